This is an optimization exercise on Yosys and OpenROAD, whose aim is small area and a short achievable clock period, not a production implementation. Function was checked by simulation only, so behaviour that the tests miss may differ from the original. The runs stand in the order in which they began. Some may have run side by side, so a run need not build on the results above it, and the first need not be the original design. Not every run is shown, and edits may drop behaviour that the tests do not exercise. Power and IR drop assume default switching activity.

## design/flow/run.sh

```bash
#!/bin/bash
# synth_recipe.tcl (not shown) runs the flow's synth.tcl, then flattens the netlist and writes it again
# the make line also repeats each setting of config.mk as NAME=value (left out here)
make -C /OpenROAD-flow-scripts/flow DESIGN_CONFIG=/design/flow/config.mk WORK_HOME=/design/flow/orfs CLKGATE_MAP_FILE= SYNTH_SCRIPT=/design/flow/synth_recipe.tcl finish
```

## design/flow/config.mk

```make
export PLATFORM = sky130hd
export DESIGN_NAME = alu
export DESIGN_NICKNAME = alu
export VERILOG_FILES = /design/flow/design.v
export SDC_FILE = /design/flow/constraint.sdc
export NUM_CORES = 8
export LEC_CHECK = 0
export CAP_MARGIN = 20
export CORE_MARGIN = 2
export CORE_UTILIZATION = 40
export SETUP_SLACK_MARGIN = 0.2
export SLEW_MARGIN = 20
```

## design/flow/constraint.sdc

```tcl
create_clock -name core_clock -period 7.5 [get_ports {clk}]
set_input_delay 1.5000 -clock core_clock [delete_from_list [all_inputs] [get_ports {clk}]]
set_output_delay 1.5000 -clock core_clock [all_outputs]
set_load 0.01 [all_outputs]
```

## design/flow/design.v

```verilog
`default_nettype none
module alu (
  input logic clk, rst,          
  input logic [31:0] in1, in2,   
  input logic fue,               
  input logic [4:0] op,          
  output logic [31:0] out,       
  output logic [3:0] fout        
);
localparam logic [4:0] ALU_CMP = 5'd0;
localparam logic [4:0] ALU_NEG = 5'd1;
localparam logic [4:0] ALU_ADD = 5'd2;
localparam logic [4:0] ALU_ADC = 5'd3;
localparam logic [4:0] ALU_SUB = 5'd4;
localparam logic [4:0] ALU_SBC = 5'd5;
localparam logic [4:0] ALU_NOT = 5'd10;
localparam logic [4:0] ALU_OR  = 5'd11;
localparam logic [4:0] ALU_AND = 5'd12;
localparam logic [4:0] ALU_BIC = 5'd13;
localparam logic [4:0] ALU_XOR = 5'd14;
localparam logic [4:0] ALU_CPY = 5'd15;
logic Ncur, Zcur, Ccur, Vcur;
assign Ncur = fout[3];
assign Zcur = fout[2];
assign Ccur = fout[1];
assign Vcur = fout[0];
logic N, Z, C, V;
logic [3:0]nfout;
always_comb begin
  case (op) 
    ALU_CMP: begin out = in1 - in2; end
    ALU_NEG: begin out = 0 - in2; end
    ALU_ADD: begin out = in1 + in2; end
    ALU_ADC: begin out = in1 + in2 + {31'b0, Ccur}; end
    ALU_SUB: begin out = in1 - in2; end
    ALU_SBC: begin out = in1 - in2 + {31'b0, Ccur}; end
    ALU_NOT: begin out = ~in2; end
    ALU_OR : begin out = in1 | in2; end
    ALU_AND: begin out = in1 & in2; end
    ALU_BIC: begin out = in1 & ~in2; end
    ALU_XOR: begin out = in1 ^ in2; end
    ALU_CPY: begin out = in2; end
    default: begin out = 0; end
  endcase
end
always_comb begin
  N = out[31] == 1'b1 ? 1'b1 : 1'b0;
  Z = out == 0 ? 1'b1: 1'b0;  
  if(op == ALU_ADD || op == ALU_ADC) begin
    if ((in1[31] == 1 && in2[31] == 1) || (in1[31] == 1 && out[31] == 0) || (in2[31] == 1 && out[31] == 0))  
      C = 1'b1;
    else
      C = 1'b0;
  end
  else if(op == ALU_SUB || op == ALU_SBC) begin
    if ((in1[31] == 1 && in2[31] == 0) || (in1[31] == 1 && out[31] == 0) || (in2[31] == 0 && out[31] == 0))  
      C = 1'b1;
    else
      C = 1'b0;
  end
  else
    C = 1'b0;
  if(op == ALU_ADD || op == ALU_ADC) begin
    if((in1[31] == 1 && in2[31] == 1 && out[31] == 0) || (in1[31] == 0 && in2[31] == 0 && out[31] == 1) )  
      V = 1'b1;
    else
      V = 1'b0;
  end
  else if (op == ALU_SUB || op == ALU_SBC) begin
    if ((in1[31] == 1 && in2[31] == 1 && out[31] == 0) || (in1[31] == 0 && in2[31] == 1 && out[31] == 1))  
      V = 1'b1;
    else
      V = 1'b0;
  end
  else
    V = 1'b0;
end
always_comb begin
  case (op) 
    ALU_CMP: nfout = {N, Z, C, V};
    ALU_NEG: nfout = {N, Z, C, V};
    ALU_ADD: nfout = {N, Z, C, V};
    ALU_ADC: nfout = {N, Z, C, V};
    ALU_SUB: nfout = {N, Z, C, V};
    ALU_SBC: nfout = {N, Z, C, V};
    ALU_NOT: nfout = {N, Z, Ccur, Vcur};
    ALU_OR : nfout = {N, Z, Ccur, Vcur};
    ALU_AND: nfout = {N, Z, Ccur, Vcur};
    ALU_BIC: nfout = {N, Z, Ccur, Vcur};
    ALU_XOR: nfout = {N, Z, Ccur, Vcur};
    ALU_CPY: nfout = {N, Z, Ccur, Vcur};
    default: nfout = {Ncur, Zcur, Ccur, Vcur};
  endcase
end
always_ff @ (posedge rst, posedge clk)
if (rst)
  fout <= 0;
else if (fue == 1)
  fout <= nfout;
endmodule
```

==> impl_metrics.yaml, run 1 <==
status:
  status: "timing/DRC/antenna clean"
routing:
  drtPass1Iterations: 6
  post_drt_wl_per_cell_um: 21.2
  postRouteAntennaNets: 0
  wl_mm: 45.9
  drtIter0Drc: 1374
  num_vias: 13500
  drc_errors: 0
  vias_per_cell: 6.21
placed_design:
  dp.final_hpwl_mm: 36.4
  place.gp.congestion: 1.01
  dp.cells: 2148
  io_buffers: 107
  post-place-ws_ns: -0.612
clock_network:
  insertion_delay_ns: 0.23
  cts_tree: "yes"
  clock-sinks: 4
  clockBufferDepth: 2
  cts_buffers: 3
  clk_pin_slew_ns: 0.03
  cts_root_buffer: "clkbuf_16"
  cts_hold_buf: 0
  cts_max_level: 1
logic_synthesis:
  synth_nets: 1644
  ys_seq_elements: 4
  synth_ff_type: "dfrtp_1"
  ys_seq_area_share_pct: 1.07
  async_flop_share_pct: 100
  yosysUniqueCellTypes: 78
  syn_area_per_cell_um2: 6.38
  syn-cell-area_um2: 9330
  postSynthCellCount: 1463
  ys_warn_count: 1
  synth_edf_count: 0
power_and_ir_drop:
  power.leakage_uw: 0.00618
  powerDensity_nw_per_um2: 90.9
  ir_worst_vdd_mv: 0.0679
sta:
  rsz0062_at_grt: "true"
  setup_viol: 0
  finalHoldViolCount: 0
  setup_tns_ns: 0
  finalClockSkew_ns: 0.000101
  final_max_slew_viol_count: 0
  fin_ws_ns: 0.270
  slew_headroom_pct: 35.3
  fin_crit_ns: 7.23
  worst_slew_pin_slew_ns: 0.966
  fmax_mhz: 138
  period_share_pct: 96.4
floorplan:
  die-area_um2: 24600
  initial_utilization_pct: 41.0
  die_h_um: 157
  dieWidth_um: 157
  coreArea_um2: 22800
  io-pin-count: 108
  row_count: 55
worst_hold_path:
  hold_path_depth: 2
  hold_path.class: "flop to flop"
setup_path:
  r2r_cells: 12
  crit_path_start_kind: "primary input"
  worstPathArrival_ns: 5.73
  endpoint_kind: "output port"
  path_max_fanout: 7
  crit_type: "primary input to output port"
  worstPathRequired_ns: 6.00
global_routing:
  grt_pass1_vias: 12800
  grt_max_degree: 41
  gr-usage-all-layers_pct: 36.1
  antenna_found_initial: 1
  grt_pass1_wl_mm: 70.0
  grt_overflow_total: 0
final_layout:
  num-fill-cells: 2181
  layout_common_cells: "buf_4, nor2_1, o21ai_0"
  drive_above_1_share_pct: 27.6
  final_common_cell: "buf_4"
  top_regs: "fout (4)"
  fin_nets: 2038
  stdcell_count: 2169
  finalCoreUtilization_pct: 61.3
  syn_to_final_growth_pct: 49.7
  top_register: "fout"
  largest_reg_flops: 4
flow_run:
  maxCapViolCount: 0
[final timing paths]
kind / start / end / slack, ns
min in group asynchronous: rst / fout[3]$_DFFE_PP0P_ / 1.47
max in group asynchronous: rst / fout[0]$_DFFE_PP0P_ / 5.87
max: in1[4] / out[13] / 0.27
min: fout[3]$_DFFE_PP0P_ / fout[3]$_DFFE_PP0P_ / 0.54
max reg2reg: fout[1]$_DFFE_PP0P_ / fout[2]$_DFFE_PP0P_ / 2.41
min reg2reg: fout[3]$_DFFE_PP0P_ / fout[3]$_DFFE_PP0P_ / 0.54
[what timing repair did]
item | in CTS | in global routing
endpoints found under the setup margin | 19 | 18
resized for setup | 86 | 92
endpoints found under the hold margin | 0 | 0
buffers inserted | 11 | 6
pin swaps | 32 | 30
[critical path: stages]
cell             delay [ns]
clkdlybuf4s50_1        0.50
inv_2                  0.06
ha_4                   0.25
a21o_1                 0.20
a221o_1                0.39
a221oi_2               0.30
o22ai_1                0.13
xnor2_1                0.17
or4b_4                 0.59
buf_4                  0.18
nor3_1                 0.22
xnor2_1                0.08
o21ai_0                0.50
clkdlybuf4s50_1        0.66
[metal layers]
layer  track usage [%]  vias to the layer above  part of all wire (%)  wire length, um
li1                  -                     6326                     -                -
met1              46.2                     6317                    41            18900
met2              61.2                      686                    45            20800
met3              4.85                      141                   9.0             4110
met4              13.8                        0                   4.6             2130
met5                 0                        -                     0                0
[Yosys cell counts, types with 13 or more instances]
| cell | instances | share of area, % |
|---|---|---|
| a211o_1 | 13 | 1.2 |
| a211oi_1 | 27 | 2.2 |
| a21oi_1 | 105 | 5.6 |
| a221o_1 | 19 | 2.0 |
| a221oi_1 | 26 | 2.4 |
| a31oi_1 | 25 | 1.7 |
| clkbuf_1 | 83 | 3.3 |
| ha_1 | 107 | 14 |
| inv_1 | 112 | 4.5 |
| mux2i_1 | 14 | 1.5 |
| nand2_1 | 108 | 4.3 |
| nand2b_1 | 16 | 1.1 |
| nand3_1 | 74 | 4.0 |
| nand4_1 | 20 | 1.3 |
| nor2_1 | 119 | 4.8 |
| nor2b_1 | 15 | 1.0 |
| nor3_1 | 47 | 2.5 |
| nor4_1 | 24 | 1.6 |
| o211ai_1 | 37 | 3.0 |
| o21ai_0 | 126 | 6.8 |
| o221ai_1 | 22 | 2.1 |
| o31ai_1 | 15 | 1.2 |
| or3_1 | 16 | 1.1 |
| or4_1 | 16 | 1.3 |
| xnor2_1 | 48 | 4.5 |
| xor2_1 | 16 | 1.5 |
[metrics by stage]
stage,area (um2),total power (uW),hold slack (ns)
after floorplan,9350,556,0.482
after global placement,13200,1090,0.521
after detailed placement,13200,1090,0.527
after CTS,13600,1210,0.540
after global routing,14000,1350,0.577
final,14000,1270,0.542
[power by group]
group | internal, uW | switching [uW] | leakage, uW
Sequential | 25.0 | 2.90 | 0.0000500
Clock | 68.4 | 17.4 | 0.0000370
Combinational | 532 | 624 | 0.00609
Total | 626 | 645 | 0.00618
[layout make-up]
class / count / area [um2] / area share [%]
flip-flops and latches: 4 / 100 / 0.716
well taps: 313 / 392 / 2.80
repair buffers: 494 / 4000 / 28.7
multi-input cells: 1241 / 8970 / 64.2
inverters: 113 / 424 / 3.04
clock buffers: 3 / 75.1 / 0.537
diodes: 1 / 2.50 / 0.0179
[logic make-up (layout without fill, tap and decap cells)]
group | count (synthesis) | in the layout | share of synthesized area, %
AOI/OAI and AO/OA | 540 | 540 | 39.6
xor gates and xnor gates | 64 | 64 | 6.01
adders and majority gates | 109 | 109 | 14.8
buffers and inverters | 218 | 610 | 9.13
DFF | 4 | 4 | 1.07
muxes | 15 | 15 | 1.62
other | 0 | 1 | 0
and+or+nand+nor | 513 | 513 | 27.8
==> run 2: changes to the inputs <==
==> design/flow/design.v (replaced) <==
`default_nettype none
module g_inv (input wire a, output wire y);
  assign y = ~a;
endmodule
module g_buf (input wire a, output wire y);
  assign y = a;
endmodule
module g_nand2 (input wire a, b, output wire y);
  assign y = ~(a & b);
endmodule
module g_nor2 (input wire a, b, output wire y);
  assign y = ~(a | b);
endmodule
module g_and2 (input wire a, b, output wire y);
  assign y = a & b;
endmodule
module g_or2 (input wire a, b, output wire y);
  assign y = a | b;
endmodule
module g_nand3 (input wire a, b, c, output wire y);
  assign y = ~(a & b & c);
endmodule
module g_nor3 (input wire a, b, c, output wire y);
  assign y = ~(a | b | c);
endmodule
module g_nand4 (input wire a, b, c, d, output wire y);
  assign y = ~(a & b & c & d);
endmodule
module g_nor4 (input wire a, b, c, d, output wire y);
  assign y = ~(a | b | c | d);
endmodule
module g_xor2 (input wire a, b, output wire y);
  assign y = a ^ b;
endmodule
module g_xnor2 (input wire a, b, output wire y);
  assign y = ~(a ^ b);
endmodule
module g_a21oi (input wire a1, a2, b1, output wire y);
  assign y = ~((a1 & a2) | b1);
endmodule
module g_o21ai (input wire a1, a2, b1, output wire y);
  assign y = ~((a1 | a2) & b1);
endmodule
module g_a22oi (input wire a1, a2, b1, b2, output wire y);
  assign y = ~((a1 & a2) | (b1 & b2));
endmodule
module g_o22ai (input wire a1, a2, b1, b2, output wire y);
  assign y = ~((a1 | a2) & (b1 | b2));
endmodule
module g_a2bb2oi (input wire a1n, a2n, b1, b2, output wire y);
  assign y = ~((~a1n & ~a2n) | (b1 & b2));
endmodule
module alu (
  input  logic clk, rst,
  input  logic [31:0] in1, in2,
  input  logic fue,
  input  logic [4:0] op,
  output logic [31:0] out,
  output logic [3:0] fout
);
  logic Ccur;
  assign Ccur = fout[1];
  logic valid, ar, arn, lg, inv, negb, nnegb, qn0, cin, cinn, cm0;
  logic sp, sg, sx, spn, sgn;
  assign lg    = ~op[4] &  op[3] &  (op[2] | op[1]);          
  assign valid = ~op[4] & ~(op[3] ? ~(op[2] | op[1]) : (op[2] & op[1]));
  assign ar    = ~op[4] & ~op[3] & ~(op[2] & op[1]) & (op[2] | op[1] | ~op[0]);  
  assign arn   = ~ar;
  logic o1, o1n, u, un;
  assign o1    = op[1];
  assign o1n   = ~op[1];
  assign u     = op[3] & ~op[2] & ~op[0];
  assign un    = ~u;
  assign inv   = ~op[1] | u;                                  
  assign negb  = op[0] & ~op[3] & (~op[2] | Ccur);             
  assign nnegb = ~negb;
  assign qn0   = ~(inv & nnegb);
  assign cin   = ~op[3] & (~op[1] | (op[0] & Ccur));          
  assign cinn  = ~cin;
  assign cm0   = cin & ar;
  assign sp    = valid & ~(op[3] & op[2] & ~op[1]);           
  assign sg    = lg & ((op[1] & op[0] & ~op[2]) | (op[2] & ~op[1]));    
  assign sx    = valid & ((~op[3] & ~op[2] & ~op[1] & op[0]) | (op[3] & ~op[2] & op[1] & ~op[0])
                          | (op[3] & op[2] & ~op[1] & ~op[0]) | (op[3] & op[2] & op[1] & op[0]));  
  assign spn   = ~sp;
  assign sgn   = ~sg;
  wire n1, n101, n103, n105, n107, n109, n11, n111, n113, n115, n117, n119;
  wire n121, n123, n125, n127, n129, n13, n131, n133, n135, n137, n139, n141;
  wire n143, n145, n147, n149, n15, n151, n153, n155, n157, n159, n161, n163;
  wire n165, n167, n169, n17, n171, n173, n175, n177, n179, n181, n183, n185;
  wire n187, n189, n19, n191, n193, n195, n197, n199, n201, n203, n205, n207;
  wire n209, n21, n211, n213, n215, n217, n219, n221, n223, n225, n227, n229;
  wire n23, n231, n233, n235, n237, n239, n241, n243, n245, n247, n249, n25;
  wire n251, n253, n255, n257, n259, n261, n263, n265, n267, n269, n27, n271;
  wire n273, n275, n277, n279, n281, n283, n285, n287, n289, n29, n291, n293;
  wire n295, n297, n299, n3, n301, n303, n305, n307, n309, n31, n311, n313;
  wire n315, n317, n319, n321, n323, n325, n327, n329, n33, n331, n333, n335;
  wire n337, n339, n341, n343, n345, n347, n349, n35, n351, n353, n355, n357;
  wire n359, n361, n363, n365, n367, n369, n37, n371, n373, n375, n377, n379;
  wire n381, n383, n385, n387, n389, n39, n391, n393, n395, n397, n399, n401;
  wire n403, n405, n407, n409, n41, n411, n413, n415, n417, n419, n421, n423;
  wire n425, n427, n429, n43, n431, n433, n435, n437, n439, n441, n443, n445;
  wire n447, n449, n45, n451, n453, n455, n457, n459, n461, n463, n465, n467;
  wire n469, n47, n471, n473, n475, n477, n479, n481, n483, n485, n487, n489;
  wire n49, n491, n493, n495, n497, n499, n5, n501, n503, n505, n507, n509;
  wire n51, n511, n513, n515, n517, n519, n521, n523, n525, n527, n529, n53;
  wire n531, n533, n535, n537, n539, n541, n543, n545, n547, n549, n55, n551;
  wire n553, n555, n557, n559, n561, n563, n565, n567, n569, n57, n571, n573;
  wire n575, n577, n579, n581, n583, n585, n587, n589, n59, n591, n593, n595;
  wire n597, n599, n601, n603, n605, n607, n609, n61, n611, n613, n615, n617;
  wire n619, n621, n623, n625, n627, n629, n63, n631, n633, n635, n637, n639;
  wire n641, n643, n645, n647, n649, n65, n651, n653, n655, n657, n659, n661;
  wire n663, n665, n667, n669, n67, n671, n673, n675, n677, n679, n681, n683;
  wire n685, n687, n689, n69, n691, n693, n695, n697, n699, n7, n701, n703;
  wire n705, n707, n709, n71, n711, n713, n715, n717, n719, n721, n723, n725;
  wire n727, n729, n73, n731, n733, n735, n737, n739, n741, n743, n745, n747;
  wire n749, n75, n751, n753, n755, n757, n759, n761, n763, n765, n767, n769;
  wire n77, n771, n773, n775, n777, n779, n781, n783, n785, n787, n789, n79;
  wire n792, n794, n797, n799, n802, n804, n807, n809, n81, n812, n814, n817;
  wire n819, n822, n824, n827, n829, n83, n832, n834, n837, n839, n842, n844;
  wire n847, n849, n85, n852, n854, n857, n859, n862, n864, n867, n869, n87;
  wire n872, n874, n877, n879, n882, n884, n887, n889, n89, n892, n894, n897;
  wire n899, n9, n902, n904, n907, n909, n91, n912, n914, n917, n919, n922;
  wire n924, n927, n929, n93, n932, n934, n937, n939, n942, n944, n95, n97;
  wire n99;
  g_nor2 u2 (.a(in2[1]), .b(in2[0]), .y(n1));
  g_nor2 u4 (.a(in2[3]), .b(in2[2]), .y(n3));
  g_nor2 u6 (.a(in2[5]), .b(in2[4]), .y(n5));
  g_nor2 u8 (.a(in2[7]), .b(in2[6]), .y(n7));
  g_nor2 u10 (.a(in2[9]), .b(in2[8]), .y(n9));
  g_nor2 u12 (.a(in2[11]), .b(in2[10]), .y(n11));
  g_nor2 u14 (.a(in2[13]), .b(in2[12]), .y(n13));
  g_nor2 u16 (.a(in2[15]), .b(in2[14]), .y(n15));
  g_nor2 u18 (.a(in2[17]), .b(in2[16]), .y(n17));
  g_nor2 u20 (.a(in2[19]), .b(in2[18]), .y(n19));
  g_nor2 u22 (.a(in2[21]), .b(in2[20]), .y(n21));
  g_nor2 u24 (.a(in2[23]), .b(in2[22]), .y(n23));
  g_nor2 u26 (.a(in2[25]), .b(in2[24]), .y(n25));
  g_nor2 u28 (.a(in2[27]), .b(in2[26]), .y(n27));
  g_nor2 u30 (.a(in2[29]), .b(in2[28]), .y(n29));
  g_nand2 u32 (.a(n3), .b(n1), .y(n31));
  g_nand2 u34 (.a(n5), .b(n3), .y(n33));
  g_nand2 u36 (.a(n7), .b(n5), .y(n35));
  g_nand2 u38 (.a(n9), .b(n7), .y(n37));
  g_nand2 u40 (.a(n11), .b(n9), .y(n39));
  g_nand2 u42 (.a(n13), .b(n11), .y(n41));
  g_nand2 u44 (.a(n15), .b(n13), .y(n43));
  g_nand2 u46 (.a(n17), .b(n15), .y(n45));
  g_nand2 u48 (.a(n19), .b(n17), .y(n47));
  g_nand2 u50 (.a(n21), .b(n19), .y(n49));
  g_nand2 u52 (.a(n23), .b(n21), .y(n51));
  g_nand2 u54 (.a(n25), .b(n23), .y(n53));
  g_nand2 u56 (.a(n27), .b(n25), .y(n55));
  g_nand2 u58 (.a(n29), .b(n27), .y(n57));
  g_inv u60 (.a(n1), .y(n59));
  g_nor2 u62 (.a(n33), .b(n59), .y(n61));
  g_nor2 u64 (.a(n35), .b(n31), .y(n63));
  g_nor2 u66 (.a(n37), .b(n33), .y(n65));
  g_nor2 u68 (.a(n39), .b(n35), .y(n67));
  g_nor2 u70 (.a(n41), .b(n37), .y(n69));
  g_nor2 u72 (.a(n43), .b(n39), .y(n71));
  g_nor2 u74 (.a(n45), .b(n41), .y(n73));
  g_nor2 u76 (.a(n47), .b(n43), .y(n75));
  g_nor2 u78 (.a(n49), .b(n45), .y(n77));
  g_nor2 u80 (.a(n51), .b(n47), .y(n79));
  g_nor2 u82 (.a(n53), .b(n49), .y(n81));
  g_nor2 u84 (.a(n55), .b(n51), .y(n83));
  g_nor2 u86 (.a(n57), .b(n53), .y(n85));
  g_nand2 u88 (.a(n65), .b(n1), .y(n87));
  g_inv u90 (.a(n31), .y(n89));
  g_nand2 u92 (.a(n67), .b(n89), .y(n91));
  g_nand2 u94 (.a(n69), .b(n61), .y(n93));
  g_nand2 u96 (.a(n71), .b(n63), .y(n95));
  g_nand2 u98 (.a(n73), .b(n65), .y(n97));
  g_nand2 u100 (.a(n75), .b(n67), .y(n99));
  g_nand2 u102 (.a(n77), .b(n69), .y(n101));
  g_nand2 u104 (.a(n79), .b(n71), .y(n103));
  g_nand2 u106 (.a(n81), .b(n73), .y(n105));
  g_nand2 u108 (.a(n83), .b(n75), .y(n107));
  g_nand2 u110 (.a(n85), .b(n77), .y(n109));
  g_nor2 u112 (.a(n97), .b(n59), .y(n111));
  g_nor2 u114 (.a(n99), .b(n31), .y(n113));
  g_inv u116 (.a(n61), .y(n115));
  g_nor2 u118 (.a(n101), .b(n115), .y(n117));
  g_inv u120 (.a(n63), .y(n119));
  g_nor2 u122 (.a(n103), .b(n119), .y(n121));
  g_nor2 u124 (.a(n105), .b(n87), .y(n123));
  g_nor2 u126 (.a(n107), .b(n91), .y(n125));
  g_nor2 u128 (.a(n109), .b(n93), .y(n127));
  g_nor2 u130 (.a(in2[2]), .b(n59), .y(n129));
  g_nor2 u132 (.a(in2[4]), .b(n31), .y(n131));
  g_nor2 u134 (.a(in2[6]), .b(n115), .y(n133));
  g_nor2 u136 (.a(in2[8]), .b(n119), .y(n135));
  g_nor2 u138 (.a(in2[10]), .b(n87), .y(n137));
  g_nor2 u140 (.a(in2[12]), .b(n91), .y(n139));
  g_nor2 u142 (.a(in2[14]), .b(n93), .y(n141));
  g_nor2 u144 (.a(in2[16]), .b(n95), .y(n143));
  g_inv u146 (.a(n111), .y(n145));
  g_nor2 u148 (.a(in2[18]), .b(n145), .y(n147));
  g_inv u150 (.a(n113), .y(n149));
  g_nor2 u152 (.a(in2[20]), .b(n149), .y(n151));
  g_inv u154 (.a(n117), .y(n153));
  g_nor2 u156 (.a(in2[22]), .b(n153), .y(n155));
  g_inv u158 (.a(n121), .y(n157));
  g_nor2 u160 (.a(in2[24]), .b(n157), .y(n159));
  g_inv u162 (.a(n123), .y(n161));
  g_nor2 u164 (.a(in2[26]), .b(n161), .y(n163));
  g_inv u166 (.a(n125), .y(n165));
  g_nor2 u168 (.a(in2[28]), .b(n165), .y(n167));
  g_inv u170 (.a(n127), .y(n169));
  g_nor2 u172 (.a(in2[30]), .b(n169), .y(n171));
  g_xnor2 b_0 (.a(in2[0]), .b(qn0), .y(n173));
  g_xnor2 p_0 (.a(in1[0]), .b(n173), .y(n175));
  g_nand2 g_0 (.a(in1[0]), .b(n173), .y(n177));
  g_nor2 t_0 (.a(in1[0]), .b(n173), .y(n179));
  g_o22ai q_1 (.a1(o1n), .a2(u), .b1(in2[0]), .b2(nnegb), .y(n181));
  g_xnor2 b_1 (.a(in2[1]), .b(n181), .y(n183));
  g_xnor2 p_1 (.a(in1[1]), .b(n183), .y(n185));
  g_nand2 g_1 (.a(in1[1]), .b(n183), .y(n187));
  g_nor2 t_1 (.a(in1[1]), .b(n183), .y(n189));
  g_a22oi q_2 (.a1(o1), .a2(un), .b1(n1), .b2(negb), .y(n191));
  g_xor2 b_2 (.a(in2[2]), .b(n191), .y(n193));
  g_xnor2 p_2 (.a(in1[2]), .b(n193), .y(n195));
  g_nand2 g_2 (.a(in1[2]), .b(n193), .y(n197));
  g_nor2 t_2 (.a(in1[2]), .b(n193), .y(n199));
  g_a22oi q_3 (.a1(o1), .a2(un), .b1(n129), .b2(negb), .y(n201));
  g_xor2 b_3 (.a(in2[3]), .b(n201), .y(n203));
  g_xnor2 p_3 (.a(in1[3]), .b(n203), .y(n205));
  g_nand2 g_3 (.a(in1[3]), .b(n203), .y(n207));
  g_nor2 t_3 (.a(in1[3]), .b(n203), .y(n209));
  g_o22ai q_4 (.a1(o1n), .a2(u), .b1(n31), .b2(nnegb), .y(n211));
  g_xnor2 b_4 (.a(in2[4]), .b(n211), .y(n213));
  g_xnor2 p_4 (.a(in1[4]), .b(n213), .y(n215));
  g_nand2 g_4 (.a(in1[4]), .b(n213), .y(n217));
  g_nor2 t_4 (.a(in1[4]), .b(n213), .y(n219));
  g_a22oi q_5 (.a1(o1), .a2(un), .b1(n131), .b2(negb), .y(n221));
  g_xor2 b_5 (.a(in2[5]), .b(n221), .y(n223));
  g_xnor2 p_5 (.a(in1[5]), .b(n223), .y(n225));
  g_nand2 g_5 (.a(in1[5]), .b(n223), .y(n227));
  g_nor2 t_5 (.a(in1[5]), .b(n223), .y(n229));
  g_a22oi q_6 (.a1(o1), .a2(un), .b1(n61), .b2(negb), .y(n231));
  g_xor2 b_6 (.a(in2[6]), .b(n231), .y(n233));
  g_xnor2 p_6 (.a(in1[6]), .b(n233), .y(n235));
  g_nand2 g_6 (.a(in1[6]), .b(n233), .y(n237));
  g_nor2 t_6 (.a(in1[6]), .b(n233), .y(n239));
  g_a22oi q_7 (.a1(o1), .a2(un), .b1(n133), .b2(negb), .y(n241));
  g_xor2 b_7 (.a(in2[7]), .b(n241), .y(n243));
  g_xnor2 p_7 (.a(in1[7]), .b(n243), .y(n245));
  g_nand2 g_7 (.a(in1[7]), .b(n243), .y(n247));
  g_nor2 t_7 (.a(in1[7]), .b(n243), .y(n249));
  g_a22oi q_8 (.a1(o1), .a2(un), .b1(n63), .b2(negb), .y(n251));
  g_xor2 b_8 (.a(in2[8]), .b(n251), .y(n253));
  g_xnor2 p_8 (.a(in1[8]), .b(n253), .y(n255));
  g_nand2 g_8 (.a(in1[8]), .b(n253), .y(n257));
  g_nor2 t_8 (.a(in1[8]), .b(n253), .y(n259));
  g_a22oi q_9 (.a1(o1), .a2(un), .b1(n135), .b2(negb), .y(n261));
  g_xor2 b_9 (.a(in2[9]), .b(n261), .y(n263));
  g_xnor2 p_9 (.a(in1[9]), .b(n263), .y(n265));
  g_nand2 g_9 (.a(in1[9]), .b(n263), .y(n267));
  g_nor2 t_9 (.a(in1[9]), .b(n263), .y(n269));
  g_o22ai q_10 (.a1(o1n), .a2(u), .b1(n87), .b2(nnegb), .y(n271));
  g_xnor2 b_10 (.a(in2[10]), .b(n271), .y(n273));
  g_xnor2 p_10 (.a(in1[10]), .b(n273), .y(n275));
  g_nand2 g_10 (.a(in1[10]), .b(n273), .y(n277));
  g_nor2 t_10 (.a(in1[10]), .b(n273), .y(n279));
  g_a22oi q_11 (.a1(o1), .a2(un), .b1(n137), .b2(negb), .y(n281));
  g_xor2 b_11 (.a(in2[11]), .b(n281), .y(n283));
  g_xnor2 p_11 (.a(in1[11]), .b(n283), .y(n285));
  g_nand2 g_11 (.a(in1[11]), .b(n283), .y(n287));
  g_nor2 t_11 (.a(in1[11]), .b(n283), .y(n289));
  g_o22ai q_12 (.a1(o1n), .a2(u), .b1(n91), .b2(nnegb), .y(n291));
  g_xnor2 b_12 (.a(in2[12]), .b(n291), .y(n293));
  g_xnor2 p_12 (.a(in1[12]), .b(n293), .y(n295));
  g_nand2 g_12 (.a(in1[12]), .b(n293), .y(n297));
  g_nor2 t_12 (.a(in1[12]), .b(n293), .y(n299));
  g_a22oi q_13 (.a1(o1), .a2(un), .b1(n139), .b2(negb), .y(n301));
  g_xor2 b_13 (.a(in2[13]), .b(n301), .y(n303));
  g_xnor2 p_13 (.a(in1[13]), .b(n303), .y(n305));
  g_nand2 g_13 (.a(in1[13]), .b(n303), .y(n307));
  g_nor2 t_13 (.a(in1[13]), .b(n303), .y(n309));
  g_o22ai q_14 (.a1(o1n), .a2(u), .b1(n93), .b2(nnegb), .y(n311));
  g_xnor2 b_14 (.a(in2[14]), .b(n311), .y(n313));
  g_xnor2 p_14 (.a(in1[14]), .b(n313), .y(n315));
  g_nand2 g_14 (.a(in1[14]), .b(n313), .y(n317));
  g_nor2 t_14 (.a(in1[14]), .b(n313), .y(n319));
  g_a22oi q_15 (.a1(o1), .a2(un), .b1(n141), .b2(negb), .y(n321));
  g_xor2 b_15 (.a(in2[15]), .b(n321), .y(n323));
  g_xnor2 p_15 (.a(in1[15]), .b(n323), .y(n325));
  g_nand2 g_15 (.a(in1[15]), .b(n323), .y(n327));
  g_nor2 t_15 (.a(in1[15]), .b(n323), .y(n329));
  g_o22ai q_16 (.a1(o1n), .a2(u), .b1(n95), .b2(nnegb), .y(n331));
  g_xnor2 b_16 (.a(in2[16]), .b(n331), .y(n333));
  g_xnor2 p_16 (.a(in1[16]), .b(n333), .y(n335));
  g_nand2 g_16 (.a(in1[16]), .b(n333), .y(n337));
  g_nor2 t_16 (.a(in1[16]), .b(n333), .y(n339));
  g_a22oi q_17 (.a1(o1), .a2(un), .b1(n143), .b2(negb), .y(n341));
  g_xor2 b_17 (.a(in2[17]), .b(n341), .y(n343));
  g_xnor2 p_17 (.a(in1[17]), .b(n343), .y(n345));
  g_nand2 g_17 (.a(in1[17]), .b(n343), .y(n347));
  g_nor2 t_17 (.a(in1[17]), .b(n343), .y(n349));
  g_a22oi q_18 (.a1(o1), .a2(un), .b1(n111), .b2(negb), .y(n351));
  g_xor2 b_18 (.a(in2[18]), .b(n351), .y(n353));
  g_xnor2 p_18 (.a(in1[18]), .b(n353), .y(n355));
  g_nand2 g_18 (.a(in1[18]), .b(n353), .y(n357));
  g_nor2 t_18 (.a(in1[18]), .b(n353), .y(n359));
  g_a22oi q_19 (.a1(o1), .a2(un), .b1(n147), .b2(negb), .y(n361));
  g_xor2 b_19 (.a(in2[19]), .b(n361), .y(n363));
  g_xnor2 p_19 (.a(in1[19]), .b(n363), .y(n365));
  g_nand2 g_19 (.a(in1[19]), .b(n363), .y(n367));
  g_nor2 t_19 (.a(in1[19]), .b(n363), .y(n369));
  g_a22oi q_20 (.a1(o1), .a2(un), .b1(n113), .b2(negb), .y(n371));
  g_xor2 b_20 (.a(in2[20]), .b(n371), .y(n373));
  g_xnor2 p_20 (.a(in1[20]), .b(n373), .y(n375));
  g_nand2 g_20 (.a(in1[20]), .b(n373), .y(n377));
  g_nor2 t_20 (.a(in1[20]), .b(n373), .y(n379));
  g_a22oi q_21 (.a1(o1), .a2(un), .b1(n151), .b2(negb), .y(n381));
  g_xor2 b_21 (.a(in2[21]), .b(n381), .y(n383));
  g_xnor2 p_21 (.a(in1[21]), .b(n383), .y(n385));
  g_nand2 g_21 (.a(in1[21]), .b(n383), .y(n387));
  g_nor2 t_21 (.a(in1[21]), .b(n383), .y(n389));
  g_a22oi q_22 (.a1(o1), .a2(un), .b1(n117), .b2(negb), .y(n391));
  g_xor2 b_22 (.a(in2[22]), .b(n391), .y(n393));
  g_xnor2 p_22 (.a(in1[22]), .b(n393), .y(n395));
  g_nand2 g_22 (.a(in1[22]), .b(n393), .y(n397));
  g_nor2 t_22 (.a(in1[22]), .b(n393), .y(n399));
  g_a22oi q_23 (.a1(o1), .a2(un), .b1(n155), .b2(negb), .y(n401));
  g_xor2 b_23 (.a(in2[23]), .b(n401), .y(n403));
  g_xnor2 p_23 (.a(in1[23]), .b(n403), .y(n405));
  g_nand2 g_23 (.a(in1[23]), .b(n403), .y(n407));
  g_nor2 t_23 (.a(in1[23]), .b(n403), .y(n409));
  g_a22oi q_24 (.a1(o1), .a2(un), .b1(n121), .b2(negb), .y(n411));
  g_xor2 b_24 (.a(in2[24]), .b(n411), .y(n413));
  g_xnor2 p_24 (.a(in1[24]), .b(n413), .y(n415));
  g_nand2 g_24 (.a(in1[24]), .b(n413), .y(n417));
  g_nor2 t_24 (.a(in1[24]), .b(n413), .y(n419));
  g_a22oi q_25 (.a1(o1), .a2(un), .b1(n159), .b2(negb), .y(n421));
  g_xor2 b_25 (.a(in2[25]), .b(n421), .y(n423));
  g_xnor2 p_25 (.a(in1[25]), .b(n423), .y(n425));
  g_nand2 g_25 (.a(in1[25]), .b(n423), .y(n427));
  g_nor2 t_25 (.a(in1[25]), .b(n423), .y(n429));
  g_a22oi q_26 (.a1(o1), .a2(un), .b1(n123), .b2(negb), .y(n431));
  g_xor2 b_26 (.a(in2[26]), .b(n431), .y(n433));
  g_xnor2 p_26 (.a(in1[26]), .b(n433), .y(n435));
  g_nand2 g_26 (.a(in1[26]), .b(n433), .y(n437));
  g_nor2 t_26 (.a(in1[26]), .b(n433), .y(n439));
  g_a22oi q_27 (.a1(o1), .a2(un), .b1(n163), .b2(negb), .y(n441));
  g_xor2 b_27 (.a(in2[27]), .b(n441), .y(n443));
  g_xnor2 p_27 (.a(in1[27]), .b(n443), .y(n445));
  g_nand2 g_27 (.a(in1[27]), .b(n443), .y(n447));
  g_nor2 t_27 (.a(in1[27]), .b(n443), .y(n449));
  g_a22oi q_28 (.a1(o1), .a2(un), .b1(n125), .b2(negb), .y(n451));
  g_xor2 b_28 (.a(in2[28]), .b(n451), .y(n453));
  g_xnor2 p_28 (.a(in1[28]), .b(n453), .y(n455));
  g_nand2 g_28 (.a(in1[28]), .b(n453), .y(n457));
  g_nor2 t_28 (.a(in1[28]), .b(n453), .y(n459));
  g_a22oi q_29 (.a1(o1), .a2(un), .b1(n167), .b2(negb), .y(n461));
  g_xor2 b_29 (.a(in2[29]), .b(n461), .y(n463));
  g_xnor2 p_29 (.a(in1[29]), .b(n463), .y(n465));
  g_nand2 g_29 (.a(in1[29]), .b(n463), .y(n467));
  g_nor2 t_29 (.a(in1[29]), .b(n463), .y(n469));
  g_a22oi q_30 (.a1(o1), .a2(un), .b1(n127), .b2(negb), .y(n471));
  g_xor2 b_30 (.a(in2[30]), .b(n471), .y(n473));
  g_xnor2 p_30 (.a(in1[30]), .b(n473), .y(n475));
  g_nand2 g_30 (.a(in1[30]), .b(n473), .y(n477));
  g_nor2 t_30 (.a(in1[30]), .b(n473), .y(n479));
  g_a22oi q_31 (.a1(o1), .a2(un), .b1(n171), .b2(negb), .y(n481));
  g_xor2 b_31 (.a(in2[31]), .b(n481), .y(n483));
  g_xnor2 p_31 (.a(in1[31]), .b(n483), .y(n485));
  g_nand2 g_31 (.a(in1[31]), .b(n483), .y(n487));
  g_nor2 t_31 (.a(in1[31]), .b(n483), .y(n489));
  g_o21ai u492 (.a1(n179), .a2(cinn), .b1(n177), .y(n491));
  g_inv u494 (.a(n491), .y(n493));
  g_o21ai u496 (.a1(n189), .a2(n493), .b1(n187), .y(n495));
  g_o21ai u498 (.a1(n209), .a2(n197), .b1(n207), .y(n497));
  g_nor2 u500 (.a(n209), .b(n199), .y(n499));
  g_o21ai u502 (.a1(n229), .a2(n217), .b1(n227), .y(n501));
  g_nor2 u504 (.a(n229), .b(n219), .y(n503));
  g_o21ai u506 (.a1(n249), .a2(n237), .b1(n247), .y(n505));
  g_nor2 u508 (.a(n249), .b(n239), .y(n507));
  g_o21ai u510 (.a1(n269), .a2(n257), .b1(n267), .y(n509));
  g_nor2 u512 (.a(n269), .b(n259), .y(n511));
  g_o21ai u514 (.a1(n289), .a2(n277), .b1(n287), .y(n513));
  g_nor2 u516 (.a(n289), .b(n279), .y(n515));
  g_o21ai u518 (.a1(n309), .a2(n297), .b1(n307), .y(n517));
  g_nor2 u520 (.a(n309), .b(n299), .y(n519));
  g_o21ai u522 (.a1(n329), .a2(n317), .b1(n327), .y(n521));
  g_nor2 u524 (.a(n329), .b(n319), .y(n523));
  g_o21ai u526 (.a1(n349), .a2(n337), .b1(n347), .y(n525));
  g_nor2 u528 (.a(n349), .b(n339), .y(n527));
  g_o21ai u530 (.a1(n369), .a2(n357), .b1(n367), .y(n529));
  g_nor2 u532 (.a(n369), .b(n359), .y(n531));
  g_o21ai u534 (.a1(n389), .a2(n377), .b1(n387), .y(n533));
  g_nor2 u536 (.a(n389), .b(n379), .y(n535));
  g_o21ai u538 (.a1(n409), .a2(n397), .b1(n407), .y(n537));
  g_nor2 u540 (.a(n409), .b(n399), .y(n539));
  g_o21ai u542 (.a1(n429), .a2(n417), .b1(n427), .y(n541));
  g_nor2 u544 (.a(n429), .b(n419), .y(n543));
  g_o21ai u546 (.a1(n449), .a2(n437), .b1(n447), .y(n545));
  g_nor2 u548 (.a(n449), .b(n439), .y(n547));
  g_o21ai u550 (.a1(n469), .a2(n457), .b1(n467), .y(n549));
  g_nor2 u552 (.a(n469), .b(n459), .y(n551));
  g_inv u554 (.a(n495), .y(n553));
  g_o21ai u556 (.a1(n199), .a2(n553), .b1(n197), .y(n555));
  g_a21oi u558 (.a1(n499), .a2(n495), .b1(n497), .y(n557));
  g_inv u560 (.a(n501), .y(n559));
  g_o21ai u562 (.a1(n239), .a2(n559), .b1(n237), .y(n561));
  g_inv u564 (.a(n503), .y(n563));
  g_nor2 u566 (.a(n239), .b(n563), .y(n565));
  g_a21oi u568 (.a1(n507), .a2(n501), .b1(n505), .y(n567));
  g_nand2 u570 (.a(n507), .b(n503), .y(n569));
  g_inv u572 (.a(n509), .y(n571));
  g_o21ai u574 (.a1(n279), .a2(n571), .b1(n277), .y(n573));
  g_inv u576 (.a(n511), .y(n575));
  g_nor2 u578 (.a(n279), .b(n575), .y(n577));
  g_a21oi u580 (.a1(n515), .a2(n509), .b1(n513), .y(n579));
  g_nand2 u582 (.a(n515), .b(n511), .y(n581));
  g_inv u584 (.a(n517), .y(n583));
  g_o21ai u586 (.a1(n319), .a2(n583), .b1(n317), .y(n585));
  g_inv u588 (.a(n519), .y(n587));
  g_nor2 u590 (.a(n319), .b(n587), .y(n589));
  g_a21oi u592 (.a1(n523), .a2(n517), .b1(n521), .y(n591));
  g_nand2 u594 (.a(n523), .b(n519), .y(n593));
  g_inv u596 (.a(n525), .y(n595));
  g_o21ai u598 (.a1(n359), .a2(n595), .b1(n357), .y(n597));
  g_inv u600 (.a(n527), .y(n599));
  g_nor2 u602 (.a(n359), .b(n599), .y(n601));
  g_a21oi u604 (.a1(n531), .a2(n525), .b1(n529), .y(n603));
  g_nand2 u606 (.a(n531), .b(n527), .y(n605));
  g_inv u608 (.a(n533), .y(n607));
  g_o21ai u610 (.a1(n399), .a2(n607), .b1(n397), .y(n609));
  g_inv u612 (.a(n535), .y(n611));
  g_nor2 u614 (.a(n399), .b(n611), .y(n613));
  g_a21oi u616 (.a1(n539), .a2(n533), .b1(n537), .y(n615));
  g_nand2 u618 (.a(n539), .b(n535), .y(n617));
  g_inv u620 (.a(n541), .y(n619));
  g_o21ai u622 (.a1(n439), .a2(n619), .b1(n437), .y(n621));
  g_inv u624 (.a(n543), .y(n623));
  g_nor2 u626 (.a(n439), .b(n623), .y(n625));
  g_a21oi u628 (.a1(n547), .a2(n541), .b1(n545), .y(n627));
  g_nand2 u630 (.a(n547), .b(n543), .y(n629));
  g_inv u632 (.a(n549), .y(n631));
  g_o21ai u634 (.a1(n479), .a2(n631), .b1(n477), .y(n633));
  g_inv u636 (.a(n551), .y(n635));
  g_nor2 u638 (.a(n479), .b(n635), .y(n637));
  g_o21ai u640 (.a1(n219), .a2(n557), .b1(n217), .y(n639));
  g_inv u642 (.a(n557), .y(n641));
  g_a21oi u644 (.a1(n503), .a2(n641), .b1(n501), .y(n643));
  g_a21oi u646 (.a1(n565), .a2(n641), .b1(n561), .y(n645));
  g_o21ai u648 (.a1(n569), .a2(n557), .b1(n567), .y(n647));
  g_o21ai u650 (.a1(n299), .a2(n579), .b1(n297), .y(n649));
  g_nor2 u652 (.a(n299), .b(n581), .y(n651));
  g_inv u654 (.a(n579), .y(n653));
  g_a21oi u656 (.a1(n519), .a2(n653), .b1(n517), .y(n655));
  g_inv u658 (.a(n581), .y(n657));
  g_nand2 u660 (.a(n519), .b(n657), .y(n659));
  g_a21oi u662 (.a1(n589), .a2(n653), .b1(n585), .y(n661));
  g_nand2 u664 (.a(n589), .b(n657), .y(n663));
  g_o21ai u666 (.a1(n593), .a2(n579), .b1(n591), .y(n665));
  g_nor2 u668 (.a(n593), .b(n581), .y(n667));
  g_o21ai u670 (.a1(n379), .a2(n603), .b1(n377), .y(n669));
  g_nor2 u672 (.a(n379), .b(n605), .y(n671));
  g_inv u674 (.a(n603), .y(n673));
  g_a21oi u676 (.a1(n535), .a2(n673), .b1(n533), .y(n675));
  g_inv u678 (.a(n605), .y(n677));
  g_nand2 u680 (.a(n535), .b(n677), .y(n679));
  g_a21oi u682 (.a1(n613), .a2(n673), .b1(n609), .y(n681));
  g_nand2 u684 (.a(n613), .b(n677), .y(n683));
  g_o21ai u686 (.a1(n617), .a2(n603), .b1(n615), .y(n685));
  g_nor2 u688 (.a(n617), .b(n605), .y(n687));
  g_o21ai u690 (.a1(n459), .a2(n627), .b1(n457), .y(n689));
  g_nor2 u692 (.a(n459), .b(n629), .y(n691));
  g_inv u694 (.a(n627), .y(n693));
  g_a21oi u696 (.a1(n551), .a2(n693), .b1(n549), .y(n695));
  g_inv u698 (.a(n629), .y(n697));
  g_nand2 u700 (.a(n551), .b(n697), .y(n699));
  g_a21oi u702 (.a1(n637), .a2(n693), .b1(n633), .y(n701));
  g_nand2 u704 (.a(n637), .b(n697), .y(n703));
  g_inv u706 (.a(n647), .y(n705));
  g_o21ai u708 (.a1(n259), .a2(n705), .b1(n257), .y(n707));
  g_a21oi u710 (.a1(n511), .a2(n647), .b1(n509), .y(n709));
  g_a21oi u712 (.a1(n577), .a2(n647), .b1(n573), .y(n711));
  g_o21ai u714 (.a1(n581), .a2(n705), .b1(n579), .y(n713));
  g_a21oi u716 (.a1(n651), .a2(n647), .b1(n649), .y(n715));
  g_o21ai u718 (.a1(n659), .a2(n705), .b1(n655), .y(n717));
  g_o21ai u720 (.a1(n663), .a2(n705), .b1(n661), .y(n719));
  g_a21oi u722 (.a1(n667), .a2(n647), .b1(n665), .y(n721));
  g_inv u724 (.a(n685), .y(n723));
  g_o21ai u726 (.a1(n419), .a2(n723), .b1(n417), .y(n725));
  g_inv u728 (.a(n687), .y(n727));
  g_nor2 u730 (.a(n419), .b(n727), .y(n729));
  g_a21oi u732 (.a1(n543), .a2(n685), .b1(n541), .y(n731));
  g_nand2 u734 (.a(n543), .b(n687), .y(n733));
  g_a21oi u736 (.a1(n625), .a2(n685), .b1(n621), .y(n735));
  g_nand2 u738 (.a(n625), .b(n687), .y(n737));
  g_o21ai u740 (.a1(n629), .a2(n723), .b1(n627), .y(n739));
  g_nor2 u742 (.a(n629), .b(n727), .y(n741));
  g_a21oi u744 (.a1(n691), .a2(n685), .b1(n689), .y(n743));
  g_nand2 u746 (.a(n691), .b(n687), .y(n745));
  g_o21ai u748 (.a1(n699), .a2(n723), .b1(n695), .y(n747));
  g_nor2 u750 (.a(n699), .b(n727), .y(n749));
  g_o21ai u752 (.a1(n703), .a2(n723), .b1(n701), .y(n751));
  g_nor2 u754 (.a(n703), .b(n727), .y(n753));
  g_o21ai u756 (.a1(n339), .a2(n721), .b1(n337), .y(n755));
  g_inv u758 (.a(n721), .y(n757));
  g_a21oi u760 (.a1(n527), .a2(n757), .b1(n525), .y(n759));
  g_a21oi u762 (.a1(n601), .a2(n757), .b1(n597), .y(n761));
  g_o21ai u764 (.a1(n605), .a2(n721), .b1(n603), .y(n763));
  g_a21oi u766 (.a1(n671), .a2(n757), .b1(n669), .y(n765));
  g_o21ai u768 (.a1(n679), .a2(n721), .b1(n675), .y(n767));
  g_o21ai u770 (.a1(n683), .a2(n721), .b1(n681), .y(n769));
  g_a21oi u772 (.a1(n687), .a2(n757), .b1(n685), .y(n771));
  g_a21oi u774 (.a1(n729), .a2(n757), .b1(n725), .y(n773));
  g_o21ai u776 (.a1(n733), .a2(n721), .b1(n731), .y(n775));
  g_o21ai u778 (.a1(n737), .a2(n721), .b1(n735), .y(n777));
  g_a21oi u780 (.a1(n741), .a2(n757), .b1(n739), .y(n779));
  g_o21ai u782 (.a1(n745), .a2(n721), .b1(n743), .y(n781));
  g_a21oi u784 (.a1(n749), .a2(n757), .b1(n747), .y(n783));
  g_a21oi u786 (.a1(n753), .a2(n757), .b1(n751), .y(n785));
  g_o22ai l_0 (.a1(n175), .a2(spn), .b1(n177), .b2(sgn), .y(n787));
  g_a21oi m_0 (.a1(in1[0]), .a2(sx), .b1(cm0), .y(n789));
  g_xnor2 o_0 (.a(n787), .b(n789), .y(out[0]));
  g_o22ai l_1 (.a1(n185), .a2(spn), .b1(n187), .b2(sgn), .y(n792));
  g_a22oi m_1 (.a1(n491), .a2(ar), .b1(in1[1]), .b2(sx), .y(n794));
  g_xnor2 o_1 (.a(n792), .b(n794), .y(out[1]));
  g_o22ai l_2 (.a1(n195), .a2(spn), .b1(n197), .b2(sgn), .y(n797));
  g_a22oi m_2 (.a1(n495), .a2(ar), .b1(in1[2]), .b2(sx), .y(n799));
  g_xnor2 o_2 (.a(n797), .b(n799), .y(out[2]));
  g_o22ai l_3 (.a1(n205), .a2(spn), .b1(n207), .b2(sgn), .y(n802));
  g_a22oi m_3 (.a1(n555), .a2(ar), .b1(in1[3]), .b2(sx), .y(n804));
  g_xnor2 o_3 (.a(n802), .b(n804), .y(out[3]));
  g_o22ai l_4 (.a1(n215), .a2(spn), .b1(n217), .b2(sgn), .y(n807));
  g_a2bb2oi m_4 (.a1n(n557), .a2n(arn), .b1(in1[4]), .b2(sx), .y(n809));
  g_xnor2 o_4 (.a(n807), .b(n809), .y(out[4]));
  g_o22ai l_5 (.a1(n225), .a2(spn), .b1(n227), .b2(sgn), .y(n812));
  g_a22oi m_5 (.a1(n639), .a2(ar), .b1(in1[5]), .b2(sx), .y(n814));
  g_xnor2 o_5 (.a(n812), .b(n814), .y(out[5]));
  g_o22ai l_6 (.a1(n235), .a2(spn), .b1(n237), .b2(sgn), .y(n817));
  g_a2bb2oi m_6 (.a1n(n643), .a2n(arn), .b1(in1[6]), .b2(sx), .y(n819));
  g_xnor2 o_6 (.a(n817), .b(n819), .y(out[6]));
  g_o22ai l_7 (.a1(n245), .a2(spn), .b1(n247), .b2(sgn), .y(n822));
  g_a2bb2oi m_7 (.a1n(n645), .a2n(arn), .b1(in1[7]), .b2(sx), .y(n824));
  g_xnor2 o_7 (.a(n822), .b(n824), .y(out[7]));
  g_o22ai l_8 (.a1(n255), .a2(spn), .b1(n257), .b2(sgn), .y(n827));
  g_a22oi m_8 (.a1(n647), .a2(ar), .b1(in1[8]), .b2(sx), .y(n829));
  g_xnor2 o_8 (.a(n827), .b(n829), .y(out[8]));
  g_o22ai l_9 (.a1(n265), .a2(spn), .b1(n267), .b2(sgn), .y(n832));
  g_a22oi m_9 (.a1(n707), .a2(ar), .b1(in1[9]), .b2(sx), .y(n834));
  g_xnor2 o_9 (.a(n832), .b(n834), .y(out[9]));
  g_o22ai l_10 (.a1(n275), .a2(spn), .b1(n277), .b2(sgn), .y(n837));
  g_a2bb2oi m_10 (.a1n(n709), .a2n(arn), .b1(in1[10]), .b2(sx), .y(n839));
  g_xnor2 o_10 (.a(n837), .b(n839), .y(out[10]));
  g_o22ai l_11 (.a1(n285), .a2(spn), .b1(n287), .b2(sgn), .y(n842));
  g_a2bb2oi m_11 (.a1n(n711), .a2n(arn), .b1(in1[11]), .b2(sx), .y(n844));
  g_xnor2 o_11 (.a(n842), .b(n844), .y(out[11]));
  g_o22ai l_12 (.a1(n295), .a2(spn), .b1(n297), .b2(sgn), .y(n847));
  g_a22oi m_12 (.a1(n713), .a2(ar), .b1(in1[12]), .b2(sx), .y(n849));
  g_xnor2 o_12 (.a(n847), .b(n849), .y(out[12]));
  g_o22ai l_13 (.a1(n305), .a2(spn), .b1(n307), .b2(sgn), .y(n852));
  g_a2bb2oi m_13 (.a1n(n715), .a2n(arn), .b1(in1[13]), .b2(sx), .y(n854));
  g_xnor2 o_13 (.a(n852), .b(n854), .y(out[13]));
  g_o22ai l_14 (.a1(n315), .a2(spn), .b1(n317), .b2(sgn), .y(n857));
  g_a22oi m_14 (.a1(n717), .a2(ar), .b1(in1[14]), .b2(sx), .y(n859));
  g_xnor2 o_14 (.a(n857), .b(n859), .y(out[14]));
  g_o22ai l_15 (.a1(n325), .a2(spn), .b1(n327), .b2(sgn), .y(n862));
  g_a22oi m_15 (.a1(n719), .a2(ar), .b1(in1[15]), .b2(sx), .y(n864));
  g_xnor2 o_15 (.a(n862), .b(n864), .y(out[15]));
  g_o22ai l_16 (.a1(n335), .a2(spn), .b1(n337), .b2(sgn), .y(n867));
  g_a2bb2oi m_16 (.a1n(n721), .a2n(arn), .b1(in1[16]), .b2(sx), .y(n869));
  g_xnor2 o_16 (.a(n867), .b(n869), .y(out[16]));
  g_o22ai l_17 (.a1(n345), .a2(spn), .b1(n347), .b2(sgn), .y(n872));
  g_a22oi m_17 (.a1(n755), .a2(ar), .b1(in1[17]), .b2(sx), .y(n874));
  g_xnor2 o_17 (.a(n872), .b(n874), .y(out[17]));
  g_o22ai l_18 (.a1(n355), .a2(spn), .b1(n357), .b2(sgn), .y(n877));
  g_a2bb2oi m_18 (.a1n(n759), .a2n(arn), .b1(in1[18]), .b2(sx), .y(n879));
  g_xnor2 o_18 (.a(n877), .b(n879), .y(out[18]));
  g_o22ai l_19 (.a1(n365), .a2(spn), .b1(n367), .b2(sgn), .y(n882));
  g_a2bb2oi m_19 (.a1n(n761), .a2n(arn), .b1(in1[19]), .b2(sx), .y(n884));
  g_xnor2 o_19 (.a(n882), .b(n884), .y(out[19]));
  g_o22ai l_20 (.a1(n375), .a2(spn), .b1(n377), .b2(sgn), .y(n887));
  g_a22oi m_20 (.a1(n763), .a2(ar), .b1(in1[20]), .b2(sx), .y(n889));
  g_xnor2 o_20 (.a(n887), .b(n889), .y(out[20]));
  g_o22ai l_21 (.a1(n385), .a2(spn), .b1(n387), .b2(sgn), .y(n892));
  g_a2bb2oi m_21 (.a1n(n765), .a2n(arn), .b1(in1[21]), .b2(sx), .y(n894));
  g_xnor2 o_21 (.a(n892), .b(n894), .y(out[21]));
  g_o22ai l_22 (.a1(n395), .a2(spn), .b1(n397), .b2(sgn), .y(n897));
  g_a22oi m_22 (.a1(n767), .a2(ar), .b1(in1[22]), .b2(sx), .y(n899));
  g_xnor2 o_22 (.a(n897), .b(n899), .y(out[22]));
  g_o22ai l_23 (.a1(n405), .a2(spn), .b1(n407), .b2(sgn), .y(n902));
  g_a22oi m_23 (.a1(n769), .a2(ar), .b1(in1[23]), .b2(sx), .y(n904));
  g_xnor2 o_23 (.a(n902), .b(n904), .y(out[23]));
  g_o22ai l_24 (.a1(n415), .a2(spn), .b1(n417), .b2(sgn), .y(n907));
  g_a2bb2oi m_24 (.a1n(n771), .a2n(arn), .b1(in1[24]), .b2(sx), .y(n909));
  g_xnor2 o_24 (.a(n907), .b(n909), .y(out[24]));
  g_o22ai l_25 (.a1(n425), .a2(spn), .b1(n427), .b2(sgn), .y(n912));
  g_a2bb2oi m_25 (.a1n(n773), .a2n(arn), .b1(in1[25]), .b2(sx), .y(n914));
  g_xnor2 o_25 (.a(n912), .b(n914), .y(out[25]));
  g_o22ai l_26 (.a1(n435), .a2(spn), .b1(n437), .b2(sgn), .y(n917));
  g_a22oi m_26 (.a1(n775), .a2(ar), .b1(in1[26]), .b2(sx), .y(n919));
  g_xnor2 o_26 (.a(n917), .b(n919), .y(out[26]));
  g_o22ai l_27 (.a1(n445), .a2(spn), .b1(n447), .b2(sgn), .y(n922));
  g_a22oi m_27 (.a1(n777), .a2(ar), .b1(in1[27]), .b2(sx), .y(n924));
  g_xnor2 o_27 (.a(n922), .b(n924), .y(out[27]));
  g_o22ai l_28 (.a1(n455), .a2(spn), .b1(n457), .b2(sgn), .y(n927));
  g_a2bb2oi m_28 (.a1n(n779), .a2n(arn), .b1(in1[28]), .b2(sx), .y(n929));
  g_xnor2 o_28 (.a(n927), .b(n929), .y(out[28]));
  g_o22ai l_29 (.a1(n465), .a2(spn), .b1(n467), .b2(sgn), .y(n932));
  g_a22oi m_29 (.a1(n781), .a2(ar), .b1(in1[29]), .b2(sx), .y(n934));
  g_xnor2 o_29 (.a(n932), .b(n934), .y(out[29]));
  g_o22ai l_30 (.a1(n475), .a2(spn), .b1(n477), .b2(sgn), .y(n937));
  g_a2bb2oi m_30 (.a1n(n783), .a2n(arn), .b1(in1[30]), .b2(sx), .y(n939));
  g_xnor2 o_30 (.a(n937), .b(n939), .y(out[30]));
  g_o22ai l_31 (.a1(n485), .a2(spn), .b1(n487), .b2(sgn), .y(n942));
  g_a2bb2oi m_31 (.a1n(n785), .a2n(arn), .b1(in1[31]), .b2(sx), .y(n944));
  g_xnor2 o_31 (.a(n942), .b(n944), .y(out[31]));
  logic a, b, o, N, Z, C, V, bx, cv_on, subf;
  assign a = in1[31];
  assign b = in2[31];
  assign o = out[31];
  assign N = o;
  assign Z = ~|out;
  assign subf  = (op == 5'd4) | (op == 5'd5);
  assign cv_on = (op == 5'd2) | (op == 5'd3) | subf;
  assign bx = b ^ subf;
  assign C = cv_on & ((a & bx) | (a & ~o) | (bx & ~o));
  assign V = cv_on & (subf ? (b & (a ^ o)) : (~(a ^ b) & (a ^ o)));
  always_ff @(posedge rst, posedge clk)
    if (rst)
      fout <= 4'b0;
    else if (fue) begin
      if (valid)          fout[3:2] <= {N, Z};
      if (~op[4] & ~op[3] & ~(op[2] & op[1])) fout[1:0] <= {C, V};
    end
endmodule
==> design/flow/flow/run.sh (new file) <==
#!/bin/bash
# Layout flow: the standard ORFS flow (standard.sh) with two changes:
#  - the port buffers are sky130_fd_sc_hd__buf_1 (the default choice is a
#    large delay cell);
#  - before floorplanning, every logic cell is set to drive strength 1
#    (flow/downsize.tcl), so that timing repair upsizes only what it needs.
set -euo pipefail
export BUFFER_PORTS_ARGS="-buffer_cell sky130_fd_sc_hd__buf_1"
export PRE_FLOORPLAN_TCL="$PWD/flow/downsize.tcl"
bash standard.sh synth > synth.log 2>&1
bash standard.sh finish > layout.log 2>&1
==> design/flow/flow/downsize.tcl (new file) <==
# Set every logic cell that synthesis mapped to a larger drive strength back
# to drive strength 1; timing repair later upsizes only where it is needed.
set db [ord::get_db]
set lib [lindex [$db getLibs] 0]
set n 0
foreach inst [[ord::get_db_block] getInsts] {
  set m [[$inst getMaster] getName]
  if {[regexp {^(sky130_fd_sc_hd__[a-z0-9]+)_([0-9]+)$} $m -> base size]} {
    if {$size > 1 && ![string match *df* $base] && ![string match *buf* $base]} {
      set target [$db findMaster ${base}_1]
      if {$target != "NULL" && $target != ""} {
        $inst swapMaster $target
        incr n
      }
    }
  }
}
puts "downsize: $n cells set to drive strength 1"
==> design/flow/standard.sh (new file) <==
#!/bin/bash
# synth_recipe.tcl (not shown) runs the flow's synth.tcl, then flattens the netlist and writes it again
# the make line also repeats each setting of config.mk as NAME=value (left out here)
make -C /OpenROAD-flow-scripts/flow DESIGN_CONFIG=/design/flow/config.mk WORK_HOME=/design/flow/orfs CLKGATE_MAP_FILE= SYNTH_SCRIPT=/design/flow/synth_recipe.tcl "${@:-finish}"
--- a/design/flow/config.mk
+++ b/design/flow/config.mk
@@ -8,5 +8,6 @@
 export CAP_MARGIN = 20
 export CORE_MARGIN = 2
 export CORE_UTILIZATION = 40
-export SETUP_SLACK_MARGIN = 0.2
+export SETUP_SLACK_MARGIN = 1.5
 export SLEW_MARGIN = 20
+export SYNTH_HIERARCHICAL = 1
removed: design/flow/run.sh
==> impl_metrics.yaml, run 2 <==
setup_path:
  worstPathRequired_ns: 6.00
  crit_type: "primary input to output port"
  worstPathArrival_ns: 4.50
  path_max_fanout: 8
  endpoint_kind: "output port"
  crit_path_start_kind: "primary input"
power_and_ir_drop:
  powerDensity_nw_per_um2: 126
  seqPwrFrac_pct: 4.8
  ir_worst_vdd_mv: 0.0629
  internal-power_uw: 283
  switchingPower_uw: 312
  swShare_pct: 52.4
  power.leakage_uw: 0.00178
  clkPwrFrac_pct: 7.6
  combPwrFrac_pct: 87.6
final_layout:
  multi_input_area_um2: 3410
  final_common_cell: "nor2_1"
  drive_above_1_share_pct: 23.1
  top_register: "fout"
  fin_nets: 789
  stdcell_count: 816
  fin_area_um2: 4710
  num-fill-cells: 792
  diodes: 0
  layout_common_cells: "nor2_1, buf_1, nand2_1"
  top_regs: "fout (4)"
  largest_reg_flops: 4
  register_area_um2: 100
  finalCoreUtilization_pct: 60.6
sta:
  finalClockSkew_ns: 0.00224
  period_share_pct: 80.0
  slew_headroom_pct: 39.4
  fin_crit_ns: 6.00
  worst_slew_pin_slew_ns: 0.909
  rsz0062_at_grt: "true"
  setup_viol: 0
  holdWs_ns: 0.484
  fmax_mhz: 167
  finalHoldViolCount: 0
  final_max_slew_viol_count: 0
  setup_tns_ns: 0
floorplan:
  coreArea_um2: 7770
  initial_utilization_pct: 41.6
  die-area_um2: 8810
  dieWidth_um: 93.9
  row_count: 32
  io-pin-count: 108
  die_h_um: 93.9
routing:
  drtIter0Drc: 297
  wl_mm: 13.1
  drtPass1Iterations: 4
  drc_errors: 0
  post_drt_wl_per_cell_um: 16.0
  postRouteAntennaNets: 0
  vias_per_cell: 5.68
  num_vias: 4634
clock_network:
  cts_root_buffer: "clkbuf_8"
  cts_hold_buf: 0
  clock-sinks: 4
  insertion_delay_ns: 0.22
  clockBufferDepth: 2
  clk_pin_slew_ns: 0.03
  cts_max_level: 1
  cts_buffers: 3
  cts_tree: "yes"
logic_synthesis:
  postSynthCellCount: 556
  synth_nets: 629
  ys_warn_count: 7
placed_design:
  dp.final_hpwl_mm: 9.27
  io_buffers: 107
  place.gp.congestion: 0.944
  dp.cells: 767
  placed_area_um2: 3840
global_routing:
  grt_max_degree: 24
  antenna_found_initial: 0
  gr-usage-all-layers_pct: 26.7
  grt_overflow_total: 0
  grt_pass1_vias: 4145
  grt_pass1_wl_mm: 19.2
worst_hold_path:
  hold_path.class: "flop to flop"
status:
  status: "timing/DRC/antenna clean"
flow_run:
  maxCapViolCount: 0
run 2: metrics by stage:
stage	total power (uW)	setup slack [ns]
finish	595	1.50
global route	640	1.35
CTS	498	1.49
detailed placement	430	0.692
global placement	427	0.793
floorplan	318	1.56
run 2: what timing repair did:
action | in CTS | in global routing
resized for setup | 20 | 110
setup buffers | 10 | 32
gates cloned | 2 | 2
endpoints found under the hold margin | 0 | 0
pin swaps | 13 | 51
endpoints found under the setup margin | 27 | 21
run 2: final cells by class:
type | count | area share (%)
clock buffer | 3 | 0.876
tap | 102 | 2.71
sequential | 4 | 2.12
multi-input combinational | 505 | 72.5
timing repair buffer | 158 | 18.2
inverter | 44 | 3.64
run 2: final timing paths:
check | startpoint | to | slack (ns) | cells after the start
min in group asynchronous | rst | fout[0]$_DFFE_PP0P_ | 1.13 | 2
max reg2reg | fout[1]$_DFFE_PP0P_ | fout[2]$_DFFE_PP0P_ | 3.28 | 21
min reg2reg | fout[3]$_DFFE_PP0P_ | fout[3]$_DFFE_PP0P_ | 0.48 | 1
max in group asynchronous | rst | fout[2]$_DFFE_PP0P_ | 6.22 | 2
max | op[2] | out[25] | 1.50 | 16
min | fout[3]$_DFFE_PP0P_ | fout[3]$_DFFE_PP0P_ | 0.48 | 1
run 2: worst max-delay path, cell delays in order:
cell	delay, ns
buf_12	0.10
nor2b_4	0.12
nor3b_4	0.34
buf_2	0.27
a22oi_1	0.10
xor2_1	0.22
nor2_1	0.17
o21ai_1	0.13
a21oi_2	0.20
o21ai_4	0.11
a21oi_4	0.30
inv_4	0.12
a21oi_1	0.24
a2bb2oi_2	0.23
xnor2_2	0.16
buf_2	0.17
run 2: power groups by stage:
stage          combinational [uW]  clock (uW)  sequential (uW)
2_1_floorplan                 289           0             29.7
3_3_place_gp                  398           0             29.0
3_5_place_dp                  401           0             29.3
4_1_cts                       423        46.3             29.0
5_1_grt                       562        49.3             29.3
6_report                      521        45.2             28.8
run 2: routing by layer:
| layer | share of wire (%) | global-route usage (%) | up-vias |
|---|---|---|---|
| li1 | - | - | 2280 |
| met1 | 45 | 36.3 | 2150 |
| met2 | 47 | 46.0 | 183 |
| met3 | 6.6 | 2.49 | 21 |
| met4 | 1.7 | 5.31 | 0 |
| met5 | 0 | 0 | - |
==> run 3: changes to the inputs <==
--- a/design/flow/design.v
+++ b/design/flow/design.v
@@ -110,19 +110,13 @@
   wire n597, n599, n601, n603, n605, n607, n609, n61, n611, n613, n615, n617;
   wire n619, n621, n623, n625, n627, n629, n63, n631, n633, n635, n637, n639;
   wire n641, n643, n645, n647, n649, n65, n651, n653, n655, n657, n659, n661;
-  wire n663, n665, n667, n669, n67, n671, n673, n675, n677, n679, n681, n683;
-  wire n685, n687, n689, n69, n691, n693, n695, n697, n699, n7, n701, n703;
-  wire n705, n707, n709, n71, n711, n713, n715, n717, n719, n721, n723, n725;
-  wire n727, n729, n73, n731, n733, n735, n737, n739, n741, n743, n745, n747;
-  wire n749, n75, n751, n753, n755, n757, n759, n761, n763, n765, n767, n769;
-  wire n77, n771, n773, n775, n777, n779, n781, n783, n785, n787, n789, n79;
-  wire n792, n794, n797, n799, n802, n804, n807, n809, n81, n812, n814, n817;
-  wire n819, n822, n824, n827, n829, n83, n832, n834, n837, n839, n842, n844;
-  wire n847, n849, n85, n852, n854, n857, n859, n862, n864, n867, n869, n87;
-  wire n872, n874, n877, n879, n882, n884, n887, n889, n89, n892, n894, n897;
-  wire n899, n9, n902, n904, n907, n909, n91, n912, n914, n917, n919, n922;
-  wire n924, n927, n929, n93, n932, n934, n937, n939, n942, n944, n95, n97;
-  wire n99;
+  wire n664, n666, n669, n67, n671, n674, n676, n679, n681, n684, n686, n689;
+  wire n69, n691, n694, n696, n699, n7, n701, n704, n706, n709, n71, n711;
+  wire n714, n716, n719, n721, n724, n726, n729, n73, n731, n734, n736, n739;
+  wire n741, n744, n746, n749, n75, n751, n754, n756, n759, n761, n764, n766;
+  wire n769, n77, n771, n774, n776, n779, n781, n784, n786, n789, n79, n791;
+  wire n794, n796, n799, n801, n804, n806, n809, n81, n811, n814, n816, n83;
+  wire n85, n87, n89, n9, n91, n93, n95, n97, n99;
   g_nor2 u2 (.a(in2[1]), .b(in2[0]), .y(n1));
   g_nor2 u4 (.a(in2[3]), .b(in2[2]), .y(n3));
   g_nor2 u6 (.a(in2[5]), .b(in2[4]), .y(n5));
@@ -399,219 +393,155 @@
   g_nor2 u548 (.a(n449), .b(n439), .y(n547));
   g_o21ai u550 (.a1(n469), .a2(n457), .b1(n467), .y(n549));
   g_nor2 u552 (.a(n469), .b(n459), .y(n551));
-  g_inv u554 (.a(n495), .y(n553));
-  g_o21ai u556 (.a1(n199), .a2(n553), .b1(n197), .y(n555));
-  g_a21oi u558 (.a1(n499), .a2(n495), .b1(n497), .y(n557));
-  g_inv u560 (.a(n501), .y(n559));
-  g_o21ai u562 (.a1(n239), .a2(n559), .b1(n237), .y(n561));
-  g_inv u564 (.a(n503), .y(n563));
-  g_nor2 u566 (.a(n239), .b(n563), .y(n565));
-  g_a21oi u568 (.a1(n507), .a2(n501), .b1(n505), .y(n567));
-  g_nand2 u570 (.a(n507), .b(n503), .y(n569));
-  g_inv u572 (.a(n509), .y(n571));
-  g_o21ai u574 (.a1(n279), .a2(n571), .b1(n277), .y(n573));
-  g_inv u576 (.a(n511), .y(n575));
-  g_nor2 u578 (.a(n279), .b(n575), .y(n577));
-  g_a21oi u580 (.a1(n515), .a2(n509), .b1(n513), .y(n579));
-  g_nand2 u582 (.a(n515), .b(n511), .y(n581));
-  g_inv u584 (.a(n517), .y(n583));
-  g_o21ai u586 (.a1(n319), .a2(n583), .b1(n317), .y(n585));
-  g_inv u588 (.a(n519), .y(n587));
-  g_nor2 u590 (.a(n319), .b(n587), .y(n589));
-  g_a21oi u592 (.a1(n523), .a2(n517), .b1(n521), .y(n591));
-  g_nand2 u594 (.a(n523), .b(n519), .y(n593));
-  g_inv u596 (.a(n525), .y(n595));
-  g_o21ai u598 (.a1(n359), .a2(n595), .b1(n357), .y(n597));
-  g_inv u600 (.a(n527), .y(n599));
-  g_nor2 u602 (.a(n359), .b(n599), .y(n601));
-  g_a21oi u604 (.a1(n531), .a2(n525), .b1(n529), .y(n603));
-  g_nand2 u606 (.a(n531), .b(n527), .y(n605));
-  g_inv u608 (.a(n533), .y(n607));
-  g_o21ai u610 (.a1(n399), .a2(n607), .b1(n397), .y(n609));
-  g_inv u612 (.a(n535), .y(n611));
-  g_nor2 u614 (.a(n399), .b(n611), .y(n613));
-  g_a21oi u616 (.a1(n539), .a2(n533), .b1(n537), .y(n615));
-  g_nand2 u618 (.a(n539), .b(n535), .y(n617));
-  g_inv u620 (.a(n541), .y(n619));
-  g_o21ai u622 (.a1(n439), .a2(n619), .b1(n437), .y(n621));
-  g_inv u624 (.a(n543), .y(n623));
-  g_nor2 u626 (.a(n439), .b(n623), .y(n625));
-  g_a21oi u628 (.a1(n547), .a2(n541), .b1(n545), .y(n627));
-  g_nand2 u630 (.a(n547), .b(n543), .y(n629));
-  g_inv u632 (.a(n549), .y(n631));
-  g_o21ai u634 (.a1(n479), .a2(n631), .b1(n477), .y(n633));
-  g_inv u636 (.a(n551), .y(n635));
-  g_nor2 u638 (.a(n479), .b(n635), .y(n637));
-  g_o21ai u640 (.a1(n219), .a2(n557), .b1(n217), .y(n639));
-  g_inv u642 (.a(n557), .y(n641));
-  g_a21oi u644 (.a1(n503), .a2(n641), .b1(n501), .y(n643));
-  g_a21oi u646 (.a1(n565), .a2(n641), .b1(n561), .y(n645));
-  g_o21ai u648 (.a1(n569), .a2(n557), .b1(n567), .y(n647));
-  g_o21ai u650 (.a1(n299), .a2(n579), .b1(n297), .y(n649));
-  g_nor2 u652 (.a(n299), .b(n581), .y(n651));
-  g_inv u654 (.a(n579), .y(n653));
-  g_a21oi u656 (.a1(n519), .a2(n653), .b1(n517), .y(n655));
-  g_inv u658 (.a(n581), .y(n657));
-  g_nand2 u660 (.a(n519), .b(n657), .y(n659));
-  g_a21oi u662 (.a1(n589), .a2(n653), .b1(n585), .y(n661));
-  g_nand2 u664 (.a(n589), .b(n657), .y(n663));
-  g_o21ai u666 (.a1(n593), .a2(n579), .b1(n591), .y(n665));
-  g_nor2 u668 (.a(n593), .b(n581), .y(n667));
-  g_o21ai u670 (.a1(n379), .a2(n603), .b1(n377), .y(n669));
-  g_nor2 u672 (.a(n379), .b(n605), .y(n671));
-  g_inv u674 (.a(n603), .y(n673));
-  g_a21oi u676 (.a1(n535), .a2(n673), .b1(n533), .y(n675));
-  g_inv u678 (.a(n605), .y(n677));
-  g_nand2 u680 (.a(n535), .b(n677), .y(n679));
-  g_a21oi u682 (.a1(n613), .a2(n673), .b1(n609), .y(n681));
-  g_nand2 u684 (.a(n613), .b(n677), .y(n683));
-  g_o21ai u686 (.a1(n617), .a2(n603), .b1(n615), .y(n685));
-  g_nor2 u688 (.a(n617), .b(n605), .y(n687));
-  g_o21ai u690 (.a1(n459), .a2(n627), .b1(n457), .y(n689));
-  g_nor2 u692 (.a(n459), .b(n629), .y(n691));
-  g_inv u694 (.a(n627), .y(n693));
-  g_a21oi u696 (.a1(n551), .a2(n693), .b1(n549), .y(n695));
-  g_inv u698 (.a(n629), .y(n697));
-  g_nand2 u700 (.a(n551), .b(n697), .y(n699));
-  g_a21oi u702 (.a1(n637), .a2(n693), .b1(n633), .y(n701));
-  g_nand2 u704 (.a(n637), .b(n697), .y(n703));
-  g_inv u706 (.a(n647), .y(n705));
-  g_o21ai u708 (.a1(n259), .a2(n705), .b1(n257), .y(n707));
-  g_a21oi u710 (.a1(n511), .a2(n647), .b1(n509), .y(n709));
-  g_a21oi u712 (.a1(n577), .a2(n647), .b1(n573), .y(n711));
-  g_o21ai u714 (.a1(n581), .a2(n705), .b1(n579), .y(n713));
-  g_a21oi u716 (.a1(n651), .a2(n647), .b1(n649), .y(n715));
-  g_o21ai u718 (.a1(n659), .a2(n705), .b1(n655), .y(n717));
-  g_o21ai u720 (.a1(n663), .a2(n705), .b1(n661), .y(n719));
-  g_a21oi u722 (.a1(n667), .a2(n647), .b1(n665), .y(n721));
-  g_inv u724 (.a(n685), .y(n723));
-  g_o21ai u726 (.a1(n419), .a2(n723), .b1(n417), .y(n725));
-  g_inv u728 (.a(n687), .y(n727));
-  g_nor2 u730 (.a(n419), .b(n727), .y(n729));
-  g_a21oi u732 (.a1(n543), .a2(n685), .b1(n541), .y(n731));
-  g_nand2 u734 (.a(n543), .b(n687), .y(n733));
-  g_a21oi u736 (.a1(n625), .a2(n685), .b1(n621), .y(n735));
-  g_nand2 u738 (.a(n625), .b(n687), .y(n737));
-  g_o21ai u740 (.a1(n629), .a2(n723), .b1(n627), .y(n739));
-  g_nor2 u742 (.a(n629), .b(n727), .y(n741));
-  g_a21oi u744 (.a1(n691), .a2(n685), .b1(n689), .y(n743));
-  g_nand2 u746 (.a(n691), .b(n687), .y(n745));
-  g_o21ai u748 (.a1(n699), .a2(n723), .b1(n695), .y(n747));
-  g_nor2 u750 (.a(n699), .b(n727), .y(n749));
-  g_o21ai u752 (.a1(n703), .a2(n723), .b1(n701), .y(n751));
-  g_nor2 u754 (.a(n703), .b(n727), .y(n753));
-  g_o21ai u756 (.a1(n339), .a2(n721), .b1(n337), .y(n755));
-  g_inv u758 (.a(n721), .y(n757));
-  g_a21oi u760 (.a1(n527), .a2(n757), .b1(n525), .y(n759));
-  g_a21oi u762 (.a1(n601), .a2(n757), .b1(n597), .y(n761));
-  g_o21ai u764 (.a1(n605), .a2(n721), .b1(n603), .y(n763));
-  g_a21oi u766 (.a1(n671), .a2(n757), .b1(n669), .y(n765));
-  g_o21ai u768 (.a1(n679), .a2(n721), .b1(n675), .y(n767));
-  g_o21ai u770 (.a1(n683), .a2(n721), .b1(n681), .y(n769));
-  g_a21oi u772 (.a1(n687), .a2(n757), .b1(n685), .y(n771));
-  g_a21oi u774 (.a1(n729), .a2(n757), .b1(n725), .y(n773));
-  g_o21ai u776 (.a1(n733), .a2(n721), .b1(n731), .y(n775));
-  g_o21ai u778 (.a1(n737), .a2(n721), .b1(n735), .y(n777));
-  g_a21oi u780 (.a1(n741), .a2(n757), .b1(n739), .y(n779));
-  g_o21ai u782 (.a1(n745), .a2(n721), .b1(n743), .y(n781));
-  g_a21oi u784 (.a1(n749), .a2(n757), .b1(n747), .y(n783));
-  g_a21oi u786 (.a1(n753), .a2(n757), .b1(n751), .y(n785));
-  g_o22ai l_0 (.a1(n175), .a2(spn), .b1(n177), .b2(sgn), .y(n787));
-  g_a21oi m_0 (.a1(in1[0]), .a2(sx), .b1(cm0), .y(n789));
-  g_xnor2 o_0 (.a(n787), .b(n789), .y(out[0]));
-  g_o22ai l_1 (.a1(n185), .a2(spn), .b1(n187), .b2(sgn), .y(n792));
-  g_a22oi m_1 (.a1(n491), .a2(ar), .b1(in1[1]), .b2(sx), .y(n794));
-  g_xnor2 o_1 (.a(n792), .b(n794), .y(out[1]));
-  g_o22ai l_2 (.a1(n195), .a2(spn), .b1(n197), .b2(sgn), .y(n797));
-  g_a22oi m_2 (.a1(n495), .a2(ar), .b1(in1[2]), .b2(sx), .y(n799));
-  g_xnor2 o_2 (.a(n797), .b(n799), .y(out[2]));
-  g_o22ai l_3 (.a1(n205), .a2(spn), .b1(n207), .b2(sgn), .y(n802));
-  g_a22oi m_3 (.a1(n555), .a2(ar), .b1(in1[3]), .b2(sx), .y(n804));
-  g_xnor2 o_3 (.a(n802), .b(n804), .y(out[3]));
-  g_o22ai l_4 (.a1(n215), .a2(spn), .b1(n217), .b2(sgn), .y(n807));
-  g_a2bb2oi m_4 (.a1n(n557), .a2n(arn), .b1(in1[4]), .b2(sx), .y(n809));
-  g_xnor2 o_4 (.a(n807), .b(n809), .y(out[4]));
-  g_o22ai l_5 (.a1(n225), .a2(spn), .b1(n227), .b2(sgn), .y(n812));
-  g_a22oi m_5 (.a1(n639), .a2(ar), .b1(in1[5]), .b2(sx), .y(n814));
-  g_xnor2 o_5 (.a(n812), .b(n814), .y(out[5]));
-  g_o22ai l_6 (.a1(n235), .a2(spn), .b1(n237), .b2(sgn), .y(n817));
-  g_a2bb2oi m_6 (.a1n(n643), .a2n(arn), .b1(in1[6]), .b2(sx), .y(n819));
-  g_xnor2 o_6 (.a(n817), .b(n819), .y(out[6]));
-  g_o22ai l_7 (.a1(n245), .a2(spn), .b1(n247), .b2(sgn), .y(n822));
-  g_a2bb2oi m_7 (.a1n(n645), .a2n(arn), .b1(in1[7]), .b2(sx), .y(n824));
-  g_xnor2 o_7 (.a(n822), .b(n824), .y(out[7]));
-  g_o22ai l_8 (.a1(n255), .a2(spn), .b1(n257), .b2(sgn), .y(n827));
-  g_a22oi m_8 (.a1(n647), .a2(ar), .b1(in1[8]), .b2(sx), .y(n829));
-  g_xnor2 o_8 (.a(n827), .b(n829), .y(out[8]));
-  g_o22ai l_9 (.a1(n265), .a2(spn), .b1(n267), .b2(sgn), .y(n832));
-  g_a22oi m_9 (.a1(n707), .a2(ar), .b1(in1[9]), .b2(sx), .y(n834));
-  g_xnor2 o_9 (.a(n832), .b(n834), .y(out[9]));
-  g_o22ai l_10 (.a1(n275), .a2(spn), .b1(n277), .b2(sgn), .y(n837));
-  g_a2bb2oi m_10 (.a1n(n709), .a2n(arn), .b1(in1[10]), .b2(sx), .y(n839));
-  g_xnor2 o_10 (.a(n837), .b(n839), .y(out[10]));
-  g_o22ai l_11 (.a1(n285), .a2(spn), .b1(n287), .b2(sgn), .y(n842));
-  g_a2bb2oi m_11 (.a1n(n711), .a2n(arn), .b1(in1[11]), .b2(sx), .y(n844));
-  g_xnor2 o_11 (.a(n842), .b(n844), .y(out[11]));
-  g_o22ai l_12 (.a1(n295), .a2(spn), .b1(n297), .b2(sgn), .y(n847));
-  g_a22oi m_12 (.a1(n713), .a2(ar), .b1(in1[12]), .b2(sx), .y(n849));
-  g_xnor2 o_12 (.a(n847), .b(n849), .y(out[12]));
-  g_o22ai l_13 (.a1(n305), .a2(spn), .b1(n307), .b2(sgn), .y(n852));
-  g_a2bb2oi m_13 (.a1n(n715), .a2n(arn), .b1(in1[13]), .b2(sx), .y(n854));
-  g_xnor2 o_13 (.a(n852), .b(n854), .y(out[13]));
-  g_o22ai l_14 (.a1(n315), .a2(spn), .b1(n317), .b2(sgn), .y(n857));
-  g_a22oi m_14 (.a1(n717), .a2(ar), .b1(in1[14]), .b2(sx), .y(n859));
-  g_xnor2 o_14 (.a(n857), .b(n859), .y(out[14]));
-  g_o22ai l_15 (.a1(n325), .a2(spn), .b1(n327), .b2(sgn), .y(n862));
-  g_a22oi m_15 (.a1(n719), .a2(ar), .b1(in1[15]), .b2(sx), .y(n864));
-  g_xnor2 o_15 (.a(n862), .b(n864), .y(out[15]));
-  g_o22ai l_16 (.a1(n335), .a2(spn), .b1(n337), .b2(sgn), .y(n867));
-  g_a2bb2oi m_16 (.a1n(n721), .a2n(arn), .b1(in1[16]), .b2(sx), .y(n869));
-  g_xnor2 o_16 (.a(n867), .b(n869), .y(out[16]));
-  g_o22ai l_17 (.a1(n345), .a2(spn), .b1(n347), .b2(sgn), .y(n872));
-  g_a22oi m_17 (.a1(n755), .a2(ar), .b1(in1[17]), .b2(sx), .y(n874));
-  g_xnor2 o_17 (.a(n872), .b(n874), .y(out[17]));
-  g_o22ai l_18 (.a1(n355), .a2(spn), .b1(n357), .b2(sgn), .y(n877));
-  g_a2bb2oi m_18 (.a1n(n759), .a2n(arn), .b1(in1[18]), .b2(sx), .y(n879));
-  g_xnor2 o_18 (.a(n877), .b(n879), .y(out[18]));
-  g_o22ai l_19 (.a1(n365), .a2(spn), .b1(n367), .b2(sgn), .y(n882));
-  g_a2bb2oi m_19 (.a1n(n761), .a2n(arn), .b1(in1[19]), .b2(sx), .y(n884));
-  g_xnor2 o_19 (.a(n882), .b(n884), .y(out[19]));
-  g_o22ai l_20 (.a1(n375), .a2(spn), .b1(n377), .b2(sgn), .y(n887));
-  g_a22oi m_20 (.a1(n763), .a2(ar), .b1(in1[20]), .b2(sx), .y(n889));
-  g_xnor2 o_20 (.a(n887), .b(n889), .y(out[20]));
-  g_o22ai l_21 (.a1(n385), .a2(spn), .b1(n387), .b2(sgn), .y(n892));
-  g_a2bb2oi m_21 (.a1n(n765), .a2n(arn), .b1(in1[21]), .b2(sx), .y(n894));
-  g_xnor2 o_21 (.a(n892), .b(n894), .y(out[21]));
-  g_o22ai l_22 (.a1(n395), .a2(spn), .b1(n397), .b2(sgn), .y(n897));
-  g_a22oi m_22 (.a1(n767), .a2(ar), .b1(in1[22]), .b2(sx), .y(n899));
-  g_xnor2 o_22 (.a(n897), .b(n899), .y(out[22]));
-  g_o22ai l_23 (.a1(n405), .a2(spn), .b1(n407), .b2(sgn), .y(n902));
-  g_a22oi m_23 (.a1(n769), .a2(ar), .b1(in1[23]), .b2(sx), .y(n904));
-  g_xnor2 o_23 (.a(n902), .b(n904), .y(out[23]));
-  g_o22ai l_24 (.a1(n415), .a2(spn), .b1(n417), .b2(sgn), .y(n907));
-  g_a2bb2oi m_24 (.a1n(n771), .a2n(arn), .b1(in1[24]), .b2(sx), .y(n909));
-  g_xnor2 o_24 (.a(n907), .b(n909), .y(out[24]));
-  g_o22ai l_25 (.a1(n425), .a2(spn), .b1(n427), .b2(sgn), .y(n912));
-  g_a2bb2oi m_25 (.a1n(n773), .a2n(arn), .b1(in1[25]), .b2(sx), .y(n914));
-  g_xnor2 o_25 (.a(n912), .b(n914), .y(out[25]));
-  g_o22ai l_26 (.a1(n435), .a2(spn), .b1(n437), .b2(sgn), .y(n917));
-  g_a22oi m_26 (.a1(n775), .a2(ar), .b1(in1[26]), .b2(sx), .y(n919));
-  g_xnor2 o_26 (.a(n917), .b(n919), .y(out[26]));
-  g_o22ai l_27 (.a1(n445), .a2(spn), .b1(n447), .b2(sgn), .y(n922));
-  g_a22oi m_27 (.a1(n777), .a2(ar), .b1(in1[27]), .b2(sx), .y(n924));
-  g_xnor2 o_27 (.a(n922), .b(n924), .y(out[27]));
-  g_o22ai l_28 (.a1(n455), .a2(spn), .b1(n457), .b2(sgn), .y(n927));
-  g_a2bb2oi m_28 (.a1n(n779), .a2n(arn), .b1(in1[28]), .b2(sx), .y(n929));
-  g_xnor2 o_28 (.a(n927), .b(n929), .y(out[28]));
-  g_o22ai l_29 (.a1(n465), .a2(spn), .b1(n467), .b2(sgn), .y(n932));
-  g_a22oi m_29 (.a1(n781), .a2(ar), .b1(in1[29]), .b2(sx), .y(n934));
-  g_xnor2 o_29 (.a(n932), .b(n934), .y(out[29]));
-  g_o22ai l_30 (.a1(n475), .a2(spn), .b1(n477), .b2(sgn), .y(n937));
-  g_a2bb2oi m_30 (.a1n(n783), .a2n(arn), .b1(in1[30]), .b2(sx), .y(n939));
-  g_xnor2 o_30 (.a(n937), .b(n939), .y(out[30]));
-  g_o22ai l_31 (.a1(n485), .a2(spn), .b1(n487), .b2(sgn), .y(n942));
-  g_a2bb2oi m_31 (.a1n(n785), .a2n(arn), .b1(in1[31]), .b2(sx), .y(n944));
-  g_xnor2 o_31 (.a(n942), .b(n944), .y(out[31]));
+  g_a21oi u554 (.a1(n499), .a2(n495), .b1(n497), .y(n553));
+  g_a21oi u556 (.a1(n507), .a2(n501), .b1(n505), .y(n555));
+  g_nand2 u558 (.a(n507), .b(n503), .y(n557));
+  g_a21oi u560 (.a1(n515), .a2(n509), .b1(n513), .y(n559));
+  g_nand2 u562 (.a(n515), .b(n511), .y(n561));
+  g_a21oi u564 (.a1(n523), .a2(n517), .b1(n521), .y(n563));
+  g_nand2 u566 (.a(n523), .b(n519), .y(n565));
+  g_a21oi u568 (.a1(n531), .a2(n525), .b1(n529), .y(n567));
+  g_nand2 u570 (.a(n531), .b(n527), .y(n569));
+  g_a21oi u572 (.a1(n539), .a2(n533), .b1(n537), .y(n571));
+  g_nand2 u574 (.a(n539), .b(n535), .y(n573));
+  g_a21oi u576 (.a1(n547), .a2(n541), .b1(n545), .y(n575));
+  g_nand2 u578 (.a(n547), .b(n543), .y(n577));
+  g_o21ai u580 (.a1(n557), .a2(n553), .b1(n555), .y(n579));
+  g_o21ai u582 (.a1(n565), .a2(n559), .b1(n563), .y(n581));
+  g_nor2 u584 (.a(n565), .b(n561), .y(n583));
+  g_o21ai u586 (.a1(n573), .a2(n567), .b1(n571), .y(n585));
+  g_nor2 u588 (.a(n573), .b(n569), .y(n587));
+  g_a21oi u590 (.a1(n583), .a2(n579), .b1(n581), .y(n589));
+  g_inv u592 (.a(n589), .y(n591));
+  g_a21oi u594 (.a1(n587), .a2(n591), .b1(n585), .y(n593));
+  g_inv u596 (.a(n579), .y(n595));
+  g_o21ai u598 (.a1(n561), .a2(n595), .b1(n559), .y(n597));
+  g_o21ai u600 (.a1(n569), .a2(n589), .b1(n567), .y(n599));
+  g_o21ai u602 (.a1(n577), .a2(n593), .b1(n575), .y(n601));
+  g_inv u604 (.a(n553), .y(n603));
+  g_a21oi u606 (.a1(n503), .a2(n603), .b1(n501), .y(n605));
+  g_a21oi u608 (.a1(n511), .a2(n579), .b1(n509), .y(n607));
+  g_a21oi u610 (.a1(n519), .a2(n597), .b1(n517), .y(n609));
+  g_a21oi u612 (.a1(n527), .a2(n591), .b1(n525), .y(n611));
+  g_a21oi u614 (.a1(n535), .a2(n599), .b1(n533), .y(n613));
+  g_inv u616 (.a(n593), .y(n615));
+  g_a21oi u618 (.a1(n543), .a2(n615), .b1(n541), .y(n617));
+  g_a21oi u620 (.a1(n551), .a2(n601), .b1(n549), .y(n619));
+  g_inv u622 (.a(n495), .y(n621));
+  g_o21ai u624 (.a1(n199), .a2(n621), .b1(n197), .y(n623));
+  g_o21ai u626 (.a1(n219), .a2(n553), .b1(n217), .y(n625));
+  g_o21ai u628 (.a1(n239), .a2(n605), .b1(n237), .y(n627));
+  g_o21ai u630 (.a1(n259), .a2(n595), .b1(n257), .y(n629));
+  g_o21ai u632 (.a1(n279), .a2(n607), .b1(n277), .y(n631));
+  g_inv u634 (.a(n597), .y(n633));
+  g_o21ai u636 (.a1(n299), .a2(n633), .b1(n297), .y(n635));
+  g_o21ai u638 (.a1(n319), .a2(n609), .b1(n317), .y(n637));
+  g_o21ai u640 (.a1(n339), .a2(n589), .b1(n337), .y(n639));
+  g_o21ai u642 (.a1(n359), .a2(n611), .b1(n357), .y(n641));
+  g_inv u644 (.a(n599), .y(n643));
+  g_o21ai u646 (.a1(n379), .a2(n643), .b1(n377), .y(n645));
+  g_o21ai u648 (.a1(n399), .a2(n613), .b1(n397), .y(n647));
+  g_o21ai u650 (.a1(n419), .a2(n593), .b1(n417), .y(n649));
+  g_o21ai u652 (.a1(n439), .a2(n617), .b1(n437), .y(n651));
+  g_inv u654 (.a(n601), .y(n653));
+  g_o21ai u656 (.a1(n459), .a2(n653), .b1(n457), .y(n655));
+  g_o21ai u658 (.a1(n479), .a2(n619), .b1(n477), .y(n657));
+  g_o22ai l_0 (.a1(n175), .a2(spn), .b1(n177), .b2(sgn), .y(n659));
+  g_a21oi m_0 (.a1(in1[0]), .a2(sx), .b1(cm0), .y(n661));
+  g_xnor2 o_0 (.a(n659), .b(n661), .y(out[0]));
+  g_o22ai l_1 (.a1(n185), .a2(spn), .b1(n187), .b2(sgn), .y(n664));
+  g_a22oi m_1 (.a1(n491), .a2(ar), .b1(in1[1]), .b2(sx), .y(n666));
+  g_xnor2 o_1 (.a(n664), .b(n666), .y(out[1]));
+  g_o22ai l_2 (.a1(n195), .a2(spn), .b1(n197), .b2(sgn), .y(n669));
+  g_a22oi m_2 (.a1(n495), .a2(ar), .b1(in1[2]), .b2(sx), .y(n671));
+  g_xnor2 o_2 (.a(n669), .b(n671), .y(out[2]));
+  g_o22ai l_3 (.a1(n205), .a2(spn), .b1(n207), .b2(sgn), .y(n674));
+  g_a22oi m_3 (.a1(n623), .a2(ar), .b1(in1[3]), .b2(sx), .y(n676));
+  g_xnor2 o_3 (.a(n674), .b(n676), .y(out[3]));
+  g_o22ai l_4 (.a1(n215), .a2(spn), .b1(n217), .b2(sgn), .y(n679));
+  g_a2bb2oi m_4 (.a1n(n553), .a2n(arn), .b1(in1[4]), .b2(sx), .y(n681));
+  g_xnor2 o_4 (.a(n679), .b(n681), .y(out[4]));
+  g_o22ai l_5 (.a1(n225), .a2(spn), .b1(n227), .b2(sgn), .y(n684));
+  g_a22oi m_5 (.a1(n625), .a2(ar), .b1(in1[5]), .b2(sx), .y(n686));
+  g_xnor2 o_5 (.a(n684), .b(n686), .y(out[5]));
+  g_o22ai l_6 (.a1(n235), .a2(spn), .b1(n237), .b2(sgn), .y(n689));
+  g_a2bb2oi m_6 (.a1n(n605), .a2n(arn), .b1(in1[6]), .b2(sx), .y(n691));
+  g_xnor2 o_6 (.a(n689), .b(n691), .y(out[6]));
+  g_o22ai l_7 (.a1(n245), .a2(spn), .b1(n247), .b2(sgn), .y(n694));
+  g_a22oi m_7 (.a1(n627), .a2(ar), .b1(in1[7]), .b2(sx), .y(n696));
+  g_xnor2 o_7 (.a(n694), .b(n696), .y(out[7]));
+  g_o22ai l_8 (.a1(n255), .a2(spn), .b1(n257), .b2(sgn), .y(n699));
+  g_a22oi m_8 (.a1(n579), .a2(ar), .b1(in1[8]), .b2(sx), .y(n701));
+  g_xnor2 o_8 (.a(n699), .b(n701), .y(out[8]));
+  g_o22ai l_9 (.a1(n265), .a2(spn), .b1(n267), .b2(sgn), .y(n704));
+  g_a22oi m_9 (.a1(n629), .a2(ar), .b1(in1[9]), .b2(sx), .y(n706));
+  g_xnor2 o_9 (.a(n704), .b(n706), .y(out[9]));
+  g_o22ai l_10 (.a1(n275), .a2(spn), .b1(n277), .b2(sgn), .y(n709));
+  g_a2bb2oi m_10 (.a1n(n607), .a2n(arn), .b1(in1[10]), .b2(sx), .y(n711));
+  g_xnor2 o_10 (.a(n709), .b(n711), .y(out[10]));
+  g_o22ai l_11 (.a1(n285), .a2(spn), .b1(n287), .b2(sgn), .y(n714));
+  g_a22oi m_11 (.a1(n631), .a2(ar), .b1(in1[11]), .b2(sx), .y(n716));
+  g_xnor2 o_11 (.a(n714), .b(n716), .y(out[11]));
+  g_o22ai l_12 (.a1(n295), .a2(spn), .b1(n297), .b2(sgn), .y(n719));
+  g_a22oi m_12 (.a1(n597), .a2(ar), .b1(in1[12]), .b2(sx), .y(n721));
+  g_xnor2 o_12 (.a(n719), .b(n721), .y(out[12]));
+  g_o22ai l_13 (.a1(n305), .a2(spn), .b1(n307), .b2(sgn), .y(n724));
+  g_a22oi m_13 (.a1(n635), .a2(ar), .b1(in1[13]), .b2(sx), .y(n726));
+  g_xnor2 o_13 (.a(n724), .b(n726), .y(out[13]));
+  g_o22ai l_14 (.a1(n315), .a2(spn), .b1(n317), .b2(sgn), .y(n729));
+  g_a2bb2oi m_14 (.a1n(n609), .a2n(arn), .b1(in1[14]), .b2(sx), .y(n731));
+  g_xnor2 o_14 (.a(n729), .b(n731), .y(out[14]));
+  g_o22ai l_15 (.a1(n325), .a2(spn), .b1(n327), .b2(sgn), .y(n734));
+  g_a22oi m_15 (.a1(n637), .a2(ar), .b1(in1[15]), .b2(sx), .y(n736));
+  g_xnor2 o_15 (.a(n734), .b(n736), .y(out[15]));
+  g_o22ai l_16 (.a1(n335), .a2(spn), .b1(n337), .b2(sgn), .y(n739));
+  g_a2bb2oi m_16 (.a1n(n589), .a2n(arn), .b1(in1[16]), .b2(sx), .y(n741));
+  g_xnor2 o_16 (.a(n739), .b(n741), .y(out[16]));
+  g_o22ai l_17 (.a1(n345), .a2(spn), .b1(n347), .b2(sgn), .y(n744));
+  g_a22oi m_17 (.a1(n639), .a2(ar), .b1(in1[17]), .b2(sx), .y(n746));
+  g_xnor2 o_17 (.a(n744), .b(n746), .y(out[17]));
+  g_o22ai l_18 (.a1(n355), .a2(spn), .b1(n357), .b2(sgn), .y(n749));
+  g_a2bb2oi m_18 (.a1n(n611), .a2n(arn), .b1(in1[18]), .b2(sx), .y(n751));
+  g_xnor2 o_18 (.a(n749), .b(n751), .y(out[18]));
+  g_o22ai l_19 (.a1(n365), .a2(spn), .b1(n367), .b2(sgn), .y(n754));
+  g_a22oi m_19 (.a1(n641), .a2(ar), .b1(in1[19]), .b2(sx), .y(n756));
+  g_xnor2 o_19 (.a(n754), .b(n756), .y(out[19]));
+  g_o22ai l_20 (.a1(n375), .a2(spn), .b1(n377), .b2(sgn), .y(n759));
+  g_a22oi m_20 (.a1(n599), .a2(ar), .b1(in1[20]), .b2(sx), .y(n761));
+  g_xnor2 o_20 (.a(n759), .b(n761), .y(out[20]));
+  g_o22ai l_21 (.a1(n385), .a2(spn), .b1(n387), .b2(sgn), .y(n764));
+  g_a22oi m_21 (.a1(n645), .a2(ar), .b1(in1[21]), .b2(sx), .y(n766));
+  g_xnor2 o_21 (.a(n764), .b(n766), .y(out[21]));
+  g_o22ai l_22 (.a1(n395), .a2(spn), .b1(n397), .b2(sgn), .y(n769));
+  g_a2bb2oi m_22 (.a1n(n613), .a2n(arn), .b1(in1[22]), .b2(sx), .y(n771));
+  g_xnor2 o_22 (.a(n769), .b(n771), .y(out[22]));
+  g_o22ai l_23 (.a1(n405), .a2(spn), .b1(n407), .b2(sgn), .y(n774));
+  g_a22oi m_23 (.a1(n647), .a2(ar), .b1(in1[23]), .b2(sx), .y(n776));
+  g_xnor2 o_23 (.a(n774), .b(n776), .y(out[23]));
+  g_o22ai l_24 (.a1(n415), .a2(spn), .b1(n417), .b2(sgn), .y(n779));
+  g_a2bb2oi m_24 (.a1n(n593), .a2n(arn), .b1(in1[24]), .b2(sx), .y(n781));
+  g_xnor2 o_24 (.a(n779), .b(n781), .y(out[24]));
+  g_o22ai l_25 (.a1(n425), .a2(spn), .b1(n427), .b2(sgn), .y(n784));
+  g_a22oi m_25 (.a1(n649), .a2(ar), .b1(in1[25]), .b2(sx), .y(n786));
+  g_xnor2 o_25 (.a(n784), .b(n786), .y(out[25]));
+  g_o22ai l_26 (.a1(n435), .a2(spn), .b1(n437), .b2(sgn), .y(n789));
+  g_a2bb2oi m_26 (.a1n(n617), .a2n(arn), .b1(in1[26]), .b2(sx), .y(n791));
+  g_xnor2 o_26 (.a(n789), .b(n791), .y(out[26]));
+  g_o22ai l_27 (.a1(n445), .a2(spn), .b1(n447), .b2(sgn), .y(n794));
+  g_a22oi m_27 (.a1(n651), .a2(ar), .b1(in1[27]), .b2(sx), .y(n796));
+  g_xnor2 o_27 (.a(n794), .b(n796), .y(out[27]));
+  g_o22ai l_28 (.a1(n455), .a2(spn), .b1(n457), .b2(sgn), .y(n799));
+  g_a22oi m_28 (.a1(n601), .a2(ar), .b1(in1[28]), .b2(sx), .y(n801));
+  g_xnor2 o_28 (.a(n799), .b(n801), .y(out[28]));
+  g_o22ai l_29 (.a1(n465), .a2(spn), .b1(n467), .b2(sgn), .y(n804));
+  g_a22oi m_29 (.a1(n655), .a2(ar), .b1(in1[29]), .b2(sx), .y(n806));
+  g_xnor2 o_29 (.a(n804), .b(n806), .y(out[29]));
+  g_o22ai l_30 (.a1(n475), .a2(spn), .b1(n477), .b2(sgn), .y(n809));
+  g_a2bb2oi m_30 (.a1n(n619), .a2n(arn), .b1(in1[30]), .b2(sx), .y(n811));
+  g_xnor2 o_30 (.a(n809), .b(n811), .y(out[30]));
+  g_o22ai l_31 (.a1(n485), .a2(spn), .b1(n487), .b2(sgn), .y(n814));
+  g_a22oi m_31 (.a1(n657), .a2(ar), .b1(in1[31]), .b2(sx), .y(n816));
+  g_xnor2 o_31 (.a(n814), .b(n816), .y(out[31]));
   logic a, b, o, N, Z, C, V, bx, cv_on, subf;
   assign a = in1[31];
   assign b = in2[31];
==> impl_metrics.yaml, run 3 <==
worst_hold_path:
  hold_path.class: "flop to flop"
  hold_path_depth: 1
  holdPathEnd: "fout[3]$_DFFE_PP0P_"
  min_from: "fout[3]$_DFFE_PP0P_"
final_layout:
  final_common_cell: "buf_1"
  register_area_um2: 100
  multi_input_area_um2: 3190
  fin_area_um2: 4440
  diodes: 0
  stdcell_count: 748
  fin_nets: 724
  layout_common_cells: "buf_1, nor2_1, nand2_1, xnor2_1, buf_4"
  drive_above_1_share_pct: 26.3
  top_register: "fout"
  largest_reg_flops: 4
  top_regs: "fout (4)"
  num-fill-cells: 731
routing:
  vias_per_cell: 5.63
  drtPass1Iterations: 7
  drc_errors: 0
  drtIter0Drc: 260
  postRouteAntennaNets: 0
  num_vias: 4214
  post_drt_wl_per_cell_um: 15.3
  wl_mm: 11.4
power_and_ir_drop:
  ir_worst_vdd_mv: 0.0519
  powerDensity_nw_per_um2: 118
  power.leakage_uw: 0.00158
setup_path:
  r2r_start: "fout[1]$_DFFE_PP0P_"
  worstPathArrival_ns: 4.57
  crit_path_start_kind: "primary input"
  endpoint_kind: "output port"
  path_max_fanout: 9
  rr_endpoint: "fout[2]$_DFFE_PP0P_"
  crit_type: "primary input to output port"
  worstPathRequired_ns: 6.00
  rrSetupSlack_ns: 3.01
  crit_start: "op[2]"
  r2r_cells: 23
placed_design:
  dp.final_hpwl_mm: 7.86
  io_buffers: 107
  dp.cells: 701
  place.gp.congestion: 0.889
  placed_area_um2: 3560
logic_synthesis:
  synth_nets: 565
  postSynthCellCount: 492
  ys_warn_count: 7
floorplan:
  coreArea_um2: 7210
  die_h_um: 90.0
  io-pin-count: 108
  initial_utilization_pct: 41.0
  dieWidth_um: 90.0
  die-area_um2: 8090
  row_count: 31
global_routing:
  antenna_found_initial: 0
  grt_overflow_total: 0
  grt_max_degree: 33
  grt_pass1_wl_mm: 17.1
  gr-usage-all-layers_pct: 24.8
  grt_pass1_vias: 3790
sta:
  finalClockSkew_ns: 0.00157
  finalHoldViolCount: 0
  final_max_slew_viol_count: 0
  fmax_mhz: 165
  setup_viol: 0
  holdWs_ns: 0.473
  slew_headroom_pct: 41.5
  setup_tns_ns: 0
  worst_slew_pin_slew_ns: 0.876
  period_share_pct: 80.9
  rsz0062_at_grt: "true"
  fin_crit_ns: 6.07
status:
  status: "timing/DRC/antenna clean"
clock_network:
  insertion_delay_ns: 0.22
  clk_pin_slew_ns: 0.03
  clockBufferDepth: 2
  cts_max_level: 1
  cts_buffers: 3
  clock-sinks: 4
  cts_root_buffer: "clkbuf_8"
  cts_tree: "yes"
flow_run:
  maxCapViolCount: 0
[run 3: changes by cell type in the layout (fill, tap and decap cells not counted), sizes merged]
cell	change
a22oi	+5
a21oi	-14
nand2	-9
clkbuf	-5
buf	+6
nor2	-14
o21ai	-9
or3b	-2
inv	-18
a2bb2oi	-5
[run 3: where the power goes]
| part | total, uW | switching, uW | leakage, uW | internal [uW] |
|---|---|---|---|---|
| combinational | 450 | 253 | 0.00150 | 197 |
| clock | 45.1 | 10.9 | 0.0000216 | 34.2 |
| sequential | 28.8 | 3.35 | 0.0000529 | 25.4 |
| total | 524 | 267 | 0.00158 | 257 |
[run 3: worst max-delay path by stage]
stage,to,slack (ns),cells after the start
finish,out[31],1.43,20
global route,out[31],1.30,20
CTS,out[31],1.51,20
detailed placement,out[31],0.76,18
global placement,out[31],0.88,18
floorplan,out[31],1.28,21
[run 3: layout make-up]
class | count | area share (%)
multi-input combinational | 457 | 71.9
tap | 99 | 2.79
timing repair buffer | 159 | 19.8
sequential | 4 | 2.26
clock buffer | 3 | 0.931
inverter | 26 | 2.28
[run 3: per-stage QoR]
stage | total power, uW | util (%) | worst slack, ns
after global routing | 563 | 61.5 | 1.30
final | 524 | 61.5 | 1.43
after global placement | 381 | 49.3 | 0.883
after detailed placement | 382 | 49.3 | 0.760
after floorplan | 285 | - | 1.28
after CTS | 465 | 54.3 | 1.51
[run 3: per-layer routing]
| metal | vias to the layer above | wire length (um) | share of wire [%] | global-route usage [%] |
|---|---|---|---|---|
| met5 | - | 0 | 0 | 0 |
| met4 | 0 | 223 | 2.0 | 5.26 |
| met3 | 27 | 557 | 4.9 | 1.76 |
| met2 | 153 | 5520 | 48 | 45.4 |
| met1 | 1968 | 5130 | 45 | 32.1 |
| li1 | 2066 | - | - | - |
[run 3: what timing repair did]
item                                    in CTS  in global routing
gates cloned                                 0                  1
buffers inserted                            25                 18
resized for setup                           32                 96
endpoints found under the setup margin      22                 17
pin swaps                                   38                 67
hold buffers                                 0                  0
endpoints found under the hold margin        0                  0
[run 3: critical path, cell delays in order]
cell and delay, ns:
buf_6 0.11, nor2b_4 0.13, nor3b_4 0.26, inv_2 0.12
buf_4 0.18, o22ai_2 0.16, xnor2_2 0.12, nand2_1 0.14
o21ai_2 0.09, a21oi_1 0.20, o21ai_2 0.12, a21oi_2 0.21
inv_2 0.08, a21oi_4 0.22, o21ai_4 0.08, a21oi_2 0.18
o21ai_2 0.07, a22oi_2 0.23, xnor2_2 0.16, buf_2 0.17
==> run 4: changes to the inputs <==
==> design/flow/design.v (replaced) <==
`default_nettype none
module g_inv (input wire a, output wire y);
  assign y = ~a;
endmodule
module g_buf (input wire a, output wire y);
  assign y = a;
endmodule
module g_nand2 (input wire a, b, output wire y);
  assign y = ~(a & b);
endmodule
module g_nor2 (input wire a, b, output wire y);
  assign y = ~(a | b);
endmodule
module g_and2 (input wire a, b, output wire y);
  assign y = a & b;
endmodule
module g_or2 (input wire a, b, output wire y);
  assign y = a | b;
endmodule
module g_nand3 (input wire a, b, c, output wire y);
  assign y = ~(a & b & c);
endmodule
module g_nor3 (input wire a, b, c, output wire y);
  assign y = ~(a | b | c);
endmodule
module g_nand4 (input wire a, b, c, d, output wire y);
  assign y = ~(a & b & c & d);
endmodule
module g_nor4 (input wire a, b, c, d, output wire y);
  assign y = ~(a | b | c | d);
endmodule
module g_xor2 (input wire a, b, output wire y);
  assign y = a ^ b;
endmodule
module g_xnor2 (input wire a, b, output wire y);
  assign y = ~(a ^ b);
endmodule
module g_a21oi (input wire a1, a2, b1, output wire y);
  assign y = ~((a1 & a2) | b1);
endmodule
module g_o21ai (input wire a1, a2, b1, output wire y);
  assign y = ~((a1 | a2) & b1);
endmodule
module g_a22oi (input wire a1, a2, b1, b2, output wire y);
  assign y = ~((a1 & a2) | (b1 & b2));
endmodule
module g_o22ai (input wire a1, a2, b1, b2, output wire y);
  assign y = ~((a1 | a2) & (b1 | b2));
endmodule
module g_a2bb2oi (input wire a1n, a2n, b1, b2, output wire y);
  assign y = ~((~a1n & ~a2n) | (b1 & b2));
endmodule
module g_o31ai (input wire a1, a2, a3, b1, output wire y);
  assign y = ~((a1 | a2 | a3) & b1);
endmodule
module g_o41ai (input wire a1, a2, a3, a4, b1, output wire y);
  assign y = ~((a1 | a2 | a3 | a4) & b1);
endmodule
module alu (
  input  logic clk, rst,
  input  logic [31:0] in1, in2,
  input  logic fue,
  input  logic [4:0] op,
  output logic [31:0] out,
  output logic [3:0] fout
);
  logic Ccur;
  assign Ccur = fout[1];
  logic valid, ar, arn, lg, inv, negb, nnegb, qn0, cin, cinn, cm0;
  logic sp, sg, sx, spn, sgn;
  assign lg    = ~op[4] &  op[3] &  (op[2] | op[1]);          
  assign valid = ~op[4] & ~(op[3] ? ~(op[2] | op[1]) : (op[2] & op[1]));
  assign ar    = ~op[4] & ~op[3] & ~(op[2] & op[1]) & (op[2] | op[1] | ~op[0]);  
  assign arn   = ~ar;
  logic o1, o1n, u, un;
  assign o1    = op[1];
  assign o1n   = ~op[1];
  assign u     = op[3] & ~op[2] & ~op[0];
  assign un    = ~u;
  assign inv   = ~op[1] | u;                                  
  logic invn;
  assign invn  = ~inv;
  assign negb  = op[0] & ~op[3] & (~op[2] | Ccur);             
  assign nnegb = ~negb;
  assign qn0   = ~(inv & nnegb);
  assign cin   = ~op[3] & (~op[1] | (op[0] & Ccur));          
  assign cinn  = ~cin;
  assign cm0   = cin & ar;
  assign sp    = valid & ~(op[3] & op[2] & ~op[1]);           
  assign sg    = lg & ((op[1] & op[0] & ~op[2]) | (op[2] & ~op[1]));    
  assign sx    = valid & ((~op[3] & ~op[2] & ~op[1] & op[0]) | (op[3] & ~op[2] & op[1] & ~op[0])
                          | (op[3] & op[2] & ~op[1] & ~op[0]) | (op[3] & op[2] & op[1] & op[0]));  
  assign spn   = ~sp;
  assign sgn   = ~sg;
  wire n1, n101, n103, n105, n107, n109, n11, n111, n113, n115, n117, n119;
  wire n121, n123, n125, n127, n129, n13, n131, n133, n135, n137, n139, n141;
  wire n143, n145, n147, n149, n15, n151, n153, n155, n157, n159, n161, n163;
  wire n165, n167, n169, n17, n171, n173, n175, n177, n179, n181, n183, n185;
  wire n187, n189, n19, n191, n193, n195, n197, n199, n201, n203, n205, n207;
  wire n209, n21, n211, n213, n215, n217, n219, n221, n223, n225, n227, n229;
  wire n23, n231, n233, n235, n237, n239, n241, n243, n245, n247, n249, n25;
  wire n251, n253, n255, n257, n259, n261, n263, n265, n267, n269, n27, n271;
  wire n273, n275, n277, n279, n281, n283, n285, n287, n289, n29, n291, n293;
  wire n295, n297, n299, n3, n301, n303, n305, n307, n309, n31, n311, n313;
  wire n315, n317, n319, n321, n323, n325, n327, n329, n33, n331, n333, n335;
  wire n337, n339, n341, n343, n345, n347, n349, n35, n351, n353, n355, n357;
  wire n359, n361, n363, n365, n367, n369, n37, n371, n373, n375, n377, n379;
  wire n381, n383, n385, n387, n389, n39, n391, n393, n395, n397, n399, n401;
  wire n403, n405, n407, n409, n41, n411, n413, n415, n417, n419, n421, n423;
  wire n425, n427, n429, n43, n431, n433, n435, n437, n439, n441, n443, n445;
  wire n447, n449, n45, n451, n453, n455, n457, n460, n462, n465, n467, n47;
  wire n470, n472, n475, n477, n480, n482, n485, n487, n49, n490, n492, n495;
  wire n497, n5, n500, n502, n505, n507, n51, n510, n512, n515, n517, n520;
  wire n522, n525, n527, n53, n530, n532, n535, n537, n540, n542, n545, n547;
  wire n55, n550, n552, n555, n557, n560, n562, n565, n567, n57, n570, n572;
  wire n575, n577, n580, n582, n585, n587, n59, n590, n592, n595, n597, n600;
  wire n602, n605, n607, n61, n610, n612, n63, n65, n67, n69, n7, n71;
  wire n73, n75, n77, n79, n81, n83, n85, n87, n89, n9, n91, n93;
  wire n95, n97, n99;
  g_nor4 u2 (.a(in2[0]), .b(in2[1]), .c(in2[2]), .d(in2[3]), .y(n1));
  g_nor4 u4 (.a(in2[4]), .b(in2[5]), .c(in2[6]), .d(in2[7]), .y(n3));
  g_nor4 u6 (.a(in2[8]), .b(in2[9]), .c(in2[10]), .d(in2[11]), .y(n5));
  g_nor4 u8 (.a(in2[12]), .b(in2[13]), .c(in2[14]), .d(in2[15]), .y(n7));
  g_nor4 u10 (.a(in2[16]), .b(in2[17]), .c(in2[18]), .d(in2[19]), .y(n9));
  g_nor4 u12 (.a(in2[20]), .b(in2[21]), .c(in2[22]), .d(in2[23]), .y(n11));
  g_nor4 u14 (.a(in2[24]), .b(in2[25]), .c(in2[26]), .d(in2[27]), .y(n13));
  g_nand4 u16 (.a(n1), .b(n3), .c(n5), .d(n7), .y(n15));
  g_nor2 u18 (.a(nnegb), .b(n15), .y(n17));
  g_nand2 u20 (.a(negb), .b(n1), .y(n19));
  g_nand3 u22 (.a(negb), .b(n1), .c(n3), .y(n21));
  g_nand4 u24 (.a(negb), .b(n1), .c(n3), .d(n5), .y(n23));
  g_inv u26 (.a(n17), .y(n25));
  g_nand2 u28 (.a(n17), .b(n9), .y(n27));
  g_nand3 u30 (.a(n17), .b(n9), .c(n11), .y(n29));
  g_nand4 u32 (.a(n17), .b(n9), .c(n11), .d(n13), .y(n31));
  g_xnor2 b_0 (.a(in2[0]), .b(qn0), .y(n33));
  g_xnor2 p_0 (.a(in1[0]), .b(n33), .y(n35));
  g_nand2 g_0 (.a(in1[0]), .b(n33), .y(n37));
  g_o21ai q_1 (.a1(nnegb), .a2(in2[0]), .b1(inv), .y(n39));
  g_xnor2 b_1 (.a(in2[1]), .b(n39), .y(n41));
  g_xnor2 p_1 (.a(in1[1]), .b(n41), .y(n43));
  g_nand2 g_1 (.a(in1[1]), .b(n41), .y(n45));
  g_o31ai q_2 (.a1(nnegb), .a2(in2[0]), .a3(in2[1]), .b1(inv), .y(n47));
  g_xnor2 b_2 (.a(in2[2]), .b(n47), .y(n49));
  g_xnor2 p_2 (.a(in1[2]), .b(n49), .y(n51));
  g_nand2 g_2 (.a(in1[2]), .b(n49), .y(n53));
  g_o41ai q_3 (.a1(nnegb), .a2(in2[0]), .a3(in2[1]), .a4(in2[2]), .b1(inv), .y(n55));
  g_xnor2 b_3 (.a(in2[3]), .b(n55), .y(n57));
  g_xnor2 p_3 (.a(in1[3]), .b(n57), .y(n59));
  g_nand2 g_3 (.a(in1[3]), .b(n57), .y(n61));
  g_nand2 q_4 (.a(n19), .b(inv), .y(n63));
  g_xnor2 b_4 (.a(in2[4]), .b(n63), .y(n65));
  g_xnor2 p_4 (.a(in1[4]), .b(n65), .y(n67));
  g_nand2 g_4 (.a(in1[4]), .b(n65), .y(n69));
  g_o21ai q_5 (.a1(n19), .a2(in2[4]), .b1(inv), .y(n71));
  g_xnor2 b_5 (.a(in2[5]), .b(n71), .y(n73));
  g_xnor2 p_5 (.a(in1[5]), .b(n73), .y(n75));
  g_nand2 g_5 (.a(in1[5]), .b(n73), .y(n77));
  g_o31ai q_6 (.a1(n19), .a2(in2[4]), .a3(in2[5]), .b1(inv), .y(n79));
  g_xnor2 b_6 (.a(in2[6]), .b(n79), .y(n81));
  g_xnor2 p_6 (.a(in1[6]), .b(n81), .y(n83));
  g_nand2 g_6 (.a(in1[6]), .b(n81), .y(n85));
  g_o41ai q_7 (.a1(n19), .a2(in2[4]), .a3(in2[5]), .a4(in2[6]), .b1(inv), .y(n87));
  g_xnor2 b_7 (.a(in2[7]), .b(n87), .y(n89));
  g_xnor2 p_7 (.a(in1[7]), .b(n89), .y(n91));
  g_nand2 g_7 (.a(in1[7]), .b(n89), .y(n93));
  g_nand2 q_8 (.a(n21), .b(inv), .y(n95));
  g_xnor2 b_8 (.a(in2[8]), .b(n95), .y(n97));
  g_xnor2 p_8 (.a(in1[8]), .b(n97), .y(n99));
  g_nand2 g_8 (.a(in1[8]), .b(n97), .y(n101));
  g_o21ai q_9 (.a1(n21), .a2(in2[8]), .b1(inv), .y(n103));
  g_xnor2 b_9 (.a(in2[9]), .b(n103), .y(n105));
  g_xnor2 p_9 (.a(in1[9]), .b(n105), .y(n107));
  g_nand2 g_9 (.a(in1[9]), .b(n105), .y(n109));
  g_o31ai q_10 (.a1(n21), .a2(in2[8]), .a3(in2[9]), .b1(inv), .y(n111));
  g_xnor2 b_10 (.a(in2[10]), .b(n111), .y(n113));
  g_xnor2 p_10 (.a(in1[10]), .b(n113), .y(n115));
  g_nand2 g_10 (.a(in1[10]), .b(n113), .y(n117));
  g_o41ai q_11 (.a1(n21), .a2(in2[8]), .a3(in2[9]), .a4(in2[10]), .b1(inv), .y(n119));
  g_xnor2 b_11 (.a(in2[11]), .b(n119), .y(n121));
  g_xnor2 p_11 (.a(in1[11]), .b(n121), .y(n123));
  g_nand2 g_11 (.a(in1[11]), .b(n121), .y(n125));
  g_nand2 q_12 (.a(n23), .b(inv), .y(n127));
  g_xnor2 b_12 (.a(in2[12]), .b(n127), .y(n129));
  g_xnor2 p_12 (.a(in1[12]), .b(n129), .y(n131));
  g_nand2 g_12 (.a(in1[12]), .b(n129), .y(n133));
  g_o21ai q_13 (.a1(n23), .a2(in2[12]), .b1(inv), .y(n135));
  g_xnor2 b_13 (.a(in2[13]), .b(n135), .y(n137));
  g_xnor2 p_13 (.a(in1[13]), .b(n137), .y(n139));
  g_nand2 g_13 (.a(in1[13]), .b(n137), .y(n141));
  g_o31ai q_14 (.a1(n23), .a2(in2[12]), .a3(in2[13]), .b1(inv), .y(n143));
  g_xnor2 b_14 (.a(in2[14]), .b(n143), .y(n145));
  g_xnor2 p_14 (.a(in1[14]), .b(n145), .y(n147));
  g_nand2 g_14 (.a(in1[14]), .b(n145), .y(n149));
  g_o41ai q_15 (.a1(n23), .a2(in2[12]), .a3(in2[13]), .a4(in2[14]), .b1(inv), .y(n151));
  g_xnor2 b_15 (.a(in2[15]), .b(n151), .y(n153));
  g_xnor2 p_15 (.a(in1[15]), .b(n153), .y(n155));
  g_nand2 g_15 (.a(in1[15]), .b(n153), .y(n157));
  g_nand2 q_16 (.a(n25), .b(inv), .y(n159));
  g_xnor2 b_16 (.a(in2[16]), .b(n159), .y(n161));
  g_xnor2 p_16 (.a(in1[16]), .b(n161), .y(n163));
  g_nand2 g_16 (.a(in1[16]), .b(n161), .y(n165));
  g_o21ai q_17 (.a1(n25), .a2(in2[16]), .b1(inv), .y(n167));
  g_xnor2 b_17 (.a(in2[17]), .b(n167), .y(n169));
  g_xnor2 p_17 (.a(in1[17]), .b(n169), .y(n171));
  g_nand2 g_17 (.a(in1[17]), .b(n169), .y(n173));
  g_o31ai q_18 (.a1(n25), .a2(in2[16]), .a3(in2[17]), .b1(inv), .y(n175));
  g_xnor2 b_18 (.a(in2[18]), .b(n175), .y(n177));
  g_xnor2 p_18 (.a(in1[18]), .b(n177), .y(n179));
  g_nand2 g_18 (.a(in1[18]), .b(n177), .y(n181));
  g_o41ai q_19 (.a1(n25), .a2(in2[16]), .a3(in2[17]), .a4(in2[18]), .b1(inv), .y(n183));
  g_xnor2 b_19 (.a(in2[19]), .b(n183), .y(n185));
  g_xnor2 p_19 (.a(in1[19]), .b(n185), .y(n187));
  g_nand2 g_19 (.a(in1[19]), .b(n185), .y(n189));
  g_nand2 q_20 (.a(n27), .b(inv), .y(n191));
  g_xnor2 b_20 (.a(in2[20]), .b(n191), .y(n193));
  g_xnor2 p_20 (.a(in1[20]), .b(n193), .y(n195));
  g_nand2 g_20 (.a(in1[20]), .b(n193), .y(n197));
  g_o21ai q_21 (.a1(n27), .a2(in2[20]), .b1(inv), .y(n199));
  g_xnor2 b_21 (.a(in2[21]), .b(n199), .y(n201));
  g_xnor2 p_21 (.a(in1[21]), .b(n201), .y(n203));
  g_nand2 g_21 (.a(in1[21]), .b(n201), .y(n205));
  g_o31ai q_22 (.a1(n27), .a2(in2[20]), .a3(in2[21]), .b1(inv), .y(n207));
  g_xnor2 b_22 (.a(in2[22]), .b(n207), .y(n209));
  g_xnor2 p_22 (.a(in1[22]), .b(n209), .y(n211));
  g_nand2 g_22 (.a(in1[22]), .b(n209), .y(n213));
  g_o41ai q_23 (.a1(n27), .a2(in2[20]), .a3(in2[21]), .a4(in2[22]), .b1(inv), .y(n215));
  g_xnor2 b_23 (.a(in2[23]), .b(n215), .y(n217));
  g_xnor2 p_23 (.a(in1[23]), .b(n217), .y(n219));
  g_nand2 g_23 (.a(in1[23]), .b(n217), .y(n221));
  g_nand2 q_24 (.a(n29), .b(inv), .y(n223));
  g_xnor2 b_24 (.a(in2[24]), .b(n223), .y(n225));
  g_xnor2 p_24 (.a(in1[24]), .b(n225), .y(n227));
  g_nand2 g_24 (.a(in1[24]), .b(n225), .y(n229));
  g_o21ai q_25 (.a1(n29), .a2(in2[24]), .b1(inv), .y(n231));
  g_xnor2 b_25 (.a(in2[25]), .b(n231), .y(n233));
  g_xnor2 p_25 (.a(in1[25]), .b(n233), .y(n235));
  g_nand2 g_25 (.a(in1[25]), .b(n233), .y(n237));
  g_o31ai q_26 (.a1(n29), .a2(in2[24]), .a3(in2[25]), .b1(inv), .y(n239));
  g_xnor2 b_26 (.a(in2[26]), .b(n239), .y(n241));
  g_xnor2 p_26 (.a(in1[26]), .b(n241), .y(n243));
  g_nand2 g_26 (.a(in1[26]), .b(n241), .y(n245));
  g_o41ai q_27 (.a1(n29), .a2(in2[24]), .a3(in2[25]), .a4(in2[26]), .b1(inv), .y(n247));
  g_xnor2 b_27 (.a(in2[27]), .b(n247), .y(n249));
  g_xnor2 p_27 (.a(in1[27]), .b(n249), .y(n251));
  g_nand2 g_27 (.a(in1[27]), .b(n249), .y(n253));
  g_nand2 q_28 (.a(n31), .b(inv), .y(n255));
  g_xnor2 b_28 (.a(in2[28]), .b(n255), .y(n257));
  g_xnor2 p_28 (.a(in1[28]), .b(n257), .y(n259));
  g_nand2 g_28 (.a(in1[28]), .b(n257), .y(n261));
  g_o21ai q_29 (.a1(n31), .a2(in2[28]), .b1(inv), .y(n263));
  g_xnor2 b_29 (.a(in2[29]), .b(n263), .y(n265));
  g_xnor2 p_29 (.a(in1[29]), .b(n265), .y(n267));
  g_nand2 g_29 (.a(in1[29]), .b(n265), .y(n269));
  g_o31ai q_30 (.a1(n31), .a2(in2[28]), .a3(in2[29]), .b1(inv), .y(n271));
  g_xnor2 b_30 (.a(in2[30]), .b(n271), .y(n273));
  g_xnor2 p_30 (.a(in1[30]), .b(n273), .y(n275));
  g_nand2 g_30 (.a(in1[30]), .b(n273), .y(n277));
  g_o41ai q_31 (.a1(n31), .a2(in2[28]), .a3(in2[29]), .a4(in2[30]), .b1(inv), .y(n279));
  g_xnor2 b_31 (.a(in2[31]), .b(n279), .y(n281));
  g_xnor2 p_31 (.a(in1[31]), .b(n281), .y(n283));
  g_nand2 g_31 (.a(in1[31]), .b(n281), .y(n285));
  g_o21ai u288 (.a1(n35), .a2(cinn), .b1(n37), .y(n287));
  g_inv u290 (.a(n287), .y(n289));
  g_o21ai u292 (.a1(n43), .a2(n289), .b1(n45), .y(n291));
  g_o21ai u294 (.a1(n59), .a2(n53), .b1(n61), .y(n293));
  g_nor2 u296 (.a(n59), .b(n51), .y(n295));
  g_o21ai u298 (.a1(n75), .a2(n69), .b1(n77), .y(n297));
  g_nor2 u300 (.a(n75), .b(n67), .y(n299));
  g_o21ai u302 (.a1(n91), .a2(n85), .b1(n93), .y(n301));
  g_nor2 u304 (.a(n91), .b(n83), .y(n303));
  g_o21ai u306 (.a1(n107), .a2(n101), .b1(n109), .y(n305));
  g_nor2 u308 (.a(n107), .b(n99), .y(n307));
  g_o21ai u310 (.a1(n123), .a2(n117), .b1(n125), .y(n309));
  g_nor2 u312 (.a(n123), .b(n115), .y(n311));
  g_o21ai u314 (.a1(n139), .a2(n133), .b1(n141), .y(n313));
  g_nor2 u316 (.a(n139), .b(n131), .y(n315));
  g_o21ai u318 (.a1(n155), .a2(n149), .b1(n157), .y(n317));
  g_nor2 u320 (.a(n155), .b(n147), .y(n319));
  g_o21ai u322 (.a1(n171), .a2(n165), .b1(n173), .y(n321));
  g_nor2 u324 (.a(n171), .b(n163), .y(n323));
  g_o21ai u326 (.a1(n187), .a2(n181), .b1(n189), .y(n325));
  g_nor2 u328 (.a(n187), .b(n179), .y(n327));
  g_o21ai u330 (.a1(n203), .a2(n197), .b1(n205), .y(n329));
  g_nor2 u332 (.a(n203), .b(n195), .y(n331));
  g_o21ai u334 (.a1(n219), .a2(n213), .b1(n221), .y(n333));
  g_nor2 u336 (.a(n219), .b(n211), .y(n335));
  g_o21ai u338 (.a1(n235), .a2(n229), .b1(n237), .y(n337));
  g_nor2 u340 (.a(n235), .b(n227), .y(n339));
  g_o21ai u342 (.a1(n251), .a2(n245), .b1(n253), .y(n341));
  g_nor2 u344 (.a(n251), .b(n243), .y(n343));
  g_o21ai u346 (.a1(n267), .a2(n261), .b1(n269), .y(n345));
  g_nor2 u348 (.a(n267), .b(n259), .y(n347));
  g_a21oi u350 (.a1(n295), .a2(n291), .b1(n293), .y(n349));
  g_a21oi u352 (.a1(n303), .a2(n297), .b1(n301), .y(n351));
  g_nand2 u354 (.a(n303), .b(n299), .y(n353));
  g_a21oi u356 (.a1(n311), .a2(n305), .b1(n309), .y(n355));
  g_nand2 u358 (.a(n311), .b(n307), .y(n357));
  g_a21oi u360 (.a1(n319), .a2(n313), .b1(n317), .y(n359));
  g_nand2 u362 (.a(n319), .b(n315), .y(n361));
  g_a21oi u364 (.a1(n327), .a2(n321), .b1(n325), .y(n363));
  g_nand2 u366 (.a(n327), .b(n323), .y(n365));
  g_a21oi u368 (.a1(n335), .a2(n329), .b1(n333), .y(n367));
  g_nand2 u370 (.a(n335), .b(n331), .y(n369));
  g_a21oi u372 (.a1(n343), .a2(n337), .b1(n341), .y(n371));
  g_nand2 u374 (.a(n343), .b(n339), .y(n373));
  g_o21ai u376 (.a1(n353), .a2(n349), .b1(n351), .y(n375));
  g_o21ai u378 (.a1(n361), .a2(n355), .b1(n359), .y(n377));
  g_nor2 u380 (.a(n361), .b(n357), .y(n379));
  g_o21ai u382 (.a1(n369), .a2(n363), .b1(n367), .y(n381));
  g_nor2 u384 (.a(n369), .b(n365), .y(n383));
  g_a21oi u386 (.a1(n379), .a2(n375), .b1(n377), .y(n385));
  g_inv u388 (.a(n385), .y(n387));
  g_a21oi u390 (.a1(n383), .a2(n387), .b1(n381), .y(n389));
  g_inv u392 (.a(n375), .y(n391));
  g_o21ai u394 (.a1(n357), .a2(n391), .b1(n355), .y(n393));
  g_o21ai u396 (.a1(n365), .a2(n385), .b1(n363), .y(n395));
  g_o21ai u398 (.a1(n373), .a2(n389), .b1(n371), .y(n397));
  g_inv u400 (.a(n349), .y(n399));
  g_a21oi u402 (.a1(n299), .a2(n399), .b1(n297), .y(n401));
  g_a21oi u404 (.a1(n307), .a2(n375), .b1(n305), .y(n403));
  g_a21oi u406 (.a1(n315), .a2(n393), .b1(n313), .y(n405));
  g_a21oi u408 (.a1(n323), .a2(n387), .b1(n321), .y(n407));
  g_a21oi u410 (.a1(n331), .a2(n395), .b1(n329), .y(n409));
  g_inv u412 (.a(n389), .y(n411));
  g_a21oi u414 (.a1(n339), .a2(n411), .b1(n337), .y(n413));
  g_a21oi u416 (.a1(n347), .a2(n397), .b1(n345), .y(n415));
  g_inv u418 (.a(n291), .y(n417));
  g_o21ai u420 (.a1(n51), .a2(n417), .b1(n53), .y(n419));
  g_o21ai u422 (.a1(n67), .a2(n349), .b1(n69), .y(n421));
  g_o21ai u424 (.a1(n83), .a2(n401), .b1(n85), .y(n423));
  g_o21ai u426 (.a1(n99), .a2(n391), .b1(n101), .y(n425));
  g_o21ai u428 (.a1(n115), .a2(n403), .b1(n117), .y(n427));
  g_inv u430 (.a(n393), .y(n429));
  g_o21ai u432 (.a1(n131), .a2(n429), .b1(n133), .y(n431));
  g_o21ai u434 (.a1(n147), .a2(n405), .b1(n149), .y(n433));
  g_o21ai u436 (.a1(n163), .a2(n385), .b1(n165), .y(n435));
  g_o21ai u438 (.a1(n179), .a2(n407), .b1(n181), .y(n437));
  g_inv u440 (.a(n395), .y(n439));
  g_o21ai u442 (.a1(n195), .a2(n439), .b1(n197), .y(n441));
  g_o21ai u444 (.a1(n211), .a2(n409), .b1(n213), .y(n443));
  g_o21ai u446 (.a1(n227), .a2(n389), .b1(n229), .y(n445));
  g_o21ai u448 (.a1(n243), .a2(n413), .b1(n245), .y(n447));
  g_inv u450 (.a(n397), .y(n449));
  g_o21ai u452 (.a1(n259), .a2(n449), .b1(n261), .y(n451));
  g_o21ai u454 (.a1(n275), .a2(n415), .b1(n277), .y(n453));
  g_o22ai l_0 (.a1(n35), .a2(spn), .b1(n37), .b2(sgn), .y(n455));
  g_a21oi m_0 (.a1(in1[0]), .a2(sx), .b1(cm0), .y(n457));
  g_xnor2 o_0 (.a(n455), .b(n457), .y(out[0]));
  g_o22ai l_1 (.a1(n43), .a2(spn), .b1(n45), .b2(sgn), .y(n460));
  g_a22oi m_1 (.a1(n287), .a2(ar), .b1(in1[1]), .b2(sx), .y(n462));
  g_xnor2 o_1 (.a(n460), .b(n462), .y(out[1]));
  g_o22ai l_2 (.a1(n51), .a2(spn), .b1(n53), .b2(sgn), .y(n465));
  g_a22oi m_2 (.a1(n291), .a2(ar), .b1(in1[2]), .b2(sx), .y(n467));
  g_xnor2 o_2 (.a(n465), .b(n467), .y(out[2]));
  g_o22ai l_3 (.a1(n59), .a2(spn), .b1(n61), .b2(sgn), .y(n470));
  g_a22oi m_3 (.a1(n419), .a2(ar), .b1(in1[3]), .b2(sx), .y(n472));
  g_xnor2 o_3 (.a(n470), .b(n472), .y(out[3]));
  g_o22ai l_4 (.a1(n67), .a2(spn), .b1(n69), .b2(sgn), .y(n475));
  g_a2bb2oi m_4 (.a1n(n349), .a2n(arn), .b1(in1[4]), .b2(sx), .y(n477));
  g_xnor2 o_4 (.a(n475), .b(n477), .y(out[4]));
  g_o22ai l_5 (.a1(n75), .a2(spn), .b1(n77), .b2(sgn), .y(n480));
  g_a22oi m_5 (.a1(n421), .a2(ar), .b1(in1[5]), .b2(sx), .y(n482));
  g_xnor2 o_5 (.a(n480), .b(n482), .y(out[5]));
  g_o22ai l_6 (.a1(n83), .a2(spn), .b1(n85), .b2(sgn), .y(n485));
  g_a2bb2oi m_6 (.a1n(n401), .a2n(arn), .b1(in1[6]), .b2(sx), .y(n487));
  g_xnor2 o_6 (.a(n485), .b(n487), .y(out[6]));
  g_o22ai l_7 (.a1(n91), .a2(spn), .b1(n93), .b2(sgn), .y(n490));
  g_a22oi m_7 (.a1(n423), .a2(ar), .b1(in1[7]), .b2(sx), .y(n492));
  g_xnor2 o_7 (.a(n490), .b(n492), .y(out[7]));
  g_o22ai l_8 (.a1(n99), .a2(spn), .b1(n101), .b2(sgn), .y(n495));
  g_a22oi m_8 (.a1(n375), .a2(ar), .b1(in1[8]), .b2(sx), .y(n497));
  g_xnor2 o_8 (.a(n495), .b(n497), .y(out[8]));
  g_o22ai l_9 (.a1(n107), .a2(spn), .b1(n109), .b2(sgn), .y(n500));
  g_a22oi m_9 (.a1(n425), .a2(ar), .b1(in1[9]), .b2(sx), .y(n502));
  g_xnor2 o_9 (.a(n500), .b(n502), .y(out[9]));
  g_o22ai l_10 (.a1(n115), .a2(spn), .b1(n117), .b2(sgn), .y(n505));
  g_a2bb2oi m_10 (.a1n(n403), .a2n(arn), .b1(in1[10]), .b2(sx), .y(n507));
  g_xnor2 o_10 (.a(n505), .b(n507), .y(out[10]));
  g_o22ai l_11 (.a1(n123), .a2(spn), .b1(n125), .b2(sgn), .y(n510));
  g_a22oi m_11 (.a1(n427), .a2(ar), .b1(in1[11]), .b2(sx), .y(n512));
  g_xnor2 o_11 (.a(n510), .b(n512), .y(out[11]));
  g_o22ai l_12 (.a1(n131), .a2(spn), .b1(n133), .b2(sgn), .y(n515));
  g_a22oi m_12 (.a1(n393), .a2(ar), .b1(in1[12]), .b2(sx), .y(n517));
  g_xnor2 o_12 (.a(n515), .b(n517), .y(out[12]));
  g_o22ai l_13 (.a1(n139), .a2(spn), .b1(n141), .b2(sgn), .y(n520));
  g_a22oi m_13 (.a1(n431), .a2(ar), .b1(in1[13]), .b2(sx), .y(n522));
  g_xnor2 o_13 (.a(n520), .b(n522), .y(out[13]));
  g_o22ai l_14 (.a1(n147), .a2(spn), .b1(n149), .b2(sgn), .y(n525));
  g_a2bb2oi m_14 (.a1n(n405), .a2n(arn), .b1(in1[14]), .b2(sx), .y(n527));
  g_xnor2 o_14 (.a(n525), .b(n527), .y(out[14]));
  g_o22ai l_15 (.a1(n155), .a2(spn), .b1(n157), .b2(sgn), .y(n530));
  g_a22oi m_15 (.a1(n433), .a2(ar), .b1(in1[15]), .b2(sx), .y(n532));
  g_xnor2 o_15 (.a(n530), .b(n532), .y(out[15]));
  g_o22ai l_16 (.a1(n163), .a2(spn), .b1(n165), .b2(sgn), .y(n535));
  g_a2bb2oi m_16 (.a1n(n385), .a2n(arn), .b1(in1[16]), .b2(sx), .y(n537));
  g_xnor2 o_16 (.a(n535), .b(n537), .y(out[16]));
  g_o22ai l_17 (.a1(n171), .a2(spn), .b1(n173), .b2(sgn), .y(n540));
  g_a22oi m_17 (.a1(n435), .a2(ar), .b1(in1[17]), .b2(sx), .y(n542));
  g_xnor2 o_17 (.a(n540), .b(n542), .y(out[17]));
  g_o22ai l_18 (.a1(n179), .a2(spn), .b1(n181), .b2(sgn), .y(n545));
  g_a2bb2oi m_18 (.a1n(n407), .a2n(arn), .b1(in1[18]), .b2(sx), .y(n547));
  g_xnor2 o_18 (.a(n545), .b(n547), .y(out[18]));
  g_o22ai l_19 (.a1(n187), .a2(spn), .b1(n189), .b2(sgn), .y(n550));
  g_a22oi m_19 (.a1(n437), .a2(ar), .b1(in1[19]), .b2(sx), .y(n552));
  g_xnor2 o_19 (.a(n550), .b(n552), .y(out[19]));
  g_o22ai l_20 (.a1(n195), .a2(spn), .b1(n197), .b2(sgn), .y(n555));
  g_a22oi m_20 (.a1(n395), .a2(ar), .b1(in1[20]), .b2(sx), .y(n557));
  g_xnor2 o_20 (.a(n555), .b(n557), .y(out[20]));
  g_o22ai l_21 (.a1(n203), .a2(spn), .b1(n205), .b2(sgn), .y(n560));
  g_a22oi m_21 (.a1(n441), .a2(ar), .b1(in1[21]), .b2(sx), .y(n562));
  g_xnor2 o_21 (.a(n560), .b(n562), .y(out[21]));
  g_o22ai l_22 (.a1(n211), .a2(spn), .b1(n213), .b2(sgn), .y(n565));
  g_a2bb2oi m_22 (.a1n(n409), .a2n(arn), .b1(in1[22]), .b2(sx), .y(n567));
  g_xnor2 o_22 (.a(n565), .b(n567), .y(out[22]));
  g_o22ai l_23 (.a1(n219), .a2(spn), .b1(n221), .b2(sgn), .y(n570));
  g_a22oi m_23 (.a1(n443), .a2(ar), .b1(in1[23]), .b2(sx), .y(n572));
  g_xnor2 o_23 (.a(n570), .b(n572), .y(out[23]));
  g_o22ai l_24 (.a1(n227), .a2(spn), .b1(n229), .b2(sgn), .y(n575));
  g_a2bb2oi m_24 (.a1n(n389), .a2n(arn), .b1(in1[24]), .b2(sx), .y(n577));
  g_xnor2 o_24 (.a(n575), .b(n577), .y(out[24]));
  g_o22ai l_25 (.a1(n235), .a2(spn), .b1(n237), .b2(sgn), .y(n580));
  g_a22oi m_25 (.a1(n445), .a2(ar), .b1(in1[25]), .b2(sx), .y(n582));
  g_xnor2 o_25 (.a(n580), .b(n582), .y(out[25]));
  g_o22ai l_26 (.a1(n243), .a2(spn), .b1(n245), .b2(sgn), .y(n585));
  g_a2bb2oi m_26 (.a1n(n413), .a2n(arn), .b1(in1[26]), .b2(sx), .y(n587));
  g_xnor2 o_26 (.a(n585), .b(n587), .y(out[26]));
  g_o22ai l_27 (.a1(n251), .a2(spn), .b1(n253), .b2(sgn), .y(n590));
  g_a22oi m_27 (.a1(n447), .a2(ar), .b1(in1[27]), .b2(sx), .y(n592));
  g_xnor2 o_27 (.a(n590), .b(n592), .y(out[27]));
  g_o22ai l_28 (.a1(n259), .a2(spn), .b1(n261), .b2(sgn), .y(n595));
  g_a22oi m_28 (.a1(n397), .a2(ar), .b1(in1[28]), .b2(sx), .y(n597));
  g_xnor2 o_28 (.a(n595), .b(n597), .y(out[28]));
  g_o22ai l_29 (.a1(n267), .a2(spn), .b1(n269), .b2(sgn), .y(n600));
  g_a22oi m_29 (.a1(n451), .a2(ar), .b1(in1[29]), .b2(sx), .y(n602));
  g_xnor2 o_29 (.a(n600), .b(n602), .y(out[29]));
  g_o22ai l_30 (.a1(n275), .a2(spn), .b1(n277), .b2(sgn), .y(n605));
  g_a2bb2oi m_30 (.a1n(n415), .a2n(arn), .b1(in1[30]), .b2(sx), .y(n607));
  g_xnor2 o_30 (.a(n605), .b(n607), .y(out[30]));
  g_o22ai l_31 (.a1(n283), .a2(spn), .b1(n285), .b2(sgn), .y(n610));
  g_a22oi m_31 (.a1(n453), .a2(ar), .b1(in1[31]), .b2(sx), .y(n612));
  g_xnor2 o_31 (.a(n610), .b(n612), .y(out[31]));
  logic a, b, o, N, Z, C, V, bx, cv_on, subf;
  assign a = in1[31];
  assign b = in2[31];
  assign o = out[31];
  assign N = o;
  assign Z = ~|out;
  assign subf  = (op == 5'd4) | (op == 5'd5);
  assign cv_on = (op == 5'd2) | (op == 5'd3) | subf;
  assign bx = b ^ subf;
  assign C = cv_on & ((a & bx) | (a & ~o) | (bx & ~o));
  assign V = cv_on & (subf ? (b & (a ^ o)) : (~(a ^ b) & (a ^ o)));
  always_ff @(posedge rst, posedge clk)
    if (rst)
      fout <= 4'b0;
    else if (fue) begin
      if (valid)          fout[3:2] <= {N, Z};
      if (~op[4] & ~op[3] & ~(op[2] & op[1])) fout[1:0] <= {C, V};
    end
endmodule
==> design/flow/flow/run.sh (replaced) <==
#!/bin/bash
# Layout flow: the standard ORFS flow (standard.sh), with these changes:
#  - the port buffers are sky130_fd_sc_hd__buf_1 (the default choice is a
#    large delay cell);
#  - before floorplanning, every logic cell is set to drive strength 1
#    (flow/downsize.tcl), so that timing repair upsizes only what it needs;
set -euo pipefail
export BUFFER_PORTS_ARGS="-buffer_cell sky130_fd_sc_hd__buf_1"
export PRE_FLOORPLAN_TCL="$PWD/flow/downsize.tcl"
bash standard.sh synth > synth.log 2>&1
bash standard.sh cts SETUP_SLACK_MARGIN=1.2 > layout_cts.log 2>&1
bash standard.sh finish SETUP_SLACK_MARGIN=0.3 > layout_finish.log 2>&1
--- a/design/flow/config.mk
+++ b/design/flow/config.mk
@@ -7,7 +7,7 @@
 export LEC_CHECK = 0
 export CAP_MARGIN = 20
 export CORE_MARGIN = 2
-export CORE_UTILIZATION = 40
-export SETUP_SLACK_MARGIN = 1.5
+export CORE_UTILIZATION = 55
+export SETUP_SLACK_MARGIN = 1.2
 export SLEW_MARGIN = 20
 export SYNTH_HIERARCHICAL = 1
==> impl_metrics.yaml, run 4 <==
status:
  status: "timing/DRC/antenna clean"
routing:
  drtPass1Iterations: 5
  wl_mm: 8.56
  postRouteAntennaNets: 0
  post_drt_wl_per_cell_um: 15.1
  num_vias: 3552
  drtIter0Drc: 208
  drc_errors: 0
  vias_per_cell: 6.25
sta:
  setup_tns_ns: 0
  holdWs_ns: 0.500
  period_share_pct: 85.8
  rsz0062_at_grt: "false"
  slew_headroom_pct: 43.5
  finalHoldViolCount: 0
  setup_viol: 0
  finalClockSkew_ns: 0.00466
  worst_slew_pin_slew_ns: 0.847
  fin_crit_ns: 6.44
  fmax_mhz: 155
  final_max_slew_viol_count: 0
  fin_ws_ns: 1.06
floorplan:
  die-area_um2: 5180
  coreArea_um2: 4410
  initial_utilization_pct: 57.5
  dieWidth_um: 71.9
  io-pin-count: 108
  die_h_um: 71.9
  row_count: 24
placed_design:
  dp.final_hpwl_mm: 6.26
  place.gp.congestion: 0.890
  io_buffers: 107
  post-place-ws_ns: 0.516
global_routing:
  use_met3_pct: 1.81
  grt_overflow_total: 0
  grt_pass1_wl_mm: 13.6
  grt-busiest-layer: "met2"
  grt_use_met2_pct: 57.9
  grt_max_degree: 33
  gr-usage-all-layers_pct: 31.7
  use_met1_pct: 40.8
  grt_pass1_vias: 3163
  antenna_found_initial: 0
setup_path:
  r2r_cells: 23
  worstPathArrival_ns: 4.94
  crit_path_end: "out[31]"
  endpoint_kind: "output port"
  crit_top_cell: "o21ai_1"
  worstPathRequired_ns: 6.00
  cp_cell_sequence: "buf_1 > nor4_4 > nand4_1 > nor2_2 > nand2_1 > o31ai_2 > xnor2_1 > xnor2_1 > nor2_1 > a21oi_1 > o21ai_1 > a21oi_4 > o21ai_1 > a21oi_1 > o21ai_1 > a22oi_2 > xnor2_2 > buf_2"
  crit_path_start_kind: "primary input"
  path_max_fanout: 4
  slowest_delay_ns: 0.40
  crit_type: "primary input to output port"
  slowest_stage: "nor4_4"
  crit_start: "in2[1]"
  rrSetupSlack_ns: 3.16
  rr_endpoint: "fout[2]$_DFFE_PP0P_"
  r2r_start: "fout[1]$_DFFE_PP0P_"
clock_network:
  cts_hold_buf: 0
  clk_pin_slew_ns: 0.04
  cts_buffers: 3
  cts_max_level: 1
  cts_tree: "yes"
  cts_root_buffer: "clkbuf_8"
  insertion_delay_ns: 0.22
  clockBufferDepth: 2
  clock-sinks: 4
final_layout:
  layout_common_cells: "buf_1, xnor2_1, nand2_1"
  register_area_um2: 100
  finalCoreUtilization_pct: 76.5
  top_register: "fout"
  num-fill-cells: 364
  multi_input_area_um2: 2540
  final_common_cell: "buf_1"
  top_regs: "fout (4)"
  largest_reg_flops: 4
  drive_above_1_share_pct: 11.2
  diodes: 0
  fin_nets: 591
flow_run:
  maxCapViolCount: 0
logic_synthesis:
  postSynthCellCount: 389
  synth_nets: 462
  ys_warn_count: 7
power_and_ir_drop:
  power_uw: 440
  ir_worst_vdd_mv: 0.120
  power.leakage_uw: 0.00109
  powerDensity_nw_per_um2: 130
worst_hold_path:
  hold_path.class: "flop to flop"
==> run 4: report_power, final <==
part	internal [uW]	switching, uW
Sequential	25.4	2.89
Combinational	149	217
Clock	34.3	12.0
==> run 4: how the worst min path moves through the flow <==
stage / end / cells past startpoint / startpoint / slack (ns)
final: fout[3]$_DFFE_PP0P_ / 1 / fout[3]$_DFFE_PP0P_ / 0.50
after global placement: fout[0]$_DFFE_PP0P_ / 2 / fout[0]$_DFFE_PP0P_ / 0.47
after global routing: fout[0]$_DFFE_PP0P_ / 2 / fout[0]$_DFFE_PP0P_ / 0.51
after detailed placement: fout[3]$_DFFE_PP0P_ / 1 / fout[3]$_DFFE_PP0P_ / 0.48
after CTS: fout[3]$_DFFE_PP0P_ / 1 / fout[3]$_DFFE_PP0P_ / 0.49
after floorplan: fout[1]$_DFFE_PP0P_ / 2 / fout[1]$_DFFE_PP0P_ / 0.50
==> run 4: routing by layer <==
| metal | part of all wire [%] | up-vias |
|---|---|---|
| li1 | - | 1729 |
| met1 | 42 | 1636 |
| met2 | 50 | 167 |
| met3 | 7.3 | 20 |
| met4 | 1.5 | 0 |
| met5 | 0 | - |
==> run 4: critical path: cells and delay by family <==
| kind | cells | cell delay, ns |
|---|---|---|
| simple gates | 5 | 1.04 |
| xor+xnor | 3 | 0.56 |
| compound gates | 8 | 1.53 |
| buf+inv | 2 | 0.31 |
==> run 4: through the flow <==
| step | cell area [um2] | instances |
|---|---|---|
| finish | 3380 | 568 |
| global route | 3380 | 568 |
| CTS | 3380 | 568 |
| detailed placement | 3060 | 549 |
| global placement | 3060 | 549 |
| floorplan | 2580 | 389 |
==> run 4: timing repair <==
action | 4_1_cts | 5_1_grt
setup buffers | 16 | 0
resized for setup | 29 | 0
setup endpoints to repair | 17 | 0
==> run 4: area by class of cell <==
| class | count | area share, % |
|---|---|---|
| multi-input combinational | 365 | 75.3 |
| sequential | 4 | 2.96 |
| tap | 52 | 1.93 |
| clock buffer | 3 | 1.22 |
| inverter | 16 | 1.78 |
| timing repair buffer | 128 | 16.8 |
==> run 5: changes to the inputs <==
==> design/flow/design.v (replaced) <==
`default_nettype none
module g_inv (input wire a, output wire y);
  assign y = ~a;
endmodule
module g_buf (input wire a, output wire y);
  assign y = a;
endmodule
module g_nand2 (input wire a, b, output wire y);
  assign y = ~(a & b);
endmodule
module g_nor2 (input wire a, b, output wire y);
  assign y = ~(a | b);
endmodule
module g_and2 (input wire a, b, output wire y);
  assign y = a & b;
endmodule
module g_or2 (input wire a, b, output wire y);
  assign y = a | b;
endmodule
module g_nand3 (input wire a, b, c, output wire y);
  assign y = ~(a & b & c);
endmodule
module g_nor3 (input wire a, b, c, output wire y);
  assign y = ~(a | b | c);
endmodule
module g_nand4 (input wire a, b, c, d, output wire y);
  assign y = ~(a & b & c & d);
endmodule
module g_nor4 (input wire a, b, c, d, output wire y);
  assign y = ~(a | b | c | d);
endmodule
module g_xor2 (input wire a, b, output wire y);
  assign y = a ^ b;
endmodule
module g_xnor2 (input wire a, b, output wire y);
  assign y = ~(a ^ b);
endmodule
module g_a21oi (input wire a1, a2, b1, output wire y);
  assign y = ~((a1 & a2) | b1);
endmodule
module g_o21ai (input wire a1, a2, b1, output wire y);
  assign y = ~((a1 | a2) & b1);
endmodule
module g_a22oi (input wire a1, a2, b1, b2, output wire y);
  assign y = ~((a1 & a2) | (b1 & b2));
endmodule
module g_o22ai (input wire a1, a2, b1, b2, output wire y);
  assign y = ~((a1 | a2) & (b1 | b2));
endmodule
module g_a2bb2oi (input wire a1n, a2n, b1, b2, output wire y);
  assign y = ~((~a1n & ~a2n) | (b1 & b2));
endmodule
module g_o31ai (input wire a1, a2, a3, b1, output wire y);
  assign y = ~((a1 | a2 | a3) & b1);
endmodule
module g_nor2b (input wire a, bn, output wire y);
  assign y = ~(a | ~bn);
endmodule
module g_o41ai (input wire a1, a2, a3, a4, b1, output wire y);
  assign y = ~((a1 | a2 | a3 | a4) & b1);
endmodule
module alu (
  input  logic clk, rst,
  input  logic [31:0] in1, in2,
  input  logic fue,
  input  logic [4:0] op,
  output logic [31:0] out,
  output logic [3:0] fout
);
  logic Ccur;
  assign Ccur = fout[1];
  logic valid, ar, arn, lg, inv, negb, nnegb, qn0, cin, cinn, cm0;
  logic sp, sg, sx, spn, sgn;
  assign lg    = ~op[4] &  op[3] &  (op[2] | op[1]);          
  assign valid = ~op[4] & ~(op[3] ? ~(op[2] | op[1]) : (op[2] & op[1]));
  assign ar    = ~op[4] & ~op[3] & ~(op[2] & op[1]) & (op[2] | op[1] | ~op[0]);  
  assign arn   = ~ar;
  logic o1, o1n, u, un;
  assign o1    = op[1];
  assign o1n   = ~op[1];
  assign u     = op[3] & ~op[2] & ~op[0];
  assign un    = ~u;
  assign inv   = ~op[1] | u;                                  
  logic invn;
  assign invn  = ~inv;
  assign negb  = op[0] & ~op[3] & (~op[2] | Ccur);             
  assign nnegb = ~negb;
  assign qn0   = ~(inv & nnegb);
  assign cin   = ~op[3] & (~op[1] | (op[0] & Ccur));          
  assign cinn  = ~cin;
  assign cm0   = cin & ar;
  assign sp    = valid & ~(op[3] & op[2] & ~op[1]);           
  assign sg    = lg & ((op[1] & op[0] & ~op[2]) | (op[2] & ~op[1]));    
  assign sx    = valid & ((~op[3] & ~op[2] & ~op[1] & op[0]) | (op[3] & ~op[2] & op[1] & ~op[0])
                          | (op[3] & op[2] & ~op[1] & ~op[0]) | (op[3] & op[2] & op[1] & op[0]));  
  assign spn   = ~sp;
  assign sgn   = ~sg;
  wire n1, n101, n103, n105, n107, n109, n11, n111, n113, n115, n117, n119;
  wire n121, n123, n125, n127, n129, n13, n131, n133, n135, n137, n139, n141;
  wire n143, n145, n147, n149, n15, n151, n153, n155, n157, n159, n161, n163;
  wire n165, n167, n169, n17, n171, n173, n175, n177, n179, n181, n183, n185;
  wire n187, n189, n19, n191, n193, n195, n197, n199, n201, n203, n205, n207;
  wire n209, n21, n211, n213, n215, n217, n219, n221, n223, n225, n227, n229;
  wire n23, n231, n233, n235, n237, n239, n241, n243, n245, n247, n249, n25;
  wire n251, n253, n255, n257, n259, n261, n263, n265, n267, n269, n27, n271;
  wire n273, n275, n277, n279, n281, n283, n285, n287, n289, n29, n291, n293;
  wire n295, n297, n299, n3, n301, n303, n305, n307, n309, n31, n311, n313;
  wire n315, n317, n319, n321, n323, n325, n327, n329, n33, n331, n333, n335;
  wire n337, n339, n341, n343, n345, n347, n349, n35, n351, n353, n355, n357;
  wire n359, n361, n363, n365, n367, n369, n37, n371, n373, n375, n377, n379;
  wire n381, n383, n385, n387, n389, n39, n391, n393, n395, n397, n399, n401;
  wire n403, n405, n407, n409, n41, n411, n413, n415, n417, n419, n421, n423;
  wire n425, n427, n429, n43, n431, n433, n435, n437, n439, n441, n443, n445;
  wire n447, n449, n45, n451, n453, n455, n457, n459, n461, n463, n465, n467;
  wire n469, n47, n471, n473, n475, n477, n479, n481, n483, n485, n487, n489;
  wire n49, n491, n493, n495, n497, n499, n5, n501, n503, n505, n507, n509;
  wire n51, n511, n513, n515, n517, n519, n521, n523, n525, n527, n529, n53;
  wire n531, n533, n535, n537, n539, n541, n544, n546, n549, n55, n551, n554;
  wire n556, n559, n561, n564, n566, n569, n57, n571, n574, n576, n579, n581;
  wire n584, n586, n589, n59, n591, n594, n596, n599, n601, n604, n606, n609;
  wire n61, n611, n614, n616, n619, n621, n624, n626, n629, n63, n631, n634;
  wire n636, n639, n641, n644, n646, n649, n65, n651, n654, n656, n659, n661;
  wire n664, n666, n669, n67, n671, n674, n676, n679, n681, n684, n686, n689;
  wire n69, n691, n694, n696, n7, n71, n73, n75, n77, n79, n81, n83;
  wire n85, n87, n89, n9, n91, n93, n95, n97, n99;
  g_nor2 u2 (.a(in2[0]), .b(in2[1]), .y(n1));
  g_nor2 u4 (.a(in2[2]), .b(in2[3]), .y(n3));
  g_nor2 u6 (.a(in2[4]), .b(in2[5]), .y(n5));
  g_nor2 u8 (.a(in2[6]), .b(in2[7]), .y(n7));
  g_nor2 u10 (.a(in2[8]), .b(in2[9]), .y(n9));
  g_nor2 u12 (.a(in2[10]), .b(in2[11]), .y(n11));
  g_nor2 u14 (.a(in2[12]), .b(in2[13]), .y(n13));
  g_nor2 u16 (.a(in2[14]), .b(in2[15]), .y(n15));
  g_nor2 u18 (.a(in2[16]), .b(in2[17]), .y(n17));
  g_nor2 u20 (.a(in2[18]), .b(in2[19]), .y(n19));
  g_nor2 u22 (.a(in2[20]), .b(in2[21]), .y(n21));
  g_nor2 u24 (.a(in2[22]), .b(in2[23]), .y(n23));
  g_nor2 u26 (.a(in2[24]), .b(in2[25]), .y(n25));
  g_nor2 u28 (.a(in2[26]), .b(in2[27]), .y(n27));
  g_nor2 u30 (.a(in2[28]), .b(in2[29]), .y(n29));
  g_nand2 u32 (.a(n1), .b(n3), .y(n31));
  g_nand2 u34 (.a(n5), .b(n7), .y(n33));
  g_nand2 u36 (.a(n9), .b(n11), .y(n35));
  g_nand2 u38 (.a(n13), .b(n15), .y(n37));
  g_nand2 u40 (.a(n17), .b(n19), .y(n39));
  g_nand2 u42 (.a(n21), .b(n23), .y(n41));
  g_nand2 u44 (.a(n25), .b(n27), .y(n43));
  g_nor2 u46 (.a(n33), .b(n31), .y(n45));
  g_nor2 u48 (.a(n37), .b(n35), .y(n47));
  g_nor2 u50 (.a(n41), .b(n39), .y(n49));
  g_inv u52 (.a(n45), .y(n51));
  g_nor2 u54 (.a(n35), .b(n51), .y(n53));
  g_nand2 u56 (.a(n47), .b(n45), .y(n55));
  g_inv u58 (.a(n49), .y(n57));
  g_nor2 u60 (.a(n43), .b(n57), .y(n59));
  g_nor2 u62 (.a(n39), .b(n55), .y(n61));
  g_inv u64 (.a(n55), .y(n63));
  g_nand2 u66 (.a(n49), .b(n63), .y(n65));
  g_nand2 u68 (.a(n59), .b(n63), .y(n67));
  g_nor2 u70 (.a(nnegb), .b(n31), .y(n69));
  g_nor2b u72 (.a(nnegb), .bn(n45), .y(n71));
  g_nor2b u74 (.a(nnegb), .bn(n53), .y(n73));
  g_nor2 u76 (.a(nnegb), .b(n55), .y(n75));
  g_nor2b u78 (.a(nnegb), .bn(n61), .y(n77));
  g_nor2 u80 (.a(nnegb), .b(n65), .y(n79));
  g_nor2 u82 (.a(nnegb), .b(n67), .y(n81));
  g_nor2 q_0 (.a(invn), .b(negb), .y(n83));
  g_xor2 d_0 (.a(in1[0]), .b(in2[0]), .y(n85));
  g_xnor2 p_0 (.a(n85), .b(n83), .y(n87));
  g_nand2 g_0 (.a(in1[0]), .b(n87), .y(n89));
  g_inv u92 (.a(in2[0]), .y(n91));
  g_a21oi q_1 (.a1(negb), .a2(n91), .b1(invn), .y(n93));
  g_xor2 d_1 (.a(in1[1]), .b(in2[1]), .y(n95));
  g_xnor2 p_1 (.a(n95), .b(n93), .y(n97));
  g_nand2 g_1 (.a(in1[1]), .b(n97), .y(n99));
  g_a21oi q_2 (.a1(negb), .a2(n1), .b1(invn), .y(n101));
  g_xor2 d_2 (.a(in1[2]), .b(in2[2]), .y(n103));
  g_xnor2 p_2 (.a(n103), .b(n101), .y(n105));
  g_nand2 g_2 (.a(in1[2]), .b(n105), .y(n107));
  g_nor3 u110 (.a(in2[0]), .b(in2[1]), .c(in2[2]), .y(n109));
  g_a21oi q_3 (.a1(negb), .a2(n109), .b1(invn), .y(n111));
  g_xor2 d_3 (.a(in1[3]), .b(in2[3]), .y(n113));
  g_xnor2 p_3 (.a(n113), .b(n111), .y(n115));
  g_nand2 g_3 (.a(in1[3]), .b(n115), .y(n117));
  g_nor2 q_4 (.a(invn), .b(n69), .y(n119));
  g_xor2 d_4 (.a(in1[4]), .b(in2[4]), .y(n121));
  g_xnor2 p_4 (.a(n121), .b(n119), .y(n123));
  g_nand2 g_4 (.a(in1[4]), .b(n123), .y(n125));
  g_inv u128 (.a(in2[4]), .y(n127));
  g_a21oi q_5 (.a1(n69), .a2(n127), .b1(invn), .y(n129));
  g_xor2 d_5 (.a(in1[5]), .b(in2[5]), .y(n131));
  g_xnor2 p_5 (.a(n131), .b(n129), .y(n133));
  g_nand2 g_5 (.a(in1[5]), .b(n133), .y(n135));
  g_a21oi q_6 (.a1(n69), .a2(n5), .b1(invn), .y(n137));
  g_xor2 d_6 (.a(in1[6]), .b(in2[6]), .y(n139));
  g_xnor2 p_6 (.a(n139), .b(n137), .y(n141));
  g_nand2 g_6 (.a(in1[6]), .b(n141), .y(n143));
  g_nor3 u146 (.a(in2[4]), .b(in2[5]), .c(in2[6]), .y(n145));
  g_a21oi q_7 (.a1(n69), .a2(n145), .b1(invn), .y(n147));
  g_xor2 d_7 (.a(in1[7]), .b(in2[7]), .y(n149));
  g_xnor2 p_7 (.a(n149), .b(n147), .y(n151));
  g_nand2 g_7 (.a(in1[7]), .b(n151), .y(n153));
  g_nor2 q_8 (.a(invn), .b(n71), .y(n155));
  g_xor2 d_8 (.a(in1[8]), .b(in2[8]), .y(n157));
  g_xnor2 p_8 (.a(n157), .b(n155), .y(n159));
  g_nand2 g_8 (.a(in1[8]), .b(n159), .y(n161));
  g_inv u164 (.a(in2[8]), .y(n163));
  g_a21oi q_9 (.a1(n71), .a2(n163), .b1(invn), .y(n165));
  g_xor2 d_9 (.a(in1[9]), .b(in2[9]), .y(n167));
  g_xnor2 p_9 (.a(n167), .b(n165), .y(n169));
  g_nand2 g_9 (.a(in1[9]), .b(n169), .y(n171));
  g_a21oi q_10 (.a1(n71), .a2(n9), .b1(invn), .y(n173));
  g_xor2 d_10 (.a(in1[10]), .b(in2[10]), .y(n175));
  g_xnor2 p_10 (.a(n175), .b(n173), .y(n177));
  g_nand2 g_10 (.a(in1[10]), .b(n177), .y(n179));
  g_nor3 u182 (.a(in2[8]), .b(in2[9]), .c(in2[10]), .y(n181));
  g_a21oi q_11 (.a1(n71), .a2(n181), .b1(invn), .y(n183));
  g_xor2 d_11 (.a(in1[11]), .b(in2[11]), .y(n185));
  g_xnor2 p_11 (.a(n185), .b(n183), .y(n187));
  g_nand2 g_11 (.a(in1[11]), .b(n187), .y(n189));
  g_nor2 q_12 (.a(invn), .b(n73), .y(n191));
  g_xor2 d_12 (.a(in1[12]), .b(in2[12]), .y(n193));
  g_xnor2 p_12 (.a(n193), .b(n191), .y(n195));
  g_nand2 g_12 (.a(in1[12]), .b(n195), .y(n197));
  g_inv u200 (.a(in2[12]), .y(n199));
  g_a21oi q_13 (.a1(n73), .a2(n199), .b1(invn), .y(n201));
  g_xor2 d_13 (.a(in1[13]), .b(in2[13]), .y(n203));
  g_xnor2 p_13 (.a(n203), .b(n201), .y(n205));
  g_nand2 g_13 (.a(in1[13]), .b(n205), .y(n207));
  g_a21oi q_14 (.a1(n73), .a2(n13), .b1(invn), .y(n209));
  g_xor2 d_14 (.a(in1[14]), .b(in2[14]), .y(n211));
  g_xnor2 p_14 (.a(n211), .b(n209), .y(n213));
  g_nand2 g_14 (.a(in1[14]), .b(n213), .y(n215));
  g_nor3 u218 (.a(in2[12]), .b(in2[13]), .c(in2[14]), .y(n217));
  g_a21oi q_15 (.a1(n73), .a2(n217), .b1(invn), .y(n219));
  g_xor2 d_15 (.a(in1[15]), .b(in2[15]), .y(n221));
  g_xnor2 p_15 (.a(n221), .b(n219), .y(n223));
  g_nand2 g_15 (.a(in1[15]), .b(n223), .y(n225));
  g_nor2 q_16 (.a(invn), .b(n75), .y(n227));
  g_xor2 d_16 (.a(in1[16]), .b(in2[16]), .y(n229));
  g_xnor2 p_16 (.a(n229), .b(n227), .y(n231));
  g_nand2 g_16 (.a(in1[16]), .b(n231), .y(n233));
  g_inv u236 (.a(in2[16]), .y(n235));
  g_a21oi q_17 (.a1(n75), .a2(n235), .b1(invn), .y(n237));
  g_xor2 d_17 (.a(in1[17]), .b(in2[17]), .y(n239));
  g_xnor2 p_17 (.a(n239), .b(n237), .y(n241));
  g_nand2 g_17 (.a(in1[17]), .b(n241), .y(n243));
  g_a21oi q_18 (.a1(n75), .a2(n17), .b1(invn), .y(n245));
  g_xor2 d_18 (.a(in1[18]), .b(in2[18]), .y(n247));
  g_xnor2 p_18 (.a(n247), .b(n245), .y(n249));
  g_nand2 g_18 (.a(in1[18]), .b(n249), .y(n251));
  g_nor3 u254 (.a(in2[16]), .b(in2[17]), .c(in2[18]), .y(n253));
  g_a21oi q_19 (.a1(n75), .a2(n253), .b1(invn), .y(n255));
  g_xor2 d_19 (.a(in1[19]), .b(in2[19]), .y(n257));
  g_xnor2 p_19 (.a(n257), .b(n255), .y(n259));
  g_nand2 g_19 (.a(in1[19]), .b(n259), .y(n261));
  g_nor2 q_20 (.a(invn), .b(n77), .y(n263));
  g_xor2 d_20 (.a(in1[20]), .b(in2[20]), .y(n265));
  g_xnor2 p_20 (.a(n265), .b(n263), .y(n267));
  g_nand2 g_20 (.a(in1[20]), .b(n267), .y(n269));
  g_inv u272 (.a(in2[20]), .y(n271));
  g_a21oi q_21 (.a1(n77), .a2(n271), .b1(invn), .y(n273));
  g_xor2 d_21 (.a(in1[21]), .b(in2[21]), .y(n275));
  g_xnor2 p_21 (.a(n275), .b(n273), .y(n277));
  g_nand2 g_21 (.a(in1[21]), .b(n277), .y(n279));
  g_a21oi q_22 (.a1(n77), .a2(n21), .b1(invn), .y(n281));
  g_xor2 d_22 (.a(in1[22]), .b(in2[22]), .y(n283));
  g_xnor2 p_22 (.a(n283), .b(n281), .y(n285));
  g_nand2 g_22 (.a(in1[22]), .b(n285), .y(n287));
  g_nor3 u290 (.a(in2[20]), .b(in2[21]), .c(in2[22]), .y(n289));
  g_a21oi q_23 (.a1(n77), .a2(n289), .b1(invn), .y(n291));
  g_xor2 d_23 (.a(in1[23]), .b(in2[23]), .y(n293));
  g_xnor2 p_23 (.a(n293), .b(n291), .y(n295));
  g_nand2 g_23 (.a(in1[23]), .b(n295), .y(n297));
  g_nor2 q_24 (.a(invn), .b(n79), .y(n299));
  g_xor2 d_24 (.a(in1[24]), .b(in2[24]), .y(n301));
  g_xnor2 p_24 (.a(n301), .b(n299), .y(n303));
  g_nand2 g_24 (.a(in1[24]), .b(n303), .y(n305));
  g_inv u308 (.a(in2[24]), .y(n307));
  g_a21oi q_25 (.a1(n79), .a2(n307), .b1(invn), .y(n309));
  g_xor2 d_25 (.a(in1[25]), .b(in2[25]), .y(n311));
  g_xnor2 p_25 (.a(n311), .b(n309), .y(n313));
  g_nand2 g_25 (.a(in1[25]), .b(n313), .y(n315));
  g_a21oi q_26 (.a1(n79), .a2(n25), .b1(invn), .y(n317));
  g_xor2 d_26 (.a(in1[26]), .b(in2[26]), .y(n319));
  g_xnor2 p_26 (.a(n319), .b(n317), .y(n321));
  g_nand2 g_26 (.a(in1[26]), .b(n321), .y(n323));
  g_nor3 u326 (.a(in2[24]), .b(in2[25]), .c(in2[26]), .y(n325));
  g_a21oi q_27 (.a1(n79), .a2(n325), .b1(invn), .y(n327));
  g_xor2 d_27 (.a(in1[27]), .b(in2[27]), .y(n329));
  g_xnor2 p_27 (.a(n329), .b(n327), .y(n331));
  g_nand2 g_27 (.a(in1[27]), .b(n331), .y(n333));
  g_nor2 q_28 (.a(invn), .b(n81), .y(n335));
  g_xor2 d_28 (.a(in1[28]), .b(in2[28]), .y(n337));
  g_xnor2 p_28 (.a(n337), .b(n335), .y(n339));
  g_nand2 g_28 (.a(in1[28]), .b(n339), .y(n341));
  g_inv u344 (.a(in2[28]), .y(n343));
  g_a21oi q_29 (.a1(n81), .a2(n343), .b1(invn), .y(n345));
  g_xor2 d_29 (.a(in1[29]), .b(in2[29]), .y(n347));
  g_xnor2 p_29 (.a(n347), .b(n345), .y(n349));
  g_nand2 g_29 (.a(in1[29]), .b(n349), .y(n351));
  g_a21oi q_30 (.a1(n81), .a2(n29), .b1(invn), .y(n353));
  g_xor2 d_30 (.a(in1[30]), .b(in2[30]), .y(n355));
  g_xnor2 p_30 (.a(n355), .b(n353), .y(n357));
  g_nand2 g_30 (.a(in1[30]), .b(n357), .y(n359));
  g_nor3 u362 (.a(in2[28]), .b(in2[29]), .c(in2[30]), .y(n361));
  g_a21oi q_31 (.a1(n81), .a2(n361), .b1(invn), .y(n363));
  g_xor2 d_31 (.a(in1[31]), .b(in2[31]), .y(n365));
  g_xnor2 p_31 (.a(n365), .b(n363), .y(n367));
  g_nand2 g_31 (.a(in1[31]), .b(n367), .y(n369));
  g_o21ai u372 (.a1(n87), .a2(cinn), .b1(n89), .y(n371));
  g_inv u374 (.a(n371), .y(n373));
  g_o21ai u376 (.a1(n97), .a2(n373), .b1(n99), .y(n375));
  g_o21ai u378 (.a1(n115), .a2(n107), .b1(n117), .y(n377));
  g_nor2 u380 (.a(n115), .b(n105), .y(n379));
  g_o21ai u382 (.a1(n133), .a2(n125), .b1(n135), .y(n381));
  g_nor2 u384 (.a(n133), .b(n123), .y(n383));
  g_o21ai u386 (.a1(n151), .a2(n143), .b1(n153), .y(n385));
  g_nor2 u388 (.a(n151), .b(n141), .y(n387));
  g_o21ai u390 (.a1(n169), .a2(n161), .b1(n171), .y(n389));
  g_nor2 u392 (.a(n169), .b(n159), .y(n391));
  g_o21ai u394 (.a1(n187), .a2(n179), .b1(n189), .y(n393));
  g_nor2 u396 (.a(n187), .b(n177), .y(n395));
  g_o21ai u398 (.a1(n205), .a2(n197), .b1(n207), .y(n397));
  g_nor2 u400 (.a(n205), .b(n195), .y(n399));
  g_o21ai u402 (.a1(n223), .a2(n215), .b1(n225), .y(n401));
  g_nor2 u404 (.a(n223), .b(n213), .y(n403));
  g_o21ai u406 (.a1(n241), .a2(n233), .b1(n243), .y(n405));
  g_nor2 u408 (.a(n241), .b(n231), .y(n407));
  g_o21ai u410 (.a1(n259), .a2(n251), .b1(n261), .y(n409));
  g_nor2 u412 (.a(n259), .b(n249), .y(n411));
  g_o21ai u414 (.a1(n277), .a2(n269), .b1(n279), .y(n413));
  g_nor2 u416 (.a(n277), .b(n267), .y(n415));
  g_o21ai u418 (.a1(n295), .a2(n287), .b1(n297), .y(n417));
  g_nor2 u420 (.a(n295), .b(n285), .y(n419));
  g_o21ai u422 (.a1(n313), .a2(n305), .b1(n315), .y(n421));
  g_nor2 u424 (.a(n313), .b(n303), .y(n423));
  g_o21ai u426 (.a1(n331), .a2(n323), .b1(n333), .y(n425));
  g_nor2 u428 (.a(n331), .b(n321), .y(n427));
  g_o21ai u430 (.a1(n349), .a2(n341), .b1(n351), .y(n429));
  g_nor2 u432 (.a(n349), .b(n339), .y(n431));
  g_a21oi u434 (.a1(n379), .a2(n375), .b1(n377), .y(n433));
  g_a21oi u436 (.a1(n387), .a2(n381), .b1(n385), .y(n435));
  g_nand2 u438 (.a(n387), .b(n383), .y(n437));
  g_a21oi u440 (.a1(n395), .a2(n389), .b1(n393), .y(n439));
  g_nand2 u442 (.a(n395), .b(n391), .y(n441));
  g_a21oi u444 (.a1(n403), .a2(n397), .b1(n401), .y(n443));
  g_nand2 u446 (.a(n403), .b(n399), .y(n445));
  g_a21oi u448 (.a1(n411), .a2(n405), .b1(n409), .y(n447));
  g_nand2 u450 (.a(n411), .b(n407), .y(n449));
  g_a21oi u452 (.a1(n419), .a2(n413), .b1(n417), .y(n451));
  g_nand2 u454 (.a(n419), .b(n415), .y(n453));
  g_a21oi u456 (.a1(n427), .a2(n421), .b1(n425), .y(n455));
  g_nand2 u458 (.a(n427), .b(n423), .y(n457));
  g_o21ai u460 (.a1(n437), .a2(n433), .b1(n435), .y(n459));
  g_o21ai u462 (.a1(n445), .a2(n439), .b1(n443), .y(n461));
  g_nor2 u464 (.a(n445), .b(n441), .y(n463));
  g_o21ai u466 (.a1(n453), .a2(n447), .b1(n451), .y(n465));
  g_nor2 u468 (.a(n453), .b(n449), .y(n467));
  g_a21oi u470 (.a1(n463), .a2(n459), .b1(n461), .y(n469));
  g_inv u472 (.a(n469), .y(n471));
  g_a21oi u474 (.a1(n467), .a2(n471), .b1(n465), .y(n473));
  g_inv u476 (.a(n459), .y(n475));
  g_o21ai u478 (.a1(n441), .a2(n475), .b1(n439), .y(n477));
  g_o21ai u480 (.a1(n449), .a2(n469), .b1(n447), .y(n479));
  g_o21ai u482 (.a1(n457), .a2(n473), .b1(n455), .y(n481));
  g_inv u484 (.a(n433), .y(n483));
  g_a21oi u486 (.a1(n383), .a2(n483), .b1(n381), .y(n485));
  g_a21oi u488 (.a1(n391), .a2(n459), .b1(n389), .y(n487));
  g_a21oi u490 (.a1(n399), .a2(n477), .b1(n397), .y(n489));
  g_a21oi u492 (.a1(n407), .a2(n471), .b1(n405), .y(n491));
  g_a21oi u494 (.a1(n415), .a2(n479), .b1(n413), .y(n493));
  g_inv u496 (.a(n473), .y(n495));
  g_a21oi u498 (.a1(n423), .a2(n495), .b1(n421), .y(n497));
  g_a21oi u500 (.a1(n431), .a2(n481), .b1(n429), .y(n499));
  g_inv u502 (.a(n375), .y(n501));
  g_o21ai u504 (.a1(n105), .a2(n501), .b1(n107), .y(n503));
  g_o21ai u506 (.a1(n123), .a2(n433), .b1(n125), .y(n505));
  g_o21ai u508 (.a1(n141), .a2(n485), .b1(n143), .y(n507));
  g_o21ai u510 (.a1(n159), .a2(n475), .b1(n161), .y(n509));
  g_o21ai u512 (.a1(n177), .a2(n487), .b1(n179), .y(n511));
  g_inv u514 (.a(n477), .y(n513));
  g_o21ai u516 (.a1(n195), .a2(n513), .b1(n197), .y(n515));
  g_o21ai u518 (.a1(n213), .a2(n489), .b1(n215), .y(n517));
  g_o21ai u520 (.a1(n231), .a2(n469), .b1(n233), .y(n519));
  g_o21ai u522 (.a1(n249), .a2(n491), .b1(n251), .y(n521));
  g_inv u524 (.a(n479), .y(n523));
  g_o21ai u526 (.a1(n267), .a2(n523), .b1(n269), .y(n525));
  g_o21ai u528 (.a1(n285), .a2(n493), .b1(n287), .y(n527));
  g_o21ai u530 (.a1(n303), .a2(n473), .b1(n305), .y(n529));
  g_o21ai u532 (.a1(n321), .a2(n497), .b1(n323), .y(n531));
  g_inv u534 (.a(n481), .y(n533));
  g_o21ai u536 (.a1(n339), .a2(n533), .b1(n341), .y(n535));
  g_o21ai u538 (.a1(n357), .a2(n499), .b1(n359), .y(n537));
  g_o22ai l_0 (.a1(n87), .a2(spn), .b1(n89), .b2(sgn), .y(n539));
  g_a21oi m_0 (.a1(in1[0]), .a2(sx), .b1(cm0), .y(n541));
  g_xnor2 o_0 (.a(n539), .b(n541), .y(out[0]));
  g_o22ai l_1 (.a1(n97), .a2(spn), .b1(n99), .b2(sgn), .y(n544));
  g_a22oi m_1 (.a1(n371), .a2(ar), .b1(in1[1]), .b2(sx), .y(n546));
  g_xnor2 o_1 (.a(n544), .b(n546), .y(out[1]));
  g_o22ai l_2 (.a1(n105), .a2(spn), .b1(n107), .b2(sgn), .y(n549));
  g_a22oi m_2 (.a1(n375), .a2(ar), .b1(in1[2]), .b2(sx), .y(n551));
  g_xnor2 o_2 (.a(n549), .b(n551), .y(out[2]));
  g_o22ai l_3 (.a1(n115), .a2(spn), .b1(n117), .b2(sgn), .y(n554));
  g_a22oi m_3 (.a1(n503), .a2(ar), .b1(in1[3]), .b2(sx), .y(n556));
  g_xnor2 o_3 (.a(n554), .b(n556), .y(out[3]));
  g_o22ai l_4 (.a1(n123), .a2(spn), .b1(n125), .b2(sgn), .y(n559));
  g_a2bb2oi m_4 (.a1n(n433), .a2n(arn), .b1(in1[4]), .b2(sx), .y(n561));
  g_xnor2 o_4 (.a(n559), .b(n561), .y(out[4]));
  g_o22ai l_5 (.a1(n133), .a2(spn), .b1(n135), .b2(sgn), .y(n564));
  g_a22oi m_5 (.a1(n505), .a2(ar), .b1(in1[5]), .b2(sx), .y(n566));
  g_xnor2 o_5 (.a(n564), .b(n566), .y(out[5]));
  g_o22ai l_6 (.a1(n141), .a2(spn), .b1(n143), .b2(sgn), .y(n569));
  g_a2bb2oi m_6 (.a1n(n485), .a2n(arn), .b1(in1[6]), .b2(sx), .y(n571));
  g_xnor2 o_6 (.a(n569), .b(n571), .y(out[6]));
  g_o22ai l_7 (.a1(n151), .a2(spn), .b1(n153), .b2(sgn), .y(n574));
  g_a22oi m_7 (.a1(n507), .a2(ar), .b1(in1[7]), .b2(sx), .y(n576));
  g_xnor2 o_7 (.a(n574), .b(n576), .y(out[7]));
  g_o22ai l_8 (.a1(n159), .a2(spn), .b1(n161), .b2(sgn), .y(n579));
  g_a22oi m_8 (.a1(n459), .a2(ar), .b1(in1[8]), .b2(sx), .y(n581));
  g_xnor2 o_8 (.a(n579), .b(n581), .y(out[8]));
  g_o22ai l_9 (.a1(n169), .a2(spn), .b1(n171), .b2(sgn), .y(n584));
  g_a22oi m_9 (.a1(n509), .a2(ar), .b1(in1[9]), .b2(sx), .y(n586));
  g_xnor2 o_9 (.a(n584), .b(n586), .y(out[9]));
  g_o22ai l_10 (.a1(n177), .a2(spn), .b1(n179), .b2(sgn), .y(n589));
  g_a2bb2oi m_10 (.a1n(n487), .a2n(arn), .b1(in1[10]), .b2(sx), .y(n591));
  g_xnor2 o_10 (.a(n589), .b(n591), .y(out[10]));
  g_o22ai l_11 (.a1(n187), .a2(spn), .b1(n189), .b2(sgn), .y(n594));
  g_a22oi m_11 (.a1(n511), .a2(ar), .b1(in1[11]), .b2(sx), .y(n596));
  g_xnor2 o_11 (.a(n594), .b(n596), .y(out[11]));
  g_o22ai l_12 (.a1(n195), .a2(spn), .b1(n197), .b2(sgn), .y(n599));
  g_a22oi m_12 (.a1(n477), .a2(ar), .b1(in1[12]), .b2(sx), .y(n601));
  g_xnor2 o_12 (.a(n599), .b(n601), .y(out[12]));
  g_o22ai l_13 (.a1(n205), .a2(spn), .b1(n207), .b2(sgn), .y(n604));
  g_a22oi m_13 (.a1(n515), .a2(ar), .b1(in1[13]), .b2(sx), .y(n606));
  g_xnor2 o_13 (.a(n604), .b(n606), .y(out[13]));
  g_o22ai l_14 (.a1(n213), .a2(spn), .b1(n215), .b2(sgn), .y(n609));
  g_a2bb2oi m_14 (.a1n(n489), .a2n(arn), .b1(in1[14]), .b2(sx), .y(n611));
  g_xnor2 o_14 (.a(n609), .b(n611), .y(out[14]));
  g_o22ai l_15 (.a1(n223), .a2(spn), .b1(n225), .b2(sgn), .y(n614));
  g_a22oi m_15 (.a1(n517), .a2(ar), .b1(in1[15]), .b2(sx), .y(n616));
  g_xnor2 o_15 (.a(n614), .b(n616), .y(out[15]));
  g_o22ai l_16 (.a1(n231), .a2(spn), .b1(n233), .b2(sgn), .y(n619));
  g_a2bb2oi m_16 (.a1n(n469), .a2n(arn), .b1(in1[16]), .b2(sx), .y(n621));
  g_xnor2 o_16 (.a(n619), .b(n621), .y(out[16]));
  g_o22ai l_17 (.a1(n241), .a2(spn), .b1(n243), .b2(sgn), .y(n624));
  g_a22oi m_17 (.a1(n519), .a2(ar), .b1(in1[17]), .b2(sx), .y(n626));
  g_xnor2 o_17 (.a(n624), .b(n626), .y(out[17]));
  g_o22ai l_18 (.a1(n249), .a2(spn), .b1(n251), .b2(sgn), .y(n629));
  g_a2bb2oi m_18 (.a1n(n491), .a2n(arn), .b1(in1[18]), .b2(sx), .y(n631));
  g_xnor2 o_18 (.a(n629), .b(n631), .y(out[18]));
  g_o22ai l_19 (.a1(n259), .a2(spn), .b1(n261), .b2(sgn), .y(n634));
  g_a22oi m_19 (.a1(n521), .a2(ar), .b1(in1[19]), .b2(sx), .y(n636));
  g_xnor2 o_19 (.a(n634), .b(n636), .y(out[19]));
  g_o22ai l_20 (.a1(n267), .a2(spn), .b1(n269), .b2(sgn), .y(n639));
  g_a22oi m_20 (.a1(n479), .a2(ar), .b1(in1[20]), .b2(sx), .y(n641));
  g_xnor2 o_20 (.a(n639), .b(n641), .y(out[20]));
  g_o22ai l_21 (.a1(n277), .a2(spn), .b1(n279), .b2(sgn), .y(n644));
  g_a22oi m_21 (.a1(n525), .a2(ar), .b1(in1[21]), .b2(sx), .y(n646));
  g_xnor2 o_21 (.a(n644), .b(n646), .y(out[21]));
  g_o22ai l_22 (.a1(n285), .a2(spn), .b1(n287), .b2(sgn), .y(n649));
  g_a2bb2oi m_22 (.a1n(n493), .a2n(arn), .b1(in1[22]), .b2(sx), .y(n651));
  g_xnor2 o_22 (.a(n649), .b(n651), .y(out[22]));
  g_o22ai l_23 (.a1(n295), .a2(spn), .b1(n297), .b2(sgn), .y(n654));
  g_a22oi m_23 (.a1(n527), .a2(ar), .b1(in1[23]), .b2(sx), .y(n656));
  g_xnor2 o_23 (.a(n654), .b(n656), .y(out[23]));
  g_o22ai l_24 (.a1(n303), .a2(spn), .b1(n305), .b2(sgn), .y(n659));
  g_a2bb2oi m_24 (.a1n(n473), .a2n(arn), .b1(in1[24]), .b2(sx), .y(n661));
  g_xnor2 o_24 (.a(n659), .b(n661), .y(out[24]));
  g_o22ai l_25 (.a1(n313), .a2(spn), .b1(n315), .b2(sgn), .y(n664));
  g_a22oi m_25 (.a1(n529), .a2(ar), .b1(in1[25]), .b2(sx), .y(n666));
  g_xnor2 o_25 (.a(n664), .b(n666), .y(out[25]));
  g_o22ai l_26 (.a1(n321), .a2(spn), .b1(n323), .b2(sgn), .y(n669));
  g_a2bb2oi m_26 (.a1n(n497), .a2n(arn), .b1(in1[26]), .b2(sx), .y(n671));
  g_xnor2 o_26 (.a(n669), .b(n671), .y(out[26]));
  g_o22ai l_27 (.a1(n331), .a2(spn), .b1(n333), .b2(sgn), .y(n674));
  g_a22oi m_27 (.a1(n531), .a2(ar), .b1(in1[27]), .b2(sx), .y(n676));
  g_xnor2 o_27 (.a(n674), .b(n676), .y(out[27]));
  g_o22ai l_28 (.a1(n339), .a2(spn), .b1(n341), .b2(sgn), .y(n679));
  g_a22oi m_28 (.a1(n481), .a2(ar), .b1(in1[28]), .b2(sx), .y(n681));
  g_xnor2 o_28 (.a(n679), .b(n681), .y(out[28]));
  g_o22ai l_29 (.a1(n349), .a2(spn), .b1(n351), .b2(sgn), .y(n684));
  g_a22oi m_29 (.a1(n535), .a2(ar), .b1(in1[29]), .b2(sx), .y(n686));
  g_xnor2 o_29 (.a(n684), .b(n686), .y(out[29]));
  g_o22ai l_30 (.a1(n357), .a2(spn), .b1(n359), .b2(sgn), .y(n689));
  g_a2bb2oi m_30 (.a1n(n499), .a2n(arn), .b1(in1[30]), .b2(sx), .y(n691));
  g_xnor2 o_30 (.a(n689), .b(n691), .y(out[30]));
  g_o22ai l_31 (.a1(n367), .a2(spn), .b1(n369), .b2(sgn), .y(n694));
  g_a22oi m_31 (.a1(n537), .a2(ar), .b1(in1[31]), .b2(sx), .y(n696));
  g_xnor2 o_31 (.a(n694), .b(n696), .y(out[31]));
  logic a, b, o, N, Z, C, V, bx, cv_on, subf;
  assign a = in1[31];
  assign b = in2[31];
  assign o = out[31];
  assign N = o;
  assign Z = ~|out;
  assign subf  = (op == 5'd4) | (op == 5'd5);
  assign cv_on = (op == 5'd2) | (op == 5'd3) | subf;
  assign bx = b ^ subf;
  assign C = cv_on & ((a & bx) | (a & ~o) | (bx & ~o));
  assign V = cv_on & (subf ? (b & (a ^ o)) : (~(a ^ b) & (a ^ o)));
  always_ff @(posedge rst, posedge clk)
    if (rst)
      fout <= 4'b0;
    else if (fue) begin
      if (valid)          fout[3:2] <= {N, Z};
      if (~op[4] & ~op[3] & ~(op[2] & op[1])) fout[1:0] <= {C, V};
    end
endmodule
--- a/design/flow/flow/run.sh
+++ b/design/flow/flow/run.sh
@@ -8,5 +8,5 @@
 export BUFFER_PORTS_ARGS="-buffer_cell sky130_fd_sc_hd__buf_1"
 export PRE_FLOORPLAN_TCL="$PWD/flow/downsize.tcl"
 bash standard.sh synth > synth.log 2>&1
-bash standard.sh cts SETUP_SLACK_MARGIN=1.2 > layout_cts.log 2>&1
+bash standard.sh cts SETUP_SLACK_MARGIN=1.5 > layout_cts.log 2>&1
 bash standard.sh finish SETUP_SLACK_MARGIN=0.3 > layout_finish.log 2>&1
--- a/design/flow/config.mk
+++ b/design/flow/config.mk
@@ -8,6 +8,7 @@
 export CAP_MARGIN = 20
 export CORE_MARGIN = 2
 export CORE_UTILIZATION = 55
-export SETUP_SLACK_MARGIN = 1.2
+export CTS_BUF_LIST = sky130_fd_sc_hd__clkbuf_2
+export SETUP_SLACK_MARGIN = 1.5
 export SLEW_MARGIN = 20
 export SYNTH_HIERARCHICAL = 1
==> impl_metrics.yaml, run 5 <==
status:
  status: "timing/DRC/antenna clean"
setup_path:
  crit_path_start_kind: "primary input"
  crit_type: "primary input to output port"
  cp_cell_sequence: "buf_1 > nor2_1 > nand2_1 > nor2_4 > nand2_1 > nor2_1 > a21oi_1 > xnor2_1 > nand2_1 > o21ai_1 > a21oi_1 > o21ai_1 > a21oi_4 > o21ai_2 > a21oi_2 > o21ai_1 > a22oi_2 > xnor2_2 > buf_2"
  worstPathRequired_ns: 6.00
  path_max_fanout: 4
  slowest_delay_ns: 0.35
  endpoint_kind: "output port"
  worstPathArrival_ns: 4.56
  critical_path.top_delay_family: "compound AO/OA/AOI/OAI gates"
  rrSetupSlack_ns: 3.19
  slowest_stage: "xnor2_1"
  path_buf_inv: 2
floorplan:
  row_count: 25
  die_h_um: 73.2
  initial_utilization_pct: 56.5
  io-pin-count: 108
  die-area_um2: 5360
  coreArea_um2: 4660
  dieWidth_um: 73.2
clock_network:
  cts_hold_buf: 0
  cts_max_level: 1
  clock-sinks: 4
  clk_pin_slew_ns: 0.05
  clockBufferDepth: 2
  cts_root_buffer: "clkbuf_2"
  cts_buffers: 3
  cts_tree: "yes"
  insertion_delay_ns: 0.22
sta:
  period_share_pct: 80.8
  final_max_slew_viol_count: 0
  setup_tns_ns: 0
  finalClockSkew_ns: 0.00568
  worst_slew_pin_slew_ns: 0.762
  fmax_mhz: 165
  finalHoldViolCount: 0
  slew_headroom_pct: 49.2
  setup_viol: 0
  fin_crit_ns: 6.06
  rsz0062_at_grt: "false"
global_routing:
  antenna_found_initial: 0
  grt_pass1_vias: 3075
  grt_pass1_wl_mm: 13.5
  grt_overflow_total: 0
  gr-usage-all-layers_pct: 30.9
  grt_max_degree: 33
final_layout:
  top_regs: "fout (4)"
  layout_common_cells: "buf_1, xnor2_1, nand2_1, nor2_1, a21oi_1"
  largest_reg_flops: 4
  drive_above_1_share_pct: 7.51
  num-fill-cells: 447
  stdcell_count: 600
  fin_nets: 621
  diodes: 0
  final_common_cell: "buf_1"
  top_register: "fout"
routing:
  num_vias: 3514
  postRouteAntennaNets: 0
  vias_per_cell: 5.86
  post_drt_wl_per_cell_um: 14.1
  drc_errors: 0
  drtIter0Drc: 170
  drtPass1Iterations: 5
  wl_mm: 8.44
power_and_ir_drop:
  ir_worst_vdd_mv: 0.0993
  powerDensity_nw_per_um2: 127
  power.leakage_uw: 0.00117
worst_hold_path:
  hold_path.class: "flop to flop"
placed_design:
  io_buffers: 107
  dp.cells: 589
  place.gp.congestion: 0.883
  dp.final_hpwl_mm: 6.17
flow_run:
  maxCapViolCount: 0
logic_synthesis:
  synth_nets: 503
  ys_warn_count: 7
  postSynthCellCount: 430
-- run 5: path summary, 6_finish.rpt --
kind,to,startpoint,cells past startpoint
max reg2reg,fout[2]$_DFFE_PP0P_,fout[1]$_DFFE_PP0P_,24
max in group asynchronous,fout[1]$_DFFE_PP0P_,rst,2
min in group asynchronous,fout[0]$_DFFE_PP0P_,rst,2
min,fout[0]$_DFFE_PP0P_,fout[0]$_DFFE_PP0P_,2
max,out[31],in2[0],19
min reg2reg,fout[0]$_DFFE_PP0P_,fout[0]$_DFFE_PP0P_,2
-- run 5: area by class of cell --
class                           count  area [um2]  share of cell area (%)
Multi-Input combinational cell    398        2540                    77.0
Inverter                           25        96.3                    2.92
Tap cell                           54        67.6                    2.05
Clock buffer                        3        15.0                   0.455
Timing Repair Buffer              116         479                    14.5
Sequential cell                     4         100                    3.03
-- run 5: tightest hold or removal path, cell delays in order, from the launching register on --
cell and delay (ns):
dfrtp_1 0.35, nand2_1 0.06, o31ai_1 0.06
-- run 5: power by group --
group | total (uW) | internal [uW] | switching, uW
clock | 21.6 | 10.8 | 10.9
combinational | 370 | 146 | 224
sequential | 28.8 | 25.4 | 3.36
total | 421 | 182 | 239
-- run 5: repair_timing --
action                                  4_1_cts  5_1_grt
buffers inserted                              7        0
endpoints found under the setup margin       21        0
gates resized for setup                      30        0
-- run 5: layer usage --
layer	part of all wire, %	routed length [um]	global-route usage (%)	vias up
li1	-	-	-	1787
met2	47	3980	52.7	152
met1	44	3740	41.2	1565
met4	1.6	131	8.02	0
met5	0	0	0	-
met3	6.9	586	3.18	10
-- run 5: stage by stage --
stage	total power [uW]	util, %	cell area, um2	setup slack (ns)	hold slack [ns]
2_1_floorplan	276	-	2640	1.51	0.489
3_3_place_gp	363	66.6	3100	0.863	0.476
3_5_place_dp	368	66.6	3100	0.678	0.480
4_1_cts	415	70.8	3300	1.50	0.505
5_1_grt	459	70.8	3300	1.10	0.528
6_report	421	70.8	3300	1.44	0.503
==> run 6: changes to the inputs <==
--- a/design/flow/design.v
+++ b/design/flow/design.v
@@ -2,33 +2,15 @@
 module g_inv (input wire a, output wire y);
   assign y = ~a;
 endmodule
-module g_buf (input wire a, output wire y);
-  assign y = a;
-endmodule
 module g_nand2 (input wire a, b, output wire y);
   assign y = ~(a & b);
 endmodule
 module g_nor2 (input wire a, b, output wire y);
   assign y = ~(a | b);
 endmodule
-module g_and2 (input wire a, b, output wire y);
-  assign y = a & b;
-endmodule
-module g_or2 (input wire a, b, output wire y);
-  assign y = a | b;
-endmodule
-module g_nand3 (input wire a, b, c, output wire y);
-  assign y = ~(a & b & c);
-endmodule
 module g_nor3 (input wire a, b, c, output wire y);
   assign y = ~(a | b | c);
 endmodule
-module g_nand4 (input wire a, b, c, d, output wire y);
-  assign y = ~(a & b & c & d);
-endmodule
-module g_nor4 (input wire a, b, c, d, output wire y);
-  assign y = ~(a | b | c | d);
-endmodule
 module g_xor2 (input wire a, b, output wire y);
   assign y = a ^ b;
 endmodule
@@ -50,15 +32,9 @@
 module g_a2bb2oi (input wire a1n, a2n, b1, b2, output wire y);
   assign y = ~((~a1n & ~a2n) | (b1 & b2));
 endmodule
-module g_o31ai (input wire a1, a2, a3, b1, output wire y);
-  assign y = ~((a1 | a2 | a3) & b1);
-endmodule
 module g_nor2b (input wire a, bn, output wire y);
   assign y = ~(a | ~bn);
 endmodule
-module g_o41ai (input wire a1, a2, a3, a4, b1, output wire y);
-  assign y = ~((a1 | a2 | a3 | a4) & b1);
-endmodule
 module alu (
   input  logic clk, rst,
   input  logic [31:0] in1, in2,
--- a/design/flow/flow/run.sh
+++ b/design/flow/flow/run.sh
@@ -8,5 +8,5 @@
 export BUFFER_PORTS_ARGS="-buffer_cell sky130_fd_sc_hd__buf_1"
 export PRE_FLOORPLAN_TCL="$PWD/flow/downsize.tcl"
 bash standard.sh synth > synth.log 2>&1
-bash standard.sh cts SETUP_SLACK_MARGIN=1.5 > layout_cts.log 2>&1
+bash standard.sh cts > layout_to_cts.log 2>&1
 bash standard.sh finish SETUP_SLACK_MARGIN=0.3 > layout_finish.log 2>&1
--- a/design/flow/flow/downsize.tcl
+++ b/design/flow/flow/downsize.tcl
@@ -6,7 +6,7 @@
 foreach inst [[ord::get_db_block] getInsts] {
   set m [[$inst getMaster] getName]
   if {[regexp {^(sky130_fd_sc_hd__[a-z0-9]+)_([0-9]+)$} $m -> base size]} {
-    if {$size > 1 && ![string match *df* $base] && ![string match *buf* $base]} {
+    if {$size > 1 && ![string match *df* $base] && ![string match *clk* $base]} {
       set target [$db findMaster ${base}_1]
       if {$target != "NULL" && $target != ""} {
         $inst swapMaster $target
==> impl_metrics.yaml, run 6 <==
logic_synthesis:
  synth_nets: 503
  ys_warn_count: 7
  postSynthCellCount: 430
sta:
  fmax_mhz: 164
  setup_tns_ns: 0
  finalHoldViolCount: 0
  fin_crit_ns: 6.08
  finalClockSkew_ns: 0.0116
  rsz0062_at_grt: "false"
  slew_headroom_pct: 45.4
  setup_viol: 0
  period_share_pct: 81.1
  final_max_slew_viol_count: 0
  worst_slew_pin_slew_ns: 0.818
global_routing:
  grt_max_degree: 33
  grt_overflow_total: 0
  grt_pass1_vias: 2966
  grt_pass1_wl_mm: 13.4
  antenna_found_initial: 0
  gr-usage-all-layers_pct: 30.8
setup_path:
  slowest_stage: "xnor2_1"
  crit_cells: 21
  rrSetupSlack_ns: 3.28
  worstPathRequired_ns: 6.00
  path_buf_inv: 5
  cp_cell_sequence: "buf_2 > nand2b_1 > nand3_4 > inv_1 > nor2_1 > xnor2_1 > nand2_1 > o21ai_1 > inv_1 > o21ai_2 > a21oi_2 > o21ai_2 > a21oi_2 > inv_1 > a21oi_4 > o21ai_2 > a21oi_2 > o21ai_1 > a22oi_2 > xnor2_2 > buf_2"
  worstPathArrival_ns: 4.58
  endpoint_kind: "output port"
  crit_path_start_kind: "primary input"
  crit_type: "primary input to output port"
  slowest_delay_ns: 0.25
  path_max_fanout: 10
  r2r_cells: 24
  critical_path.top_delay_family: "compound AO/OA/AOI/OAI gates"
final_layout:
  num-fill-cells: 447
  final_common_cell: "buf_1"
  layout_common_cells: "buf_1, xnor2_1, nand2_1"
  diodes: 0
  drive_above_1_share_pct: 6.63
  fin_nets: 618
  top_regs: "fout (4)"
  finalCoreUtilization_pct: 69.8
  top_register: "fout"
  largest_reg_flops: 4
routing:
  drc_errors: 0
  drtPass1Iterations: 5
  wl_mm: 8.32
  post_drt_wl_per_cell_um: 13.9
  num_vias: 3482
  vias_per_cell: 5.83
  drtIter0Drc: 202
  postRouteAntennaNets: 0
clock_network:
  cts_hold_buf: 0
  cts_tree: "yes"
  insertion_delay_ns: 0.23
  cts_buffers: 3
  clock-sinks: 4
  cts_max_level: 1
  clockBufferDepth: 2
  cts_root_buffer: "clkbuf_2"
  clk_pin_slew_ns: 0.06
floorplan:
  initial_utilization_pct: 56.2
  die_h_um: 73.0
  coreArea_um2: 4660
  row_count: 25
  io-pin-count: 108
  dieWidth_um: 73.0
  die-area_um2: 5330
power_and_ir_drop:
  powerDensity_nw_per_um2: 127
  power.leakage_uw: 0.00114
  ir_worst_vdd_mv: 0.0900
worst_hold_path:
  hold_path_depth: 2
  hold_path.class: "flop to flop"
placed_design:
  dp.final_hpwl_mm: 5.99
  io_buffers: 107
  place.gp.congestion: 0.855
flow_run:
  maxCapViolCount: 0
status:
  status: "timing/DRC/antenna clean"
run 6: cell types whose count changed in the layout (fill, tap and decap cells not counted):
cell	change
buf_4	-4
xnor2_1	+3
xnor2_2	-3
nor2_1	-2
nor2_2	+2
buf_1	+1
nor2b_2	+1
nor2b_4	-1
run 6: tightest hold or removal path, cell delays in order, from the launching register on:
cell	delay [ns]
dfrtp_1	0.35
nand2_1	0.05
o31ai_1	0.06
run 6: area by class of cell:
| cell class | count | area, um2 | share of cell area, % |
|---|---|---|---|
| well taps | 54 | 67.6 | 2.08 |
| inverters | 25 | 96.3 | 2.96 |
| flip-flops and latches | 4 | 100 | 3.08 |
| repair buffers | 113 | 453 | 13.9 |
| multi-input cells | 398 | 2520 | 77.5 |
| clock buffers | 3 | 15.0 | 0.462 |
run 6: per-stage QoR:
stage          instance area (um2)  instances  hold slack [ns]  worst slack, ns  power [uW]
6_report                      3250        597            0.497             1.42         413
4_1_cts                       3250        597            0.496             1.51         407
3_3_place_gp                  3100        589            0.471            0.844         364
2_1_floorplan                 2630        430            0.486             1.51         274
3_5_place_dp                  3100        589            0.477            0.701         366
5_1_grt                       3250        597            0.536            0.966         450
run 6: power by group:
part	switching, uW	internal, uW
Combinational	222	140
Clock	11.3	10.8
Sequential	2.79	25.4
run 6: what timing repair did:
action | 4_1_cts | 5_1_grt
setup endpoints to repair | 19 | 0
buffers inserted | 4 | 0
gates resized for setup | 26 | 0
run 6: routing by layer:
metal	global-route usage [%]	vias up	part of all wire [%]
met5	0	-	0
met4	8.02	0	1.6
met3	2.62	13	6.5
met2	51.0	154	46
met1	43.0	1537	46
li1	-	1778	-
run 6: worst paths after layout:
kind | from | to
setup / recovery | op[2] | out[31]
hold / removal | fout[0]$_DFFE_PP0P_ | fout[0]$_DFFE_PP0P_
setup reg to reg | fout[1]$_DFFE_PP0P_ | fout[2]$_DFFE_PP0P_
hold reg to reg | fout[0]$_DFFE_PP0P_ | fout[0]$_DFFE_PP0P_
max in group asynchronous | rst | fout[3]$_DFFE_PP0P_
min in group asynchronous | rst | fout[0]$_DFFE_PP0P_

==> static timing again, ports no longer ideal <==
Ports are ideal in the flow. The routed layouts listed here were re-timed in OpenROAD. Step 1 sets driving cells, clkbuf_16 on the clock port and buf_2 on the other inputs (assumed; they add their load-dependent delay and slew). Step 2 adds t to the input delays and takes it off the output delays; t is the mean of the earliest and latest rising clock arrival at the registers after step 1. Input paths then give back, and output paths get back, about the clock's delay inside the block. Slacks: no drivers / after step 1 / after step 2; pairs: no drivers / after step 1.
| run | t, ns | setup slack, ns | worst data-port slew with drivers (ns) |
|---|---|---|---|
| run 1 | 0.250 | 0.270 / 0.248 / 0.173 | 0.04 |
| run 2 | 0.236 | 1.503 / 1.429 / 1.429 | 0.11 |
| run 3 | 0.237 | 1.432 / 1.393 / 1.393 | 0.06 |
| run 4 | 0.234 | 1.063 / 1.036 / 1.036 | 0.05 |
| run 5 | 0.239 | 1.443 / 1.421 / 1.421 | 0.04 |
| run 6 | 0.242 | 1.418 / 1.399 / 1.399 | 0.04 |
After both steps every run listed still meets setup and hold. For run 1, which loses most, drivers alone change the setup slack by -0.022 ns; drivers and shift together by -0.097 ns.
